Context: an optimization exercise on an open-source flow, tuned for small area. The choices shown serve that exercise and are no tape-out recipe. In this exercise RTL edits were held to simulation tests only and were not proved equivalent to the original. The runs stand in the order in which they began. Some may have run side by side, so a run need not build on the results above it, and the first need not be the original design. The series may have gaps, and a smaller design here may also do less where the tests do not look. Power is estimated from default activity; no workload was simulated.

===== flow/design.v =====
`timescale 1ns/1ps
module fetch_rv #
	( parameter[29:0] START_ADDR  = 30'b0
	, parameter USE_RISCV  = 1
	)
	( clk_i
	, rst_i
	, lli_re_o
	, lli_adr_o
	, lli_dat_i
	, lli_busy_i
	, lli_cc_invalidate_o
	, word_o
	, next_ip_o
	, valid_o
	, ready_i
	, fence_i_i
	, jump_valid_i
	, jump_dst_i
	, jump_ready_o
	);
	input clk_i; 
	input rst_i; 
	output lli_re_o; 
	output[29:0] lli_adr_o; 
	input[31:0] lli_dat_i; 
	input lli_busy_i; 
	output lli_cc_invalidate_o; 
	output[31:0] word_o; 
	output[29:0] next_ip_o; 
	output reg valid_o; 
	input ready_i; 
	input fence_i_i; 
	input jump_valid_i; 
	input[29:0] jump_dst_i; 
	output jump_ready_o; 
	reg[29:0] fetch_addr; 
	reg[29:0] last_addr; 
	wire next_word; 
	reg suppress_re; 
	wire re; 
	reg requested; 
	wire fifo_rst; 
	wire fifo_we; 
	wire[61:0] fifo_din; 
	reg[61:0] fifo_dout; 
	reg jr; 
	always @(posedge clk_i)
		last_addr <= fetch_addr; 
	always @(posedge clk_i)
		begin
			if (rst_i)
				begin
					fetch_addr <= START_ADDR ; 
					requested <= 1'b0 ; 
					jr <= 1'b0 ; 
					suppress_re <= 1'b0 ; 
				end
			else
				begin
					jr <= 1'b0 ; 
					suppress_re <= jump_valid_i & ~jr & ~next_word ; 
					if (lli_busy_i == 1'b0)
						begin
							requested <= re & ~(jump_valid_i & ~jr) ; 
						end 
					if (next_word == 1'b1)
						begin
							if (jump_valid_i == 1'b1 & jr == 1'b0)
								begin
									fetch_addr <= jump_dst_i ; 
									jr <= 1'b1 ; 
								end
							else
								begin
									fetch_addr <= fetch_addr + 1'b1 ; 
								end 
						end 
				end  
		end 
	assign next_word = (ready_i) & ~lli_busy_i ;
	assign re = (ready_i) & ~suppress_re ;
	assign lli_re_o = re ;
	assign lli_adr_o = (ready_i)?fetch_addr: last_addr;
	assign jump_ready_o = jr ;
	assign lli_cc_invalidate_o = fence_i_i ;
	assign fifo_rst = rst_i | (jump_valid_i & ~jr) ;
	assign fifo_we = requested & ~lli_busy_i ;
	assign fifo_din = (ready_i)? {fetch_addr, lli_dat_i} : {last_addr, lli_dat_i} ;
	always @(posedge clk_i)
		begin
			if (rst_i)
				begin
					valid_o <= 1'b0 ; 
					fifo_dout <= {62'b0} ; 
				end
			else
				begin
					if (ready_i) begin
							valid_o <= 1'b1 ; 
							fifo_dout <= fifo_din ;
					end
				end  
		end 
	assign next_ip_o = fifo_dout[61:32] ;
	assign word_o = fifo_dout[31:0]  ;
endmodule
`timescale 1ns/1ps
module reg_bank
	(input				rst_i
	,input				clk_i
	,input		[4:0]	read1, read2, read3, read4
	,output reg	[31:0]	data1, data2, data3, data4
	,input				regwrite
	,input		[4:0]	wrreg
	,input		[31:0]	wrdata
	,input  			wait_i
	);
	reg 		[31:0]  r [0:31];   
	reg 		[31:0]  data_1, data_2;
	wire		[31:0]  data_3 = 32'b0, data_4 = 32'b0;
	always @(*) begin
			if (read1 == 5'd0)
				data_1 = 32'd0;
			else if ((read1 == wrreg) && regwrite)
				data_1 = wrdata;
			else
				data_1 = r[read1];
		end
	always @(*) begin
			if (read2 == 5'd0)
				data_2 = 32'd0;
			else if ((read2 == wrreg) && regwrite)
				data_2 = wrdata;
			else
				data_2 = r[read2];
		end
	always @(posedge clk_i)
		if (rst_i)
			begin
				r[0]<= 32'b0;
				r[1]<= 32'b0;r[2]<= 32'b0;r[3]<= 32'b0;r[4]<= 32'b0;r[5]<= 32'b0;r[6]<= 32'b0;r[7]<= 32'b0;r[8]<= 32'b0;r[9]<= 32'b0;
				r[10]<= 32'b0;r[11]<= 32'b0;r[12]<= 32'b0;r[13]<= 32'b0;r[14]<= 32'b0;r[15]<= 32'b0;r[16]<= 32'b0;r[17]<= 32'b0;r[18]<= 32'b0;
				r[19]<= 32'b0;r[20]<= 32'b0;r[21]<= 32'b0;r[22]<= 32'b0;r[23]<= 32'b0;r[24]<= 32'b0;r[25]<= 32'b0;r[26]<= 32'b0;r[27]<= 32'b0;
				r[28]<= 32'b0;r[29]<= 32'b0;r[30]<= 32'b0;r[31]<= 32'b0;
			end
		else if (regwrite && wrreg != 5'd0)
			r[wrreg] <= wrdata; 
	always @(posedge clk_i)
		if (rst_i)
			begin
				data1 <= 32'b0;
				data2 <= 32'b0;
				data3 <= 32'b0;
				data4 <= 32'b0;
			end
		else if (!wait_i)
			begin
				data1 <= data_1;
				data2 <= data_2;
				data3 <= data_3;
				data4 <= data_4;
			end
endmodule
`timescale 1ns/1ps
module riscv_decode_k
	( clk_i
	, rst_i
	, word_i
	, next_ip_i
	, valid_i
	, jump_valid_i
	, ready_o
	, fencei_o
	, interrupt_valid_i
	, interrupt_vector_i
	, interrupt_ready_o
	, sp_raddr1_o
	, sp_rdata1_i
	, sp_raddr2_o
	, sp_rdata2_i
	, displacement_o
	, ready_i
	, valid_o
	, cmd_loadop3_o
	, cmd_signed_o
	, cmd_dbus_o
	, cmd_dbus_store_o
	, cmd_dbus_byte_o
	, cmd_dbus_hword_o
	, cmd_addsub_o
	, cmd_mul_o
	, cmd_div_o
	, cmd_div_mod_o
	, cmd_cmp_o
	, cmd_jump_o
	, cmd_negate_op2_o
	, cmd_and_o
	, cmd_xor_o
	, cmd_shift_o
	, cmd_shift_right_o
	, cmd_mul_high_o
	, cmd_signed_b_o
	, cmd_slt_o
	, cmd_csr_o
	, csr_x0_o
	, csr_op_o
	, cmd_trap_o
	, cmd_tret_o
	, trap_cause_o
	, interrupt_o
	, epc_o
	, epc_i
	, tvec_i
	, sstep_i
	, jump_type_o
	, op1_o
	, op2_o
	, op3_o
	, dst_o
	);
	input clk_i; 
	input rst_i; 
	input[31:0] word_i; 
	input[29:0] next_ip_i; 
	input valid_i; 
	input jump_valid_i; 
	output ready_o; 
	output reg fencei_o; 
	input interrupt_valid_i; 
	input[2:0] interrupt_vector_i; 
	output interrupt_ready_o; 
	output[7:0] sp_raddr1_o; 
	input[31:0] sp_rdata1_i; 
	output[7:0] sp_raddr2_o;
	input[31:0] sp_rdata2_i; 
	output reg [11:0] displacement_o; 
	input ready_i; 
	output valid_o; 
	output reg cmd_loadop3_o; 
	output reg cmd_signed_o; 
	output reg cmd_dbus_o; 
	output reg cmd_dbus_store_o; 
	output reg cmd_dbus_byte_o; 
	output reg cmd_dbus_hword_o; 
	output reg cmd_addsub_o; 
	output reg cmd_mul_o; 
	output reg cmd_div_o; 
	output reg cmd_div_mod_o; 
	output reg cmd_cmp_o; 
	output reg cmd_jump_o; 
	output reg cmd_negate_op2_o; 
	output reg cmd_and_o; 
	output reg cmd_xor_o; 
	output reg cmd_shift_o; 
	output reg cmd_shift_right_o; 
	output reg cmd_mul_high_o; 
	output reg cmd_signed_b_o; 
	output reg cmd_slt_o; 
	output reg cmd_csr_o; 
	output reg csr_x0_o; 
	output reg [1:0] csr_op_o; 
	output reg cmd_trap_o; 
	output reg cmd_tret_o; 
	output reg [3:0] trap_cause_o; 
	output reg interrupt_o; 
	output reg [31:2] epc_o; 
	input      [31:2] epc_i; 
	input      [31:2] tvec_i; 
	input sstep_i; 
	output reg [3:0] jump_type_o; 
	output reg [31:0] op1_o; 
	output reg [31:0] op2_o; 
	output reg [31:0] op3_o; 
	output     [7:0] dst_o; 
	wire [6:2] opcode; 
	wire [4:0] rd; 
	wire [4:0] rs1; 
	wire [4:0] rs2; 
	wire [2:0] funct3; 
	wire [6:0] funct7; 
	wire [29:0] current_ip; 
	wire [29:0] link_ip; 
	wire downstream_busy; 
	reg self_busy; 
	wire busy; 
	reg valid_out; 
	reg interrupt_ready; 
	wire [7:0] rd1; 
	reg[7:0] rd1_reg; 
	wire [7:0] rd2; 
	reg[7:0] rd2_reg; 
	parameter[1:0] undef = 0; 
	parameter[1:0] Registered = 1; 
	parameter[1:0] imm = 2; 
	reg[1:0] rd1_select; 
	reg[31:0] rd1_direct; 
	reg[1:0] rd2_select; 
	reg[31:0] rd2_direct; 
	reg rd1_zero; 
	reg rd2_zero; 
	reg[7:0] dst_out; 
	wire [7:0] radr1_out; 
	wire [7:0] radr2_out; 
	reg trap_on_next; 
	reg trap_on_current; 
	parameter[6:2] op_imm = 5'b00100; 
	parameter[6:2] op_op = 5'b01100; 
	parameter[6:2] op_jal = 5'b11011; 
	parameter[6:2] op_jalr = 5'b11001; 
	parameter[6:2] op_load = 5'b00000; 
	parameter[6:2] op_store = 5'b01000; 
	parameter[6:2] op_branch = 5'b11000; 
	parameter[6:2] op_lui = 5'b01101; 
	parameter[6:2] op_auipc = 5'b00101; 
	parameter[6:2] op_system = 5'b11100; 
	parameter[6:2] op_miscmem = 5'b00011; 
	parameter[3:0] rv_imm = 0; 
	parameter[3:0] rv_op = 1; 
	parameter[3:0] rv_jal = 2; 
	parameter[3:0] rv_jalr = 3; 
	parameter[3:0] rv_load = 4; 
	parameter[3:0] rv_store = 5; 
	parameter[3:0] rv_branch = 6; 
	parameter[3:0] rv_lui = 7; 
	parameter[3:0] rv_auipc = 8; 
	parameter[3:0] rv_system = 9; 
	parameter[3:0] rv_miscmem = 10; 
	parameter[3:0] rv_invalid = 11; 
	parameter[2:0] add = 3'b000; 
	parameter[2:0] slt = 3'b010; 
	parameter[2:0] sltu = 3'b011; 
	parameter[2:0] f_xor = 3'b100; 
	parameter[2:0] f_or = 3'b110; 
	parameter[2:0] f_and = 3'b111; 
	parameter[2:0] sl = 3'b001; 
	parameter[2:0] sr = 3'b101; 
	parameter[6:0] mulext = 7'b0000001; 
	parameter[2:0] mul = 3'b000; 
	parameter[2:0] mulh = 3'b001; 
	parameter[2:0] div = 3'b100; 
	parameter[2:0] divu = 3'b101; 
	parameter[2:0] f_rem = 3'b110; 
	parameter[2:0] remu = 3'b111; 
	parameter[1:0] regular = 0; 
	parameter[1:0] continuecjmp = 1; 
	parameter[1:0] halt = 2; 
	reg[1:0] state; 
	wire [31:0] debug_pc; 
	function [32 - 1:0]get_sb_immediate;
		input[32 - 1:0] instr; 
		reg[32 - 1:0] temp; 
		reg[12:0] t2; 
		begin
			t2 = {instr[31], instr[7], instr[30:25], instr[11:8], 1'b0}; 
			temp = { {19{ t2[12]}} , t2};
			get_sb_immediate = temp; 
		end
	endfunction
	function [3:0]decode_op;
		input[6:2] opcode; 
		begin
			case (opcode)
				op_imm :
					begin
						decode_op = rv_imm; 
					end
				op_op :
					begin
						decode_op = rv_op; 
					end
				op_jal :
					begin
						decode_op = rv_jal; 
					end
				op_jalr :
					begin
						decode_op = rv_jalr; 
					end
				op_load :
					begin
						decode_op = rv_load; 
					end
				op_store :
					begin
						decode_op = rv_store; 
					end
				op_branch :
					begin
						decode_op = rv_branch; 
					end
				op_lui :
					begin
						decode_op = rv_lui; 
					end
				op_auipc :
					begin
						decode_op = rv_auipc; 
					end
				op_system :
					begin
						decode_op = rv_system; 
					end
				op_miscmem :
					begin
						decode_op = rv_miscmem; 
					end
				default :
					begin
						decode_op = rv_invalid; 
					end
			endcase 
		end
	endfunction
	assign opcode = word_i[6:2] ;
	assign rd = word_i[11:7] ;
	assign funct3 = word_i[14:12] ;
	assign rs1 = word_i[19:15] ;
	assign rs2 = word_i[24:20] ;
	assign funct7 = word_i[31:25] ;
	assign rd1 = {3'b000, rs1} ;
	assign rd2 = {3'b000, rs2} ;
	assign downstream_busy = valid_out & ~ready_i ;
	assign busy = downstream_busy | self_busy ;
	assign current_ip = next_ip_i ;
	assign link_ip = next_ip_i + 1'b1 ;
	assign debug_pc = {current_ip, 2'b00} ;
	assign valid_o = valid_out ;
	assign dst_o = dst_out ;
	assign ready_o = ~busy ;
	assign interrupt_ready_o = interrupt_ready ;
	always @(posedge clk_i)
		begin : xhdl_18
			reg [31:0] branch_target; 
			reg [31:0] u_immed; 
			reg [11:0] displacement; 
			reg t_valid; 
			reg trap; 
			reg not_implemented; 
			reg [3:0] optype; 
			if (rst_i == 1'b1)
				begin
					valid_out <= 1'b0 ; 
					self_busy <= 1'b0 ; 
					state <= regular ; 
					interrupt_ready <= 1'b0 ; 
					cmd_loadop3_o <= 1'b0 ; 
					cmd_signed_o <= 1'b0 ; 
					cmd_dbus_o <= 1'b0 ; 
					cmd_dbus_store_o <= 1'b0 ; 
					cmd_dbus_byte_o <= 1'b0 ; 
					cmd_dbus_hword_o <= 1'b0 ; 
					cmd_addsub_o <= 1'b0 ; 
					cmd_negate_op2_o <= 1'b0 ; 
					cmd_mul_o <= 1'b0 ; 
					cmd_div_o <= 1'b0 ; 
					cmd_div_mod_o <= 1'b0 ; 
					cmd_cmp_o <= 1'b0 ; 
					cmd_jump_o <= 1'b0 ; 
					cmd_and_o <= 1'b0 ; 
					cmd_xor_o <= 1'b0 ; 
					cmd_shift_o <= 1'b0 ; 
					cmd_shift_right_o <= 1'b0 ; 
					rd1_select <= undef ; 
					rd1_direct <= {32'b0} ; 
					rd2_select <= undef ; 
					rd2_direct <= {32'b0} ; 
					op3_o <= {32'b0} ; 
					jump_type_o <= {4'b0} ; 
					dst_out <= {8'b0} ; 
					displacement = 12'b0; 
					cmd_mul_high_o <= 1'b0 ; 
					cmd_signed_b_o <= 1'b0 ; 
					cmd_slt_o <= 1'b0 ; 
					cmd_csr_o <= 1'b0 ; 
					cmd_trap_o <= 1'b0 ; 
					cmd_tret_o <= 1'b0 ; 
					interrupt_o <= 1'b0 ; 
					trap_on_next <= 1'b0 ; 
					trap_on_current <= 1'b0 ;
					epc_o <= 32'b0;
					trap_cause_o <= 4'h0 ;
					csr_x0_o <= 1'b0 ; 
				end
			else
				begin
					fencei_o <= 1'b0 ; 
					if (jump_valid_i == 1'b1)
						begin
							valid_out <= 1'b0 ; 
							self_busy <= 1'b0 ; 
							state <= regular ; 
						end
					else if (downstream_busy == 1'b0)
						begin
							case (state)
								regular :
									begin
										cmd_loadop3_o <= 1'b0 ; 
										cmd_signed_o <= 1'b0 ; 
										cmd_dbus_o <= 1'b0 ; 
										cmd_dbus_store_o <= 1'b0 ; 
										cmd_dbus_byte_o <= 1'b0 ; 
										cmd_dbus_hword_o <= 1'b0 ; 
										cmd_addsub_o <= 1'b0 ; 
										cmd_negate_op2_o <= 1'b0 ; 
										cmd_mul_o <= 1'b0 ; 
										cmd_div_o <= 1'b0 ; 
										cmd_div_mod_o <= 1'b0 ; 
										cmd_cmp_o <= 1'b0 ; 
										cmd_jump_o <= 1'b0 ; 
										cmd_and_o <= 1'b0 ; 
										cmd_xor_o <= 1'b0 ; 
										cmd_shift_o <= 1'b0 ; 
										cmd_shift_right_o <= 1'b0 ; 
										cmd_slt_o <= 1'b0 ; 
										cmd_csr_o <= 1'b0 ; 
										cmd_trap_o <= 1'b0 ; 
										cmd_tret_o <= 1'b0 ; 
										interrupt_o <= 1'b0 ; 
										jump_type_o <= 4'b0000 ; 
										dst_out <= {8{1'b0}} ; 
										displacement = {12'b0};
										t_valid = 1'b0; 
										not_implemented = 1'b0; 
										trap = 1'b0; 
										if (valid_i == 1'b1)
											begin
												trap_on_current <= trap_on_next ; 
												trap_on_next <= 1'b0 ; 
												if (interrupt_valid_i == 1'b1)
													begin
														t_valid = 1'b1; 
														interrupt_o <= 1'b1 ; 
														cmd_trap_o <= 1'b1 ; 
														cmd_jump_o <= 1'b1 ; 
														trap_on_next <= 1'b0 ; 
														trap_on_current <= 1'b0 ; 
													end
												else if (trap_on_current == 1'b1)
													begin
														cmd_trap_o <= 1'b1 ; 
														cmd_jump_o <= 1'b1 ; 
														trap_cause_o <= 4'h3 ; 
														t_valid = 1'b1; 
													end
												else if (word_i[1:0] == 2'b11)
													begin
														optype = decode_op(opcode); 
														case (optype)
															rv_imm, rv_op :
																begin
																	rd1_select <= Registered ; 
																	dst_out <= {3'b000, rd} ; 
																	if ((opcode[5]) == 1'b1)
																		begin
																			rd2_select <= Registered ; 
																		end
																	else
																		begin
																			rd2_direct <= {{20{word_i[31]}}, word_i[31:20]} ; 
																			rd2_select <= imm ; 
																		end 
																	if (funct7 == mulext & optype == rv_op)
																		begin
																			if ((funct3[2]) == 1'b0)
																				begin
																					cmd_mul_o <= 1'b1 ; 
																					case (funct3[1:0])
																						2'b00 :
																							begin
																								cmd_mul_high_o <= 1'b0 ; 
																								cmd_signed_o <= 1'b0 ; 
																								cmd_signed_b_o <= 1'b0 ; 
																							end
																						2'b11 :
																							begin
																								cmd_mul_high_o <= 1'b1 ; 
																								cmd_signed_o <= 1'b0 ; 
																								cmd_signed_b_o <= 1'b0 ; 
																							end
																						2'b01 :
																							begin
																								cmd_mul_high_o <= 1'b1 ; 
																								cmd_signed_o <= 1'b1 ; 
																								cmd_signed_b_o <= 1'b1 ; 
																							end
																						2'b10 :
																							begin
																								cmd_mul_high_o <= 1'b1 ; 
																								cmd_signed_o <= 1'b1 ; 
																								cmd_signed_b_o <= 1'b0 ; 
																							end
																						default :
																							begin
																								not_implemented = 1'b1; 
																							end
																					endcase 
																				end
																			else
																				begin
																					cmd_div_o <= 1'b1 ; 
																					cmd_div_mod_o <= funct3[1] ; 
																					cmd_signed_o <= ~funct3[0] ; 
																				end 
																		end
																	else
																		begin
																			case (funct3)
																				add :
																					begin
																						cmd_addsub_o <= 1'b1 ; 
																						if ((opcode[5]) == 1'b1)
																							begin
																								cmd_negate_op2_o <= word_i[30] ; 
																							end 
																					end
																				f_and :
																					begin
																						cmd_and_o <= 1'b1 ; 
																					end
																				f_xor :
																					begin
																						cmd_xor_o <= 1'b1 ; 
																					end
																				f_or :
																					begin
																						cmd_and_o <= 1'b1 ; 
																						cmd_xor_o <= 1'b1 ; 
																					end
																				sl :
																					begin
																						cmd_shift_o <= 1'b1 ; 
																					end
																				sr :
																					begin
																						cmd_shift_o <= 1'b1 ; 
																						cmd_shift_right_o <= 1'b1 ; 
																						cmd_signed_o <= word_i[30] ; 
																					end
																				slt :
																					begin
																						cmd_cmp_o <= 1'b1 ; 
																						cmd_negate_op2_o <= 1'b1 ; 
																						cmd_slt_o <= 1'b1 ; 
																						jump_type_o <= 4'b0100 ; 
																					end
																				sltu :
																					begin
																						cmd_cmp_o <= 1'b1 ; 
																						cmd_negate_op2_o <= 1'b1 ; 
																						cmd_slt_o <= 1'b1 ; 
																						jump_type_o <= 4'b0110 ; 
																					end
																				default :
																					begin
																					end
																			endcase 
																		end 
																	t_valid = 1'b1; 
																end
															rv_jal :
																begin
																	rd1_select <= imm ; 
																	rd1_direct <= {current_ip, 2'b00} + ({12'b0, word_i[31], word_i[19:12], word_i[20], word_i[30:21], 1'b0}); 
																	cmd_jump_o <= 1'b1 ; 
																	cmd_loadop3_o <= 1'b1 ; 
																	op3_o <= {link_ip, 2'b00} ; 
																	dst_out <= {3'b000, rd} ; 
																	t_valid = 1'b1; 
																end
															rv_jalr :
																begin
																	rd1_select <= Registered ; 
																	cmd_jump_o <= 1'b1 ; 
																	cmd_loadop3_o <= 1'b1 ; 
																	op3_o <= {link_ip, 2'b00} ; 
																	dst_out <= {3'b000, rd} ; 
																	displacement = word_i[31:20]; 
																	t_valid = 1'b1; 
																end
															rv_branch :
																begin
																	branch_target = {current_ip, 2'b00} + get_sb_immediate(word_i); 
																	rd1_select <= Registered; 
																	rd2_select <= Registered; 
																	jump_type_o <= {1'b0, funct3} ; 
																	cmd_cmp_o <= 1'b1 ; 
																	cmd_negate_op2_o <= 1'b1 ; 
																	t_valid = 1'b1; 
																	self_busy <= 1'b1 ; 
																	state <= continuecjmp ; 
																end
															rv_load :
																begin
																	rd1_select <= Registered; 
																	displacement = word_i[31:20]; 
																	cmd_dbus_o <= 1'b1 ; 
																	dst_out <= {3'b000, rd} ; 
																	if (funct3[1:0] == 2'b00)
																		begin
																			cmd_dbus_byte_o <= 1'b1 ; 
																		end
																	else if (funct3[1:0] == 2'b01)
																		begin
																			cmd_dbus_hword_o <= 1'b1 ; 
																		end 
																	cmd_signed_o <= ~funct3[2] ; 
																	t_valid = 1'b1; 
																end
															rv_store :
																begin
																	rd1_select <= Registered;
																	displacement = {word_i[31:25], word_i[11:7] }; 
																	rd2_select <= Registered; 
																	cmd_dbus_o <= 1'b1 ; 
																	cmd_dbus_store_o <= 1'b1 ; 
																	if (funct3[1:0] == 2'b00)
																		begin
																			cmd_dbus_byte_o <= 1'b1 ; 
																		end
																	else if (funct3[1:0] == 2'b01)
																		begin
																			cmd_dbus_hword_o <= 1'b1 ; 
																		end 
																	t_valid = 1'b1; 
																end
															rv_lui, rv_auipc :
																begin
																	u_immed = {word_i[31:12], 12'b0};
																	rd2_select <= imm ; 
																	rd2_direct <= u_immed ;  
																	rd1_select <= imm ; 
																	cmd_addsub_o <= 1'b1 ; 
																	if ((word_i[5]) == 1'b1)
																		begin
																			rd1_direct <= {32{1'b0}} ; 
																		end
																	else
																		begin
																			rd1_direct <= {current_ip, 2'b00} ; 
																		end 
																	dst_out <= {3'b000, rd} ; 
																	t_valid = 1'b1; 
																end
															rv_system :
																begin
																	if (funct3 == 3'b000)
																		begin
																			cmd_jump_o <= 1'b1 ; 
																			interrupt_o <= 1'b0 ; 
																			case (word_i[21:20])
																				2'b01 :
																					begin
																						trap_cause_o <= 4'h3 ; 
																						trap = 1'b1; 
																						t_valid = 1'b1; 
																					end
																				2'b00 :
																					begin
																						trap_cause_o <= 4'hB ; 
																						trap = 1'b1; 
																						t_valid = 1'b1; 
																					end
																				2'b10 :
																					begin
																						cmd_tret_o <= 1'b1 ; 
																						t_valid = 1'b1; 
																						if (sstep_i == 1'b1)
																							begin
																								trap_on_next <= 1'b1 ; 
																							end 
																					end
																				default :
																					begin
																					end
																			endcase 
																			cmd_trap_o <= trap ; 
																		end
																	else
																		begin
																			cmd_csr_o <= 1'b1 ; 
																			csr_op_o <= funct3[1:0] ; 
																			if (rs1 == 5'b00000)
																				begin
																					csr_x0_o <= 1'b1 ; 
																				end
																			else
																				begin
																					csr_x0_o <= 1'b0 ; 
																				end 
																			displacement = word_i[31:20]; 
																			if ((funct3[2]) == 1'b1)
																				begin
																					rd1_select <= imm ; 
																					rd1_direct <= {{29{word_i[19]}}, word_i[19:15]} ;
																				end
																			else
																				begin
																					rd1_select <= Registered; 
																				end 
																			dst_out <= {3'b000, rd} ; 
																			t_valid = 1'b1; 
																		end 
																end
															rv_miscmem :
																begin
																	case (funct3)
																		3'b000 :
																			begin
																				t_valid = 1'b1; 
																			end
																		3'b001 :
																			begin
																				rd1_select <= imm ; 
																				rd1_direct <= {link_ip, 2'b00};
																				cmd_jump_o <= 1'b1 ; 
																				fencei_o <= 1'b1 ; 
																				t_valid = 1'b1; 
																			end
																		default :
																			begin
																				not_implemented = 1'b1; 
																			end
																	endcase 
																end
															rv_invalid :
																begin
																	not_implemented = 1'b1; 
																end
														endcase 
													end
												else
													begin
														not_implemented = 1'b1; 
													end 
												if (t_valid == 1'b0 | not_implemented == 1'b1)
													begin
														cmd_jump_o <= 1'b1 ; 
														interrupt_o <= 1'b0 ; 
														trap_cause_o <= 'h2 ; 
														cmd_trap_o <= 1'b1 ; 
														valid_out <= 1'b1 ; 
													end
												else
													begin
														valid_out <= t_valid ; 
													end 
												epc_o <= current_ip;  
											end 
									end
								continuecjmp :
									begin
										rd1_select <= imm ; 
										rd1_direct <= branch_target ; 
										valid_out <= 1'b1 ; 
										cmd_jump_o <= 1'b1 ; 
										self_busy <= 1'b0 ; 
										state <= regular ; 
									end
								halt :
									begin
										if (interrupt_valid_i == 1'b1)
											begin
												self_busy <= 1'b0 ; 
												state <= regular ; 
											end 
									end
							endcase 
						end 
				end 
			displacement_o <= displacement ;  
		end 
	always @(posedge clk_i)
		begin
			if (busy == 1'b0)
				begin
					rd1_reg <= rd1 ; 
					if (rd1[4:0] == 5'b00000)
						begin
							rd1_zero <= 1'b1 ; 
						end
					else
						begin
							rd1_zero <= 1'b0 ; 
						end 
					rd2_reg <= rd2 ; 
					if (rd2[4:0] == 5'b00000)
						begin
							rd2_zero <= 1'b1 ; 
						end
					else
						begin
							rd2_zero <= 1'b0 ; 
						end 
				end  
		end 
	assign radr1_out = (busy == 1'b1) ? rd1_reg : rd1 ;
	assign sp_raddr1_o = radr1_out ;
	assign radr2_out = (busy == 1'b1) ? rd2_reg : rd2 ;
	assign sp_raddr2_o = radr2_out ;
	always @(*)
		begin : xhdl_25
			reg[31:0] rdata; 
			if (rd1_select == imm)
				begin
					op1_o <= rd1_direct ; 
				end
			else
				begin
					if (rd1_zero == 1'b1)
						begin
							op1_o <= 'h00000000 ; 
						end
					else
						begin
							op1_o <= sp_rdata1_i ; 
						end 
				end 
		end 
	always @(*)
		begin
			if (rd2_select == imm)
				begin
					op2_o <= rd2_direct ; 
				end
			else
				begin
					if (rd2_zero == 1'b1)
						begin
							op2_o <= 'h00000000 ; 
						end
					else
						begin
							op2_o <= sp_rdata2_i ; 
						end 
				end 
		end 
endmodule
`timescale 1ns/1ps
module riscv_intrpts 
	( mie
	, ir_in
	, ir_out
	, interrupt_exec_o
	, interrupt_ack_i
	, mcause_o
	, ext_irq_in
	, timer_irq_in
	, software_irq_in
	, l_irq_in
	, clk_i
	, rst_i
	);
	parameter NUM_LOCALINTERUPTS  = 8;
	output [18:0] ir_out; 
	output interrupt_exec_o; 
	output reg [4:0] mcause_o; 
	input interrupt_ack_i;
	input mie; 
	input [18:0] ir_in;
	input ext_irq_in; 
	input timer_irq_in; 
	input software_irq_in; 
	input [NUM_LOCALINTERUPTS - 1:0] l_irq_in; 
	input clk_i; 
	input rst_i; 
	reg interrupt_exec; 
	reg [18:0] irq_pending;
	parameter MCYCLE_EN =1'b1;
	parameter [18:0] c_pending_init = 18'b0;
	parameter IRQ_CODE_MSOFTWARE = 3;
	parameter IRQ_CODE_MTIMER = 7;
	parameter IRQ_CODE_MEXTERNAL = 11;
	parameter IRQ_CODE_LOCAL_BASE = 16;
	function [4:0] IrqPosition;
		input [7:0] Irq;
		integer i;
		begin
			IrqPosition = 5'b0;
			for (i = 0; i < 8; i = i + 1)
				if (Irq[i])
					IrqPosition = i;
		end
	endfunction
	assign ir_out = irq_pending ;
	always @(posedge clk_i)
		begin
			if (rst_i == 1'b1)
				begin
					irq_pending <= c_pending_init ; 
				end
			else
				begin
					irq_pending[1] <= timer_irq_in ; 
					irq_pending[0] <= software_irq_in ; 
					irq_pending[2] <= ext_irq_in ; 
					irq_pending[18:3] <= {8'b0, l_irq_in} ; 
				end  
		end 
	assign interrupt_exec_o = interrupt_exec ;
	wire [15:0] irq_req = ir_in[18:3] & irq_pending [18:3];
	always @(posedge clk_i)
		begin : xhdl_5
			reg found;
			if (rst_i == 1'b1)
				interrupt_exec <= 1'b0 ; 
			else
				begin
					found = 0; 
					if (mie == 1'b1 & interrupt_exec == 1'b0)
						begin
							if (irq_req)
								begin
									interrupt_exec <= 1'b1 ; 
									found = 1;
									mcause_o <= IrqPosition (irq_req);
								end
							if (~found)
								begin
									if (ir_in[2] == 1'b1 & irq_pending[2] == 1'b1) 
										begin
											interrupt_exec <= 1'b1 ; 
											mcause_o <= IRQ_CODE_MEXTERNAL;
										end
									else if (ir_in[0] == 1'b1 & irq_pending[0] == 1'b1) 
										begin
											interrupt_exec <= 1'b1 ; 
											mcause_o <= IRQ_CODE_MSOFTWARE ; 
										end
									else if (ir_in[1] == 1'b1 & irq_pending[1] == 1'b1) 
										begin
											interrupt_exec <= 1'b1 ; 
											mcause_o <= IRQ_CODE_MTIMER ; 
										end 
								end 
						end
					else
						if (interrupt_exec == 1'b1 & interrupt_ack_i == 1'b1)
							interrupt_exec <= 1'b0 ; 
				end  
		end 
endmodule
`timescale 1ns/1ps
module rv_alu #
	(
	parameter           DIVIDER_EN    = 0,     
	parameter           MUL_ARCH      = "dsp" 
	)
	( clk_i, rst_i
	, valid_i, cmd_signed_i, cmd_addsub_i, cmd_mul_i
	, cmd_div_i, cmd_div_mod_i, cmd_cmp_i, cmd_negate_op2_i
	, cmd_and_i, cmd_xor_i, cmd_shift_i, cmd_shift_right_i
	, cmd_mul_high_i, cmd_signed_b_i, op1_i, op2_i, result_o
	, cmp_eq_o, cmp_ug_o, cmp_sg_o, we_o, busy_o, wait_o
	);
	input clk_i; 
	input rst_i; 
	input valid_i; 
	input cmd_signed_i; 
	input cmd_addsub_i; 
	input cmd_mul_i; 
	input cmd_div_i; 
	input cmd_div_mod_i; 
	input cmd_cmp_i; 
	input cmd_negate_op2_i; 
	input cmd_and_i; 
	input cmd_xor_i; 
	input cmd_shift_i; 
	input cmd_shift_right_i; 
	input cmd_mul_high_i; 
	input cmd_signed_b_i; 
	input[31:0] op1_i; 
	input[31:0] op2_i; 
	output[31:0] result_o;
	output reg cmp_eq_o; 
	output cmp_ug_o; 
	output cmp_sg_o; 
	output we_o; 
	output busy_o; 
	output wait_o; 
	wire[31:0] addend1; 
	wire[31:0] addend2; 
	wire[32:0] adder_result; 
	wire adder_we; 
	reg cmp_carry; 
	reg cmp_s1; 
	reg cmp_s2; 
	wire[31:0] logic_result; 
	wire logic_we; 
	wire[31:0] mul_result; 
	wire[31:0] mul_result_high; 
	wire[31:0] mul_result_low; 
	wire mul_ce; 
	wire mul_we; 
	reg mul_high; 
	wire[31:0] div_result; 
	wire div_ce; 
	wire div_we; 
	wire[31:0] shift_result; 
	wire shift_ce; 
	wire shift_we; 
	wire result_we; 
	reg busy; 
	wire[31:0] cmd_and_vect; 
	wire[31:0] cmd_xor_vect; 
	wire[31:0] adder_we_vect; 
	wire[31:0] logic_we_vect; 
	wire[31:0] mul_we_vect; 
	wire[31:0] div_we_vect; 
	wire[31:0] shift_we_vect; 
	assign addend1 = op1_i ;
	assign addend2 = (cmd_negate_op2_i == 1'b0) ? op2_i: ((~op2_i) +1'b1);
	assign adder_result = ({1'b0, addend1}) + ({1'b0, addend2}) ;  
	assign adder_we = cmd_addsub_i & valid_i ;
	always @(posedge clk_i)
		if (rst_i)
			begin
				cmp_eq_o     <= 1'b0 ;
				cmp_carry    <= 1'b0 ;
				cmp_s1       <= 1'b0 ; 
				cmp_s2       <= 1'b0 ;
			end
		else if (valid_i & cmd_cmp_i)
			begin
				if (op1_i == op2_i)
					cmp_eq_o <= 1'b1 ; 
				else
					cmp_eq_o <= 1'b0 ; 
				cmp_carry    <= adder_result[32] ; 
				cmp_s1       <= op1_i[31] ; 
				cmp_s2       <= op2_i[31] ; 
			end  
	assign cmp_ug_o     = cmp_carry & ~cmp_eq_o ;
	assign cmp_sg_o     = ((cmp_s1 & cmp_s2 & cmp_carry) | (~cmp_s1 & ~cmp_s2 & cmp_carry) | (~cmp_s1 & cmp_s2)) & ~cmp_eq_o ;
	assign cmd_and_vect = (cmd_and_i) ? {32'hffffffff} : {32'b0} ;
	assign cmd_xor_vect = (cmd_xor_i) ? {32'hffffffff} : {32'b0} ;
	assign logic_result = (op1_i & op2_i & cmd_and_vect) | ((op1_i ^ op2_i) & cmd_xor_vect) ;
	assign logic_we     = (cmd_and_i | cmd_xor_i) & valid_i ;
	assign mul_ce       =  cmd_mul_i & valid_i ;
	always @(posedge clk_i)
		begin : mul_reg
			if (mul_ce )
				mul_high <= cmd_mul_high_i ; 
		end 
	rv_mul_dsp #(.pipelined(1'b0))
		rv_mul_inst
		( .clk_i(clk_i)
		, .rst_i(rst_i)
		, .ce_i(mul_ce)
		, .op1_i(op1_i)
		, .op2_i(op2_i)
		, .ce_o(mul_we)
		, .result_o(mul_result_low)
		, .result_high_o(mul_result_high)
		); 
	assign mul_result = (mul_high ) ? mul_result_high : mul_result_low ;
	assign div_ce = cmd_div_i & valid_i;
	assign div_we = div_ce ;
	assign div_result = 32'b0;
	assign shift_ce = cmd_shift_i & valid_i ;
	rv_shifter
		rv_shifter_inst
		( .clk_i(clk_i)
		, .rst_i(rst_i)
		, .ce_i(shift_ce)
		, .d_i(op1_i)
		, .s_i(op2_i[4:0])
		, .right_i(cmd_shift_right_i)
		, .sig_i(cmd_signed_i)
		, .ce_o(shift_we)
		, .d_o(shift_result)
		); 
	assign adder_we_vect = (adder_we ) ? {32'hffffffff} : {32'b0} ;
	assign logic_we_vect = (logic_we ) ? {32'hffffffff} : {32'b0} ;
	assign mul_we_vect = (mul_we ) ? {32'hffffffff} : {32'b0} ;
	assign div_we_vect = (div_we ) ? {32'hffffffff} : {32'b0} ;
	assign shift_we_vect = (shift_we ) ? {32'hffffffff} : {32'b0} ;
	assign result_o = (adder_result[31:0] & adder_we_vect) | (logic_result & logic_we_vect) | 
		(mul_result & mul_we_vect) | (div_result & div_we_vect) | (shift_result & shift_we_vect) ;
	assign result_we = adder_we | logic_we | mul_we | div_we | shift_we ;
	assign we_o = result_we ;
	always @(posedge clk_i)
		if (rst_i | result_we)
			busy <= 1'b0 ; 
		else if (shift_ce | mul_ce | div_ce)
			busy <= 1'b1 ;
	assign busy_o = busy ;
	assign wait_o = shift_ce | mul_ce | div_ce ;
endmodule
`timescale 1ns/1ps
module rv_ctrl_unit
	#(
	parameter           DIVIDER_EN    = 1,     
	parameter           MUL_ARCH      = "dsp"  
	)
	( clk_i
	, rst_i
	, op1_i
	, wdata_o
	, we_o
	, csr_exception
	, csr_adr
	, ce_i
	, busy_o
	, csr_x0_i
	, csr_op_i
	, mtvec_o
	, mepc_o
	, sstep_o
	, mcause_i
	, mepc_i
	, adr_i
	, mtrap_strobe_i
	, cmd_tret_i
	, ext_irq_in
	, interrupt_exec_o
	, interrupt_ack_i
	);
	parameter [3:0]	m_stdprefix = 4'h3;
	parameter [3:0] m_nonstdprefix =4'h7;
	parameter [3:0] m_roprefix =4'hf; 
	parameter [7:0] status = 8'h00; 
	parameter [7:0] isa    = 8'h01;
	parameter [7:0] edeleg = 8'h02;
	parameter [7:0] ideleg = 8'h03;
	parameter [7:0] a_ie   = 8'h04;
	parameter [7:0] tvec =   8'h05;
	parameter [7:0] vendorid =  8'h11;
	parameter [7:0] marchid =  8'h12;
	parameter [7:0] impid   =  8'h13;
	parameter [7:0] hartid  =  8'h14;
	parameter [7:0] scratch =   8'h40;
	parameter [7:0] epc=        8'h41;
	parameter [7:0] cause =     8'h42;
	parameter [7:0] badaddr =   8'h43;
	parameter [7:0] a_ip =      8'h44;
	parameter [11:0] a_mcycle  = 12'HB00;
	parameter [11:0] a_mcycleh = 12'HB80;
	parameter [11:0] m_bonfire_csr = 12'H7C0;
	parameter [31:0] impvers = 32'h00010010;
	parameter MCYCLE_EN =1'b1;
	input  [31:0] op1_i; 
	output reg [31:0] wdata_o; 
	output we_o; 
	output csr_exception; 
	input  [11:0] csr_adr; 
	input  ce_i; 
	output busy_o; 
	input  csr_x0_i; 
	input  [01:0] csr_op_i; 
	output [31:2] mtvec_o; 
	output [31:2] mepc_o; 
	output sstep_o; 
	input  [3:0] mcause_i; 
	input  [31:2] mepc_i; 
	input  [31:0] adr_i; 
	input  mtrap_strobe_i; 
	input  cmd_tret_i; 
	input  [07:0] ext_irq_in; 
	output interrupt_exec_o; 
	input  interrupt_ack_i; 
	input  clk_i; 
	input  rst_i; 
	wire  [31:0] csr_in; 
	reg   [31:0] csr_out; 
	wire  [07:0] csr_offset; 
	wire  [31:0] csr_t1; 
	wire  busy; 
	reg   we; 
	reg   exception; 
	reg   [31:2] mtvec; 
	reg   [31:0] mscratch; 
	reg   [31:2] mepc; 
	reg   [04:0] mcause; 
	reg   [04:0] mcause_31; 
	reg   [31:0] mbadaddr; 
	reg   mie; 
	reg   mpie; 
	reg   [18:0] irq_enable; 
	wire  [18:0] irq_pending;
	wire  timer_irq_in = 1'b0; 
	function [31:0] get_mie;
		input [18:0] ir;
		reg [31:0] mie;
		begin
			mie = 32'b0;
			mie[3] = ir[0];
			mie[7] = ir[1];
			mie[11] = ir[2];
			mie[31:16] = ir[18:3];
			get_mie = mie;
		end
	endfunction
	function [31:0] cause_csr;
		input is_irq;
		input [4:0] cause;
		reg [31:0] csr;
		begin
			csr = 32'b0;
			csr[4:0]    =  cause;
			csr[31]     =  is_irq;
			cause_csr   =  csr;
		end
	endfunction
	wire  [04:0] mcause_irq; 
	reg   [01:0] m_bonfire;  
	wire  [63:0] mcycle;
	reg   [63:0] mcycl_count;
	assign we_o = we ;
	assign busy_o = we | exception ;
	assign csr_exception = exception ;
	assign mtvec_o = mtvec ;
	assign mepc_o = mepc ;
	assign sstep_o = m_bonfire[1] ;
	assign csr_offset = csr_adr[7:0] ;
	assign csr_t1 = (csr_offset == status) ? {24'b0000-0000-0000-0000-0001-1000, mpie, 3'b0, mie, 3'b0} : (csr_offset == isa) ? 
		32'b0100-0000-0000-0000-0001-0001-0000-0000 : (csr_offset == tvec) ? {mtvec, 2'b00} : (csr_offset == scratch) ?
		mscratch : (csr_offset == cause) ? cause_csr(mcause_31, mcause) : (csr_offset == badaddr) ?
		mbadaddr : (csr_offset == epc) ? {mepc, 2'b00} : (csr_offset == impid) ? impvers : (csr_offset == a_ie) 
		? get_mie(irq_enable) : (csr_offset == a_ip) ? get_mie(irq_pending) : {32{1'b0}} ; 
	assign csr_in = ((csr_adr[11:8] == m_stdprefix) | (csr_adr[11:8] == m_roprefix)) ? csr_t1 : (csr_adr == a_mcycle) ?	mcycle[31:0]
		: (csr_adr == a_mcycleh) ? mcycle[63:32] : (csr_adr == m_bonfire_csr) ? {31'b0, m_bonfire[0]} : {32'b0} ;
	always @(posedge clk_i)
		begin
			if (rst_i)
				mcycl_count <= 0;
			else
				mcycl_count <= mcycl_count + 1'b1;
		end		
	assign mcycle =  mcycl_count;
	always @(*)
		begin : csr_alu
			case (csr_op_i)
				2'b01 :	csr_out <= op1_i ; 
				2'b10 :	csr_out <= csr_in | op1_i ; 
				2'b11 :	csr_out <= csr_in & (~op1_i) ; 
				default : csr_out <= {32{1'b0}} ; 
			endcase 
		end 
	riscv_intrpts #()
		irq_unit
		( .mie(mie)
		, .ir_in(irq_enable)
		, .ir_out(irq_pending)
		, .interrupt_exec_o(interrupt_exec_o)
		, .interrupt_ack_i(interrupt_ack_i)
		, .mcause_o(mcause_irq)
		, .ext_irq_in(ext_irq_in[0])
		, .l_irq_in(ext_irq_in[7:1])
		, .timer_irq_in(timer_irq_in)
		, .software_irq_in(1'b0)
		, .clk_i(clk_i)
		, .rst_i(rst_i)
		); 
	always @(posedge clk_i)
		begin : xhdl_11
			reg l_exception; 
			if (rst_i == 1'b1)
				begin
					exception  <= 1'b0 ; 
					mtvec      <= 30'b0 ; 
					mepc       <= 30'b0 ; 
					mcause     <= 32'b0 ; 
					mcause_31  <= 1'b0 ; 
					we         <= 1'b0 ; 
					mie        <= 1'b0 ; 
					mpie       <= 1'b0 ; 
					irq_enable <= 19'b0 ; 
					m_bonfire  <= 2'b0 ; 
					mscratch   <= 32'b0 ; 
					mbadaddr   <= 32'b0 ; 
				end
			else
				begin
					if (exception == 1'b1)
						exception <= 1'b0 ; 
					if (we == 1'b1)
						we <= 1'b0 ; 
					if (mtrap_strobe_i == 1'b1)
						begin
							if (interrupt_ack_i == 1'b1)
								begin
									mcause_31 <= 1'b1 ; 
									mcause <= mcause_irq ; 
								end
							else
								begin
									mcause_31 <= 1'b0 ; 
									mcause <= {1'b0, mcause_i} ; 
									case (mcause_i)
										'h4, 'h6, 'h0 :
											mbadaddr <= adr_i ; 
										'h2, 'h3 :
											mbadaddr <= {mepc_i, 2'b00} ; 
										default : begin end
									endcase 
								end 
							mepc <= mepc_i ; 
							mpie <= mie ; 
							mie <= 1'b0 ; 
						end
					else if (cmd_tret_i == 1'b1)
						mie <= mpie ; 
					if (ce_i == 1'b1)
						begin
							if (csr_adr[11:8] == m_stdprefix)
								begin
									l_exception = 1'b0; 
									case (csr_adr[7:0])
										status :
											begin
												mie <= csr_out[3] ; 
												mpie <= csr_out[7] ; 
											end
										isa     : begin end
										tvec    : mtvec <= csr_out[31:2];
										scratch : mscratch <= csr_out; 
										epc     : mepc <= csr_out[31:2];
										cause   :
											begin
												mcause <= csr_out[4:0] ; 
												mcause_31 <= csr_out[31] ; 
											end
										badaddr : mbadaddr <= csr_out;
										a_ie    : irq_enable <= {csr_out[31:16], csr_out[11], csr_out[7], csr_out[3]};
										edeleg, ideleg, a_ip : begin end
										default : l_exception = 1'b1;
									endcase 
								end
							else if (MCYCLE_EN & (csr_adr == a_mcycle | csr_adr == a_mcycleh))
								l_exception = 1'b0;
							else if (csr_adr[11:8] == m_roprefix)
								case (csr_adr[7:0])
									vendorid, marchid, impid, hartid :
										l_exception = 1'b0; 
									default :
										l_exception = 1'b1; 
								endcase 
							else if (csr_adr == m_bonfire_csr)
								begin
									l_exception = 1'b0; 
									m_bonfire[1] <= csr_out[0];
								end
							else
								l_exception = 1'b1; 
							if (l_exception == 1'b0)
								begin
									wdata_o <= csr_in ; 
									we <= 1'b1 ; 
								end
							else
								wdata_o <= {32{1'b0}} ; 
							exception <= l_exception ; 
						end 
				end  
		end 
endmodule
`timescale 1ns/1ps
module rv_db
	#(
	parameter           DB_RMW           = 0,     
	parameter           ENABLE_LOCALMAP    = 1,     
	parameter[31:16]    LOCAL_PREFIX       = 'hFFFF
	)
	( clk_i
	, rst_i
	, valid_i
	, cmd_dbus_i
	, cmd_dbus_store_i
	, cmd_dbus_byte_i
	, cmd_dbus_hword_i
	, cmd_signed_i
	, addr_i
	, wdata_i
	, rdata_o
	, we_o
	, busy_o
	, misalign_o
	, dbus_cyc_o
	, dbus_stb_o
	, dbus_we_o
	, dbus_sel_o
	, dbus_ack_i
	, dbus_adr_o
	, dbus_dat_o
	, dbus_dat_i
	);
	input clk_i; 
	input rst_i; 
	input valid_i; 
	input cmd_dbus_i; 
	input cmd_dbus_store_i; 
	input cmd_dbus_byte_i; 
	input cmd_dbus_hword_i; 
	input cmd_signed_i; 
	input[31:0] addr_i; 
	input[31:0] wdata_i; 
	output[31:0] rdata_o; 
	reg[31:0] rdata_o;
	output we_o;
	output busy_o; 
	output misalign_o; 
	output dbus_cyc_o; 
	output dbus_stb_o; 
	output dbus_we_o; 
	output[3:0] dbus_sel_o; 
	input dbus_ack_i; 
	output[31:2] dbus_adr_o; 
	reg[31:2] dbus_adr_o;
	output[31:0] dbus_dat_o; 
	reg[31:0] dbus_dat_o;
	input[31:0] dbus_dat_i; 
	reg strobe;
	reg we_out;
	reg we; 
	reg byte_mode; 
	reg hword_mode; 
	reg[3:0] sel; 
	reg sig; 
	reg[1:0] adr_reg; 
	reg local_cyc; 
	reg dbus_cyc; 
	reg[31:0] dbus_rdata; 
	wire[7:0] selected_byte; 
	reg misalign; 
	function [31:0]dbus_align;
		input[1:0] adr_i; 
		input[31:0] db_i; 
		reg[31:0] db_o; 
		reg[15:0] low16; 
		begin
			low16 = db_i[15:0]; 
			case (adr_i)
				2'b00 : begin
						db_o = db_i; 
					end
				2'b01 : begin
						db_o = {8'h00, low16, 8'h00}; 
					end
				2'b10 : begin
						db_o = {low16, 16'h0000}; 
					end
				2'b11 : begin
						db_o = {low16[7:0], 24'h000000}; 
					end
				default : begin
						db_o = {32{1'b0}}; 
					end
			endcase 
			dbus_align = db_o; 
		end
	endfunction
	always @(posedge clk_i)
		begin 
			reg misalign_t; 
			if (rst_i == 1'b1)
				begin
					we_out <= 1'b0 ; 
					strobe <= 1'b0 ; 
					sig <= 1'b0 ; 
					byte_mode <= 1'b0 ; 
					sel <= 4'b0;
					we <= 1'b0 ; 
					dbus_adr_o <= 30'b0 ; 
					dbus_dat_o <= 32'b0 ; 
					misalign <= 1'b0 ; 
					local_cyc <= 1'b0 ; 
					dbus_cyc <= 1'b0 ;
					hword_mode <= 1'b0 ; 
				end
			else
				begin
					we_out <= 1'b0 ; 
					misalign_t = 1'b0; 
					if (strobe == 1'b0)
						begin
							if (valid_i & cmd_dbus_i)
								begin
									sig <= cmd_signed_i ; 
									dbus_adr_o <= addr_i[31:2] ; 
									adr_reg <= addr_i[1:0] ; 
									dbus_dat_o <= dbus_align(addr_i[1:0], wdata_i) ; 
									if (cmd_dbus_byte_i)
										begin
											byte_mode <= 1'b1 ; 
											hword_mode <= 1'b0 ; 
											case (addr_i[1:0])
												default : begin
														sel <= 4'b0001 ; 
													end
												2'b01 : begin
														sel <= 4'b0010 ; 
													end
												2'b10 : begin
														sel <= 4'b0100 ; 
													end
												2'b11 : begin
														sel <= 4'b1000 ; 
													end
											endcase 
										end
									else if (cmd_dbus_hword_i)
										begin
											byte_mode <= 1'b0 ; 
											hword_mode <= 1'b1 ;
											case (addr_i[1:0])
												default : begin
														sel <= 4'b0011 ; 
													end
												2'b01 : begin
														sel <= 4'b0110 ; 
													end
												2'b10 : begin
														sel <= 4'b1100 ; 
													end
												2'b11 : begin
														sel <= 4'b0000 ; 
														misalign_t = 1'b1; 
													end
											endcase 
										end
									else
										begin 
											byte_mode <= 1'b0 ; 
											hword_mode <= 1'b0 ;
											if (addr_i[1:0] == 2'b00)
												sel <= 4'b1111 ; 
											else
												begin
													sel <= 4'b0000 ; 
													misalign_t = 1'b1; 
												end 
										end 
									we <= cmd_dbus_store_i ; 
									if (misalign_t == 1'b0)
										begin
											strobe <= 1'b1 ; 
											dbus_cyc <= 1'b1 ; 
										end 
								end 
						end
					else
						begin
							if (dbus_ack_i)
								begin
									strobe         <= 1'b0 ; 
									local_cyc      <= 1'b0 ; 
									dbus_cyc       <= 1'b0 ; 
									if (!we)
										we_out <= 1'b1 ; 
								end 
						end 
					misalign <= misalign_t ; 
				end  
		end 
	assign dbus_cyc_o = dbus_cyc ;
	always @(posedge clk_i)
		begin
			dbus_rdata <= dbus_dat_i ;  
		end 
	assign dbus_sel_o = sel;
	assign dbus_stb_o = strobe ;
	assign dbus_we_o  = we ;
	always @(*)
		begin : rdata_mux
			reg[7:0] byte8; 
			reg[15:0] hword; 
			if (byte_mode == 1'b1)
				begin
					case (adr_reg)
						2'b00 : begin
								byte8 = dbus_rdata[7:0]; 
							end
						2'b01 : begin
								byte8 = dbus_rdata[15:8]; 
							end
						2'b10 : begin
								byte8 = dbus_rdata[23:16]; 
							end
						2'b11 : begin
								byte8 = dbus_rdata[31:24]; 
							end
						default : begin
								byte8 = {8{1'b0}}; 
							end
					endcase 
					if ((sig == 1'b0) | (byte8[7] == 1'b0) )
						rdata_o <= {24'h000000, byte8} ; 
					else
						rdata_o <= {24'hFFFFFF, byte8} ; 
				end
			else if (hword_mode == 1'b1)
				begin
					case (adr_reg)
						2'b00 : begin
								hword = dbus_rdata[15:0]; 
							end
						2'b01 :begin
								hword = dbus_rdata[23:8]; 
							end
						2'b10 : begin
								hword = dbus_rdata[31:16]; 
							end
						default : begin
								hword = {16{1'b0}}; 
							end
					endcase 
					if (sig == 1'b0 | (hword[15] == 1'b0))
						rdata_o <= {16'h0000, hword};
					else
						rdata_o <= {16'hFFFF, hword} ;
				end
			else
				begin
					rdata_o <= dbus_rdata ; 
				end 
		end 
	assign we_o = we_out ;
	assign busy_o = strobe | we_out ;
	assign misalign_o = misalign ;
endmodule
`timescale 1ns/1ps
module rv_exec #
	(
	parameter           DB_RMW      = 0,     
	parameter           DIVIDER_EN    = 1,     
	parameter           MUL_ARCH      = "dsp", 
	parameter           USE_RISCV     = 1,     
	parameter           ENABLE_TIMER  = 1,     
	parameter           TIMER_XLEN    = 32     
	)
	(clk_i
	, rst_i
	, cmd_loadop3_i
	, cmd_signed_i
	, cmd_dbus_i
	, cmd_dbus_store_i
	, cmd_dbus_byte_i
	, cmd_dbus_hword_i
	, cmd_addsub_i
	, cmd_mul_i
	, cmd_div_i
	, cmd_div_mod_i
	, cmd_cmp_i
	, cmd_jump_i
	, cmd_negate_op2_i
	, cmd_and_i
	, cmd_xor_i
	, cmd_shift_i
	, cmd_shift_right_i
	, cmd_mul_high_i
	, cmd_signed_b_i
	, cmd_slt_i
	, cmd_csr_i
	, csr_x0_i
	, csr_op_i
	, cmd_trap_i
	, cmd_tret_i
	, trap_cause_i
	, interrupt_i
	, epc_i
	, ext_irq_in
	, riscv_interrupt_exec_o
	, epc_o
	, tvec_o
	, sstep_o
	, jump_type_i
	, op1_i
	, op2_i
	, op3_i
	, dst_i
	, sp_waddr_o
	, sp_we_o
	, sp_wdata_o
	, displacement_i
	, valid_i
	, ready_o
	, dbus_cyc_o
	, dbus_stb_o
	, dbus_we_o
	, dbus_sel_o
	, dbus_ack_i
	, dbus_adr_o
	, dbus_dat_o
	, dbus_dat_i
	, jump_valid_o
	, jump_dst_o
	, jump_ready_i
	, interrupt_return_o
	, wait_o
	);
	output riscv_interrupt_exec_o; 
	output[31:2] epc_o; 
	output[31:2] tvec_o; 
	output sstep_o; 
	output[7:0] sp_waddr_o; 
	output sp_we_o; 
	output[31:0] sp_wdata_o; 
	output ready_o; 
	output dbus_cyc_o; 
	output dbus_stb_o; 
	output dbus_we_o; 
	output[3:0] dbus_sel_o; 
	output[31:2] dbus_adr_o; 
	output[31:0] dbus_dat_o; 
	output jump_valid_o; 
	output[29:0] jump_dst_o; 
	output interrupt_return_o;
	output  wait_o;	
	input clk_i; 
	input rst_i; 
	input cmd_loadop3_i; 
	input cmd_signed_i; 
	input cmd_dbus_i; 
	input cmd_dbus_store_i; 
	input cmd_dbus_byte_i; 
	input cmd_dbus_hword_i; 
	input cmd_addsub_i; 
	input cmd_mul_i; 
	input cmd_div_i; 
	input cmd_div_mod_i; 
	input cmd_cmp_i; 
	input cmd_jump_i; 
	input cmd_negate_op2_i; 
	input cmd_and_i; 
	input cmd_xor_i; 
	input cmd_shift_i; 
	input cmd_shift_right_i; 
	input cmd_mul_high_i; 
	input cmd_signed_b_i; 
	input cmd_slt_i; 
	input cmd_csr_i; 
	input csr_x0_i; 
	input[1:0] csr_op_i; 
	input cmd_trap_i; 
	input cmd_tret_i; 
	input[3:0] trap_cause_i; 
	input interrupt_i; 
	input[31:2] epc_i; 
	input[7:0] ext_irq_in; 
	input[3:0] jump_type_i; 
	input[31:0] op1_i; 
	input[31:0] op2_i; 
	input[31:0] op3_i; 
	input[7:0] dst_i; 
	input[11:0] displacement_i; 
	input valid_i; 
	input dbus_ack_i; 
	input[31:0] dbus_dat_i; 
	input jump_ready_i; 
	wire busy; 
	wire can_execute; 
	wire[31:0] alu_result; 
	wire alu_we; 
	wire alu_busy; 
	wire alu_cmp_eq; 
	wire alu_cmp_ug; 
	wire alu_cmp_sg; 
	wire loadop3_we; 
	reg jump_condition; 
	reg jump_valid; 
	reg[29:0] jump_dst; 
	reg[29:0] jump_dst_r; 
	reg[2:0] cond_reg; 
	reg slt_we; 
	wire slt_ce; 
	reg[31:0] slt_result; 
	reg slt_busy; 
	wire csr_we; 
	wire csr_ce; 
	wire csr_exception; 
	wire csr_busy; 
	wire[31:0] csr_result; 
	wire mtrap_strobe; 
	wire[3:0] trap_cause; 
	wire csr_tret_exec; 
	wire[31:2] mepc; 
	wire[31:2] mtvec; 
	wire mie; 
	reg[31:0] adr_reg; 
	reg store_reg; 
	wire ex_exception; 
	reg ex_exception_r; 
	reg[31:2] epc_reg; 
	wire[31:2] epc_mux; 
	reg[31:0] target_address; 
	wire[31:0] dbus_result; 
	wire dbus_busy; 
	wire dbus_we; 
	wire dbus_misalign; 
	wire s_dbus_cyc_o; 
	wire s_local_cyc_o; 
	wire s_dbus_stb_o; 
	wire s_dbus_we_o; 
	wire[3:0] s_dbus_sel_o; 
	wire s_dbus_ack_i; 
	wire s_local_ack; 
	wire[31:2] s_dbus_adr_o; 
	wire[31:0] s_dbus_dat_o; 
	wire timer_irq; 
	wire[31:0] result_mux; 
	wire result_valid; 
	wire[7:0] result_regaddr; 
	reg[7:0] dst_reg; 
	reg interrupt_return; 
	wire [31:0] alu_we_vect= (alu_we)? 32'hffffffff: 32'b0;
	wire [31:0] csr_we_vect= (csr_we)? 32'hffffffff: 32'b0;
	wire [31:0] slt_we_vect= (slt_we)? 32'hffffffff: 32'b0;
	wire [31:0] dbus_we_vect= (dbus_we)? 32'hffffffff: 32'b0;
	wire [31:0] loadop3_we_vect= (loadop3_we)? 32'hffffffff: 32'b0;
	assign ex_exception = dbus_misalign | csr_exception ;
	assign tvec_o = mtvec ;
	assign epc_o = mepc ;
	assign busy = alu_busy | dbus_busy | slt_busy | csr_busy | ex_exception | ex_exception_r ;
	assign ready_o = ~busy ;
	assign can_execute = valid_i & ~busy ;
	rv_alu #
		( .DIVIDER_EN(DIVIDER_EN)
		, .MUL_ARCH  (MUL_ARCH)
		)
		rv_alu_inst
		( .clk_i(clk_i)
		, .rst_i(rst_i)
		, .valid_i(can_execute)
		, .cmd_signed_i(cmd_signed_i)
		, .cmd_addsub_i(cmd_addsub_i)
		, .cmd_mul_i(cmd_mul_i)
		, .cmd_div_i(cmd_div_i)
		, .cmd_div_mod_i(cmd_div_mod_i)
		, .cmd_cmp_i(cmd_cmp_i)
		, .cmd_negate_op2_i(cmd_negate_op2_i)
		, .cmd_and_i(cmd_and_i)
		, .cmd_xor_i(cmd_xor_i)
		, .cmd_shift_i(cmd_shift_i)
		, .cmd_shift_right_i(cmd_shift_right_i)
		, .cmd_mul_high_i(cmd_mul_high_i)
		, .cmd_signed_b_i(cmd_signed_b_i)
		, .op1_i(op1_i)
		, .op2_i(op2_i)
		, .result_o(alu_result)
		, .cmp_eq_o(alu_cmp_eq)
		, .cmp_ug_o(alu_cmp_ug)
		, .cmp_sg_o(alu_cmp_sg)
		, .we_o(alu_we)
		, .busy_o(alu_busy)
		, .wait_o(wait_o)
		);
	assign loadop3_we = can_execute & cmd_loadop3_i ;
	always @(*)
		begin 
			reg c; 
			case (cond_reg)
				3'b000 :
					begin
						c = alu_cmp_eq; 
					end
				3'b001 :
					begin
						c = ~alu_cmp_eq; 
					end
				3'b100 :
					begin
						c = ~alu_cmp_eq & ~alu_cmp_sg; 
					end
				3'b101 :
					begin
						c = alu_cmp_eq | alu_cmp_sg; 
					end
				3'b110 :
					begin
						c = ~alu_cmp_eq & ~alu_cmp_ug; 
					end
				3'b111 :
					begin
						c = alu_cmp_eq | alu_cmp_ug; 
					end
				default :
					begin
						c = 1'b0; 
					end
			endcase 
			slt_result <= {31'b0, c} ; 
			if (cmd_cmp_i == 1'b0)
				begin
					jump_condition <= 1'b1 ; 
				end
			else
				begin
					jump_condition <= c ; 
				end 
		end 
	assign slt_ce = cmd_slt_i & can_execute ;
	always @(posedge clk_i)
		begin : slt_ctrl
			if (cmd_cmp_i == 1'b1)
				begin
					cond_reg <= jump_type_i[2:0] ; 
				end 
			slt_we <= slt_ce ; 
			if (slt_we == 1'b1 | rst_i == 1'b1)
				begin
					slt_busy <= 1'b0 ; 
				end
			else if (slt_ce == 1'b1)
				begin
					slt_busy <= 1'b1 ; 
				end  
		end 
	always @(*)
		begin : xhdl_12
			reg[11:0] d; 
			target_address <= op1_i +  {{20{displacement_i[11]}},  displacement_i};
		end 
	always @(*)
		begin
			if (cmd_tret_i == 1'b1)
				begin
					jump_dst <= mepc ; 
				end
			else if (cmd_trap_i == 1'b1 | ex_exception == 1'b1)
				begin
					jump_dst <= mtvec ; 
				end
			else
				begin
					jump_dst <= target_address[31:2] ; 
				end 
		end 
	always @(posedge clk_i)
		begin
			if (rst_i == 1'b1)
				begin
					jump_valid <= 1'b0 ; 
					interrupt_return <= 1'b0 ; 
					jump_dst_r <= {30{1'b0}} ; 
					ex_exception_r <= 1'b0 ; 
				end
			else
				begin
					if (jump_valid == 1'b0)
						begin
							jump_dst_r <= jump_dst ; 
							ex_exception_r <= ex_exception ; 
							if ((can_execute == 1'b1 & cmd_jump_i == 1'b1 & jump_condition == 1'b1) | ex_exception == 1'b1)
								begin
									jump_valid <= 1'b1 ; 
								end 
						end
					else if (jump_ready_i == 1'b1)
						begin
							jump_valid <= 1'b0 ; 
							ex_exception_r <= 1'b0 ; 
							interrupt_return <= 1'b0 ; 
						end 
				end  
		end 
	assign jump_valid_o = jump_valid | (can_execute & cmd_jump_i & jump_condition) ;
	assign jump_dst_o = (jump_valid == 1'b1) ? jump_dst_r : jump_dst ;
	assign interrupt_return_o = interrupt_return ;
	assign s_dbus_ack_i = (s_dbus_cyc_o) ? dbus_ack_i : 1'b0 ;
	assign dbus_adr_o = s_dbus_adr_o ;
	assign dbus_cyc_o = s_dbus_cyc_o ;
	assign dbus_stb_o = s_dbus_stb_o & s_dbus_cyc_o ;
	assign dbus_we_o = s_dbus_we_o ;
	assign dbus_dat_o = s_dbus_dat_o ;
	assign dbus_sel_o = s_dbus_sel_o ;
	rv_db #
		(
		.ENABLE_LOCALMAP(USE_RISCV),
		.DB_RMW       (DB_RMW)
		)
		rv_dbus_inst
		(. clk_i(clk_i)
		, .rst_i(rst_i)
		, .valid_i(can_execute)
		, .cmd_dbus_i(cmd_dbus_i)
		, .cmd_dbus_store_i(cmd_dbus_store_i)
		, .cmd_dbus_byte_i(cmd_dbus_byte_i)
		, .cmd_dbus_hword_i(cmd_dbus_hword_i)
		, .cmd_signed_i(cmd_signed_i)
		, .addr_i(target_address)
		, .wdata_i(op2_i)
		, .rdata_o(dbus_result)
		, .busy_o(dbus_busy)
		, .we_o(dbus_we)
		, .misalign_o(dbus_misalign)
		, .dbus_cyc_o(s_dbus_cyc_o)
		, .dbus_stb_o(s_dbus_stb_o)
		, .dbus_we_o(s_dbus_we_o)
		, .dbus_sel_o(s_dbus_sel_o)
		, .dbus_ack_i(s_dbus_ack_i)
		, .dbus_adr_o(s_dbus_adr_o)
		, .dbus_dat_o(s_dbus_dat_o)
		, .dbus_dat_i(dbus_dat_i)
	); 
	assign csr_ce = cmd_csr_i & can_execute ;
	assign mtrap_strobe = (cmd_trap_i & can_execute) | ex_exception ;
	assign trap_cause = (dbus_misalign == 1'b1 & store_reg == 1'b0) ? 'h4 : (dbus_misalign == 1'b1 & store_reg == 1'b1) ? 'h6 : (csr_exception == 1'b1) ? 'h2 : trap_cause_i ;
	always @(posedge clk_i)
		begin
			if (can_execute == 1'b1)
				begin
					epc_reg <= epc_i ; 
					adr_reg <= target_address ; 
					store_reg <= cmd_dbus_store_i ; 
				end  
		end
	assign epc_mux = (ex_exception == 1'b1) ? epc_reg : epc_i ;
	assign csr_tret_exec = cmd_tret_i & can_execute ;
	rv_ctrl_unit #
		(
		.DIVIDER_EN(DIVIDER_EN),
		.MUL_ARCH  (MUL_ARCH)
		)
		rv_ctrl_inst
		(. op1_i(op1_i)
		, .wdata_o(csr_result)
		, .we_o(csr_we)
		, .csr_exception(csr_exception)
		, .csr_adr(displacement_i)
		, .ce_i(csr_ce)
		, .busy_o(csr_busy)
		, .csr_x0_i(csr_x0_i)
		, .csr_op_i(csr_op_i)
		, .clk_i(clk_i)
		, .rst_i(rst_i)
		, .mtvec_o(mtvec)
		, .mepc_o(mepc)
		, .sstep_o(sstep_o)
		, .mcause_i(trap_cause)
		, .mepc_i(epc_mux)
		, .mtrap_strobe_i(mtrap_strobe)
		, .adr_i(adr_reg)
		, .cmd_tret_i(csr_tret_exec)
		, .interrupt_ack_i(interrupt_i)
		, .ext_irq_in(ext_irq_in)
		, .interrupt_exec_o(riscv_interrupt_exec_o)
		); 
	assign result_mux   = (alu_result & alu_we_vect) |(op3_i & loadop3_we_vect) |(dbus_result & dbus_we_vect) |(csr_result & csr_we_vect) |(slt_result & slt_we_vect) ;
	assign result_valid = (                 alu_we   |              loadop3_we  |                    dbus_we  |                   csr_we  |                   slt_we) ;
	always @(posedge clk_i)
		if (can_execute == 1'b1)
			dst_reg <= dst_i ; 
	assign result_regaddr = (can_execute == 1'b1) ? dst_i : dst_reg ;
	assign sp_we_o = result_valid ;
	assign sp_waddr_o = result_regaddr ;
	assign sp_wdata_o = result_mux ;
endmodule
`timescale 1ns/1ps
module rv_mul_dsp 
	( clk_i
	, rst_i
	, ce_i
	, op1_i
	, op2_i
	, ce_o
	, result_o
	, result_high_o
	);
	parameter pipelined  = 1;
	input clk_i; 
	input rst_i; 
	input ce_i; 
	input[31:0] op1_i; 
	input[31:0] op2_i; 
	output ce_o; 
	wire ce_o;
	output[31:0] result_o; 
	wire[31:0] result_o;
	output[31:0] result_high_o; 
	wire[31:0] result_high_o;
	reg[31:0] pp00; 
	reg[31:0] pp01; 
	reg[31:0] pp10; 
	reg[31:0] pp11; 
	wire[31:0] product; 
	wire[31:0] product_h; 
	reg ceo; 
	wire ce1; 
	always @(posedge clk_i)
		begin
			pp00 <= ((op1_i[15:0]) * (op2_i[15:0])) ; 
			pp01 <= ((op1_i[15:0]) * (op2_i[31:16])) ; 
			pp10 <= ((op1_i[31:16]) * (op2_i[15:0])) ; 
			pp11 <= ((op1_i[31:16]) * (op2_i[31:16])) ;  
		end 
	assign product[31:16] = (pp00[31:16]) + (pp01[15:0]) + (pp10[15:0]) ;
	assign product[15:0] = (pp00[15:0]) ;
	assign product_h[15:0] = (pp01[31:16]) + (pp10[31:16]) + (pp11[15:0]) ;
	assign product_h[31:16] = (pp11[31:16]) ;
	assign result_o = (product) ;
	assign result_high_o = (product_h) ;
	always @(posedge clk_i)
		if (rst_i == 1'b1)
			ceo <= 1'b0 ; 
		else
			ceo <= ce_i ;
	assign ce_o = ceo ;
endmodule
`timescale 1ns/1ps
module rv_shifter
	( clk_i
	, rst_i
	, ce_i
	, d_i
	, s_i
	, right_i
	, sig_i
	, ce_o
	, d_o
	);
	input         clk_i; 
	input         rst_i; 
	input         ce_i; 
	input  [31:0] d_i; 
	input  [4:0]  s_i; 
	input         right_i; 
	input         sig_i; 
	output        ce_o; 
	output[31:0]  d_o; 
	wire[31:0]    datax;
	wire[31:0] data_shifted; 
	wire fill; 
	wire[3:0] fill_v; 
	wire[31:0] cascades0; 
	wire[31:0] cascades1; 
	wire[31:0] cascades2; 
	wire[31:0] cascades3; 
	wire[31:0] cascades4; 
	reg[31:0] stage2_data; 
	reg[4:0] stage2_s; 
	reg stage2_fill; 
	wire[15:0] stage2_fill_v; 
	reg stage2_right; 
	reg ceo; 
	function [31:0] ReverseBits32;
		input [31:0] Byte;
		integer i;
		begin
			for (i = 0; i < 32; i = i + 1)
				ReverseBits32[31-i] = Byte[i];
		end
	endfunction
	assign datax = (right_i)? ReverseBits32(d_i): d_i;
	assign fill = sig_i & datax[0] ;
	assign fill_v = {4{fill}} ;
	assign cascades0 = (s_i[0]) ? {datax[30:0], fill_v[0]} : datax ;
	assign cascades1 = (s_i[1]) ? {cascades0[29:0], fill_v[1:0]} : cascades0 ;
	assign cascades2 = (s_i[2]) ? {cascades1[27:0], fill_v[3:0]} : cascades1 ;
	always @(posedge clk_i)
		if (rst_i)
			begin
				ceo <= 1'b0 ; 
				stage2_data <= {32{1'b0}} ; 
				stage2_s <= {5{1'b0}} ; 
				stage2_fill <= 1'b0 ; 
				stage2_right <= 1'b0 ; 
			end
		else
			begin
				ceo <= ce_i ; 
				stage2_data <= cascades2; 
				stage2_s <= s_i ; 
				stage2_fill <= fill ; 
				stage2_right <= right_i ; 
			end  
	assign stage2_fill_v = {16{stage2_fill}} ;
	assign cascades3 = (stage2_s[3]) ? {stage2_data[23:0], stage2_fill_v[7:0]} : stage2_data ;
	assign cascades4 = (stage2_s[4]) ? {cascades3[15:0], stage2_fill_v[15:0]} : cascades3 ;
	assign data_shifted = (stage2_right == 1'b0) ? cascades4 : (ReverseBits32(cascades4));
	assign d_o = data_shifted ;
	assign ce_o = ceo ;
endmodule
`timescale 1ns/1ps
module rv_cpu 
  #(
  parameter           DB_RMW        = 0,     
  parameter           DIVIDER_EN    = 1,     
  parameter           MUL_ARCH      = "dsp", 
  parameter  [29:0]   START_ADDR    = 30'b0, 
  parameter           REG_RAM_STYLE = 1,     
  parameter           ENABLE_TIMER  = 1,     
  parameter           TIMER_XLEN    = 32     
  )
  (
  clk_i,
  rst_i,
  lli_re_o,
  lli_adr_o,
  lli_dat_i, 
  lli_busy_i,
  lli_cc_invalidate_o,
  dbus_cyc_o,
  dbus_stb_o,
  dbus_we_o,
  dbus_sel_o,
  dbus_ack_i, 
  dbus_adr_o, 
  dbus_dat_o, 
  dbus_dat_i,
  irq_i
  );
  input clk_i; 
  input rst_i; 
  output lli_re_o; 
  output [29:0] lli_adr_o; 
  input  [31:0] lli_dat_i; 
  input lli_busy_i; 
  output lli_cc_invalidate_o; 
  output dbus_cyc_o; 
  output dbus_stb_o; 
  output dbus_we_o; 
  output [3:0]  dbus_sel_o; 
  input dbus_ack_i; 
  output [31:2] dbus_adr_o; 
  output [31:0] dbus_dat_o; 
  input  [31:0] dbus_dat_i; 
  input  [7:0]  irq_i; 
  wire [31:0] fetch_word; 
  wire [29:0] fetch_next_ip; 
  wire fetch_valid; 
  wire fetch_jump_ready; 
  wire fetch_fence_i; 
  wire decode_ready; 
  wire decode_valid; 
  wire decode_cmd_loadop3; 
  wire decode_cmd_signed; 
  wire decode_cmd_dbus; 
  wire decode_cmd_dbus_store; 
  wire decode_cmd_dbus_byte; 
  wire decode_cmd_dbus_hword; 
  wire decode_cmd_addsub; 
  wire decode_cmd_mul; 
  wire decode_cmd_div; 
  wire decode_cmd_div_mod; 
  wire decode_cmd_cmp; 
  wire decode_cmd_jump; 
  wire decode_cmd_negate_op2; 
  wire decode_cmd_and; 
  wire decode_cmd_xor; 
  wire decode_cmd_shift; 
  wire decode_cmd_shift_right; 
  wire decode_cmd_mul_high; 
  wire decode_cmd_signed_b; 
  wire decode_cmd_slt; 
  wire decode_cmd_csr; 
  wire decode_cmd_trap; 
  wire decode_cmd_tret; 
  wire [3:0] decode_jump_type; 
  wire [31:0] decode_op1; 
  wire [31:0] decode_op2; 
  wire [31:0] decode_op3; 
  wire [7:0] decode_dst; 
  wire decode_csr_x0_o; 
  wire [1:0] decode_csr_op_o; 
  wire execute_ready; 
  wire execute_jump_valid; 
  wire [29:0] execute_jump_dst; 
  wire [7:0] sp_raddr1; 
  wire [31:0] sp_rdata1; 
  wire [7:0] sp_raddr2; 
  wire [31:0] sp_rdata2; 
  wire [7:0] sp_waddr; 
  wire sp_we; 
  wire [31:0] sp_wdata; 
  wire[11:0] displacement; 
  wire interrupt_valid; 
  wire[2:0] interrupt_vector; 
  wire interrupt_ready; 
  wire interrupt_return; 
  wire[3:0] decode_trap_cause; 
  wire decode_interrupt; 
  wire[31:2] decode_epc; 
  wire[31:2] ex_epc; 
  wire[31:2] ex_tvec; 
  wire sstep; 
  wire wait_s;
  fetch_rv #(
    .START_ADDR (START_ADDR),
    .USE_RISCV  (1)
    )
    fetch_inst
    (
    .  clk_i(clk_i)
    , .rst_i(rst_i)
    , .lli_re_o(lli_re_o)
    , .lli_adr_o(lli_adr_o)
    , .lli_dat_i(lli_dat_i)
    , .lli_busy_i(lli_busy_i)
    , .lli_cc_invalidate_o(lli_cc_invalidate_o)
    , .word_o(fetch_word)
    , .next_ip_o(fetch_next_ip)
    , .valid_o(fetch_valid)
    , .ready_i(decode_ready)
    , .fence_i_i(fetch_fence_i)
    , .jump_valid_i(execute_jump_valid)
    , .jump_dst_i(execute_jump_dst)
    , .jump_ready_o(fetch_jump_ready)
    ); 
  riscv_decode_k decode_inst_k
    (
    .  clk_i(clk_i)
    , .rst_i(rst_i)
    , .word_i(fetch_word)
    , .next_ip_i(fetch_next_ip)
    , .valid_i(fetch_valid)
    , .jump_valid_i(execute_jump_valid)
    , .ready_o(decode_ready)
    , .fencei_o(fetch_fence_i)
    , .interrupt_valid_i(interrupt_valid)
    , .interrupt_vector_i(interrupt_vector)
    , .interrupt_ready_o(interrupt_ready)
    , .sp_raddr1_o(sp_raddr1)
    , .sp_rdata1_i(sp_rdata1)
    , .sp_raddr2_o(sp_raddr2)
    , .sp_rdata2_i(sp_rdata2)
    , .displacement_o(displacement)
    , .ready_i(execute_ready)
    , .valid_o(decode_valid)
    , .cmd_loadop3_o(decode_cmd_loadop3)
    , .cmd_signed_o(decode_cmd_signed)
    , .cmd_dbus_o(decode_cmd_dbus)
    , .cmd_dbus_store_o(decode_cmd_dbus_store)
    , .cmd_dbus_byte_o(decode_cmd_dbus_byte)
    , .cmd_dbus_hword_o(decode_cmd_dbus_hword)
    , .cmd_addsub_o(decode_cmd_addsub)
    , .cmd_mul_o(decode_cmd_mul)
    , .cmd_div_o(decode_cmd_div)
    , .cmd_div_mod_o(decode_cmd_div_mod)
    , .cmd_cmp_o(decode_cmd_cmp)
    , .cmd_jump_o(decode_cmd_jump)
    , .cmd_negate_op2_o(decode_cmd_negate_op2)
    , .cmd_and_o(decode_cmd_and)
    , .cmd_xor_o(decode_cmd_xor)
    , .cmd_shift_o(decode_cmd_shift)
    , .cmd_shift_right_o(decode_cmd_shift_right)
    , .cmd_mul_high_o(decode_cmd_mul_high)
    , .cmd_signed_b_o(decode_cmd_signed_b)
    , .cmd_slt_o(decode_cmd_slt)
    , .cmd_csr_o(decode_cmd_csr)
    , .csr_x0_o(decode_csr_x0_o)
    , .csr_op_o(decode_csr_op_o)
    , .cmd_trap_o(decode_cmd_trap)
    , .cmd_tret_o(decode_cmd_tret)
    , .trap_cause_o(decode_trap_cause)
    , .interrupt_o(decode_interrupt)
    , .epc_o(decode_epc)
    , .epc_i(ex_epc)
    , .tvec_i(ex_tvec)
    , .sstep_i(sstep)
    , .jump_type_o(decode_jump_type)
    , .op1_o(decode_op1)
    , .op2_o(decode_op2)
    , .op3_o(decode_op3)
    , .dst_o(decode_dst)
    ); 		   
  reg [31:0] exec_next_ip, exec_word ;
  reg exec_ready;
  always @ (posedge clk_i)
    begin
      exec_next_ip <= fetch_next_ip;
      exec_word <= fetch_word;
      exec_ready <= decode_ready;
    end
  rv_exec
    #(
    .DB_RMW       (DB_RMW),
    .DIVIDER_EN   (DIVIDER_EN),
    .MUL_ARCH     (MUL_ARCH),
    .USE_RISCV    (1),
    .ENABLE_TIMER (ENABLE_TIMER),
    .TIMER_XLEN   (TIMER_XLEN)
    ) 
    execute_inst
    (
    .  clk_i(clk_i)
    , .rst_i(rst_i)
    , .cmd_loadop3_i(decode_cmd_loadop3)
    , .cmd_signed_i(decode_cmd_signed)
    , .cmd_dbus_i(decode_cmd_dbus)
    , .cmd_dbus_store_i(decode_cmd_dbus_store)
    , .cmd_dbus_byte_i(decode_cmd_dbus_byte)
    , .cmd_dbus_hword_i(decode_cmd_dbus_hword)
    , .cmd_addsub_i(decode_cmd_addsub)
    , .cmd_mul_i(decode_cmd_mul)
    , .cmd_div_i(decode_cmd_div)
    , .cmd_div_mod_i(decode_cmd_div_mod)
    , .cmd_cmp_i(decode_cmd_cmp)
    , .cmd_jump_i(decode_cmd_jump)
    , .cmd_negate_op2_i(decode_cmd_negate_op2)
    , .cmd_and_i(decode_cmd_and)
    , .cmd_xor_i(decode_cmd_xor)
    , .cmd_shift_i(decode_cmd_shift)
    , .cmd_shift_right_i(decode_cmd_shift_right)
    , .cmd_mul_high_i(decode_cmd_mul_high)
    , .cmd_signed_b_i(decode_cmd_signed_b)
    , .cmd_slt_i(decode_cmd_slt)
    , .cmd_csr_i(decode_cmd_csr)
    , .csr_op_i(decode_csr_op_o)
    , .csr_x0_i(decode_csr_x0_o)
    , .cmd_trap_i(decode_cmd_trap)
    , .cmd_tret_i(decode_cmd_tret)
    , .trap_cause_i(decode_trap_cause)
    , .interrupt_i(decode_interrupt)
    , .epc_i(decode_epc)
    , .epc_o(ex_epc)
    , .tvec_o(ex_tvec)
    , .sstep_o(sstep)
    , .jump_type_i(decode_jump_type)
    , .op1_i(decode_op1)
    , .op2_i(decode_op2)
    , .op3_i(decode_op3)
    , .dst_i(decode_dst)
    , .sp_waddr_o(sp_waddr)
    , .sp_we_o(sp_we)
    , .sp_wdata_o(sp_wdata)
    , .displacement_i(displacement)
    , .valid_i(decode_valid)
    , .ready_o(execute_ready)
    , .dbus_cyc_o(dbus_cyc_o)
    , .dbus_stb_o(dbus_stb_o)
    , .dbus_we_o(dbus_we_o)
    , .dbus_sel_o(dbus_sel_o)
    , .dbus_ack_i(dbus_ack_i)
    , .dbus_adr_o(dbus_adr_o)
    , .dbus_dat_o(dbus_dat_o)
    , .dbus_dat_i(dbus_dat_i)
    , .jump_valid_o(execute_jump_valid)
    , .jump_dst_o(execute_jump_dst)
    , .jump_ready_i(fetch_jump_ready)
    , .interrupt_return_o(interrupt_return)
    , .ext_irq_in(irq_i)
    , .riscv_interrupt_exec_o(interrupt_valid)
	, .wait_o(wait_s)
    ); 
  reg [31:0] reg_next_ip, reg_word ;
  reg reg_ready;
  always @ (posedge clk_i)
    begin
      reg_next_ip <= exec_next_ip;
      reg_word <= exec_word;
      reg_ready <= exec_ready;
    end
  wire [4:0] wrreg = sp_waddr;
  reg_bank regfile
    (.rst_i(rst_i)
    ,.clk_i(clk_i)
    ,.read1(sp_raddr1)
    ,.read2(sp_raddr2)
    ,.read3(5'b0)
    ,.read4(5'b0)
    ,.data1(sp_rdata1)
    ,.data2(sp_rdata2)
    ,.data3()
    ,.data4()
    ,.regwrite(sp_we)
    ,.wrreg(wrreg)
    ,.wrdata(sp_wdata)
	,.wait_i(wait_s)
    );
endmodule

===== flow/run.sh =====
#!/bin/bash
# synth_recipe.tcl (not shown) runs the flow's synth.tcl, then flattens the netlist and writes it again
# the make line also repeats each setting of config.mk as NAME=value (left out here)
make -C /OpenROAD-flow-scripts/flow DESIGN_CONFIG=/design/flow/config.mk WORK_HOME=/design/flow/orfs CLKGATE_MAP_FILE= SYNTH_SCRIPT=/design/flow/synth_recipe.tcl finish

===== flow/config.mk =====
export PLATFORM = sky130hd
export DESIGN_NAME = rv_cpu
export DESIGN_NICKNAME = rv_cpu
export VERILOG_FILES = /design/flow/design.v
export SDC_FILE = /design/flow/constraint.sdc
export NUM_CORES = 4
export LEC_CHECK = 0
export CAP_MARGIN = 20
export CORE_MARGIN = 2
export CORE_UTILIZATION = 40
export SLEW_MARGIN = 20

===== flow/constraint.sdc =====
create_clock -name core_clock -period 14.0 [get_ports {clk_i}]
set_input_delay 2.8000 -clock core_clock [delete_from_list [all_inputs] [get_ports {clk_i}]]
set_output_delay 2.8000 -clock core_clock [all_outputs]
set_load 0.01 [all_outputs]

==> results.json, run 1 <==
{
  "drive_gt1_share_pct": 7.081,
  "grt_pass1_wl_um": 933100,
  "numPortBuffers": 176,
  "htree_levels": 4,
  "regMostFlops": "regfile.r",
  "hold_path_class": "reg2reg",
  "dieArea_mm2": 0.3647,
  "hpwl_um": 458600,
  "clock-sinks": 2089,
  "dpl-instance-area_mm2": 0.1510,
  "synthCells": 17030,
  "final_design_area_no_fill_mm2": 0.1593,
  "tightest_slew_ns": 1.316,
  "netlist_area_mm2": 0.1439,
  "fillers": 35080,
  "whs_ns": 0.4199,
  "area_growth_syn_to_layout_pct": 10.70,
  "hold_violations": 0,
  "end_kind": "register",
  "r2r_slack_ns": 5.15,
  "dp.cells": 21100,
  "p_clk_share_pct": 38.7,
  "critPathBufInv": 6,
  "cts.path.max_buffers": 4,
  "path_common_cell": "fa_1",
  "setup_tns_ns": 0,
  "post_drt_wl_per_cell_um": 30.95,
  "track_usage_pct": 35.64,
  "routed_via_density": 6.128,
  "hold_start": "fetch_inst.fetch_addr[14]$_SDFFE_PP0P_",
  "relSlewSlack_pct": 11.76,
  "postRouteAntennaNets": 0,
  "clock_latency_ns": 1.02,
  "root_buffer": "clkbuf_16",
  "wl_met3_um": 81650,
  "rsz0062_at_grt": "false",
  "reg2regPathDepth": 26,
  "start_util_pct": 40.13,
  "seq_area_frac_synth_pct": 37.16,
  "cp_slowest_stage_delay_ns": 0.92,
  "grt_pass1_vias": 123600,
  "p_int_mw": 11.43,
  "crit_family": "adder cells",
  "cts_setup_buffers": 0,
  "drc_errors": 0,
  "worst_path_max_delay_cell": "clkinv_1",
  "mostFrequentLayoutCells": "3,512 x nand2_1, 2,127 x nor2_1, 1,166 x nand3_1, 1,166 x edfxtp_1, 1,093 x inv_1",
  "finalNonFillerCells": 21590,
  "min_period_ns": 8.850,
  "regToRegEndpoint": "execute_inst.rv_alu_inst.rv_mul_inst.pp11[31]$_DFF_P_",
  "cts_resized": 0,
  "outcome": "complete, no violations",
  "ys_ff_latch": 2089,
  "reg_top3": "regfile.r: 1024 flops, execute_inst.rv_ctrl_inst.mcycl_count: 64 flops, fetch_inst.fifo_dout: 62 flops",
  "vias": 132300,
  "place_congestion": 1.071,
  "wl_met2_um": 281500,
  "crit_path_max_fanout": 32,
  "vdd_drop_max_mv": 0.1136,
  "drt_iter0_markers": 19200,
  "cp-start-kind": "register",
  "grt_antenna_before_repair": 42,
  "synth.avg_cell_area_um2": 8.451,
  "p_seq_share_pct": 40.9,
  "core_area_mm2": 0.3587,
  "fp-row-count": 220,
  "min_period_over_period_pct": 63.21,
  "highest-signal-layer": "met5",
  "required_ns": 14.82,
  "ys.flop_type": "edfxtp_1",
  "p_per_area_mw_per_mm2": 107.4,
  "slew_viol_final": 0,
  "worst_ep_arrival_time_ns": 9.67,
  "grt_max_degree": 148,
  "layout_commonest_cell": "nand2_1",
  "fin_skew_ns": 0.1417,
  "r2r_start": "decode_inst_k.rd2_select[0]$_SDFFE_PP0P_",
  "met1_length_um": 239200,
  "drt-total-wl_um": 668000,
  "ios": 177,
  "ys_types": 111,
  "dr.pass1.iters": 11,
  "path_clk_slew_ns": 0.06,
  "combPwrFrac_pct": 20.4,
  "leakagePower_nw": 62.45,
  "cts_hold_buf": 0,
  "cts_buffers": 239,
  "cap_violations": 0,
  "final_nets": 18070,
  "largest_register_ffs": 1024,
  "hold_end": "fetch_inst.last_addr[14]$_DFF_P_",
  "fmax_ghz": 0.1130,
  "dieHeight_um": 603.9,
  "switching_share_pct": 33.21,
  "finalSetupViolCount": 0,
  "path_class": "reg2reg",
  "hold-path-cell-count": 0,
  "tritoncts": "built",
  "overflow": 0,
  "ys.warnings.count": 14,
  "switching_power_mw": 5.684,
  "die_w_um": 603.9,
  "synth_async_sr_flop_share_pct": 0,
  "synth-edff-count": 1166
}
## per-stage QoR
stage	utilization (%)	setup WS, ns	power (mW)
finish	44.42	5.150	17.11
global route	44.41	4.781	17.52
CTS	44.36	5.356	16.97
detailed placement	42.10	5.455	10.42
global placement	42.09	5.387	10.41
floorplan	-	6.218	8.846
## cells by family after synthesis
| logic type | Yosys count | synth area share (%) |
|---|---|---|
| xor+xnor | 349 | 2.134 |
| other cells | 1 | 0.002605 |
| fa+ha+maj | 1407 | 16.47 |
| compound gates | 2726 | 12.93 |
| flops | 2089 | 37.16 |
| buf+inv | 2487 | 6.638 |
| mux | 196 | 1.821 |
| simple gates | 7777 | 22.84 |
## power by group through the flow
stage	clock network [mW]	logic (mW)	registers [mW]
2_1_floorplan	0	1.89	6.96
3_3_place_gp	0	3.30	7.11
3_5_place_dp	0	3.31	7.11
4_1_cts	6.66	3.33	6.98
5_1_grt	6.88	3.64	7.00
6_report	6.63	3.49	6.99
## layer usage
| layer | vias up | track usage, % |
|---|---|---|
| met5 | - | 0 |
| met1 | 64010 | 43.41 |
| li1 | 57000 | - |
| met3 | 2160 | 9.979 |
| met2 | 9091 | 52.68 |
| met4 | 22 | 28.96 |
## synthesized netlist by cell type, drive strengths merged (386+ instances only)
cell type / count / area share, %
dfxtp: 923 / 13
a21oi: 749 / 2.6
o21ai: 454 / 1.6
clkbuf: 1061 / 2.8
inv: 1117 / 2.9
edfxtp: 1166 / 24
nor2: 2166 / 5.7
nand2: 3573 / 9.3
fa: 812 / 11
ha: 595 / 5.2
nand3: 1166 / 4.1
a311oi: 386 / 2.4
## worst max path at each step
| stage | from | to | slack, ns | depth (start not counted) |
|---|---|---|---|---|
| after global routing | decode_inst_k.rd1_zero$_DFFE_PP_ | execute_inst.rv_alu_inst.rv_mul_inst.pp00[29]$_DFF_P_ | 4.78 | 26 |
| after floorplan | decode_inst_k.rd1_select[1]$_SDFFE_PP0P_ | execute_inst.rv_alu_inst.rv_mul_inst.pp01[31]$_DFF_P_ | 6.22 | 31 |
| final | decode_inst_k.rd2_select[0]$_SDFFE_PP0P_ | execute_inst.rv_alu_inst.rv_mul_inst.pp11[31]$_DFF_P_ | 5.15 | 26 |
| after global placement | decode_inst_k.rd2_select[0]$_SDFFE_PP0P_ | execute_inst.rv_alu_inst.rv_mul_inst.pp11[31]$_DFF_P_ | 5.39 | 26 |
| after detailed placement | decode_inst_k.rd1_zero$_DFFE_PP_ | execute_inst.rv_alu_inst.rv_mul_inst.pp00[29]$_DFF_P_ | 5.46 | 25 |
| after CTS | decode_inst_k.rd2_select[0]$_SDFFE_PP0P_ | execute_inst.rv_alu_inst.rv_mul_inst.pp11[31]$_DFF_P_ | 5.36 | 30 |
## layout make-up
class	instances	area, um2	share of cell area, %
multi-input combinational	12490	82020	51.48
sequential	2089	53500	33.58
clock buffer	287	6347	3.984
tap	4773	5972	3.748
timing repair buffer	635	5416	3.399
inverter	1131	4282	2.687
clock inverter	162	1739	1.092
antenna	23	57.56	0.03612
==> inputs of run 2 (changes only) <==
--- a/flow/design.v
+++ b/flow/design.v
@@ -109,58 +109,61 @@
 module reg_bank
 	(input				rst_i
 	,input				clk_i
-	,input		[4:0]	read1, read2, read3, read4
-	,output reg	[31:0]	data1, data2, data3, data4
+	,input		[4:0]	read1, read2
+	,output 	[31:0]	data1, data2
 	,input				regwrite
+	,input				wzero
 	,input		[4:0]	wrreg
 	,input		[31:0]	wrdata
 	,input  			wait_i
 	);
-	reg 		[31:0]  r [0:31];   
-	reg 		[31:0]  data_1, data_2;
-	wire		[31:0]  data_3 = 32'b0, data_4 = 32'b0;
-	always @(*) begin
-			if (read1 == 5'd0)
-				data_1 = 32'd0;
-			else if ((read1 == wrreg) && regwrite)
-				data_1 = wrdata;
-			else
-				data_1 = r[read1];
-		end
-	always @(*) begin
-			if (read2 == 5'd0)
-				data_2 = 32'd0;
-			else if ((read2 == wrreg) && regwrite)
-				data_2 = wrdata;
-			else
-				data_2 = r[read2];
-		end
+	reg 		[31:0]  r [1:31];
+	reg 		[31:1]  valid;
+	reg 		[4:0]   a1q, a2q;
+	reg 				v1q, v2q;
+	wire [31:0] vld = {valid, 1'b0};
+	wire wr = regwrite && wrreg != 5'd0;
+	wire v1n = (wr && wrreg == read1) ? ~wzero : vld[read1];
+	wire v2n = (wr && wrreg == read2) ? ~wzero : vld[read2];
+	integer i;
 	always @(posedge clk_i)
-		if (rst_i)
-			begin
-				r[0]<= 32'b0;
-				r[1]<= 32'b0;r[2]<= 32'b0;r[3]<= 32'b0;r[4]<= 32'b0;r[5]<= 32'b0;r[6]<= 32'b0;r[7]<= 32'b0;r[8]<= 32'b0;r[9]<= 32'b0;
-				r[10]<= 32'b0;r[11]<= 32'b0;r[12]<= 32'b0;r[13]<= 32'b0;r[14]<= 32'b0;r[15]<= 32'b0;r[16]<= 32'b0;r[17]<= 32'b0;r[18]<= 32'b0;
-				r[19]<= 32'b0;r[20]<= 32'b0;r[21]<= 32'b0;r[22]<= 32'b0;r[23]<= 32'b0;r[24]<= 32'b0;r[25]<= 32'b0;r[26]<= 32'b0;r[27]<= 32'b0;
-				r[28]<= 32'b0;r[29]<= 32'b0;r[30]<= 32'b0;r[31]<= 32'b0;
-			end
-		else if (regwrite && wrreg != 5'd0)
-			r[wrreg] <= wrdata; 
+		for (i = 1; i < 32; i = i + 1)
+			if (wr && !wzero && wrreg == i)
+				r[i] <= wrdata;
 	always @(posedge clk_i)
 		if (rst_i)
 			begin
-				data1 <= 32'b0;
-				data2 <= 32'b0;
-				data3 <= 32'b0;
-				data4 <= 32'b0;
+				valid <= 31'b0;
+				v1q <= 1'b0;
+				v2q <= 1'b0;
+				a1q <= 5'b0;
+				a2q <= 5'b0;
 			end
-		else if (!wait_i)
+		else
 			begin
-				data1 <= data_1;
-				data2 <= data_2;
-				data3 <= data_3;
-				data4 <= data_4;
+				if (wr)
+					valid[wrreg] <= ~wzero;
+				if (!wait_i)
+					begin
+						a1q <= read1;
+						a2q <= read2;
+						v1q <= v1n;
+						v2q <= v2n;
+					end
 			end
+	reg [31:0] o1, o2;
+	always @(*)
+		begin
+			o1 = 32'b0;
+			o2 = 32'b0;
+			for (i = 1; i < 32; i = i + 1)
+				begin
+					o1 = o1 | (r[i] & {32{v1q && a1q == i}});
+					o2 = o2 | (r[i] & {32{v2q && a2q == i}});
+				end
+		end
+	assign data1 = o1;
+	assign data2 = o2;
 endmodule
 `timescale 1ns/1ps
 module riscv_decode_k
@@ -218,6 +221,7 @@
 	, op2_o
 	, op3_o
 	, dst_o
+	, opzero_o
 	);
 	input clk_i; 
 	input rst_i; 
@@ -273,6 +277,7 @@
 	output reg [31:0] op2_o; 
 	output reg [31:0] op3_o; 
 	output     [7:0] dst_o; 
+	output opzero_o; 
 	wire [6:2] opcode; 
 	wire [4:0] rd; 
 	wire [4:0] rs1; 
@@ -899,6 +904,7 @@
 	assign sp_raddr1_o = radr1_out ;
 	assign radr2_out = (busy == 1'b1) ? rd2_reg : rd2 ;
 	assign sp_raddr2_o = radr2_out ;
+	assign opzero_o = rd1_zero | rd2_zero ;
 	always @(*)
 		begin : xhdl_25
 			reg[31:0] rdata; 
@@ -1053,6 +1059,7 @@
 	, cmd_and_i, cmd_xor_i, cmd_shift_i, cmd_shift_right_i
 	, cmd_mul_high_i, cmd_signed_b_i, op1_i, op2_i, result_o
 	, cmp_eq_o, cmp_ug_o, cmp_sg_o, we_o, busy_o, wait_o
+	, d1_i, d2_i, zero_i
 	);
 	input clk_i; 
 	input rst_i; 
@@ -1072,6 +1079,9 @@
 	input cmd_signed_b_i; 
 	input[31:0] op1_i; 
 	input[31:0] op2_i; 
+	input[31:0] d1_i; 
+	input[31:0] d2_i; 
+	input zero_i; 
 	output[31:0] result_o;
 	output reg cmp_eq_o; 
 	output cmp_ug_o; 
@@ -1138,23 +1148,20 @@
 	assign logic_result = (op1_i & op2_i & cmd_and_vect) | ((op1_i ^ op2_i) & cmd_xor_vect) ;
 	assign logic_we     = (cmd_and_i | cmd_xor_i) & valid_i ;
 	assign mul_ce       =  cmd_mul_i & valid_i ;
-	always @(posedge clk_i)
-		begin : mul_reg
-			if (mul_ce )
-				mul_high <= cmd_mul_high_i ; 
-		end 
-	rv_mul_dsp #(.pipelined(1'b0))
+	rv_mul_dsp
 		rv_mul_inst
 		( .clk_i(clk_i)
 		, .rst_i(rst_i)
 		, .ce_i(mul_ce)
+		, .high_i(cmd_mul_high_i)
+		, .zero_i(zero_i)
 		, .op1_i(op1_i)
 		, .op2_i(op2_i)
+		, .d1_i(d1_i)
+		, .d2_i(d2_i)
 		, .ce_o(mul_we)
-		, .result_o(mul_result_low)
-		, .result_high_o(mul_result_high)
+		, .result_o(mul_result)
 		); 
-	assign mul_result = (mul_high ) ? mul_result_high : mul_result_low ;
 	assign div_ce = cmd_div_i & valid_i;
 	assign div_we = div_ce ;
 	assign div_result = 32'b0;
@@ -1789,6 +1796,10 @@
 	, jump_ready_i
 	, interrupt_return_o
 	, wait_o
+	, d1_i
+	, d2_i
+	, zero_i
+	, wzero_o
 	);
 	output riscv_interrupt_exec_o; 
 	output[31:2] epc_o; 
@@ -1849,6 +1860,10 @@
 	input dbus_ack_i; 
 	input[31:0] dbus_dat_i; 
 	input jump_ready_i; 
+	input[31:0] d1_i; 
+	input[31:0] d2_i; 
+	input zero_i; 
+	output wzero_o; 
 	wire busy; 
 	wire can_execute; 
 	wire[31:0] alu_result; 
@@ -1945,6 +1960,9 @@
 		, .we_o(alu_we)
 		, .busy_o(alu_busy)
 		, .wait_o(wait_o)
+		, .d1_i(d1_i)
+		, .d2_i(d2_i)
+		, .zero_i(zero_i)
 		);
 	assign loadop3_we = can_execute & cmd_loadop3_i ;
 	always @(*)
@@ -2144,53 +2162,54 @@
 			dst_reg <= dst_i ; 
 	assign result_regaddr = (can_execute == 1'b1) ? dst_i : dst_reg ;
 	assign sp_we_o = result_valid ;
+	assign wzero_o = cmd_div_i & can_execute ;
 	assign sp_waddr_o = result_regaddr ;
 	assign sp_wdata_o = result_mux ;
 endmodule
 `timescale 1ns/1ps
-module rv_mul_dsp 
+module rv_mul_dsp
 	( clk_i
 	, rst_i
 	, ce_i
+	, high_i
+	, zero_i
 	, op1_i
 	, op2_i
+	, d1_i
+	, d2_i
 	, ce_o
 	, result_o
-	, result_high_o
 	);
-	parameter pipelined  = 1;
 	input clk_i; 
 	input rst_i; 
 	input ce_i; 
+	input high_i; 
+	input zero_i; 
 	input[31:0] op1_i; 
 	input[31:0] op2_i; 
+	input[31:0] d1_i; 
+	input[31:0] d2_i; 
 	output ce_o; 
-	wire ce_o;
 	output[31:0] result_o; 
-	wire[31:0] result_o;
-	output[31:0] result_high_o; 
-	wire[31:0] result_high_o;
-	reg[31:0] pp00; 
-	reg[31:0] pp01; 
-	reg[31:0] pp10; 
-	reg[31:0] pp11; 
-	wire[31:0] product; 
-	wire[31:0] product_h; 
 	reg ceo; 
-	wire ce1; 
+	reg hi; 
+	reg zq; 
+	reg[15:0] r; 
+	wire z = ceo ? zq : zero_i;
+	wire[15:0] xa = (ceo & hi) ? d1_i[31:16] : d1_i[15:0];
+	wire[15:0] x = xa & {16{~z}};
+	wire[15:0] y = (ceo & ~hi) ? d2_i[15:0] : d2_i[31:16];
+	wire[31:0] pm = x * y;
+	wire[31:0] p10 = op1_i[31:16] * op2_i[15:0];
 	always @(posedge clk_i)
-		begin
-			pp00 <= ((op1_i[15:0]) * (op2_i[15:0])) ; 
-			pp01 <= ((op1_i[15:0]) * (op2_i[31:16])) ; 
-			pp10 <= ((op1_i[31:16]) * (op2_i[15:0])) ; 
-			pp11 <= ((op1_i[31:16]) * (op2_i[31:16])) ;  
-		end 
-	assign product[31:16] = (pp00[31:16]) + (pp01[15:0]) + (pp10[15:0]) ;
-	assign product[15:0] = (pp00[15:0]) ;
-	assign product_h[15:0] = (pp01[31:16]) + (pp10[31:16]) + (pp11[15:0]) ;
-	assign product_h[31:16] = (pp11[31:16]) ;
-	assign result_o = (product) ;
-	assign result_high_o = (product_h) ;
+		if (ce_i)
+			begin
+				hi <= high_i;
+				zq <= zero_i;
+				r <= high_i ? (pm[31:16] + p10[31:16]) : (pm[15:0] + p10[15:0]);
+			end
+	wire[15:0] s = (hi ? pm[15:0] : pm[31:16]) + r;
+	assign result_o = hi ? {pm[31:16], s} : {s, pm[15:0]};
 	always @(posedge clk_i)
 		if (rst_i == 1'b1)
 			ceo <= 1'b0 ; 
@@ -2376,6 +2395,8 @@
   wire[31:2] ex_tvec; 
   wire sstep; 
   wire wait_s;
+  wire decode_opzero;
+  wire sp_wzero;
   fetch_rv #(
     .START_ADDR (START_ADDR),
     .USE_RISCV  (1)
@@ -2454,6 +2475,7 @@
     , .op2_o(decode_op2)
     , .op3_o(decode_op3)
     , .dst_o(decode_dst)
+    , .opzero_o(decode_opzero)
     ); 		   
   reg [31:0] exec_next_ip, exec_word ;
   reg exec_ready;
@@ -2533,6 +2555,10 @@
     , .ext_irq_in(irq_i)
     , .riscv_interrupt_exec_o(interrupt_valid)
 	, .wait_o(wait_s)
+    , .d1_i(sp_rdata1)
+    , .d2_i(sp_rdata2)
+    , .zero_i(decode_opzero)
+    , .wzero_o(sp_wzero)
     ); 
   reg [31:0] reg_next_ip, reg_word ;
   reg reg_ready;
@@ -2546,17 +2572,14 @@
   reg_bank regfile
     (.rst_i(rst_i)
     ,.clk_i(clk_i)
-    ,.read1(sp_raddr1)
-    ,.read2(sp_raddr2)
-    ,.read3(5'b0)
-    ,.read4(5'b0)
+    ,.read1(sp_raddr1[4:0])
+    ,.read2(sp_raddr2[4:0])
     ,.data1(sp_rdata1)
     ,.data2(sp_rdata2)
-    ,.data3()
-    ,.data4()
     ,.regwrite(sp_we)
+    ,.wzero(sp_wzero)
     ,.wrreg(wrreg)
     ,.wrdata(sp_wdata)
-	,.wait_i(wait_s)
+    ,.wait_i(wait_s)
     );
 endmodule
==> run 2 against run 1 <==
  * Critical endpoint is now regfile.r[30][11]$_DFFE_PP_
  * Worst hold slack got worse by 0.016 ns
  * Largest power group unchanged
  * Area after synthesis decreased by 22%
  * Register-to-register slack got worse by 4.3 ns
  * Synthesized cell count decreased by 32%
  * Sequential power decreased by 13%
  * First-iteration DRC count increased by 1.4%
  * Non-clock buffer count increased by 14
  * Clock power decreased by 12%
==> results.json, run 2 <==
{
  "slew_viol_final": 0,
  "drt-total-wl_um": 577900,
  "rsz0062_at_grt": "false",
  "end_kind": "register",
  "tritoncts": "built",
  "cts_hold_buf": 0,
  "vias": 105600,
  "synth_common_cells": "1,151 x edfxtp_1, 1,103 x nand2_1, 1,039 x nor2_1, 810 x a22oi_1, 774 x dfxtp_1",
  "dieHeight_um": 535.0,
  "numPortBuffers": 176,
  "synth.avg_cell_area_um2": 9.763,
  "path_common_cell": "fa_1",
  "final_nets": 12520,
  "ys.warnings.count": 13,
  "fillers": 26180,
  "reg_top3": "regfile.r: 992 flops, execute_inst.rv_ctrl_inst.mcycl_count: 64 flops, fetch_inst.fifo_dout: 62 flops",
  "place_worst_setup_slack_ns": 1.343,
  "min_period_ns": 13.14,
  "synth_top_area_share_pct": 30.64,
  "largest_register_ffs": 992,
  "post_drt_wl_per_cell_um": 37.18,
  "cp-start-kind": "register",
  "synthCells": 11550,
  "worst_ep_arrival_time_ns": 13.75,
  "required_ns": 14.61,
  "track_usage_pct": 39.08,
  "mostFrequentLayoutCells": "1,151 x edfxtp_1, 1,099 x nand2_1, 1,016 x nor2_1",
  "core_area_mm2": 0.2799,
  "grt_pass1_wl_um": 787900,
  "cts_setup_buffers": 0,
  "outcome": "complete, no violations",
  "utilization_pct": 45.69,
  "hpwl_um": 401000,
  "seq_area_frac_synth_pct": 44.38,
  "die_w_um": 535.0,
  "dieArea_mm2": 0.2863,
  "netlist_area_mm2": 0.1128,
  "fp-row-count": 194,
  "finalSetupViolCount": 0,
  "fmax_ghz": 0.07611,
  "p_per_area_mw_per_mm2": 100.3,
  "cp_slowest_stage_delay_ns": 0.94,
  "clock_latency_ns": 0.95,
  "layout_commonest_cell": "edfxtp_1",
  "grt_max_degree": 98,
  "drive_gt1_share_pct": 10.26,
  "drc_errors": 0,
  "overflow": 0,
  "cts_buffers": 211,
  "ios": 177,
  "routed_via_density": 6.796,
  "min_period_over_period_pct": 93.85,
  "ys.flop_type": "edfxtp_1",
  "finalWorstSetupSlack_ns": 0.8615,
  "path_class": "reg2reg",
  "cts_resized": 0,
  "fin_skew_ns": 0.08630,
  "vdd_drop_max_mv": 0.1015,
  "dp.cells": 15130,
  "tightest_slew_ns": 1.258,
  "yosysTopAreaCell": "edfxtp_1",
  "relSlewSlack_pct": 15.77,
  "htree_levels": 4,
  "postRouteAntennaNets": 0,
  "clock-sinks": 1925,
  "start_util_pct": 40.30,
  "cts.path.max_buffers": 4,
  "hold_violations": 0,
  "yosys.cell_count.top_type": "edfxtp_1",
  "yosys-top-cells-area": "edfxtp_1 31%, dfxtp_1 14%, fa_1 7.0%",
  "place_congestion": 1.086,
  "leakagePower_nw": 47.31,
  "crit_path_max_fanout": 31,
  "ys_types": 97,
  "hold_path_class": "reg2reg",
  "synth_async_sr_flop_share_pct": 0,
  "cap_violations": 0,
  "setup_tns_ns": 0,
  "regMostFlops": "regfile.r",
  "finalNonFillerCells": 15540,
  "synth-edff-count": 1151,
  "root_buffer": "clkbuf_16",
  "grt_pass1_vias": 98600,
  "ys_ff_latch": 1925,
  "grt_antenna_before_repair": 61,
  "worst_path_max_delay_cell": "and2_1",
  "area_growth_syn_to_layout_pct": 13.37,
  "path_clk_slew_ns": 0.06,
  "drt_iter0_markers": 19470,
  "dr.pass1.iters": 15
}
-- run 2: worst paths after layout --
path | start | to | slack [ns] | cells past startpoint
hold reg to reg | fetch_inst.fetch_addr[15]$_SDFFE_PP0P_ | fetch_inst.last_addr[15]$_DFF_P_ | 0.40 | 0
setup reg to reg | regfile.a1q[3]$_SDFFE_PP0N_ | regfile.r[30][11]$_DFFE_PP_ | 0.86 | 38
hold / removal | fetch_inst.fetch_addr[15]$_SDFFE_PP0P_ | fetch_inst.last_addr[15]$_DFF_P_ | 0.40 | 0
setup / recovery | regfile.a1q[3]$_SDFFE_PP0N_ | regfile.r[30][11]$_DFFE_PP_ | 0.86 | 38
-- run 2: metrics by stage --
step / instance area [um2] / hold slack [ns] / total power [mW]
CTS: 127700 / 0.4020 / 12.76
floorplan: 112800 / 0.3729 / 6.612
finish: 127900 / 0.4042 / 12.82
detailed placement: 120600 / 0.3934 / 7.047
global route: 127800 / 0.4138 / 13.04
global placement: 120600 / 0.3973 / 7.038
-- run 2: critical path, delay by kind of cell, from the launching register on --
family	cells	cell delay [ns]
buffers and inverters	6	1.03
xor gates and xnor gates	2	0.61
adders and majority gates	8	3.65
AOI/OAI and AO/OA	11	2.05
muxes	2	1.16
and+or+nand+nor	9	3.65
DFF	1	0.57
-- run 2: cells by family (layout without fill, tap and decap cells) --
| kind of cell | count (synthesis) | after routing | synth area share [%] |
|---|---|---|---|
| flip-flops | 1925 | 1925 | 44.38 |
| AO/OA/AOI/OAI | 2894 | 2894 | 17.68 |
| XOR/XNOR | 308 | 308 | 2.391 |
| other | 0 | 25 | 0 |
| adder cells (fa/ha/maj) | 815 | 815 | 11.67 |
| buffers and inverters | 1467 | 1708 | 4.925 |
| AND/OR/NAND/NOR | 3866 | 3866 | 16.27 |
| multiplexers | 279 | 279 | 2.692 |
-- run 2: where the power goes --
part	total [mW]	switching [mW]	leakage [nW]	internal [mW]
combinational	0.934	0.681	29.2	0.254
clock	5.85	2.48	3.44	3.36
sequential	6.05	0.0554	14.7	5.99
-- run 2: layer usage --
metal	up-vias	part of all wire, %	track usage (%)
met5	-	0.028	0
met4	26	8.8	27.32
met3	2418	14	13.56
met2	8795	40	55.45
met1	51900	36	49.63
li1	42500	-	-
-- run 2: layout make-up --
cell class | instances | area, um2 | area share [%]
diodes | 25 | 62.56 | 0.04892
clock buffers | 273 | 5863 | 4.585
clock inverters | 109 | 1197 | 0.9364
inverters | 677 | 2542 | 1.988
multi-input cells | 8162 | 57960 | 45.32
flip-flops and latches | 1925 | 50060 | 39.15
well taps | 3724 | 4659 | 3.644
repair buffers | 649 | 5534 | 4.328
--- run 3: outline of the changes from run 2 ---
flow/design.v: 2585 -> 2946 lines; modules unchanged: 0
  add_ha: new, 4 lines
  inc_ripple: new, 11 lines
  add_ripple: new, 11 lines
  add30_cs: new, 8 lines
  rf_aoi222: new, 3 lines
  rf_nand2: new, 3 lines
  rf_nand3: new, 3 lines
  rf_nand4: new, 3 lines
  rf_or3: new, 3 lines
  rf_rdbit: new, 16 lines
  mul_fa: new, 4 lines
  mul16x16: new, 642 lines
  rv_cpu: edited, 291 -> 2231 lines, shown in part
  removed: fetch_rv, reg_bank, riscv_decode_k, riscv_intrpts, rv_alu, rv_ctrl_unit, rv_db, rv_exec, rv_mul_dsp, rv_shifter
  code outside the modules changed too, not shown
==> module add_ha as of run 3 <==
module add_ha (input a, b, output s, co);
	assign s = a ^ b;
	assign co = a & b;
endmodule
==> module inc_ripple as of run 3 <==
module inc_ripple #(parameter W = 30) (input [W-1:0] a, input cin, output [W-1:0] s, output co);
	wire [W:0] c;
	assign c[0] = cin;
	genvar i;
	generate
		for (i = 0; i < W; i = i + 1) begin : g
			add_ha u (.a(a[i]), .b(c[i]), .s(s[i]), .co(c[i+1]));
		end
	endgenerate
	assign co = c[W];
endmodule
==> module add_ripple as of run 3 <==
module add_ripple #(parameter W = 15) (input [W-1:0] a, b, input cin, output [W-1:0] s, output co);
	wire [W:0] c;
	assign c[0] = cin;
	genvar i;
	generate
		for (i = 0; i < W; i = i + 1) begin : g
			mul_fa u (.a(a[i]), .b(b[i]), .ci(c[i]), .s(s[i]), .co(c[i+1]));
		end
	endgenerate
	assign co = c[W];
endmodule
==> module add30_cs as of run 3 <==
module add30_cs (input [29:0] a, b, output [29:0] s);
	wire cl, c0, c1;
	wire [14:0] h0, h1;
	add_ripple #(15) lo (.a(a[14:0]), .b(b[14:0]), .cin(1'b0), .s(s[14:0]), .co(cl));
	add_ripple #(15) hz (.a(a[29:15]), .b(b[29:15]), .cin(1'b0), .s(h0), .co(c0));
	add_ripple #(15) ho (.a(a[29:15]), .b(b[29:15]), .cin(1'b1), .s(h1), .co(c1));
	assign s[29:15] = cl ? h1 : h0;
endmodule
==> module rf_aoi222 as of run 3 <==
module rf_aoi222 (input a1, a2, b1, b2, c1, c2, output y);
	assign y = ~((a1 & a2) | (b1 & b2) | (c1 & c2));
endmodule
==> module rf_nand2 as of run 3 <==
module rf_nand2 (input a, b, output y);
	assign y = ~(a & b);
endmodule
==> module rf_nand3 as of run 3 <==
module rf_nand3 (input a, b, c, output y);
	assign y = ~(a & b & c);
endmodule
==> module rf_nand4 as of run 3 <==
module rf_nand4 (input a, b, c, d, output y);
	assign y = ~(a & b & c & d);
endmodule
==> module rf_or3 as of run 3 <==
module rf_or3 (input a, b, c, output y);
	assign y = a | b | c;
endmodule
==> module rf_rdbit as of run 3 <==
module rf_rdbit (input [31:1] sel, input [31:1] d, output q);
	wire [10:0] n;
	genvar k;
	generate
		for (k = 0; k < 10; k = k + 1) begin : g
			rf_aoi222 u (.a1(sel[3*k+1]), .a2(d[3*k+1]), .b1(sel[3*k+2]), .b2(d[3*k+2]),
			             .c1(sel[3*k+3]), .c2(d[3*k+3]), .y(n[k]));
		end
	endgenerate
	rf_nand2 u31 (.a(sel[31]), .b(d[31]), .y(n[10]));
	wire m0, m1, m2;
	rf_nand4 u0 (.a(n[0]), .b(n[1]), .c(n[2]), .d(n[3]), .y(m0));
	rf_nand4 u1 (.a(n[4]), .b(n[5]), .c(n[6]), .d(n[7]), .y(m1));
	rf_nand3 u2 (.a(n[8]), .b(n[9]), .c(n[10]), .y(m2));
	rf_or3 uo (.a(m0), .b(m1), .c(m2), .y(q));
endmodule
==> module mul_fa as of run 3 <==
module mul_fa (input a, b, ci, output s, co);
	assign s = a ^ b ^ ci;
	assign co = (a & b) | (a & ci) | (b & ci);
endmodule
==> module mul16x16 as of run 3 <==
module mul16x16(input [15:0] a, input [15:0] b, output [31:0] p);
	wire [255:0] pp;
	genvar i, j;
	generate for (i = 0; i < 16; i = i + 1) begin : gi
		for (j = 0; j < 16; j = j + 1) begin : gj
			assign pp[i*16+j] = ~(a[i] & b[j]);
		end
	end endgenerate
	wire t1;
	wire t2;
	wire t3;
	wire t4;
	wire t5;
	wire t6;
	wire t7;
	wire t8;
	wire t9;
	wire t10;
	wire t11;
	wire t12;
	wire t13;
	wire t14;
	wire t15;
	wire t16;
	wire t17;
	wire t18;
	wire t19;
	wire t20;
	wire t21;
	wire t22;
	wire t23;
	wire t24;
	wire t25;
	wire t26;
	wire t27;
	wire t28;
	wire t29;
	wire t30;
	wire t31;
	wire t32;
	wire t33;
	wire t34;
	wire t35;
	wire t36;
	wire t37;
	wire t38;
	wire t39;
	wire t40;
	wire t41;
	wire t42;
	wire t43;
	wire t44;
	wire t45;
	wire t46;
	wire t47;
	wire t48;
	wire t49;
	wire t50;
	wire t51;
	wire t52;
	wire t53;
	wire t54;
	wire t55;
	wire t56;
	wire t57;
	wire t58;
	wire t59;
	wire t60;
	wire t61;
	wire t62;
	wire t63;
	wire t64;
	wire t65;
	wire t66;
	wire t67;
	wire t68;
	wire t69;
	wire t70;
	wire t71;
	wire t72;
	wire t73;
	wire t74;
	wire t75;
	wire t76;
	wire t77;
	wire t78;
	wire t79;
	wire t80;
	wire t81;
	wire t82;
	wire t83;
	wire t84;
	wire t85;
	wire t86;
	wire t87;
	wire t88;
	wire t89;
	wire t90;
	wire t91;
	wire t92;
	wire t93;
	wire t94;
	wire t95;
	wire t96;
	wire t97;
	wire t98;
	wire t99;
	wire t100;
	wire t101;
	wire t102;
	wire t103;
	wire t104;
	wire t105;
	wire t106;
	wire t107;
	wire t108;
	wire t109;
	wire t110;
	wire t111;
	wire t112;
	wire t113;
	wire t114;
	wire t115;
	wire t116;
	wire t117;
	wire t118;
	wire t119;
	wire t120;
	wire t121;
	wire t122;
	wire t123;
	wire t124;
	wire t125;
	wire t126;
	wire t127;
	wire t128;
	wire t129;
	wire t130;
	wire t131;
	wire t132;
	wire t133;
	wire t134;
	wire t135;
	wire t136;
	wire t137;
	wire t138;
	wire t139;
	wire t140;
	wire t141;
	wire t142;
	wire t143;
	wire t144;
	wire t145;
	wire t146;
	wire t147;
	wire t148;
	wire t149;
	wire t150;
	wire t151;
	wire t152;
	wire t153;
	wire t154;
	wire t155;
	wire t156;
	wire t157;
	wire t158;
	wire t159;
	wire t160;
	wire t161;
	wire t162;
	wire t163;
	wire t164;
	wire t165;
	wire t166;
	wire t167;
	wire t168;
	wire t169;
	wire t170;
	wire t171;
	wire t172;
	wire t173;
	wire t174;
	wire t175;
	wire t176;
	wire t177;
	wire t178;
	wire t179;
	wire t180;
	wire t181;
	wire t182;
	wire t183;
	wire t184;
	wire t185;
	wire t186;
	wire t187;
	wire t188;
	wire t189;
	wire t190;
	wire t191;
	wire t192;
	wire t193;
	wire t194;
	wire t195;
	wire t196;
	wire t197;
	wire t198;
	wire t199;
	wire t200;
	wire t201;
	wire t202;
	wire t203;
	wire t204;
	wire t205;
	wire t206;
	wire t207;
	wire t208;
	wire t209;
	wire t210;
	wire t211;
	wire t212;
	wire t213;
	wire t214;
	wire t215;
	wire t216;
	wire t217;
	wire t218;
	wire t219;
	wire t220;
	wire t221;
	wire t222;
	wire t223;
	wire t224;
	wire t225;
	wire t226;
	wire t227;
	wire t228;
	wire t229;
	wire t230;
	wire t231;
	wire t232;
	wire t233;
	wire t234;
	wire t235;
	wire t236;
	wire t237;
	wire t238;
	wire t239;
	wire t240;
	wire t241;
	wire t242;
	wire t243;
	wire t244;
	wire t245;
	wire t246;
	wire t247;
	wire t248;
	wire t249;
	wire t250;
	wire t251;
	wire t252;
	wire t253;
	wire t254;
	wire t255;
	wire t256;
	wire t257;
	wire t258;
	wire t259;
	wire t260;
	wire t261;
	wire t262;
	wire t263;
	wire t264;
	wire t265;
	wire t266;
	wire t267;
	wire t268;
	wire t269;
	wire t270;
	wire t271;
	wire t272;
	wire t273;
	wire t274;
	wire t275;
	wire t276;
	wire t277;
	wire t278;
	wire t279;
	wire t280;
	wire t281;
	wire t282;
	wire t283;
	wire t284;
	wire t285;
	wire t286;
	wire t287;
	wire t288;
	wire t289;
	wire t290;
	wire t291;
	wire t292;
	wire t293;
	wire t294;
	wire t295;
	wire t296;
	wire t297;
	wire t298;
	wire t299;
	wire t300;
	wire t301;
	wire t302;
	wire t303;
	wire t304;
	wire t305;
	wire t306;
	wire t307;
	wire t308;
	wire t309;
	wire t310;
	wire t311;
	wire t312;
	wire t313;
	wire t314;
	wire t315;
	wire t316;
	wire t317;
	wire t318;
	wire t319;
	wire t320;
	wire t321;
	wire t322;
	wire t323;
	wire t324;
	wire t325;
	wire t326;
	wire t327;
	wire t328;
	wire t329;
	wire t330;
	wire t331;
	wire t332;
	wire t333;
	wire t334;
	wire t335;
	wire t336;
	wire t337;
	wire t338;
	wire t339;
	wire t340;
	wire t341;
	wire t342;
	wire t343;
	wire t344;
	wire t345;
	wire t346;
	wire t347;
	wire t348;
	wire t349;
	wire t350;
	wire t351;
	wire t352;
	wire t353;
	wire t354;
	wire t355;
	wire t356;
	wire t357;
	wire t358;
	wire t359;
	wire t360;
	wire t361;
	wire t362;
	wire t363;
	wire t364;
	wire t365;
	wire t366;
	wire t367;
	wire t368;
	wire t369;
	wire t370;
	wire t371;
	wire t372;
	wire t373;
	wire t374;
	wire t375;
	wire t376;
	wire t377;
	wire t378;
	wire t379;
	wire t380;
	wire t381;
	wire t382;
	wire t383;
	wire t384;
	wire t385;
	wire t386;
	wire t387;
	wire t388;
	wire t389;
	wire t390;
	wire t391;
	wire t392;
	wire t393;
	wire t394;
	wire t395;
	wire t396;
	wire t397;
	wire t398;
	wire t399;
	wire t400;
	wire t401;
	wire t402;
	wire t403;
	wire t404;
	wire t405;
	wire t406;
	wire t407;
	wire t408;
	wire t409;
	wire t410;
	wire t411;
	wire t412;
	wire t413;
	wire t414;
	wire t415;
	wire t416;
	wire t417;
	wire t418;
	wire t419;
	wire t420;
	mul_fa ut1 (.a(pp[13]), .b(pp[28]), .ci(1'b1), .s(t1), .co(t2));
	mul_fa ut3 (.a(pp[14]), .b(pp[29]), .ci(pp[44]), .s(t3), .co(t4));
	mul_fa ut5 (.a(pp[59]), .b(pp[74]), .ci(1'b1), .s(t5), .co(t6));
	mul_fa ut7 (.a(pp[15]), .b(pp[30]), .ci(pp[45]), .s(t7), .co(t8));
	mul_fa ut9 (.a(pp[60]), .b(pp[75]), .ci(pp[90]), .s(t9), .co(t10));
	mul_fa ut11 (.a(pp[105]), .b(pp[120]), .ci(1'b1), .s(t11), .co(t12));
	mul_fa ut13 (.a(pp[31]), .b(pp[46]), .ci(pp[61]), .s(t13), .co(t14));
	mul_fa ut15 (.a(pp[76]), .b(pp[91]), .ci(pp[106]), .s(t15), .co(t16));
	mul_fa ut17 (.a(pp[121]), .b(pp[136]), .ci(1'b1), .s(t17), .co(t18));
	mul_fa ut19 (.a(pp[47]), .b(pp[62]), .ci(pp[77]), .s(t19), .co(t20));
	mul_fa ut21 (.a(pp[92]), .b(pp[107]), .ci(pp[122]), .s(t21), .co(t22));
	mul_fa ut23 (.a(pp[63]), .b(pp[78]), .ci(pp[93]), .s(t23), .co(t24));
	mul_fa ut25 (.a(pp[9]), .b(pp[24]), .ci(1'b1), .s(t25), .co(t26));
	mul_fa ut27 (.a(pp[10]), .b(pp[25]), .ci(pp[40]), .s(t27), .co(t28));
	mul_fa ut29 (.a(pp[55]), .b(pp[70]), .ci(1'b1), .s(t29), .co(t30));
	mul_fa ut31 (.a(pp[11]), .b(pp[26]), .ci(pp[41]), .s(t31), .co(t32));
	mul_fa ut33 (.a(pp[56]), .b(pp[71]), .ci(pp[86]), .s(t33), .co(t34));
	mul_fa ut35 (.a(pp[101]), .b(pp[116]), .ci(1'b1), .s(t35), .co(t36));
	mul_fa ut37 (.a(pp[12]), .b(pp[27]), .ci(pp[42]), .s(t37), .co(t38));
	mul_fa ut39 (.a(pp[57]), .b(pp[72]), .ci(pp[87]), .s(t39), .co(t40));
	mul_fa ut41 (.a(pp[102]), .b(pp[117]), .ci(pp[132]), .s(t41), .co(t42));
	mul_fa ut43 (.a(pp[147]), .b(pp[162]), .ci(1'b1), .s(t43), .co(t44));
	mul_fa ut45 (.a(t1), .b(pp[43]), .ci(pp[58]), .s(t45), .co(t46));
	mul_fa ut47 (.a(pp[73]), .b(pp[88]), .ci(pp[103]), .s(t47), .co(t48));
	mul_fa ut49 (.a(pp[118]), .b(pp[133]), .ci(pp[148]), .s(t49), .co(t50));
	mul_fa ut51 (.a(pp[163]), .b(pp[178]), .ci(pp[193]), .s(t51), .co(t52));
	mul_fa ut53 (.a(t2), .b(t3), .ci(t5), .s(t53), .co(t54));
	mul_fa ut55 (.a(pp[89]), .b(pp[104]), .ci(pp[119]), .s(t55), .co(t56));
	mul_fa ut57 (.a(pp[134]), .b(pp[149]), .ci(pp[164]), .s(t57), .co(t58));
	mul_fa ut59 (.a(pp[179]), .b(pp[194]), .ci(pp[209]), .s(t59), .co(t60));
	mul_fa ut61 (.a(t4), .b(t6), .ci(t7), .s(t61), .co(t62));
	mul_fa ut63 (.a(t9), .b(t11), .ci(pp[135]), .s(t63), .co(t64));
	mul_fa ut65 (.a(pp[150]), .b(pp[165]), .ci(pp[180]), .s(t65), .co(t66));
	mul_fa ut67 (.a(pp[195]), .b(pp[210]), .ci(pp[225]), .s(t67), .co(t68));
	mul_fa ut69 (.a(t8), .b(t10), .ci(t12), .s(t69), .co(t70));
	mul_fa ut71 (.a(t13), .b(t15), .ci(t17), .s(t71), .co(t72));
	mul_fa ut73 (.a(pp[151]), .b(pp[166]), .ci(pp[181]), .s(t73), .co(t74));
	mul_fa ut75 (.a(pp[196]), .b(pp[211]), .ci(pp[226]), .s(t75), .co(t76));
	mul_fa ut77 (.a(t14), .b(t16), .ci(t18), .s(t77), .co(t78));
	mul_fa ut79 (.a(t19), .b(t21), .ci(pp[137]), .s(t79), .co(t80));
	mul_fa ut81 (.a(pp[152]), .b(pp[167]), .ci(pp[182]), .s(t81), .co(t82));
	mul_fa ut83 (.a(pp[197]), .b(pp[212]), .ci(pp[227]), .s(t83), .co(t84));
	mul_fa ut85 (.a(t20), .b(t22), .ci(t23), .s(t85), .co(t86));
	mul_fa ut87 (.a(pp[108]), .b(pp[123]), .ci(pp[138]), .s(t87), .co(t88));
	mul_fa ut89 (.a(pp[153]), .b(pp[168]), .ci(pp[183]), .s(t89), .co(t90));
	mul_fa ut91 (.a(pp[198]), .b(pp[213]), .ci(pp[228]), .s(t91), .co(t92));
	mul_fa ut93 (.a(t24), .b(pp[79]), .ci(pp[94]), .s(t93), .co(t94));
	mul_fa ut95 (.a(pp[109]), .b(pp[124]), .ci(pp[139]), .s(t95), .co(t96));
	mul_fa ut97 (.a(pp[154]), .b(pp[169]), .ci(pp[184]), .s(t97), .co(t98));
	mul_fa ut99 (.a(pp[199]), .b(pp[214]), .ci(pp[229]), .s(t99), .co(t100));
	mul_fa ut101 (.a(pp[95]), .b(pp[110]), .ci(pp[125]), .s(t101), .co(t102));
	mul_fa ut103 (.a(pp[140]), .b(pp[155]), .ci(pp[170]), .s(t103), .co(t104));
	mul_fa ut105 (.a(pp[185]), .b(pp[200]), .ci(pp[215]), .s(t105), .co(t106));
	mul_fa ut107 (.a(pp[111]), .b(pp[126]), .ci(pp[141]), .s(t107), .co(t108));
	mul_fa ut109 (.a(pp[156]), .b(pp[171]), .ci(pp[186]), .s(t109), .co(t110));
	mul_fa ut111 (.a(pp[127]), .b(pp[142]), .ci(pp[157]), .s(t111), .co(t112));
	mul_fa ut113 (.a(pp[6]), .b(pp[21]), .ci(1'b1), .s(t113), .co(t114));
	mul_fa ut115 (.a(pp[7]), .b(pp[22]), .ci(pp[37]), .s(t115), .co(t116));
	mul_fa ut117 (.a(pp[52]), .b(pp[67]), .ci(1'b1), .s(t117), .co(t118));
	mul_fa ut119 (.a(pp[8]), .b(pp[23]), .ci(pp[38]), .s(t119), .co(t120));
	mul_fa ut121 (.a(pp[53]), .b(pp[68]), .ci(pp[83]), .s(t121), .co(t122));
	mul_fa ut123 (.a(pp[98]), .b(pp[113]), .ci(1'b1), .s(t123), .co(t124));
	mul_fa ut125 (.a(t25), .b(pp[39]), .ci(pp[54]), .s(t125), .co(t126));
	mul_fa ut127 (.a(pp[69]), .b(pp[84]), .ci(pp[99]), .s(t127), .co(t128));
	mul_fa ut129 (.a(pp[114]), .b(pp[129]), .ci(pp[144]), .s(t129), .co(t130));
	mul_fa ut131 (.a(t26), .b(t27), .ci(t29), .s(t131), .co(t132));
	mul_fa ut133 (.a(pp[85]), .b(pp[100]), .ci(pp[115]), .s(t133), .co(t134));
	mul_fa ut135 (.a(pp[130]), .b(pp[145]), .ci(pp[160]), .s(t135), .co(t136));
	mul_fa ut137 (.a(t28), .b(t30), .ci(t31), .s(t137), .co(t138));
	mul_fa ut139 (.a(t33), .b(t35), .ci(pp[131]), .s(t139), .co(t140));
	mul_fa ut141 (.a(pp[146]), .b(pp[161]), .ci(pp[176]), .s(t141), .co(t142));
	mul_fa ut143 (.a(t32), .b(t34), .ci(t36), .s(t143), .co(t144));
	mul_fa ut145 (.a(t37), .b(t39), .ci(t41), .s(t145), .co(t146));
	mul_fa ut147 (.a(t43), .b(pp[177]), .ci(pp[192]), .s(t147), .co(t148));
	mul_fa ut149 (.a(t38), .b(t40), .ci(t42), .s(t149), .co(t150));
	mul_fa ut151 (.a(t44), .b(t45), .ci(t47), .s(t151), .co(t152));
	mul_fa ut153 (.a(t49), .b(t51), .ci(pp[208]), .s(t153), .co(t154));
	mul_fa ut155 (.a(t46), .b(t48), .ci(t50), .s(t155), .co(t156));
	mul_fa ut157 (.a(t52), .b(t53), .ci(t55), .s(t157), .co(t158));
	mul_fa ut159 (.a(t57), .b(t59), .ci(pp[224]), .s(t159), .co(t160));
	mul_fa ut161 (.a(t54), .b(t56), .ci(t58), .s(t161), .co(t162));
	mul_fa ut163 (.a(t60), .b(t61), .ci(t63), .s(t163), .co(t164));
	mul_fa ut165 (.a(t65), .b(t67), .ci(pp[240]), .s(t165), .co(t166));
	mul_fa ut167 (.a(t62), .b(t64), .ci(t66), .s(t167), .co(t168));
	mul_fa ut169 (.a(t68), .b(t69), .ci(t71), .s(t169), .co(t170));
	mul_fa ut171 (.a(t73), .b(t75), .ci(pp[241]), .s(t171), .co(t172));
	mul_fa ut173 (.a(t70), .b(t72), .ci(t74), .s(t173), .co(t174));
	mul_fa ut175 (.a(t76), .b(t77), .ci(t79), .s(t175), .co(t176));
	mul_fa ut177 (.a(t81), .b(t83), .ci(pp[242]), .s(t177), .co(t178));
	mul_fa ut179 (.a(t78), .b(t80), .ci(t82), .s(t179), .co(t180));
	mul_fa ut181 (.a(t84), .b(t85), .ci(t87), .s(t181), .co(t182));
	mul_fa ut183 (.a(t89), .b(t91), .ci(pp[243]), .s(t183), .co(t184));
	mul_fa ut185 (.a(t86), .b(t88), .ci(t90), .s(t185), .co(t186));
	mul_fa ut187 (.a(t92), .b(t93), .ci(t95), .s(t187), .co(t188));
	mul_fa ut189 (.a(t97), .b(t99), .ci(pp[244]), .s(t189), .co(t190));
	mul_fa ut191 (.a(t94), .b(t96), .ci(t98), .s(t191), .co(t192));
	mul_fa ut193 (.a(t100), .b(t101), .ci(t103), .s(t193), .co(t194));
	mul_fa ut195 (.a(t105), .b(pp[230]), .ci(pp[245]), .s(t195), .co(t196));
	mul_fa ut197 (.a(t102), .b(t104), .ci(t106), .s(t197), .co(t198));
	mul_fa ut199 (.a(t107), .b(t109), .ci(pp[201]), .s(t199), .co(t200));
	mul_fa ut201 (.a(pp[216]), .b(pp[231]), .ci(pp[246]), .s(t201), .co(t202));
	mul_fa ut203 (.a(t108), .b(t110), .ci(t111), .s(t203), .co(t204));
	mul_fa ut205 (.a(pp[172]), .b(pp[187]), .ci(pp[202]), .s(t205), .co(t206));
	mul_fa ut207 (.a(pp[217]), .b(pp[232]), .ci(pp[247]), .s(t207), .co(t208));
	mul_fa ut209 (.a(t112), .b(pp[143]), .ci(pp[158]), .s(t209), .co(t210));
	mul_fa ut211 (.a(pp[173]), .b(pp[188]), .ci(pp[203]), .s(t211), .co(t212));
	mul_fa ut213 (.a(pp[218]), .b(pp[233]), .ci(pp[248]), .s(t213), .co(t214));
	mul_fa ut215 (.a(pp[159]), .b(pp[174]), .ci(pp[189]), .s(t215), .co(t216));
	mul_fa ut217 (.a(pp[204]), .b(pp[219]), .ci(pp[234]), .s(t217), .co(t218));
	mul_fa ut219 (.a(pp[175]), .b(pp[190]), .ci(pp[205]), .s(t219), .co(t220));
	mul_fa ut221 (.a(pp[4]), .b(pp[19]), .ci(1'b1), .s(t221), .co(t222));
	mul_fa ut223 (.a(pp[5]), .b(pp[20]), .ci(pp[35]), .s(t223), .co(t224));
	mul_fa ut225 (.a(pp[50]), .b(pp[65]), .ci(1'b1), .s(t225), .co(t226));
	mul_fa ut227 (.a(t113), .b(pp[36]), .ci(pp[51]), .s(t227), .co(t228));
	mul_fa ut229 (.a(pp[66]), .b(pp[81]), .ci(pp[96]), .s(t229), .co(t230));
	mul_fa ut231 (.a(t114), .b(t115), .ci(t117), .s(t231), .co(t232));
	mul_fa ut233 (.a(pp[82]), .b(pp[97]), .ci(pp[112]), .s(t233), .co(t234));
	mul_fa ut235 (.a(t116), .b(t118), .ci(t119), .s(t235), .co(t236));
	mul_fa ut237 (.a(t121), .b(t123), .ci(pp[128]), .s(t237), .co(t238));
	mul_fa ut239 (.a(t120), .b(t122), .ci(t124), .s(t239), .co(t240));
	mul_fa ut241 (.a(t125), .b(t127), .ci(t129), .s(t241), .co(t242));
	mul_fa ut243 (.a(t126), .b(t128), .ci(t130), .s(t243), .co(t244));
	mul_fa ut245 (.a(t131), .b(t133), .ci(t135), .s(t245), .co(t246));
	mul_fa ut247 (.a(t132), .b(t134), .ci(t136), .s(t247), .co(t248));
	mul_fa ut249 (.a(t137), .b(t139), .ci(t141), .s(t249), .co(t250));
	mul_fa ut251 (.a(t138), .b(t140), .ci(t142), .s(t251), .co(t252));
	mul_fa ut253 (.a(t143), .b(t145), .ci(t147), .s(t253), .co(t254));
	mul_fa ut255 (.a(t144), .b(t146), .ci(t148), .s(t255), .co(t256));
	mul_fa ut257 (.a(t149), .b(t151), .ci(t153), .s(t257), .co(t258));
	mul_fa ut259 (.a(t150), .b(t152), .ci(t154), .s(t259), .co(t260));
	mul_fa ut261 (.a(t155), .b(t157), .ci(t159), .s(t261), .co(t262));
	mul_fa ut263 (.a(t156), .b(t158), .ci(t160), .s(t263), .co(t264));
	mul_fa ut265 (.a(t161), .b(t163), .ci(t165), .s(t265), .co(t266));
	mul_fa ut267 (.a(t162), .b(t164), .ci(t166), .s(t267), .co(t268));
	mul_fa ut269 (.a(t167), .b(t169), .ci(t171), .s(t269), .co(t270));
	mul_fa ut271 (.a(t168), .b(t170), .ci(t172), .s(t271), .co(t272));
	mul_fa ut273 (.a(t173), .b(t175), .ci(t177), .s(t273), .co(t274));
	mul_fa ut275 (.a(t174), .b(t176), .ci(t178), .s(t275), .co(t276));
	mul_fa ut277 (.a(t179), .b(t181), .ci(t183), .s(t277), .co(t278));
	mul_fa ut279 (.a(t180), .b(t182), .ci(t184), .s(t279), .co(t280));
	mul_fa ut281 (.a(t185), .b(t187), .ci(t189), .s(t281), .co(t282));
	mul_fa ut283 (.a(t186), .b(t188), .ci(t190), .s(t283), .co(t284));
	mul_fa ut285 (.a(t191), .b(t193), .ci(t195), .s(t285), .co(t286));
	mul_fa ut287 (.a(t192), .b(t194), .ci(t196), .s(t287), .co(t288));
	mul_fa ut289 (.a(t197), .b(t199), .ci(t201), .s(t289), .co(t290));
	mul_fa ut291 (.a(t198), .b(t200), .ci(t202), .s(t291), .co(t292));
	mul_fa ut293 (.a(t203), .b(t205), .ci(t207), .s(t293), .co(t294));
	mul_fa ut295 (.a(t204), .b(t206), .ci(t208), .s(t295), .co(t296));
	mul_fa ut297 (.a(t209), .b(t211), .ci(t213), .s(t297), .co(t298));
	mul_fa ut299 (.a(t210), .b(t212), .ci(t214), .s(t299), .co(t300));
	mul_fa ut301 (.a(t215), .b(t217), .ci(pp[249]), .s(t301), .co(t302));
	mul_fa ut303 (.a(t216), .b(t218), .ci(t219), .s(t303), .co(t304));
	mul_fa ut305 (.a(pp[220]), .b(pp[235]), .ci(pp[250]), .s(t305), .co(t306));
	mul_fa ut307 (.a(t220), .b(pp[191]), .ci(pp[206]), .s(t307), .co(t308));
	mul_fa ut309 (.a(pp[221]), .b(pp[236]), .ci(pp[251]), .s(t309), .co(t310));
	mul_fa ut311 (.a(pp[207]), .b(pp[222]), .ci(pp[237]), .s(t311), .co(t312));
	mul_fa ut313 (.a(pp[3]), .b(pp[18]), .ci(1'b1), .s(t313), .co(t314));
	mul_fa ut315 (.a(t221), .b(pp[34]), .ci(pp[49]), .s(t315), .co(t316));
	mul_fa ut317 (.a(t222), .b(t223), .ci(t225), .s(t317), .co(t318));
	mul_fa ut319 (.a(t224), .b(t226), .ci(t227), .s(t319), .co(t320));
	mul_fa ut321 (.a(t228), .b(t230), .ci(t231), .s(t321), .co(t322));
	mul_fa ut323 (.a(t232), .b(t234), .ci(t235), .s(t323), .co(t324));
	mul_fa ut325 (.a(t236), .b(t238), .ci(t239), .s(t325), .co(t326));
	mul_fa ut327 (.a(t240), .b(t242), .ci(t243), .s(t327), .co(t328));
	mul_fa ut329 (.a(t244), .b(t246), .ci(t247), .s(t329), .co(t330));
	mul_fa ut331 (.a(t248), .b(t250), .ci(t251), .s(t331), .co(t332));
	mul_fa ut333 (.a(t252), .b(t254), .ci(t255), .s(t333), .co(t334));
	mul_fa ut335 (.a(t256), .b(t258), .ci(t259), .s(t335), .co(t336));
	mul_fa ut337 (.a(t260), .b(t262), .ci(t263), .s(t337), .co(t338));
	mul_fa ut339 (.a(t264), .b(t266), .ci(t267), .s(t339), .co(t340));
	mul_fa ut341 (.a(t268), .b(t270), .ci(t271), .s(t341), .co(t342));
	mul_fa ut343 (.a(t272), .b(t274), .ci(t275), .s(t343), .co(t344));
	mul_fa ut345 (.a(t276), .b(t278), .ci(t279), .s(t345), .co(t346));
	mul_fa ut347 (.a(t280), .b(t282), .ci(t283), .s(t347), .co(t348));
	mul_fa ut349 (.a(t284), .b(t286), .ci(t287), .s(t349), .co(t350));
	mul_fa ut351 (.a(t288), .b(t290), .ci(t291), .s(t351), .co(t352));
	mul_fa ut353 (.a(t292), .b(t294), .ci(t295), .s(t353), .co(t354));
	mul_fa ut355 (.a(t296), .b(t298), .ci(t299), .s(t355), .co(t356));
	mul_fa ut357 (.a(t300), .b(t302), .ci(t303), .s(t357), .co(t358));
	mul_fa ut359 (.a(t304), .b(t306), .ci(t307), .s(t359), .co(t360));
	mul_fa ut361 (.a(t308), .b(t310), .ci(t311), .s(t361), .co(t362));
	mul_fa ut363 (.a(t312), .b(pp[223]), .ci(pp[238]), .s(t363), .co(t364));
	mul_fa ut365 (.a(pp[2]), .b(pp[17]), .ci(1'b1), .s(t365), .co(t366));
	mul_fa ut367 (.a(t313), .b(pp[33]), .ci(pp[48]), .s(t367), .co(t368));
	mul_fa ut369 (.a(t314), .b(t315), .ci(pp[64]), .s(t369), .co(t370));
	mul_fa ut371 (.a(t316), .b(t317), .ci(pp[80]), .s(t371), .co(t372));
	mul_fa ut373 (.a(t318), .b(t319), .ci(t229), .s(t373), .co(t374));
	mul_fa ut375 (.a(t320), .b(t321), .ci(t233), .s(t375), .co(t376));
	mul_fa ut377 (.a(t322), .b(t323), .ci(t237), .s(t377), .co(t378));
	mul_fa ut379 (.a(t324), .b(t325), .ci(t241), .s(t379), .co(t380));
	mul_fa ut381 (.a(t326), .b(t327), .ci(t245), .s(t381), .co(t382));
	mul_fa ut383 (.a(t328), .b(t329), .ci(t249), .s(t383), .co(t384));
	mul_fa ut385 (.a(t330), .b(t331), .ci(t253), .s(t385), .co(t386));
	mul_fa ut387 (.a(t332), .b(t333), .ci(t257), .s(t387), .co(t388));
	mul_fa ut389 (.a(t334), .b(t335), .ci(t261), .s(t389), .co(t390));
	mul_fa ut391 (.a(t336), .b(t337), .ci(t265), .s(t391), .co(t392));
	mul_fa ut393 (.a(t338), .b(t339), .ci(t269), .s(t393), .co(t394));
	mul_fa ut395 (.a(t340), .b(t341), .ci(t273), .s(t395), .co(t396));
	mul_fa ut397 (.a(t342), .b(t343), .ci(t277), .s(t397), .co(t398));
	mul_fa ut399 (.a(t344), .b(t345), .ci(t281), .s(t399), .co(t400));
	mul_fa ut401 (.a(t346), .b(t347), .ci(t285), .s(t401), .co(t402));
	mul_fa ut403 (.a(t348), .b(t349), .ci(t289), .s(t403), .co(t404));
	mul_fa ut405 (.a(t350), .b(t351), .ci(t293), .s(t405), .co(t406));
	mul_fa ut407 (.a(t352), .b(t353), .ci(t297), .s(t407), .co(t408));
	mul_fa ut409 (.a(t354), .b(t355), .ci(t301), .s(t409), .co(t410));
	mul_fa ut411 (.a(t356), .b(t357), .ci(t305), .s(t411), .co(t412));
	mul_fa ut413 (.a(t358), .b(t359), .ci(t309), .s(t413), .co(t414));
	mul_fa ut415 (.a(t360), .b(t361), .ci(pp[252]), .s(t415), .co(t416));
	mul_fa ut417 (.a(t362), .b(t363), .ci(pp[253]), .s(t417), .co(t418));
	mul_fa ut419 (.a(t364), .b(pp[239]), .ci(pp[254]), .s(t419), .co(t420));
	wire [31:0] r0 = {1'b1, t420, t418, t416, t414, t412, t410, t408, t406, t404, t402, t400, t398, t396, t394, t392, t390, t388, t386, t384, t382, t380, t378, t376, t374, t372, t370, t368, t366, t365, pp[1], pp[0]};
	wire [31:0] r1 = {1'b1, pp[255], t419, t417, t415, t413, t411, t409, t407, t405, t403, t401, t399, t397, t395, t393, t391, t389, t387, t385, t383, t381, t379, t377, t375, t373, t371, t369, t367, pp[32], pp[16], 1'b1};
	assign p = ~r0 + ~r1;
endmodule
==> module rv_cpu as of run 3, first 75 of 2231 lines <==
module rv_cpu 
  #(
  parameter           DB_RMW        = 0,     
  parameter           DIVIDER_EN    = 1,     
  parameter           MUL_ARCH      = "dsp", 
  parameter  [29:0]   START_ADDR    = 30'b0, 
  parameter           REG_RAM_STYLE = 1,     
  parameter           ENABLE_TIMER  = 1,     
  parameter           TIMER_XLEN    = 32     
  )
  (
  clk_i,
  rst_i,
  lli_re_o,
  lli_adr_o,
  lli_dat_i, 
  lli_busy_i,
  lli_cc_invalidate_o,
  dbus_cyc_o,
  dbus_stb_o,
  dbus_we_o,
  dbus_sel_o,
  dbus_ack_i, 
  dbus_adr_o, 
  dbus_dat_o, 
  dbus_dat_i,
  irq_i
  );
  input clk_i; 
  input rst_i; 
  output lli_re_o; 
  output [29:0] lli_adr_o; 
  input  [31:0] lli_dat_i; 
  input lli_busy_i; 
  output lli_cc_invalidate_o; 
  output dbus_cyc_o; 
  output dbus_stb_o; 
  output dbus_we_o; 
  output [3:0]  dbus_sel_o; 
  input dbus_ack_i; 
  output [31:2] dbus_adr_o; 
  output [31:0] dbus_dat_o; 
  input  [31:0] dbus_dat_i; 
  input  [7:0]  irq_i; 
  wire [31:0] fetch_word; 
  wire [29:0] fetch_next_ip; 
  wire fetch_valid; 
  wire fetch_jump_ready; 
  wire fetch_fence_i; 
  wire decode_ready; 
  wire decode_valid; 
  wire decode_cmd_loadop3; 
  wire decode_cmd_signed; 
  wire decode_cmd_dbus; 
  wire decode_cmd_dbus_store; 
  wire decode_cmd_dbus_byte; 
  wire decode_cmd_dbus_hword; 
  wire decode_cmd_addsub; 
  wire decode_cmd_mul; 
  wire decode_cmd_div; 
  wire decode_cmd_div_mod; 
  wire decode_cmd_cmp; 
  wire decode_cmd_jump; 
  wire decode_cmd_negate_op2; 
  wire decode_cmd_and; 
  wire decode_cmd_xor; 
  wire decode_cmd_shift; 
  wire decode_cmd_shift_right; 
  wire decode_cmd_mul_high; 
  wire decode_cmd_signed_b; 
  wire decode_cmd_slt; 
  wire decode_cmd_csr; 
  wire decode_cmd_trap; 
  wire decode_cmd_tret; 
  wire [3:0] decode_jump_type; 
--- a/flow/config.mk
+++ b/flow/config.mk
@@ -9,3 +9,4 @@
 export CORE_MARGIN = 2
 export CORE_UTILIZATION = 40
 export SLEW_MARGIN = 20
+export SYNTH_HIERARCHICAL = 1
==> run 3 against run 2 <==
  * Count of clock-buffer cells in the layout down 26
  * Critical path depth down 3
  * Worst setup slack better by 1.0 ns
  * Non-clock buffer count down 141
  * Synthesized cell count down 19%
  * Via count down 17%
  * Area after synthesis down 12%
  * Global-route usage down 4.6 points
  * Sequential share of layout area up 1.3 points
  * Combinational power down 11%
  * Sequential power down 9.4%
  * Routed wire length down 22%
  * Critical path type unchanged
  * Critical endpoint is now rf__r[27][15]$_DFFE_PP_
==> results.json, run 3 <==
{
  "cap_violations": 0,
  "hold-path-cell-count": 0,
  "ys_ff_latch": 1743,
  "regMostFlops": "rf__r",
  "path_clk_slew_ns": 0.06,
  "cts_resized": 0,
  "cp_slowest_stage_delay_ns": 0.84,
  "use_met1_pct": 45.53,
  "dieHeight_um": 503.3,
  "yosys-top-cells-area": "edfxtp_1 33%, dfxtp_1 13%, fa_1 9.5%",
  "track_usage_pct": 34.52,
  "seq_area_frac_synth_pct": 45.91,
  "path_class": "reg2reg",
  "die_w_um": 503.3,
  "place_worst_setup_slack_ns": 2.349,
  "ys.flop_type": "edfxtp_1",
  "hold_start": "de__jump_type_o[0]$_SDFFE_PP0P_",
  "whs_ns": 0.4442,
  "dr.pass1.iters": 14,
  "r2r_start": "rf__a1q[2]$_SDFFE_PP0N_",
  "synth_common_cells": "1,410 x nand2_1, 1,088 x edfxtp_1, 704 x a222oi_1, 704 x nor2_1, 655 x dfxtp_1",
  "rsz0062_at_grt": "false",
  "worst_path_max_delay_cell": "nor2_4",
  "regToRegEndpoint": "rf__r[27][15]$_DFFE_PP_",
  "cp-start-kind": "register",
  "drt_iter0_markers": 17810,
  "setup_tns_ns": 0,
  "vdd_drop_max_mv": 0.1260,
  "overflow": 0,
  "synth-edff-count": 1088,
  "hold_path_class": "reg2reg",
  "min_period_ns": 12.11,
  "drc_errors": 0,
  "end_kind": "register",
  "min_period_over_period_pct": 86.47,
  "hold_violations": 0,
  "use_met3_pct": 10.40,
  "clock-sinks": 1743,
  "final_nets": 10360,
  "cts_setup_buffers": 0,
  "outcome": "complete, no violations",
  "numPortBuffers": 176,
  "synth_top_area_share_pct": 32.76,
  "grt_max_degree": 90,
  "start_util_pct": 40.18,
  "grtUsageMet2_pct": 50.58,
  "ys_types": 116,
  "mostFrequentLayoutCells": "1,407 x nand2_1, 1,088 x edfxtp_1, 704 x a222oi_1",
  "worst_ep_arrival_time_ns": 12.69,
  "post_drt_wl_per_cell_um": 34.66,
  "ys.warnings.count": 8,
  "relSlewSlack_pct": 11.25,
  "hpwl_um": 315100,
  "synth.avg_cell_area_um2": 10.62,
  "required_ns": 14.59,
  "fin_skew_ns": 0.1077,
  "cts.path.max_buffers": 3,
  "tritoncts": "built",
  "finalSetupViolCount": 0,
  "reg2regPathDepth": 35,
  "r2r_slack_ns": 1.89,
  "grt_pass1_vias": 82940,
  "leakagePower_nw": 37.68,
  "finalWorstSetupSlack_ns": 1.894,
  "hold_end": "ex__cond_reg[0]$_DFFE_PP_",
  "routed_via_density": 6.737,
  "place_congestion": 1.028,
  "synth_async_sr_flop_share_pct": 0,
  "tightest_slew_ns": 1.325,
  "vias": 87750,
  "p_per_area_mw_per_mm2": 101.7,
  "netlist_area_mm2": 0.09973,
  "drt-total-wl_um": 451500,
  "dieArea_mm2": 0.2533,
  "yosysTopAreaCell": "edfxtp_1",
  "postRouteAntennaNets": 0,
  "crit_path_max_fanout": 31,
  "slew_viol_final": 0,
  "synthCells": 9391,
  "largest_register_ffs": 992,
  "grt_antenna_before_repair": 44,
  "clock_latency_ns": 0.93,
  "reg_top3": "rf__r: 992 flops, cu__mcycl_count: 64 flops, fe__fifo_dout: 62 flops",
  "yosys.cell_count.top_type": "nand2_1",
  "layout_commonest_cell": "nand2_1",
  "htree_levels": 4,
  "cts_hold_buf": 0,
  "area_growth_syn_to_layout_pct": 13.39,
  "top_usage_layer": "met2",
  "drive_gt1_share_pct": 10.44,
  "grt_pass1_wl_um": 626900,
  "path_common_cell": "fa_1",
  "ios": 177,
  "cts_buffers": 187,
  "fp-row-count": 183,
  "fmax_ghz": 0.08260,
  "root_buffer": "clkbuf_16",
  "core_area_mm2": 0.2482
}
-- run 3: cell types whose count changed after synthesis, sizes merged, moves of 94 or more --
cell and delta:
a22oi -727, a222oi +589, inv -425, nor2 -331, and3 -320, nand2 +307, nand3 -208, clkbuf -205
a21oi -162, or2 -138, ha -124, dfxtp -119, xnor2 -112, a2111oi -94
-- run 3: worst max-delay path by stage --
stage / cells after the start / slack, ns / start / endpoint
global route: 37 / 1.47 / rf__v1q$_SDFFE_PP0N_ / rf__r[27][15]$_DFFE_PP_
detailed placement: 36 / 2.35 / rf__v1q$_SDFFE_PP0N_ / rf__r[25][15]$_DFFE_PP_
CTS: 35 / 2.27 / rf__v1q$_SDFFE_PP0N_ / rf__r[31][27]$_DFFE_PP_
finish: 35 / 1.89 / rf__a1q[2]$_SDFFE_PP0N_ / rf__r[27][15]$_DFFE_PP_
floorplan: 36 / 3.33 / rf__v2q$_SDFFE_PP0N_ / rf__r[10][14]$_DFFE_PP_
global placement: 35 / 2.42 / rf__v1q$_SDFFE_PP0N_ / rf__r[1][28]$_DFFE_PP_
-- run 3: logic make-up after synthesis --
| family | Yosys count | share of synthesized area [%] |
|---|---|---|
| muxes | 351 | 3.927 |
| other | 5 | 0.01882 |
| and+or+nand+nor | 3058 | 13.77 |
| DFF | 1743 | 45.91 |
| xor gates and xnor gates | 155 | 1.369 |
| AOI/OAI and AO/OA | 2470 | 18.42 |
| buffers and inverters | 842 | 3.419 |
| adders and majority gates | 767 | 13.17 |
-- run 3: report_power, final --
part / leakage (nW) / internal (mW) / switching (mW) / total (mW)
Clock: 3.12 / 2.93 / 2.26 / 5.19
Combinational: 20.0 / 0.245 / 0.590 / 0.835
Sequential: 14.6 / 5.43 / 0.0459 / 5.48
Total: 37.7 / 8.61 / 2.89 / 11.5
-- run 3: final cells by class --
class | instances | area (um2)
timing repair buffer | 508 | 4257
antenna | 19 | 47.55
multi-input combinational | 6837 | 51500
tap | 3330 | 4167
inverter | 235 | 888.4
fill | 23070 | 135100
clock buffer | 247 | 5086
clock inverter | 106 | 1353
sequential | 1743 | 45790
-- run 3: per-module statistics from Yosys (local to each module, per instance), a selection --
module	cells	area, um2
add30_cs	19	245.2
rf_aoi222	1	10.01
rf_nand2	1	3.754
rf_nand4	1	6.256
rf_or3	1	6.256
rv_cpu	6641	74520
-- run 3: stage by stage --
step	total power, mW	cells	cell area [um2]	utilization, %
2_1_floorplan	6.034	9422	99850	-
6_report	11.50	13030	113100	45.56
3_5_place_dp	6.388	12650	106600	42.94
3_3_place_gp	6.380	12650	106600	42.94
4_1_cts	11.49	13010	113000	45.54
5_1_grt	11.78	13010	113100	45.55
-- run 3: metal layers --
| layer | wire, um | share of wire [%] |
|---|---|---|
| met2 | 191400 | 42 |
| met5 | 180 | 0.040 |
| met3 | 61760 | 14 |
| met1 | 168200 | 37 |
| met4 | 29970 | 6.6 |
-- run 3: worst max-delay path: cells and delay by family (launching register included) --
family	cells	cell delay, ns
adders and majority gates	8	3.70
DFF	1	0.41
xor gates and xnor gates	2	1.06
and+or+nand+nor	10	3.00
buffers and inverters	3	0.67
muxes	1	0.29
AOI/OAI and AO/OA	11	2.57
==> inputs of run 4 (changes only) <==
--- a/flow/design.v
+++ b/flow/design.v
@@ -953,6 +953,9 @@
 	wire [7:0] de__sp_raddr2_o;
 	wire [31:0] de__sp_rdata2_i; 
 	reg [11:0] de__displacement_o; 
+	reg [7:0] de__dext_o; 
+	reg [1:0] de__dmode_o; 
+	reg [1:0] de__rd1_kind; 
 	wire  de__ready_i; 
 	wire  de__valid_o; 
 	reg  de__cmd_loadop3_o; 
@@ -1013,7 +1016,6 @@
 	parameter[1:0] de__Registered = 1; 
 	parameter[1:0] de__imm = 2; 
 	reg[1:0] de__rd1_select; 
-	reg[31:0] de__rd1_direct; 
 	reg[1:0] de__rd2_select; 
 	reg[31:0] de__rd2_direct; 
 	reg de__rd1_zero; 
@@ -1142,11 +1144,6 @@
 	assign de__downstream_busy = de__valid_out & ~de__ready_i ;
 	assign de__busy = de__downstream_busy | de__self_busy ;
 	assign de__current_ip = de__next_ip_i ;
-	wire [31:0] de__pc_imm = (de__opcode == de__op_jal) ? {11'b0, de__word_i[31], de__word_i[19:12], de__word_i[20], de__word_i[30:21], 1'b0} :
-	                     (de__opcode == de__op_branch) ? de__get_sb_immediate(de__word_i) : 32'd4 ;
-	wire [31:0] de__pc_add;
-	assign de__pc_add[1:0] = de__pc_imm[1:0];
-	add30_cs de__pc_adder (.a(de__current_ip), .b(de__pc_imm[31:2]), .s(de__pc_add[31:2]));
 	wire [29:0] de__link;
 	inc_ripple #(30) de__link_inc (.a(de__epc_o), .cin(1'b1), .s(de__link), .co());
 	assign de__op3_o = {de__link, 2'b00} ;
@@ -1159,6 +1156,8 @@
 		begin : de__xhdl_18
 			reg [31:0] de__u_immed; 
 			reg [11:0] de__displacement; 
+			reg [7:0] de__dext; 
+			reg [1:0] de__dmode; 
 			reg de__t_valid; 
 			reg de__trap; 
 			reg de__not_implemented; 
@@ -1187,12 +1186,13 @@
 					de__cmd_shift_o <= 1'b0 ; 
 					de__cmd_shift_right_o <= 1'b0 ; 
 					de__rd1_select <= de__undef ; 
-					de__rd1_direct <= {32'b0} ; 
 					de__rd2_select <= de__undef ; 
 					de__rd2_direct <= {32'b0} ; 
 					de__jump_type_o <= {4'b0} ; 
 					de__dst_out <= {8'b0} ; 
 					de__displacement = 12'b0; 
+					de__dext = 8'b0; 
+					de__dmode = 2'b0; 
 					de__cmd_mul_high_o <= 1'b0 ; 
 					de__cmd_signed_b_o <= 1'b0 ; 
 					de__cmd_slt_o <= 1'b0 ; 
@@ -1245,6 +1245,8 @@
 										de__jump_type_o <= 4'b0000 ; 
 										de__dst_out <= {8{1'b0}} ; 
 										de__displacement = {12'b0};
+										de__dext = 8'b0; 
+										de__dmode = 2'b0; 
 										de__t_valid = 1'b0; 
 										de__not_implemented = 1'b0; 
 										de__trap = 1'b0; 
@@ -1386,7 +1388,9 @@
 															de__rv_jal :
 																begin
 																	de__rd1_select <= de__imm ; 
-																	de__rd1_direct <= de__pc_add ; 
+																	de__rd1_kind <= 2'd0 ; 
+																	{de__dext, de__displacement} = {de__word_i[31], de__word_i[19:12], de__word_i[20], de__word_i[30:21]}; 
+																	de__dmode = 2'd1; 
 																	de__cmd_jump_o <= 1'b1 ; 
 																	de__cmd_loadop3_o <= 1'b1 ; 
 																	de__dst_out <= {3'b000, de__rd} ; 
@@ -1403,7 +1407,9 @@
 																end
 															de__rv_branch :
 																begin
-																	de__rd1_direct <= de__pc_add ; 
+																	de__rd1_kind <= 2'd0 ; 
+																	de__displacement = {de__word_i[31], de__word_i[7], de__word_i[30:25], de__word_i[11:8]}; 
+																	de__dmode = 2'd2; 
 																	de__rd1_select <= de__Registered; 
 																	de__rd2_select <= de__Registered; 
 																	de__jump_type_o <= {1'b0, de__funct3} ; 
@@ -1456,11 +1462,11 @@
 																	de__cmd_addsub_o <= 1'b1 ; 
 																	if ((de__word_i[5]) == 1'b1)
 																		begin
-																			de__rd1_direct <= {32{1'b0}} ; 
+																			de__rd1_kind <= 2'd1 ; 
 																		end
 																	else
 																		begin
-																			de__rd1_direct <= {de__current_ip, 2'b00} ; 
+																			de__rd1_kind <= 2'd0 ; 
 																		end 
 																	de__dst_out <= {3'b000, de__rd} ; 
 																	de__t_valid = 1'b1; 
@@ -1515,7 +1521,7 @@
 																			if ((de__funct3[2]) == 1'b1)
 																				begin
 																					de__rd1_select <= de__imm ; 
-																					de__rd1_direct <= {{29{de__word_i[19]}}, de__word_i[19:15]} ;
+																					de__rd1_kind <= 2'd2 ;
 																				end
 																			else
 																				begin
@@ -1535,7 +1541,8 @@
 																		3'b001 :
 																			begin
 																				de__rd1_select <= de__imm ; 
-																				de__rd1_direct <= de__pc_add ;
+																				de__rd1_kind <= 2'd0 ; 
+																				de__dmode = 2'd3; 
 																				de__cmd_jump_o <= 1'b1 ; 
 																				de__fencei_o <= 1'b1 ; 
 																				de__t_valid = 1'b1; 
@@ -1591,6 +1598,8 @@
 						end 
 				end 
 			de__displacement_o <= de__displacement ;  
+			de__dext_o <= de__dext ;  
+			de__dmode_o <= de__dmode ;  
 		end 
 	always @(posedge clk_i)
 		begin
@@ -1627,7 +1636,11 @@
 			reg[31:0] de__rdata; 
 			if (de__rd1_select == de__imm)
 				begin
-					de__op1_o <= de__rd1_direct ; 
+					case (de__rd1_kind)
+						2'd0 : de__op1_o <= {de__epc_o, 2'b00} ; 
+						2'd1 : de__op1_o <= 32'b0 ; 
+						default : de__op1_o <= {{27{de__rd1_reg[4]}}, de__rd1_reg[4:0]} ; 
+					endcase
 				end
 			else
 				begin
@@ -1793,7 +1806,7 @@
 	reg ex__jump_condition; 
 	reg ex__jump_valid; 
 	reg[29:0] ex__jump_dst; 
-	reg[29:0] ex__jump_dst_r; 
+	reg ex__tret_r; 
 	reg[2:0] ex__cond_reg; 
 	reg ex__slt_we; 
 	wire ex__slt_ce; 
@@ -1934,14 +1947,14 @@
 				begin
 					ex__jump_valid <= 1'b0 ; 
 					ex__interrupt_return <= 1'b0 ; 
-					ex__jump_dst_r <= {30{1'b0}} ; 
+					ex__tret_r <= 1'b0 ; 
 					ex__ex_exception_r <= 1'b0 ; 
 				end
 			else
 				begin
 					if (ex__jump_valid == 1'b0)
 						begin
-							ex__jump_dst_r <= ex__jump_dst ; 
+							ex__tret_r <= ex__cmd_tret_i ; 
 							ex__ex_exception_r <= ex__ex_exception ; 
 							if ((ex__can_execute == 1'b1 & ex__cmd_jump_i == 1'b1 & ex__jump_condition == 1'b1) | ex__ex_exception == 1'b1)
 								begin
@@ -1957,7 +1970,8 @@
 				end  
 		end 
 	assign ex__jump_valid_o = ex__jump_valid | (ex__can_execute & ex__cmd_jump_i & ex__jump_condition) ;
-	assign ex__jump_dst_o = (ex__jump_valid == 1'b1) ? ex__jump_dst_r : ex__jump_dst ;
+	assign ex__jump_dst_o = (ex__jump_valid == 1'b1) ? (ex__tret_r ? ex__mepc : ex__mtvec) : ex__jump_dst ;
+	wire ex__exc_taken = ex__jump_valid & ex__jump_ready_i & ex__ex_exception_r ;
 	assign ex__interrupt_return_o = ex__interrupt_return ;
 	assign ex__s_dbus_ack_i = (ex__s_dbus_cyc_o) ? ex__dbus_ack_i : 1'b0 ;
 	assign ex__dbus_adr_o = ex__s_dbus_adr_o ;
@@ -2113,7 +2127,15 @@
 	assign al__addend1 = al__op1_i ;
 	wire al__use_disp = ex__cmd_dbus_i | ex__cmd_jump_i;
 	wire al__sub = al__cmd_negate_op2_i & ~al__use_disp;
-	assign al__addend2 = al__use_disp ? {{20{ex__displacement_i[11]}}, ex__displacement_i} : (al__op2_i ^ {32{al__sub}});
+	reg [31:0] al__disp;
+	always @(*)
+		case (de__dmode_o)
+			2'd0 : al__disp = {{20{ex__displacement_i[11]}}, ex__displacement_i};
+			2'd1 : al__disp = {11'b0, de__dext_o, ex__displacement_i, 1'b0};
+			2'd2 : al__disp = {{19{ex__displacement_i[11]}}, ex__displacement_i, 1'b0};
+			default : al__disp = 32'd4;
+		endcase
+	assign al__addend2 = al__use_disp ? al__disp : (al__op2_i ^ {32{al__sub}});
 	assign al__adder_result = {1'b0, al__addend1} + {1'b0, al__addend2} + {32'b0, al__sub} ;  
 	assign al__adder_we = al__cmd_addsub_i & al__valid_i ;
 	always @(posedge clk_i)
@@ -2559,7 +2581,7 @@
 	parameter [31:0] cu__impvers = 32'h00010010;
 	parameter cu__MCYCLE_EN =1'b1;
 	wire [31:0] cu__op1_i; 
-	reg [31:0] cu__wdata_o; 
+	wire [31:0] cu__wdata_o; 
 	wire  cu__we_o; 
 	wire  cu__csr_exception; 
 	wire [11:0] cu__csr_adr; 
@@ -2623,20 +2645,38 @@
 	reg   [01:0] cu__m_bonfire;  
 	wire  [63:0] cu__mcycle;
 	reg   [63:0] cu__mcycl_count;
-	assign cu__we_o = cu__we ;
+	wire cu__csr_ok = ((cu__csr_adr[11:8] == cu__m_stdprefix) &
+	                   ((cu__csr_adr[7:0] <= 8'h05) | (cu__csr_adr[7:0] >= 8'h40 & cu__csr_adr[7:0] <= 8'h44))) |
+	                  (cu__csr_adr == cu__a_mcycle) | (cu__csr_adr == cu__a_mcycleh) |
+	                  ((cu__csr_adr[11:8] == cu__m_roprefix) & (cu__csr_adr[7:0] >= 8'h11 & cu__csr_adr[7:0] <= 8'h14)) |
+	                  (cu__csr_adr == cu__m_bonfire_csr);
+	assign cu__we_o = cu__ce_i & cu__csr_ok ;
+	assign cu__wdata_o = cu__csr_in ;
 	assign cu__busy_o = cu__we | cu__exception ;
 	assign cu__csr_exception = cu__exception ;
 	assign cu__mtvec_o = cu__mtvec ;
 	assign cu__mepc_o = cu__mepc ;
 	assign cu__sstep_o = cu__m_bonfire[1] ;
 	assign cu__csr_offset = cu__csr_adr[7:0] ;
-	assign cu__csr_t1 = (cu__csr_offset == cu__status) ? {24'b0000-0000-0000-0000-0001-1000, cu__mpie, 3'b0, cu__mie, 3'b0} : (cu__csr_offset == cu__isa) ? 
-		32'b0100-0000-0000-0000-0001-0001-0000-0000 : (cu__csr_offset == cu__tvec) ? {cu__mtvec, 2'b00} : (cu__csr_offset == cu__scratch) ?
-		cu__mscratch : (cu__csr_offset == cu__cause) ? cu__cause_csr(cu__mcause_31, cu__mcause) : (cu__csr_offset == cu__badaddr) ?
-		cu__mbadaddr : (cu__csr_offset == cu__epc) ? {cu__mepc, 2'b00} : (cu__csr_offset == cu__impid) ? cu__impvers : (cu__csr_offset == cu__a_ie) 
-		? cu__get_mie(cu__irq_enable) : (cu__csr_offset == cu__a_ip) ? cu__get_mie(cu__irq_pending) : {32{1'b0}} ; 
-	assign cu__csr_in = ((cu__csr_adr[11:8] == cu__m_stdprefix) | (cu__csr_adr[11:8] == cu__m_roprefix)) ? cu__csr_t1 : (cu__csr_adr == cu__a_mcycle) ?	cu__mcycle[31:0]
-		: (cu__csr_adr == cu__a_mcycleh) ? cu__mcycle[63:32] : (cu__csr_adr == cu__m_bonfire_csr) ? {31'b0, cu__m_bonfire[0]} : {32'b0} ;
+	wire [31:0] cu__v_status = {24'b0000-0000-0000-0000-0001-1000, cu__mpie, 3'b0, cu__mie, 3'b0};
+	wire [31:0] cu__v_isa = 32'b0100-0000-0000-0000-0001-0001-0000-0000;
+	wire cu__p3f = (cu__csr_adr[11:8] == cu__m_stdprefix) | (cu__csr_adr[11:8] == cu__m_roprefix);
+	assign cu__csr_t1 = 
+		({32{cu__csr_offset == cu__status}}  & cu__v_status) |
+		({32{cu__csr_offset == cu__isa}}     & cu__v_isa) |
+		({32{cu__csr_offset == cu__tvec}}    & {cu__mtvec, 2'b00}) |
+		({32{cu__csr_offset == cu__scratch}} & cu__mscratch) |
+		({32{cu__csr_offset == cu__cause}}   & cu__cause_csr(cu__mcause_31, cu__mcause)) |
+		({32{cu__csr_offset == cu__badaddr}} & cu__mbadaddr) |
+		({32{cu__csr_offset == cu__epc}}     & {cu__mepc, 2'b00}) |
+		({32{cu__csr_offset == cu__impid}}   & cu__impvers) |
+		({32{cu__csr_offset == cu__a_ie}}    & cu__get_mie(cu__irq_enable)) |
+		({32{cu__csr_offset == cu__a_ip}}    & cu__get_mie(cu__irq_pending)) ;
+	assign cu__csr_in = 
+		({32{cu__p3f}} & cu__csr_t1) |
+		({32{cu__csr_adr == cu__a_mcycle}} & cu__mcycle[31:0]) |
+		({32{cu__csr_adr == cu__a_mcycleh}} & cu__mcycle[63:32]) |
+		({32{cu__csr_adr == cu__m_bonfire_csr}} & {31'b0, cu__m_bonfire[0]}) ;
 	always @(posedge clk_i)
 		begin
 			if (rst_i)
@@ -2697,12 +2737,15 @@
 										default : begin end
 									endcase 
 								end 
-							cu__mepc <= cu__mepc_i ; 
+							if (!ex__ex_exception)
+								cu__mepc <= cu__mepc_i ; 
 							cu__mpie <= cu__mie ; 
 							cu__mie <= 1'b0 ; 
 						end
 					else if (cu__cmd_tret_i == 1'b1)
-						cu__mie <= cu__mpie ; 
+						cu__mie <= cu__mpie ;
+					if (ex__exc_taken)
+						cu__mepc <= ex__epc_reg ; 
 					if (cu__ce_i == 1'b1)
 						begin
 							if (cu__csr_adr[11:8] == cu__m_stdprefix)
@@ -2746,12 +2789,7 @@
 							else
 								cu__l_exception = 1'b1; 
 							if (cu__l_exception == 1'b0)
-								begin
-									cu__wdata_o <= cu__csr_in ; 
-									cu__we <= 1'b1 ; 
-								end
-							else
-								cu__wdata_o <= {32{1'b0}} ; 
+								cu__we <= 1'b1 ; 
 							cu__exception <= cu__l_exception ; 
 						end 
 				end  
==> flow/flow/run.sh (new file) <==
#!/bin/bash
set -euo pipefail
export BUFFER_PORTS_ARGS="-buffer_cell sky130_fd_sc_hd__buf_1"
export CTS_ARGS="-sink_clustering_enable -repair_clock_nets -buf_list sky130_fd_sc_hd__clkbuf_8 -dont_use_dummy_load"
bash standard.sh > standard.log 2>&1
==> flow/standard.sh (new file) <==
#!/bin/bash
# synth_recipe.tcl (not shown) runs the flow's synth.tcl, then flattens the netlist and writes it again
# the make line also repeats each setting of config.mk as NAME=value (left out here)
make -C /OpenROAD-flow-scripts/flow DESIGN_CONFIG=/design/flow/config.mk WORK_HOME=/design/flow/orfs CLKGATE_MAP_FILE= SYNTH_SCRIPT=/design/flow/synth_recipe.tcl "${@:-finish}"
removed: flow/run.sh
==> run 4 against run 3 <==
  * Global-route usage is 1.1 points lower
  * Design area decreased by 6.1%
  * Still clean
  * Combinational power up 11%
  * First-iteration DRC count decreased by 7.7%
  * Area after synthesis fell by 3.8%
  * Critical path type unchanged
  * Clock power shrank 27%
  * Utilization decreased by 0.99 points
  * Via count is 2.8% lower
==> results.json, run 4 <==
{
  "leakagePower_nw": 34.76,
  "netlist_area_mm2": 0.09598,
  "cap_violations": 0,
  "hold_violations": 0,
  "ys.warnings.count": 8,
  "cts_resized": 0,
  "utilization_pct": 44.57,
  "postRouteAntennaNets": 0,
  "grt_max_degree": 149,
  "cp_slowest_stage_delay_ns": 0.75,
  "track_usage_pct": 33.39,
  "seq_area_frac_synth_pct": 45.70,
  "final_design_area_no_fill_mm2": 0.1062,
  "synth_top_area_share_pct": 33.10,
  "yosys-top-cells-area": "edfxtp_1 33%, dfxtp_1 13%, fa_1 8.9%",
  "worst_path_max_delay_cell": "nand2_1",
  "ys_types": 99,
  "r2r_slack_ns": 1.83,
  "synth-edff-count": 1058,
  "start_util_pct": 40.28,
  "final_nets": 10080,
  "drt-total-wl_um": 422100,
  "dp.cells": 12140,
  "die_w_um": 493.8,
  "overflow": 0,
  "routed_via_density": 6.830,
  "cp-start-kind": "register",
  "min_period_over_period_pct": 86.96,
  "synth.avg_cell_area_um2": 10.64,
  "dieArea_mm2": 0.2439,
  "end_kind": "register",
  "ys.flop_type": "edfxtp_1",
  "synth_common_cells": "1,249 x nand2_1, 1,058 x edfxtp_1, 716 x a222oi_1, 655 x a21oi_1, 644 x nor2_1",
  "path_common_cell": "fa_1",
  "fp-row-count": 179,
  "hpwl_um": 295700,
  "finalNonFillerCells": 12480,
  "vias": 85260,
  "cts.path.max_buffers": 4,
  "finalSetupViolCount": 0,
  "drt_iter0_markers": 16440,
  "power.total_mw": 9.962,
  "synthCells": 9020,
  "root_buffer": "clkbuf_8",
  "path_class": "reg2reg",
  "grt_antenna_before_repair": 50,
  "regMostFlops": "rf__r",
  "fmax_ghz": 0.08214,
  "ios": 177,
  "required_ns": 14.69,
  "ys_ff_latch": 1662,
  "slew_viol_final": 0,
  "htree_levels": 5,
  "reg_top3": "rf__r: 992 flops, cu__mcycl_count: 64 flops, fe__fifo_dout: 62 flops",
  "rsz0062_at_grt": "false",
  "yosysTopAreaCell": "edfxtp_1",
  "grt_pass1_wl_um": 591200,
  "tightest_slew_ns": 1.317,
  "drive_gt1_share_pct": 11.08,
  "p_per_area_mw_per_mm2": 93.79,
  "min_period_ns": 12.17,
  "worst_ep_arrival_time_ns": 12.87,
  "setup_tns_ns": 0,
  "cts_hold_buf": 0,
  "yosys.cell_count.top_type": "nand2_1",
  "hold_path_class": "reg2reg",
  "dieHeight_um": 493.8,
  "area_growth_syn_to_layout_pct": 10.67,
  "outcome": "complete, no violations",
  "path_clk_slew_ns": 0.06,
  "largest_register_ffs": 992,
  "drc_errors": 0,
  "post_drt_wl_per_cell_um": 33.82,
  "relSlewSlack_pct": 12.18,
  "numPortBuffers": 176,
  "core_area_mm2": 0.2383,
  "clock-sinks": 1662,
  "grt_pass1_vias": 81070,
  "layout_commonest_cell": "nand2_1",
  "crit_path_max_fanout": 31,
  "dr.pass1.iters": 14,
  "fillers": 22500,
  "dpl-instance-area_mm2": 0.1019,
  "synth_async_sr_flop_share_pct": 0,
  "fin_skew_ns": 0.1486,
  "cts_setup_buffers": 0,
  "cts_buffers": 303,
  "mostFrequentLayoutCells": "1,245 x nand2_1, 1,058 x edfxtp_1, 716 x a222oi_1",
  "tritoncts": "built",
  "place_congestion": 1.012,
  "vdd_drop_max_mv": 0.09396,
  "clock_latency_ns": 1.07
}
## run 4: cell types whose count changed after synthesis, moves of 16 or more
cell      delta
edfxtp_1    -30
o21ai_0    -136
nor3_1      -23
a22oi_1     -29
clkbuf_1    +16
nor2_1      -60
buf_2       -24
inv_1       -22
a21oi_1    +126
dfxtp_1     -51
o211ai_1    +20
fa_1        -45
nand2_1    -161
a221oi_1    +27
## run 4: cell families (layout without fill, tap and decap cells)
group | Yosys count | count (layout) | share of synthesized area (%)
AOI/OAI and AO/OA | 2471 | 2471 | 19.17
xor gates and xnor gates | 153 | 153 | 1.396
adders and majority gates | 725 | 725 | 12.78
buffers and inverters | 809 | 1040 | 3.306
DFF | 1662 | 1662 | 45.70
muxes | 352 | 352 | 4.174
other | 3 | 68 | 0.01173
and+or+nand+nor | 2845 | 2845 | 13.46
## run 4: final timing paths
kind                                      start                      end  cells after the start
max                        rf__v2q$_SDFFE_PP0N_  rf__r[30][30]$_DFFE_PP_                     35
min          de__cmd_shift_right_o$_SDFFE_PP0P_           sh__rq$_DFF_P_                      0
max reg2reg                rf__v2q$_SDFFE_PP0N_  rf__r[30][30]$_DFFE_PP_                     35
min reg2reg  de__cmd_shift_right_o$_SDFFE_PP0P_           sh__rq$_DFF_P_                      0
## run 4: layout make-up
cell class                 count  area (um2)  share of cell area (%)
timing repair buffer         525        3307                   3.113
inverter                     212       795.8                  0.7492
sequential                  1662       43860                   41.30
clock buffer                 303        4170                   3.926
antenna                       35       87.58                 0.08246
tap                         3167        3963                   3.731
multi-input combinational   6579       50030                   47.10
## run 4: worst max-delay path: cells and delay by family, from the launching register on
kind	cells	cell delay (ns)
adders and majority gates	9	4.05
AOI/OAI and AO/OA	12	2.36
and+or+nand+nor	8	3.09
DFF	1	0.43
muxes	1	0.28
xor gates and xnor gates	2	0.67
buffers and inverters	3	0.82
## run 4: stage by stage
stage | hold WS (ns) | worst slack, ns
final | 0.3879 | 1.826
after global routing | 0.4052 | 1.501
after detailed placement | 0.4244 | 2.242
after floorplan | 0.3306 | 3.059
after global placement | 0.4206 | 2.277
after CTS | 0.3966 | 2.145
## run 4: per-module statistics from Yosys, one instance, submodules excluded, excerpt
module	cells	cell area, um2	flops+latches	copies in the design
rf_or3	1	6.256	0	64
rv_cpu	6334	71910	1662	1
mul_fa	1	20.02	0	420
add_ha	1	12.51	0	124
rf_nand2	1	3.754	0	64
rf_aoi222	1	10.01	0	640
mul16x16	591	2972	0	2
rf_nand4	1	6.256	0	128
rf_nand3	1	5.005	0	64
## run 4: per-layer routing
layer | wire (um) | global-route usage (%) | up-vias | part of all wire (%)
li1 | - | - | 35200 | -
met1 | 153800 | 42.98 | 42000 | 36
met2 | 180100 | 49.39 | 6687 | 43
met3 | 56490 | 9.367 | 1366 | 13
met4 | 31640 | 21.25 | 14 | 7.5
met5 | 80 | 0 | - | 0.019
## run 4: power by group
part           switching [mW]  internal [mW]  total [mW]  leakage, nW
Combinational           0.670          0.260       0.930         19.2
Sequential             0.0469           5.20        5.25         13.4
Clock                    1.88           1.91        3.78         2.18
Total                    2.60           7.37        9.96         34.8
==> inputs of run 5 (changes only) <==
--- a/flow/design.v
+++ b/flow/design.v
@@ -14,25 +14,6 @@
 	endgenerate
 	assign co = c[W];
 endmodule
-module add_ripple #(parameter W = 15) (input [W-1:0] a, b, input cin, output [W-1:0] s, output co);
-	wire [W:0] c;
-	assign c[0] = cin;
-	genvar i;
-	generate
-		for (i = 0; i < W; i = i + 1) begin : g
-			mul_fa u (.a(a[i]), .b(b[i]), .ci(c[i]), .s(s[i]), .co(c[i+1]));
-		end
-	endgenerate
-	assign co = c[W];
-endmodule
-module add30_cs (input [29:0] a, b, output [29:0] s);
-	wire cl, c0, c1;
-	wire [14:0] h0, h1;
-	add_ripple #(15) lo (.a(a[14:0]), .b(b[14:0]), .cin(1'b0), .s(s[14:0]), .co(cl));
-	add_ripple #(15) hz (.a(a[29:15]), .b(b[29:15]), .cin(1'b0), .s(h0), .co(c0));
-	add_ripple #(15) ho (.a(a[29:15]), .b(b[29:15]), .cin(1'b1), .s(h1), .co(c1));
-	assign s[29:15] = cl ? h1 : h0;
-endmodule
 `timescale 1ns/1ps
 module rf_aoi222 (input a1, a2, b1, b2, c1, c2, output y);
 	assign y = ~((a1 & a2) | (b1 & b2) | (c1 & c2));
@@ -712,6 +693,649 @@
 	wire [31:0] r1 = {1'b1, pp[255], t419, t417, t415, t413, t411, t409, t407, t405, t403, t401, t399, t397, t395, t393, t391, t389, t387, t385, t383, t381, t379, t377, t375, t373, t371, t369, t367, pp[32], pp[16], 1'b1};
 	assign p = ~r0 + ~r1;
 endmodule
+module mul16x16cs(input [15:0] a, input [15:0] b, output [31:0] nr0, nr1);
+	wire [255:0] pp;
+	genvar i, j;
+	generate for (i = 0; i < 16; i = i + 1) begin : gi
+		for (j = 0; j < 16; j = j + 1) begin : gj
+			assign pp[i*16+j] = ~(a[i] & b[j]);
+		end
+	end endgenerate
+	wire t1;
+	wire t2;
+	wire t3;
+	wire t4;
+	wire t5;
+	wire t6;
+	wire t7;
+	wire t8;
+	wire t9;
+	wire t10;
+	wire t11;
+	wire t12;
+	wire t13;
+	wire t14;
+	wire t15;
+	wire t16;
+	wire t17;
+	wire t18;
+	wire t19;
+	wire t20;
+	wire t21;
+	wire t22;
+	wire t23;
+	wire t24;
+	wire t25;
+	wire t26;
+	wire t27;
+	wire t28;
+	wire t29;
+	wire t30;
+	wire t31;
+	wire t32;
+	wire t33;
+	wire t34;
+	wire t35;
+	wire t36;
+	wire t37;
+	wire t38;
+	wire t39;
+	wire t40;
+	wire t41;
+	wire t42;
+	wire t43;
+	wire t44;
+	wire t45;
+	wire t46;
+	wire t47;
+	wire t48;
+	wire t49;
+	wire t50;
+	wire t51;
+	wire t52;
+	wire t53;
+	wire t54;
+	wire t55;
+	wire t56;
+	wire t57;
+	wire t58;
+	wire t59;
+	wire t60;
+	wire t61;
+	wire t62;
+	wire t63;
+	wire t64;
+	wire t65;
+	wire t66;
+	wire t67;
+	wire t68;
+	wire t69;
+	wire t70;
+	wire t71;
+	wire t72;
+	wire t73;
+	wire t74;
+	wire t75;
+	wire t76;
+	wire t77;
+	wire t78;
+	wire t79;
+	wire t80;
+	wire t81;
+	wire t82;
+	wire t83;
+	wire t84;
+	wire t85;
+	wire t86;
+	wire t87;
+	wire t88;
+	wire t89;
+	wire t90;
+	wire t91;
+	wire t92;
+	wire t93;
+	wire t94;
+	wire t95;
+	wire t96;
+	wire t97;
+	wire t98;
+	wire t99;
+	wire t100;
+	wire t101;
+	wire t102;
+	wire t103;
+	wire t104;
+	wire t105;
+	wire t106;
+	wire t107;
+	wire t108;
+	wire t109;
+	wire t110;
+	wire t111;
+	wire t112;
+	wire t113;
+	wire t114;
+	wire t115;
+	wire t116;
+	wire t117;
+	wire t118;
+	wire t119;
+	wire t120;
+	wire t121;
+	wire t122;
+	wire t123;
+	wire t124;
+	wire t125;
+	wire t126;
+	wire t127;
+	wire t128;
+	wire t129;
+	wire t130;
+	wire t131;
+	wire t132;
+	wire t133;
+	wire t134;
+	wire t135;
+	wire t136;
+	wire t137;
+	wire t138;
+	wire t139;
+	wire t140;
+	wire t141;
+	wire t142;
+	wire t143;
+	wire t144;
+	wire t145;
+	wire t146;
+	wire t147;
+	wire t148;
+	wire t149;
+	wire t150;
+	wire t151;
+	wire t152;
+	wire t153;
+	wire t154;
+	wire t155;
+	wire t156;
+	wire t157;
+	wire t158;
+	wire t159;
+	wire t160;
+	wire t161;
+	wire t162;
+	wire t163;
+	wire t164;
+	wire t165;
+	wire t166;
+	wire t167;
+	wire t168;
+	wire t169;
+	wire t170;
+	wire t171;
+	wire t172;
+	wire t173;
+	wire t174;
+	wire t175;
+	wire t176;
+	wire t177;
+	wire t178;
+	wire t179;
+	wire t180;
+	wire t181;
+	wire t182;
+	wire t183;
+	wire t184;
+	wire t185;
+	wire t186;
+	wire t187;
+	wire t188;
+	wire t189;
+	wire t190;
+	wire t191;
+	wire t192;
+	wire t193;
+	wire t194;
+	wire t195;
+	wire t196;
+	wire t197;
+	wire t198;
+	wire t199;
+	wire t200;
+	wire t201;
+	wire t202;
+	wire t203;
+	wire t204;
+	wire t205;
+	wire t206;
+	wire t207;
+	wire t208;
+	wire t209;
+	wire t210;
+	wire t211;
+	wire t212;
+	wire t213;
+	wire t214;
+	wire t215;
+	wire t216;
+	wire t217;
+	wire t218;
+	wire t219;
+	wire t220;
+	wire t221;
+	wire t222;
+	wire t223;
+	wire t224;
+	wire t225;
+	wire t226;
+	wire t227;
+	wire t228;
+	wire t229;
+	wire t230;
+	wire t231;
+	wire t232;
+	wire t233;
+	wire t234;
+	wire t235;
+	wire t236;
+	wire t237;
+	wire t238;
+	wire t239;
+	wire t240;
+	wire t241;
+	wire t242;
+	wire t243;
+	wire t244;
+	wire t245;
+	wire t246;
+	wire t247;
+	wire t248;
+	wire t249;
+	wire t250;
+	wire t251;
+	wire t252;
+	wire t253;
+	wire t254;
+	wire t255;
+	wire t256;
+	wire t257;
+	wire t258;
+	wire t259;
+	wire t260;
+	wire t261;
+	wire t262;
+	wire t263;
+	wire t264;
+	wire t265;
+	wire t266;
+	wire t267;
+	wire t268;
+	wire t269;
+	wire t270;
+	wire t271;
+	wire t272;
+	wire t273;
+	wire t274;
+	wire t275;
+	wire t276;
+	wire t277;
+	wire t278;
+	wire t279;
+	wire t280;
+	wire t281;
+	wire t282;
+	wire t283;
+	wire t284;
+	wire t285;
+	wire t286;
+	wire t287;
+	wire t288;
+	wire t289;
+	wire t290;
+	wire t291;
+	wire t292;
+	wire t293;
+	wire t294;
+	wire t295;
+	wire t296;
+	wire t297;
+	wire t298;
+	wire t299;
+	wire t300;
+	wire t301;
+	wire t302;
+	wire t303;
+	wire t304;
+	wire t305;
+	wire t306;
+	wire t307;
+	wire t308;
+	wire t309;
+	wire t310;
+	wire t311;
+	wire t312;
+	wire t313;
+	wire t314;
+	wire t315;
+	wire t316;
+	wire t317;
+	wire t318;
+	wire t319;
+	wire t320;
+	wire t321;
+	wire t322;
+	wire t323;
+	wire t324;
+	wire t325;
+	wire t326;
+	wire t327;
+	wire t328;
+	wire t329;
+	wire t330;
+	wire t331;
+	wire t332;
+	wire t333;
+	wire t334;
+	wire t335;
+	wire t336;
+	wire t337;
+	wire t338;
+	wire t339;
+	wire t340;
+	wire t341;
+	wire t342;
+	wire t343;
+	wire t344;
+	wire t345;
+	wire t346;
+	wire t347;
+	wire t348;
+	wire t349;
+	wire t350;
+	wire t351;
+	wire t352;
+	wire t353;
+	wire t354;
+	wire t355;
+	wire t356;
+	wire t357;
+	wire t358;
+	wire t359;
+	wire t360;
+	wire t361;
+	wire t362;
+	wire t363;
+	wire t364;
+	wire t365;
+	wire t366;
+	wire t367;
+	wire t368;
+	wire t369;
+	wire t370;
+	wire t371;
+	wire t372;
+	wire t373;
+	wire t374;
+	wire t375;
+	wire t376;
+	wire t377;
+	wire t378;
+	wire t379;
+	wire t380;
+	wire t381;
+	wire t382;
+	wire t383;
+	wire t384;
+	wire t385;
+	wire t386;
+	wire t387;
+	wire t388;
+	wire t389;
+	wire t390;
+	wire t391;
+	wire t392;
+	wire t393;
+	wire t394;
+	wire t395;
+	wire t396;
+	wire t397;
+	wire t398;
+	wire t399;
+	wire t400;
+	wire t401;
+	wire t402;
+	wire t403;
+	wire t404;
+	wire t405;
+	wire t406;
+	wire t407;
+	wire t408;
+	wire t409;
+	wire t410;
+	wire t411;
+	wire t412;
+	wire t413;
+	wire t414;
+	wire t415;
+	wire t416;
+	wire t417;
+	wire t418;
+	wire t419;
+	wire t420;
+	mul_fa ut1 (.a(pp[13]), .b(pp[28]), .ci(1'b1), .s(t1), .co(t2));
+	mul_fa ut3 (.a(pp[14]), .b(pp[29]), .ci(pp[44]), .s(t3), .co(t4));
+	mul_fa ut5 (.a(pp[59]), .b(pp[74]), .ci(1'b1), .s(t5), .co(t6));
+	mul_fa ut7 (.a(pp[15]), .b(pp[30]), .ci(pp[45]), .s(t7), .co(t8));
+	mul_fa ut9 (.a(pp[60]), .b(pp[75]), .ci(pp[90]), .s(t9), .co(t10));
+	mul_fa ut11 (.a(pp[105]), .b(pp[120]), .ci(1'b1), .s(t11), .co(t12));
+	mul_fa ut13 (.a(pp[31]), .b(pp[46]), .ci(pp[61]), .s(t13), .co(t14));
+	mul_fa ut15 (.a(pp[76]), .b(pp[91]), .ci(pp[106]), .s(t15), .co(t16));
+	mul_fa ut17 (.a(pp[121]), .b(pp[136]), .ci(1'b1), .s(t17), .co(t18));
+	mul_fa ut19 (.a(pp[47]), .b(pp[62]), .ci(pp[77]), .s(t19), .co(t20));
+	mul_fa ut21 (.a(pp[92]), .b(pp[107]), .ci(pp[122]), .s(t21), .co(t22));
+	mul_fa ut23 (.a(pp[63]), .b(pp[78]), .ci(pp[93]), .s(t23), .co(t24));
+	mul_fa ut25 (.a(pp[9]), .b(pp[24]), .ci(1'b1), .s(t25), .co(t26));
+	mul_fa ut27 (.a(pp[10]), .b(pp[25]), .ci(pp[40]), .s(t27), .co(t28));
+	mul_fa ut29 (.a(pp[55]), .b(pp[70]), .ci(1'b1), .s(t29), .co(t30));
+	mul_fa ut31 (.a(pp[11]), .b(pp[26]), .ci(pp[41]), .s(t31), .co(t32));
+	mul_fa ut33 (.a(pp[56]), .b(pp[71]), .ci(pp[86]), .s(t33), .co(t34));
+	mul_fa ut35 (.a(pp[101]), .b(pp[116]), .ci(1'b1), .s(t35), .co(t36));
+	mul_fa ut37 (.a(pp[12]), .b(pp[27]), .ci(pp[42]), .s(t37), .co(t38));
+	mul_fa ut39 (.a(pp[57]), .b(pp[72]), .ci(pp[87]), .s(t39), .co(t40));
+	mul_fa ut41 (.a(pp[102]), .b(pp[117]), .ci(pp[132]), .s(t41), .co(t42));
+	mul_fa ut43 (.a(pp[147]), .b(pp[162]), .ci(1'b1), .s(t43), .co(t44));
+	mul_fa ut45 (.a(t1), .b(pp[43]), .ci(pp[58]), .s(t45), .co(t46));
+	mul_fa ut47 (.a(pp[73]), .b(pp[88]), .ci(pp[103]), .s(t47), .co(t48));
+	mul_fa ut49 (.a(pp[118]), .b(pp[133]), .ci(pp[148]), .s(t49), .co(t50));
+	mul_fa ut51 (.a(pp[163]), .b(pp[178]), .ci(pp[193]), .s(t51), .co(t52));
+	mul_fa ut53 (.a(t2), .b(t3), .ci(t5), .s(t53), .co(t54));
+	mul_fa ut55 (.a(pp[89]), .b(pp[104]), .ci(pp[119]), .s(t55), .co(t56));
+	mul_fa ut57 (.a(pp[134]), .b(pp[149]), .ci(pp[164]), .s(t57), .co(t58));
+	mul_fa ut59 (.a(pp[179]), .b(pp[194]), .ci(pp[209]), .s(t59), .co(t60));
+	mul_fa ut61 (.a(t4), .b(t6), .ci(t7), .s(t61), .co(t62));
+	mul_fa ut63 (.a(t9), .b(t11), .ci(pp[135]), .s(t63), .co(t64));
+	mul_fa ut65 (.a(pp[150]), .b(pp[165]), .ci(pp[180]), .s(t65), .co(t66));
+	mul_fa ut67 (.a(pp[195]), .b(pp[210]), .ci(pp[225]), .s(t67), .co(t68));
+	mul_fa ut69 (.a(t8), .b(t10), .ci(t12), .s(t69), .co(t70));
+	mul_fa ut71 (.a(t13), .b(t15), .ci(t17), .s(t71), .co(t72));
+	mul_fa ut73 (.a(pp[151]), .b(pp[166]), .ci(pp[181]), .s(t73), .co(t74));
+	mul_fa ut75 (.a(pp[196]), .b(pp[211]), .ci(pp[226]), .s(t75), .co(t76));
+	mul_fa ut77 (.a(t14), .b(t16), .ci(t18), .s(t77), .co(t78));
+	mul_fa ut79 (.a(t19), .b(t21), .ci(pp[137]), .s(t79), .co(t80));
+	mul_fa ut81 (.a(pp[152]), .b(pp[167]), .ci(pp[182]), .s(t81), .co(t82));
+	mul_fa ut83 (.a(pp[197]), .b(pp[212]), .ci(pp[227]), .s(t83), .co(t84));
+	mul_fa ut85 (.a(t20), .b(t22), .ci(t23), .s(t85), .co(t86));
+	mul_fa ut87 (.a(pp[108]), .b(pp[123]), .ci(pp[138]), .s(t87), .co(t88));
+	mul_fa ut89 (.a(pp[153]), .b(pp[168]), .ci(pp[183]), .s(t89), .co(t90));
+	mul_fa ut91 (.a(pp[198]), .b(pp[213]), .ci(pp[228]), .s(t91), .co(t92));
+	mul_fa ut93 (.a(t24), .b(pp[79]), .ci(pp[94]), .s(t93), .co(t94));
+	mul_fa ut95 (.a(pp[109]), .b(pp[124]), .ci(pp[139]), .s(t95), .co(t96));
+	mul_fa ut97 (.a(pp[154]), .b(pp[169]), .ci(pp[184]), .s(t97), .co(t98));
+	mul_fa ut99 (.a(pp[199]), .b(pp[214]), .ci(pp[229]), .s(t99), .co(t100));
+	mul_fa ut101 (.a(pp[95]), .b(pp[110]), .ci(pp[125]), .s(t101), .co(t102));
+	mul_fa ut103 (.a(pp[140]), .b(pp[155]), .ci(pp[170]), .s(t103), .co(t104));
+	mul_fa ut105 (.a(pp[185]), .b(pp[200]), .ci(pp[215]), .s(t105), .co(t106));
+	mul_fa ut107 (.a(pp[111]), .b(pp[126]), .ci(pp[141]), .s(t107), .co(t108));
+	mul_fa ut109 (.a(pp[156]), .b(pp[171]), .ci(pp[186]), .s(t109), .co(t110));
+	mul_fa ut111 (.a(pp[127]), .b(pp[142]), .ci(pp[157]), .s(t111), .co(t112));
+	mul_fa ut113 (.a(pp[6]), .b(pp[21]), .ci(1'b1), .s(t113), .co(t114));
+	mul_fa ut115 (.a(pp[7]), .b(pp[22]), .ci(pp[37]), .s(t115), .co(t116));
+	mul_fa ut117 (.a(pp[52]), .b(pp[67]), .ci(1'b1), .s(t117), .co(t118));
+	mul_fa ut119 (.a(pp[8]), .b(pp[23]), .ci(pp[38]), .s(t119), .co(t120));
+	mul_fa ut121 (.a(pp[53]), .b(pp[68]), .ci(pp[83]), .s(t121), .co(t122));
+	mul_fa ut123 (.a(pp[98]), .b(pp[113]), .ci(1'b1), .s(t123), .co(t124));
+	mul_fa ut125 (.a(t25), .b(pp[39]), .ci(pp[54]), .s(t125), .co(t126));
+	mul_fa ut127 (.a(pp[69]), .b(pp[84]), .ci(pp[99]), .s(t127), .co(t128));
+	mul_fa ut129 (.a(pp[114]), .b(pp[129]), .ci(pp[144]), .s(t129), .co(t130));
+	mul_fa ut131 (.a(t26), .b(t27), .ci(t29), .s(t131), .co(t132));
+	mul_fa ut133 (.a(pp[85]), .b(pp[100]), .ci(pp[115]), .s(t133), .co(t134));
+	mul_fa ut135 (.a(pp[130]), .b(pp[145]), .ci(pp[160]), .s(t135), .co(t136));
+	mul_fa ut137 (.a(t28), .b(t30), .ci(t31), .s(t137), .co(t138));
+	mul_fa ut139 (.a(t33), .b(t35), .ci(pp[131]), .s(t139), .co(t140));
+	mul_fa ut141 (.a(pp[146]), .b(pp[161]), .ci(pp[176]), .s(t141), .co(t142));
+	mul_fa ut143 (.a(t32), .b(t34), .ci(t36), .s(t143), .co(t144));
+	mul_fa ut145 (.a(t37), .b(t39), .ci(t41), .s(t145), .co(t146));
+	mul_fa ut147 (.a(t43), .b(pp[177]), .ci(pp[192]), .s(t147), .co(t148));
+	mul_fa ut149 (.a(t38), .b(t40), .ci(t42), .s(t149), .co(t150));
+	mul_fa ut151 (.a(t44), .b(t45), .ci(t47), .s(t151), .co(t152));
+	mul_fa ut153 (.a(t49), .b(t51), .ci(pp[208]), .s(t153), .co(t154));
+	mul_fa ut155 (.a(t46), .b(t48), .ci(t50), .s(t155), .co(t156));
+	mul_fa ut157 (.a(t52), .b(t53), .ci(t55), .s(t157), .co(t158));
+	mul_fa ut159 (.a(t57), .b(t59), .ci(pp[224]), .s(t159), .co(t160));
+	mul_fa ut161 (.a(t54), .b(t56), .ci(t58), .s(t161), .co(t162));
+	mul_fa ut163 (.a(t60), .b(t61), .ci(t63), .s(t163), .co(t164));
+	mul_fa ut165 (.a(t65), .b(t67), .ci(pp[240]), .s(t165), .co(t166));
+	mul_fa ut167 (.a(t62), .b(t64), .ci(t66), .s(t167), .co(t168));
+	mul_fa ut169 (.a(t68), .b(t69), .ci(t71), .s(t169), .co(t170));
+	mul_fa ut171 (.a(t73), .b(t75), .ci(pp[241]), .s(t171), .co(t172));
+	mul_fa ut173 (.a(t70), .b(t72), .ci(t74), .s(t173), .co(t174));
+	mul_fa ut175 (.a(t76), .b(t77), .ci(t79), .s(t175), .co(t176));
+	mul_fa ut177 (.a(t81), .b(t83), .ci(pp[242]), .s(t177), .co(t178));
+	mul_fa ut179 (.a(t78), .b(t80), .ci(t82), .s(t179), .co(t180));
+	mul_fa ut181 (.a(t84), .b(t85), .ci(t87), .s(t181), .co(t182));
+	mul_fa ut183 (.a(t89), .b(t91), .ci(pp[243]), .s(t183), .co(t184));
+	mul_fa ut185 (.a(t86), .b(t88), .ci(t90), .s(t185), .co(t186));
+	mul_fa ut187 (.a(t92), .b(t93), .ci(t95), .s(t187), .co(t188));
+	mul_fa ut189 (.a(t97), .b(t99), .ci(pp[244]), .s(t189), .co(t190));
+	mul_fa ut191 (.a(t94), .b(t96), .ci(t98), .s(t191), .co(t192));
+	mul_fa ut193 (.a(t100), .b(t101), .ci(t103), .s(t193), .co(t194));
+	mul_fa ut195 (.a(t105), .b(pp[230]), .ci(pp[245]), .s(t195), .co(t196));
+	mul_fa ut197 (.a(t102), .b(t104), .ci(t106), .s(t197), .co(t198));
+	mul_fa ut199 (.a(t107), .b(t109), .ci(pp[201]), .s(t199), .co(t200));
+	mul_fa ut201 (.a(pp[216]), .b(pp[231]), .ci(pp[246]), .s(t201), .co(t202));
+	mul_fa ut203 (.a(t108), .b(t110), .ci(t111), .s(t203), .co(t204));
+	mul_fa ut205 (.a(pp[172]), .b(pp[187]), .ci(pp[202]), .s(t205), .co(t206));
+	mul_fa ut207 (.a(pp[217]), .b(pp[232]), .ci(pp[247]), .s(t207), .co(t208));
+	mul_fa ut209 (.a(t112), .b(pp[143]), .ci(pp[158]), .s(t209), .co(t210));
+	mul_fa ut211 (.a(pp[173]), .b(pp[188]), .ci(pp[203]), .s(t211), .co(t212));
+	mul_fa ut213 (.a(pp[218]), .b(pp[233]), .ci(pp[248]), .s(t213), .co(t214));
+	mul_fa ut215 (.a(pp[159]), .b(pp[174]), .ci(pp[189]), .s(t215), .co(t216));
+	mul_fa ut217 (.a(pp[204]), .b(pp[219]), .ci(pp[234]), .s(t217), .co(t218));
+	mul_fa ut219 (.a(pp[175]), .b(pp[190]), .ci(pp[205]), .s(t219), .co(t220));
+	mul_fa ut221 (.a(pp[4]), .b(pp[19]), .ci(1'b1), .s(t221), .co(t222));
+	mul_fa ut223 (.a(pp[5]), .b(pp[20]), .ci(pp[35]), .s(t223), .co(t224));
+	mul_fa ut225 (.a(pp[50]), .b(pp[65]), .ci(1'b1), .s(t225), .co(t226));
+	mul_fa ut227 (.a(t113), .b(pp[36]), .ci(pp[51]), .s(t227), .co(t228));
+	mul_fa ut229 (.a(pp[66]), .b(pp[81]), .ci(pp[96]), .s(t229), .co(t230));
+	mul_fa ut231 (.a(t114), .b(t115), .ci(t117), .s(t231), .co(t232));
+	mul_fa ut233 (.a(pp[82]), .b(pp[97]), .ci(pp[112]), .s(t233), .co(t234));
+	mul_fa ut235 (.a(t116), .b(t118), .ci(t119), .s(t235), .co(t236));
+	mul_fa ut237 (.a(t121), .b(t123), .ci(pp[128]), .s(t237), .co(t238));
+	mul_fa ut239 (.a(t120), .b(t122), .ci(t124), .s(t239), .co(t240));
+	mul_fa ut241 (.a(t125), .b(t127), .ci(t129), .s(t241), .co(t242));
+	mul_fa ut243 (.a(t126), .b(t128), .ci(t130), .s(t243), .co(t244));
+	mul_fa ut245 (.a(t131), .b(t133), .ci(t135), .s(t245), .co(t246));
+	mul_fa ut247 (.a(t132), .b(t134), .ci(t136), .s(t247), .co(t248));
+	mul_fa ut249 (.a(t137), .b(t139), .ci(t141), .s(t249), .co(t250));
+	mul_fa ut251 (.a(t138), .b(t140), .ci(t142), .s(t251), .co(t252));
+	mul_fa ut253 (.a(t143), .b(t145), .ci(t147), .s(t253), .co(t254));
+	mul_fa ut255 (.a(t144), .b(t146), .ci(t148), .s(t255), .co(t256));
+	mul_fa ut257 (.a(t149), .b(t151), .ci(t153), .s(t257), .co(t258));
+	mul_fa ut259 (.a(t150), .b(t152), .ci(t154), .s(t259), .co(t260));
+	mul_fa ut261 (.a(t155), .b(t157), .ci(t159), .s(t261), .co(t262));
+	mul_fa ut263 (.a(t156), .b(t158), .ci(t160), .s(t263), .co(t264));
+	mul_fa ut265 (.a(t161), .b(t163), .ci(t165), .s(t265), .co(t266));
+	mul_fa ut267 (.a(t162), .b(t164), .ci(t166), .s(t267), .co(t268));
+	mul_fa ut269 (.a(t167), .b(t169), .ci(t171), .s(t269), .co(t270));
+	mul_fa ut271 (.a(t168), .b(t170), .ci(t172), .s(t271), .co(t272));
+	mul_fa ut273 (.a(t173), .b(t175), .ci(t177), .s(t273), .co(t274));
+	mul_fa ut275 (.a(t174), .b(t176), .ci(t178), .s(t275), .co(t276));
+	mul_fa ut277 (.a(t179), .b(t181), .ci(t183), .s(t277), .co(t278));
+	mul_fa ut279 (.a(t180), .b(t182), .ci(t184), .s(t279), .co(t280));
+	mul_fa ut281 (.a(t185), .b(t187), .ci(t189), .s(t281), .co(t282));
+	mul_fa ut283 (.a(t186), .b(t188), .ci(t190), .s(t283), .co(t284));
+	mul_fa ut285 (.a(t191), .b(t193), .ci(t195), .s(t285), .co(t286));
+	mul_fa ut287 (.a(t192), .b(t194), .ci(t196), .s(t287), .co(t288));
+	mul_fa ut289 (.a(t197), .b(t199), .ci(t201), .s(t289), .co(t290));
+	mul_fa ut291 (.a(t198), .b(t200), .ci(t202), .s(t291), .co(t292));
+	mul_fa ut293 (.a(t203), .b(t205), .ci(t207), .s(t293), .co(t294));
+	mul_fa ut295 (.a(t204), .b(t206), .ci(t208), .s(t295), .co(t296));
+	mul_fa ut297 (.a(t209), .b(t211), .ci(t213), .s(t297), .co(t298));
+	mul_fa ut299 (.a(t210), .b(t212), .ci(t214), .s(t299), .co(t300));
+	mul_fa ut301 (.a(t215), .b(t217), .ci(pp[249]), .s(t301), .co(t302));
+	mul_fa ut303 (.a(t216), .b(t218), .ci(t219), .s(t303), .co(t304));
+	mul_fa ut305 (.a(pp[220]), .b(pp[235]), .ci(pp[250]), .s(t305), .co(t306));
+	mul_fa ut307 (.a(t220), .b(pp[191]), .ci(pp[206]), .s(t307), .co(t308));
+	mul_fa ut309 (.a(pp[221]), .b(pp[236]), .ci(pp[251]), .s(t309), .co(t310));
+	mul_fa ut311 (.a(pp[207]), .b(pp[222]), .ci(pp[237]), .s(t311), .co(t312));
+	mul_fa ut313 (.a(pp[3]), .b(pp[18]), .ci(1'b1), .s(t313), .co(t314));
+	mul_fa ut315 (.a(t221), .b(pp[34]), .ci(pp[49]), .s(t315), .co(t316));
+	mul_fa ut317 (.a(t222), .b(t223), .ci(t225), .s(t317), .co(t318));
+	mul_fa ut319 (.a(t224), .b(t226), .ci(t227), .s(t319), .co(t320));
+	mul_fa ut321 (.a(t228), .b(t230), .ci(t231), .s(t321), .co(t322));
+	mul_fa ut323 (.a(t232), .b(t234), .ci(t235), .s(t323), .co(t324));
+	mul_fa ut325 (.a(t236), .b(t238), .ci(t239), .s(t325), .co(t326));
+	mul_fa ut327 (.a(t240), .b(t242), .ci(t243), .s(t327), .co(t328));
+	mul_fa ut329 (.a(t244), .b(t246), .ci(t247), .s(t329), .co(t330));
+	mul_fa ut331 (.a(t248), .b(t250), .ci(t251), .s(t331), .co(t332));
+	mul_fa ut333 (.a(t252), .b(t254), .ci(t255), .s(t333), .co(t334));
+	mul_fa ut335 (.a(t256), .b(t258), .ci(t259), .s(t335), .co(t336));
+	mul_fa ut337 (.a(t260), .b(t262), .ci(t263), .s(t337), .co(t338));
+	mul_fa ut339 (.a(t264), .b(t266), .ci(t267), .s(t339), .co(t340));
+	mul_fa ut341 (.a(t268), .b(t270), .ci(t271), .s(t341), .co(t342));
+	mul_fa ut343 (.a(t272), .b(t274), .ci(t275), .s(t343), .co(t344));
+	mul_fa ut345 (.a(t276), .b(t278), .ci(t279), .s(t345), .co(t346));
+	mul_fa ut347 (.a(t280), .b(t282), .ci(t283), .s(t347), .co(t348));
+	mul_fa ut349 (.a(t284), .b(t286), .ci(t287), .s(t349), .co(t350));
+	mul_fa ut351 (.a(t288), .b(t290), .ci(t291), .s(t351), .co(t352));
+	mul_fa ut353 (.a(t292), .b(t294), .ci(t295), .s(t353), .co(t354));
+	mul_fa ut355 (.a(t296), .b(t298), .ci(t299), .s(t355), .co(t356));
+	mul_fa ut357 (.a(t300), .b(t302), .ci(t303), .s(t357), .co(t358));
+	mul_fa ut359 (.a(t304), .b(t306), .ci(t307), .s(t359), .co(t360));
+	mul_fa ut361 (.a(t308), .b(t310), .ci(t311), .s(t361), .co(t362));
+	mul_fa ut363 (.a(t312), .b(pp[223]), .ci(pp[238]), .s(t363), .co(t364));
+	mul_fa ut365 (.a(pp[2]), .b(pp[17]), .ci(1'b1), .s(t365), .co(t366));
+	mul_fa ut367 (.a(t313), .b(pp[33]), .ci(pp[48]), .s(t367), .co(t368));
+	mul_fa ut369 (.a(t314), .b(t315), .ci(pp[64]), .s(t369), .co(t370));
+	mul_fa ut371 (.a(t316), .b(t317), .ci(pp[80]), .s(t371), .co(t372));
+	mul_fa ut373 (.a(t318), .b(t319), .ci(t229), .s(t373), .co(t374));
+	mul_fa ut375 (.a(t320), .b(t321), .ci(t233), .s(t375), .co(t376));
+	mul_fa ut377 (.a(t322), .b(t323), .ci(t237), .s(t377), .co(t378));
+	mul_fa ut379 (.a(t324), .b(t325), .ci(t241), .s(t379), .co(t380));
+	mul_fa ut381 (.a(t326), .b(t327), .ci(t245), .s(t381), .co(t382));
+	mul_fa ut383 (.a(t328), .b(t329), .ci(t249), .s(t383), .co(t384));
+	mul_fa ut385 (.a(t330), .b(t331), .ci(t253), .s(t385), .co(t386));
+	mul_fa ut387 (.a(t332), .b(t333), .ci(t257), .s(t387), .co(t388));
+	mul_fa ut389 (.a(t334), .b(t335), .ci(t261), .s(t389), .co(t390));
+	mul_fa ut391 (.a(t336), .b(t337), .ci(t265), .s(t391), .co(t392));
+	mul_fa ut393 (.a(t338), .b(t339), .ci(t269), .s(t393), .co(t394));
+	mul_fa ut395 (.a(t340), .b(t341), .ci(t273), .s(t395), .co(t396));
+	mul_fa ut397 (.a(t342), .b(t343), .ci(t277), .s(t397), .co(t398));
+	mul_fa ut399 (.a(t344), .b(t345), .ci(t281), .s(t399), .co(t400));
+	mul_fa ut401 (.a(t346), .b(t347), .ci(t285), .s(t401), .co(t402));
+	mul_fa ut403 (.a(t348), .b(t349), .ci(t289), .s(t403), .co(t404));
+	mul_fa ut405 (.a(t350), .b(t351), .ci(t293), .s(t405), .co(t406));
+	mul_fa ut407 (.a(t352), .b(t353), .ci(t297), .s(t407), .co(t408));
+	mul_fa ut409 (.a(t354), .b(t355), .ci(t301), .s(t409), .co(t410));
+	mul_fa ut411 (.a(t356), .b(t357), .ci(t305), .s(t411), .co(t412));
+	mul_fa ut413 (.a(t358), .b(t359), .ci(t309), .s(t413), .co(t414));
+	mul_fa ut415 (.a(t360), .b(t361), .ci(pp[252]), .s(t415), .co(t416));
+	mul_fa ut417 (.a(t362), .b(t363), .ci(pp[253]), .s(t417), .co(t418));
+	mul_fa ut419 (.a(t364), .b(pp[239]), .ci(pp[254]), .s(t419), .co(t420));
+	wire [31:0] r0 = {1'b1, t420, t418, t416, t414, t412, t410, t408, t406, t404, t402, t400, t398, t396, t394, t392, t390, t388, t386, t384, t382, t380, t378, t376, t374, t372, t370, t368, t366, t365, pp[1], pp[0]};
+	wire [31:0] r1 = {1'b1, pp[255], t419, t417, t415, t413, t411, t409, t407, t405, t403, t401, t399, t397, t395, t393, t391, t389, t387, t385, t383, t381, t379, t377, t375, t373, t371, t369, t367, pp[32], pp[16], 1'b1};
+	assign nr0 = r0;
+	assign nr1 = r1;
+endmodule
 `timescale 1ns/1ps
 module rv_cpu 
   #(
@@ -1017,7 +1641,8 @@
 	parameter[1:0] de__imm = 2; 
 	reg[1:0] de__rd1_select; 
 	reg[1:0] de__rd2_select; 
-	reg[31:0] de__rd2_direct; 
+	reg[19:0] de__rd2_raw; 
+	reg de__rd2_u; 
 	reg de__rd1_zero; 
 	reg de__rd2_zero; 
 	reg[7:0] de__dst_out; 
@@ -1187,7 +1812,8 @@
 					de__cmd_shift_right_o <= 1'b0 ; 
 					de__rd1_select <= de__undef ; 
 					de__rd2_select <= de__undef ; 
-					de__rd2_direct <= {32'b0} ; 
+					de__rd2_raw <= 20'b0 ; 
+					de__rd2_u <= 1'b0 ; 
 					de__jump_type_o <= {4'b0} ; 
 					de__dst_out <= {8'b0} ; 
 					de__displacement = 12'b0; 
@@ -1284,7 +1910,7 @@
 																		end
 																	else
 																		begin
-																			de__rd2_direct <= {{20{de__word_i[31]}}, de__word_i[31:20]} ; 
+																			de__rd2_raw <= de__word_i[31:12] ; de__rd2_u <= 1'b0 ; 
 																			de__rd2_select <= de__imm ; 
 																		end 
 																	if (de__funct7 == de__mulext & de__optype == de__rv_op)
@@ -1457,7 +2083,7 @@
 																begin
 																	de__u_immed = {de__word_i[31:12], 12'b0};
 																	de__rd2_select <= de__imm ; 
-																	de__rd2_direct <= de__u_immed ;  
+																	de__rd2_raw <= de__word_i[31:12] ; de__rd2_u <= 1'b1 ;  
 																	de__rd1_select <= de__imm ; 
 																	de__cmd_addsub_o <= 1'b1 ; 
 																	if ((de__word_i[5]) == 1'b1)
@@ -1658,7 +2284,7 @@
 		begin
 			if (de__rd2_select == de__imm)
 				begin
-					de__op2_o <= de__rd2_direct ; 
+					de__op2_o <= de__rd2_u ? {de__rd2_raw, 12'b0} : {{20{de__rd2_raw[19]}}, de__rd2_raw[19:8]} ; 
 				end
 			else
 				begin
@@ -2136,7 +2762,29 @@
 			default : al__disp = 32'd4;
 		endcase
 	assign al__addend2 = al__use_disp ? al__disp : (al__op2_i ^ {32{al__sub}});
-	assign al__adder_result = {1'b0, al__addend1} + {1'b0, al__addend2} + {32'b0, al__sub} ;  
+	wire [31:0] al__p = al__addend1 ^ al__addend2;
+	wire [31:0] al__g = al__addend1 & al__addend2;
+	reg  [31:0] al__pg, al__gg;
+	integer al__d, al__k;
+	always @(*)
+		begin
+			al__pg = al__p;
+			al__gg = al__g;
+			al__gg[0] = al__g[0] | (al__p[0] & al__sub);
+			for (al__d = 1; al__d < 32; al__d = al__d * 2)
+				for (al__k = 2 * al__d - 1; al__k < 32; al__k = al__k + 2 * al__d)
+					begin
+						al__gg[al__k] = al__gg[al__k] | (al__pg[al__k] & al__gg[al__k - al__d]);
+						al__pg[al__k] = al__pg[al__k] & al__pg[al__k - al__d];
+					end
+			for (al__d = 8; al__d >= 1; al__d = al__d / 2)
+				for (al__k = 3 * al__d - 1; al__k < 32; al__k = al__k + 2 * al__d)
+					begin
+						al__gg[al__k] = al__gg[al__k] | (al__pg[al__k] & al__gg[al__k - al__d]);
+						al__pg[al__k] = al__pg[al__k] & al__pg[al__k - al__d];
+					end
+		end
+	assign al__adder_result = {al__gg[31], al__p ^ {al__gg[30:0], al__sub}} ;  
 	assign al__adder_we = al__cmd_addsub_i & al__valid_i ;
 	always @(posedge clk_i)
 		if (rst_i)
@@ -2157,7 +2805,7 @@
 	assign al__cmp_sg_o     = ((al__cmp_s1 & al__cmp_s2 & al__cmp_carry) | (~al__cmp_s1 & ~al__cmp_s2 & al__cmp_carry) | (~al__cmp_s1 & al__cmp_s2)) & ~al__cmp_eq_o ;
 	assign al__cmd_and_vect = (al__cmd_and_i) ? {32'hffffffff} : {32'b0} ;
 	assign al__cmd_xor_vect = (al__cmd_xor_i) ? {32'hffffffff} : {32'b0} ;
-	assign al__logic_result = (al__op1_i & al__op2_i & al__cmd_and_vect) | ((al__op1_i ^ al__op2_i) & al__cmd_xor_vect) ;
+	assign al__logic_result = (al__g & al__cmd_and_vect) | (al__p & al__cmd_xor_vect) ;
 	assign al__logic_we     = (al__cmd_and_i | al__cmd_xor_i) & al__valid_i ;
 	assign al__mul_ce       =  al__cmd_mul_i & al__valid_i ;
 	assign al__div_ce = al__cmd_div_i & al__valid_i;
@@ -2225,15 +2873,27 @@
 	wire[15:0] mu__x = mu__xa & {16{~mu__z}};
 	wire[15:0] mu__y = (mu__ceo & ~mu__hi) ? mu__d2_i[15:0] : mu__d2_i[31:16];
 	wire[31:0] mu__pm;
-	wire[31:0] mu__p10;
 	mul16x16 mu__m1 (.a(mu__x), .b(mu__y), .p(mu__pm));
-	mul16x16 mu__m2 (.a(mu__op1_i[31:16]), .b(mu__op2_i[15:0]), .p(mu__p10));
+	wire[31:0] mu__nr0, mu__nr1;
+	mul16x16cs mu__m2 (.a(mu__op1_i[31:16]), .b(mu__op2_i[15:0]), .nr0(mu__nr0), .nr1(mu__nr1));
+	wire[16:0] mu__lo_sum = {1'b0, ~mu__nr0[15:0]} + {1'b0, ~mu__nr1[15:0]};
+	wire mu__c16 = mu__lo_sum[16];
+	wire[15:0] mu__nx = ~(mu__high_i ? mu__pm[31:16] : mu__pm[15:0]);
+	wire[15:0] mu__ny0 = mu__high_i ? mu__nr0[31:16] : mu__nr0[15:0];
+	wire[15:0] mu__ny1 = mu__high_i ? mu__nr1[31:16] : mu__nr1[15:0];
+	wire[15:0] mu__ns, mu__nc;
+	genvar mu__k;
+	generate
+		for (mu__k = 0; mu__k < 16; mu__k = mu__k + 1) begin : mu__csa
+			mul_fa u (.a(mu__nx[mu__k]), .b(mu__ny0[mu__k]), .ci(mu__ny1[mu__k]), .s(mu__ns[mu__k]), .co(mu__nc[mu__k]));
+		end
+	endgenerate
 	always @(posedge clk_i)
 		if (mu__ce_i)
 			begin
 				mu__hi <= mu__high_i;
 				mu__zq <= mu__zero_i;
-				mu__r <= (mu__high_i ? mu__pm[31:16] : mu__pm[15:0]) + (mu__high_i ? mu__p10[31:16] : mu__p10[15:0]);
+				mu__r <= ~mu__ns + {~mu__nc[14:0], mu__high_i & mu__c16};
 			end
 	wire[15:0] mu__s = (mu__hi ? mu__pm[15:0] : mu__pm[31:16]) + mu__r;
 	assign mu__result_o = mu__hi ? {mu__pm[31:16], mu__s} : {mu__s, mu__pm[15:0]};
@@ -2943,8 +3603,9 @@
 			end
 		else
 			begin
-				if (rf__wr)
-					rf__valid[rf__wrreg] <= ~rf__wzero;
+				for (rf__i = 1; rf__i < 32; rf__i = rf__i + 1)
+					if (rf__wr && rf__wrreg == rf__i)
+						rf__valid[rf__i] <= ~rf__wzero;
 				if (!rf__wait_i)
 					begin
 						rf__a1q <= rf__read1;
==> flow/flow/run.sh (replaced) <==
#!/bin/bash
set -euo pipefail
export BUFFER_PORTS_ARGS="-buffer_cell sky130_fd_sc_hd__buf_1"
export CTS_ARGS="-sink_clustering_enable -repair_clock_nets -buf_list sky130_fd_sc_hd__clkbuf_8 -dont_use_dummy_load -sink_clustering_size 12 -sink_clustering_max_diameter 80"
bash standard.sh > standard.log 2>&1
==> run 5 against run 4 <==
  * Still clean on timing, DRC and antenna
  * Critical path type unchanged
  * Utilization down 1.4 points
  * First-iteration DRC count up 9.7%
  * Largest cell class unchanged
  * Critical path depth down 2
  * Routed wire length up 0.59%
  * Die area down 0.83%
  * Cell count down 3.6%
  * Global-route usage up 0.61 points
==> results.json, run 5 <==
{
  "outcome": "complete, no violations",
  "postRouteAntennaNets": 0,
  "fmax_ghz": 0.08199,
  "fin_skew_ns": 0.1260,
  "min_period_over_period_pct": 87.12,
  "required_ns": 14.66,
  "cp_slowest_stage_delay_ns": 0.87,
  "cts_buffers": 160,
  "hold_path_class": "reg2reg",
  "vdd_drop_max_mv": 0.1012,
  "drt-total-wl_um": 424600,
  "min_period_ns": 12.20,
  "crit_path_max_fanout": 31,
  "reg_top3": "rf__r: 992 flops, cu__mcycl_count: 64 flops, fe__fifo_dout: 62 flops",
  "grt_antenna_before_repair": 35,
  "synthAdderAreaFrac_pct": 12.79,
  "path_common_cell": "fa_1",
  "ys_ff_latch": 1651,
  "relSlewSlack_pct": 16.87,
  "cts_resized": 0,
  "cts_setup_buffers": 0,
  "regMostFlops": "rf__r",
  "clock-sinks": 1651,
  "dr.pass1.iters": 17,
  "p_per_area_mw_per_mm2": 88.03,
  "synth_common_cells": "1,306 x nand2_1, 1,058 x edfxtp_1, 701 x a222oi_1, 593 x dfxtp_1, 554 x a21oi_1",
  "mostFrequentLayoutCells": "1,304 x nand2_1, 1,058 x edfxtp_1, 701 x a222oi_1",
  "switching_power_mw": 2.518,
  "synth_top_area_share_pct": 33.38,
  "combPwrFrac_pct": 12.6,
  "synth_mux_area_share_pct": 4.104,
  "slew_viol_final": 0,
  "finalWorstSetupSlack_ns": 1.804,
  "overflow": 0,
  "clock_latency_ns": 1.04,
  "drc_errors": 0,
  "final_nets": 9615,
  "ios": 177,
  "layout_commonest_cell": "nand2_1",
  "synth.avg_cell_area_um2": 10.84,
  "synth_compound_area_share_pct": 18.67,
  "grt_max_degree": 156,
  "seq_area_frac_synth_pct": 45.86,
  "post_synth_xor_area_fraction_pct": 1.049,
  "post_drt_wl_per_cell_um": 35.30,
  "ys.flop_type": "edfxtp_1",
  "rsz0062_at_grt": "false",
  "hold_violations": 0,
  "numPortBuffers": 176,
  "whs_ns": 0.4446,
  "area_growth_syn_to_layout_pct": 7.555,
  "yosys-top-cells-area": "edfxtp_1 33%, dfxtp_1 12%, fa_1 9.6%",
  "p_int_mw": 6.492,
  "synth-edff-count": 1058,
  "path_class": "reg2reg",
  "finalSetupViolCount": 0,
  "track_usage_pct": 33.99,
  "drt_iter0_markers": 18030,
  "core_area_mm2": 0.2372,
  "synthCells": 8780,
  "vias": 82710,
  "start_util_pct": 40.13,
  "htree_levels": 4,
  "place_congestion": 1.017,
  "dieArea_mm2": 0.2418,
  "cap_violations": 0,
  "p_seq_share_pct": 57.7,
  "cts_hold_buf": 0,
  "worst_ep_arrival_time_ns": 12.85,
  "dieHeight_um": 491.8,
  "cts.path.max_buffers": 3,
  "tightest_slew_ns": 1.238,
  "drive_gt1_share_pct": 10.17,
  "grt_pass1_wl_um": 593200,
  "largest_register_ffs": 992,
  "hpwl_um": 299400,
  "netlist_area_mm2": 0.09517,
  "synth_simple_gate_area_share_pct": 13.08,
  "cp-start-kind": "register",
  "p_clk_share_pct": 29.8,
  "fp-row-count": 179,
  "synth_top_family_by_area": "compound AO/OA/AOI/OAI gates",
  "leakagePower_nw": 31.59,
  "switching_share_pct": 27.95,
  "path_clk_slew_ns": 0.08,
  "die_w_um": 491.8,
  "setup_tns_ns": 0,
  "final_design_area_no_fill_mm2": 0.1024,
  "tritoncts": "built",
  "grt_pass1_vias": 78400,
  "yosys.cell_count.top_type": "nand2_1",
  "ys_types": 103,
  "place_worst_setup_slack_ns": 2.022,
  "worst_path_max_delay_cell": "nor2_2",
  "ys.warnings.count": 8,
  "yosysTopAreaCell": "edfxtp_1",
  "end_kind": "register",
  "root_buffer": "clkbuf_8",
  "synth_async_sr_flop_share_pct": 0,
  "routed_via_density": 6.876,
  "dpl-instance-area_mm2": 0.1001,
  "fillers": 22290
}
==> run 5: power groups by stage <==
stage | registers (mW) | logic, mW | clock network, mW
6_report | 5.20 | 1.13 | 2.68
5_1_grt | 5.20 | 1.17 | 2.87
4_1_cts | 5.19 | 1.08 | 2.69
3_5_place_dp | 5.31 | 1.08 | 0
3_3_place_gp | 5.30 | 1.07 | 0
2_1_floorplan | 5.28 | 0.659 | 0
==> run 5: critical path, delay by kind of cell (launching register included) <==
kind	cells	cell delay [ns]
mux	2	0.66
fa+ha+maj	8	3.72
simple gates	11	3.64
flops	1	0.44
buf+inv	2	0.46
compound gates	8	2.49
xor+xnor	2	0.40
==> run 5: stage by stage <==
stage / util [%] / total power [mW] / cells
final: 43.16 / 9.010 / 12030
after detailed placement: 42.18 / 6.383 / 11840
after floorplan: - / 5.944 / 8813
after global routing: 43.14 / 9.239 / 12010
after CTS: 43.11 / 8.967 / 12000
after global placement: 42.15 / 6.378 / 11840
==> run 5: modules after synthesis, one instance, submodules excluded, excerpt <==
module | flip-flops and latches | copies in the design | cells
mul_fa | 0 | 436 | 1
mul16x16 | 0 | 1 | 611
rf_nand4 | 0 | 128 | 1
rf_nand3 | 0 | 64 | 1
mul16x16cs | 0 | 1 | 385
rf_aoi222 | 0 | 640 | 1
rf_or3 | 0 | 64 | 1
rv_cpu | 1651 | 1 | 6264
add_ha | 0 | 124 | 1
rf_nand2 | 0 | 64 | 1
==> run 5: path summary, 6_finish.rpt <==
| kind | from | endpoint | slack (ns) | cells after the start |
|---|---|---|---|---|
| hold reg to reg | fe__fifo_dout[42]$_SDFFE_PP0P_ | de__epc_o[12]$_SDFFE_PP0P_ | 0.44 | 2 |
| hold / removal | fe__fifo_dout[42]$_SDFFE_PP0P_ | de__epc_o[12]$_SDFFE_PP0P_ | 0.44 | 2 |
| setup reg to reg | rf__v2q$_SDFFE_PP0N_ | rf__r[8][15]$_DFFE_PP_ | 1.80 | 33 |
| setup / recovery | rf__v2q$_SDFFE_PP0N_ | rf__r[8][15]$_DFFE_PP_ | 1.80 | 33 |
==> run 5: logic make-up (layout without fill, tap and decap cells) <==
family | after synthesis | count (layout)
AO/OA/AOI/OAI | 2367 | 2367
AND/OR/NAND/NOR | 2743 | 2743
XOR/XNOR | 114 | 114
other | 3 | 59
multiplexers | 320 | 320
buffers and inverters | 883 | 908
flip-flops | 1651 | 1651
adder cells (fa/ha/maj) | 699 | 699
==> run 5: cell type report <==
cell class | instances | area, um2 | share of cell area, %
multi-input combinational | 6279 | 48230 | 47.12
sequential | 1651 | 43650 | 42.64
tap | 3167 | 3963 | 3.871
timing repair buffer | 534 | 3451 | 3.371
clock buffer | 160 | 2202 | 2.151
inverter | 214 | 809.5 | 0.7909
antenna | 23 | 57.56 | 0.05623
==> run 5: routing by layer <==
metal  share of wire [%]  global-route usage, %  routed length (um)  up-vias
met4                 7.9                  22.55               33740       28
met2                  42                  48.98              177500     6799
met3                  14                  9.758               57630     1328
li1                    -                      -                   -    33710
met5               0.049                0.07937                 207        -
met1                  37                  44.34              155500    40840
==> inputs of run 6 (changes only) <==
==> flow/flow/run.sh (replaced) <==
#!/bin/bash
set -euo pipefail
export BUFFER_PORTS_ARGS="-buffer_cell sky130_fd_sc_hd__buf_1"
export CTS_ARGS="-sink_clustering_enable -repair_clock_nets -buf_list sky130_fd_sc_hd__clkbuf_8 -dont_use_dummy_load -sink_clustering_size 13 -sink_clustering_max_diameter 90"
bash standard.sh > standard.log 2>&1
--- a/flow/config.mk
+++ b/flow/config.mk
@@ -7,6 +7,7 @@
 export LEC_CHECK = 0
 export CAP_MARGIN = 20
 export CORE_MARGIN = 2
-export CORE_UTILIZATION = 40
+export CORE_UTILIZATION = 50
+export PLACE_DENSITY = 0.65
 export SLEW_MARGIN = 20
 export SYNTH_HIERARCHICAL = 1
==> run 6 against run 5 <==
  * Routed wire length is 0.84% lower
  * Count of clock-buffer cells in the layout shrank 11
  * First-iteration DRC count rose by 6.0%
  * Register-to-register slack worse by 0.61 ns
  * Sequential power hardly changed
  * Combinational power hardly changed
  * Cell count shrank 5.5%
  * Clock power down 4%
  * Via count increased by 1.1%
  * Area after synthesis unchanged
  * Worst hold slack got worse by 0.070 ns
==> results.json, run 6 <==
{
  "drive_gt1_share_pct": 9.665,
  "combPwrFrac_pct": 12.6,
  "synth_top_area_share_pct": 33.38,
  "hold_path_class": "reg2reg",
  "switching_share_pct": 27.67,
  "post_drt_wl_per_cell_um": 37.03,
  "ys_ff_latch": 1651,
  "fmax_ghz": 0.07809,
  "cp_slowest_stage_delay_ns": 0.89,
  "start_util_pct": 50.20,
  "p_seq_share_pct": 58.6,
  "ys_types": 103,
  "cp-start-kind": "register",
  "vias": 83600,
  "finalSetupViolCount": 0,
  "cts.path.max_buffers": 3,
  "final_nets": 9582,
  "fp-row-count": 160,
  "p_clk_share_pct": 28.9,
  "yosys.cell_count.top_type": "nand2_1",
  "grt_antenna_before_repair": 72,
  "hold_violations": 0,
  "switching_power_mw": 2.455,
  "reg_top3": "rf__r: 992 flops, cu__mcycl_count: 64 flops, fe__fifo_dout: 62 flops",
  "dr.pass1.iters": 15,
  "seqCellArea_mm2": 0.04365,
  "mostFrequentLayoutCells": "1,304 x nand2_1, 1,058 x edfxtp_1, 701 x a222oi_1",
  "clock-sinks": 1651,
  "ys.flop_type": "edfxtp_1",
  "fillers": 16550,
  "grt_pass1_wl_um": 585400,
  "area_growth_syn_to_layout_pct": 6.358,
  "slew_viol_final": 0,
  "rsz0062_at_grt": "false",
  "seq_area_frac_synth_pct": 45.86,
  "hpwl_um": 300400,
  "largest_register_ffs": 992,
  "worst_ep_arrival_time_ns": 13.54,
  "path_clk_slew_ns": 0.10,
  "ios": 177,
  "r2r_slack_ns": 1.19,
  "hold_end": "sh__rq$_DFF_P_",
  "crit_path_max_fanout": 31,
  "postRouteAntennaNets": 0,
  "netlist_area_mm2": 0.09517,
  "track_usage_pct": 42.40,
  "yosys-top-cells-area": "edfxtp_1 33%, dfxtp_1 12%, fa_1 9.6%",
  "tightest_slew_ns": 1.286,
  "regMostFlops": "rf__r",
  "outcome": "complete, no violations",
  "synthCells": 8780,
  "root_buffer": "clkbuf_8",
  "ys.warnings.count": 8,
  "regToRegEndpoint": "rf__r[3][31]$_DFFE_PP_",
  "place_congestion": 1.060,
  "die_w_um": 440.3,
  "drt_iter0_markers": 19110,
  "overflow": 0,
  "synth-edff-count": 1058,
  "numPortBuffers": 176,
  "path_class": "reg2reg",
  "cts_hold_buf": 0,
  "drc_errors": 0,
  "p_per_area_mw_per_mm2": 87.67,
  "routed_via_density": 7.351,
  "tritoncts": "built",
  "p_int_mw": 6.419,
  "vdd_drop_max_mv": 0.08237,
  "multi_input_area_mm2": 0.04816,
  "cts_setup_buffers": 0,
  "utilization_pct": 53.39,
  "layout_commonest_cell": "nand2_1",
  "hold-path-cell-count": 0,
  "reg2regPathDepth": 34,
  "synth_common_cells": "1,306 x nand2_1, 1,058 x edfxtp_1, 701 x a222oi_1, 593 x dfxtp_1, 554 x a21oi_1",
  "place_worst_setup_slack_ns": 1.888,
  "leakagePower_nw": 31.33,
  "min_period_ns": 12.81,
  "path_common_cell": "fa_1",
  "synth_async_sr_flop_share_pct": 0,
  "relSlewSlack_pct": 14.25,
  "synth.avg_cell_area_um2": 10.84,
  "dieHeight_um": 440.3,
  "cts_resized": 0,
  "htree_levels": 4,
  "grt_max_degree": 212,
  "r2r_start": "rf__v1q$_SDFFE_PP0N_",
  "finalWorstSetupSlack_ns": 1.194,
  "drt-total-wl_um": 421100,
  "required_ns": 14.74,
  "dieArea_mm2": 0.1938,
  "end_kind": "register",
  "min_period_over_period_pct": 91.47,
  "setup_tns_ns": 0,
  "fin_skew_ns": 0.1806,
  "hold_start": "de__cmd_shift_right_o$_SDFFE_PP0P_",
  "cts_buffers": 149,
  "grt_pass1_vias": 77800,
  "worst_path_max_delay_cell": "nor2_2",
  "yosysTopAreaCell": "edfxtp_1",
  "cap_violations": 0,
  "clock_latency_ns": 1.04,
  "core_area_mm2": 0.1896
}
## run 6: cell count changes in the layout (fill, tap and decap cells not counted), sizes merged
cell    before  now
diode       23   56
buf        531  511
clkbuf     163  150
inv        210  198
clkinv       4   16
## run 6: cell type report
| type | count | area share [%] |
|---|---|---|
| inverter | 214 | 0.7948 |
| multi-input combinational | 6279 | 47.58 |
| timing repair buffer | 512 | 3.236 |
| sequential | 1651 | 43.12 |
| antenna | 56 | 0.1384 |
| tap | 2511 | 3.104 |
| clock buffer | 149 | 2.026 |
## run 6: modules after synthesis, one instance, submodules excluded, a selection
module / times used / area, um2 / flops+latches
mul16x16cs: 1 / 2207 / 0
rf_nand4: 128 / 6.256 / 0
add_ha: 124 / 12.51 / 0
rf_aoi222: 640 / 10.01 / 0
rv_cpu: 1 / 71410 / 1651
rf_or3: 64 / 6.256 / 0
rf_nand2: 64 / 3.754 / 0
rf_nand3: 64 / 5.005 / 0
mul_fa: 436 / 20.02 / 0
mul16x16: 1 / 3102 / 0
## run 6: metrics by stage
step           cells  total power, mW  area [um2]  hold WS (ns)
2_1_floorplan   8813            5.944       95300        0.3306
3_3_place_gp   11160            6.361       98910        0.3403
3_5_place_dp   11160            6.365       98940        0.3428
4_1_cts        11310            8.821      101000        0.3697
5_1_grt        11340            9.077      101100        0.3757
6_report       11370            8.874      101200        0.3746
## run 6: how the worst max path moves through the flow
stage                               startpoint                       to
after floorplan           rf__v1q$_SDFFE_PP0N_  rf__r[10][15]$_DFFE_PP_
after detailed placement  rf__v1q$_SDFFE_PP0N_  rf__r[20][30]$_DFFE_PP_
after global placement    rf__v1q$_SDFFE_PP0N_  rf__r[17][26]$_DFFE_PP_
after global routing      rf__v1q$_SDFFE_PP0N_  rf__r[31][30]$_DFFE_PP_
final                     rf__v1q$_SDFFE_PP0N_   rf__r[3][31]$_DFFE_PP_
after CTS                 rf__v1q$_SDFFE_PP0N_   rf__r[2][31]$_DFFE_PP_
## run 6: critical path, delay by kind of cell, from the launching register on
family,cells,cell delay [ns]
AOI/OAI and AO/OA,8,2.26
xor gates and xnor gates,3,1.06
adders and majority gates,8,3.77
buffers and inverters,2,0.43
DFF,1,0.42
muxes,1,0.29
and+or+nand+nor,12,4.28
## run 6: routing by layer
layer | share of wire, % | track usage [%]
met1 | 36 | 54.74
met3 | 16 | 17.28
met5 | 0.065 | 0.07444
met4 | 7.4 | 25.46
met2 | 41 | 59.35
## run 6: logic make-up (layout without fill, tap and decap cells)
group,count (synthesis),after routing,share of synthesized area (%)
flip-flops,1651,1651,45.86
other,3,92,0.01183
buffers and inverters,883,875,4.442
multiplexers,320,320,4.104
AND/OR/NAND/NOR,2743,2743,13.08
XOR/XNOR,114,114,1.049
adder cells (fa/ha/maj),699,699,12.79
AO/OA/AOI/OAI,2367,2367,18.67
## run 6: power by group through the flow
stage	combinational [mW]	sequential, mW	clock (mW)
finish	1.12	5.20	2.56
CTS	1.06	5.20	2.56
floorplan	0.659	5.28	0
detailed placement	1.06	5.31	0
global placement	1.06	5.31	0
global route	1.16	5.20	2.72

-- re-timing with driven ports --
The flow's constraints put no driver on any port. The routed layouts listed below were extracted and timed again, unchanged, in two steps. Step 1 (the two cells are an assumption about what drives the block):
set clk [get_ports {clk_i}]
set_driving_cell -lib_cell sky130_fd_sc_hd__clkbuf_16 $clk
set_driving_cell -lib_cell sky130_fd_sc_hd__buf_2 [delete_from_list [all_inputs] $clk]
Step 2 times the ports against the registers' clock, not the clock port: input delays grow and output delays shrink by t, the midpoint of the rising clock arrivals with the driver on. Three values: ideal, step 1, step 2; two values: the first two.
| run | t (ns) | setup slack, ns | worst hold slack (ns) | worst setup path after step 2 | worst register clock-pin slew, ns |
|---|---|---|---|---|---|
| run 1 | 1.077 | 5.150 / 5.150 / 5.150 | 0.420 / 0.420 / 0.420 | register to register | 0.08 / 0.08 |
| run 2 | 1.016 | 0.861 / 0.861 / 0.861 | 0.404 / 0.404 / 0.404 | register to register | 0.07 / 0.07 |
| run 3 | 0.980 | 1.894 / 1.894 / 1.894 | 0.444 / 0.444 / 0.444 | register to register | 0.09 / 0.09 |
| run 4 | 1.102 | 1.826 / 1.826 / 1.826 | 0.388 / 0.388 / 0.388 | register to register | 0.07 / 0.07 |
| run 5 | 1.065 | 1.804 / 1.804 / 1.804 | 0.445 / 0.445 / 0.445 | register to register | 0.10 / 0.10 |
| run 6 | 1.043 | 1.194 / 1.194 / 1.194 | 0.375 / 0.375 / 0.375 | register to register | 0.10 / 0.10 |
After both steps every run listed still meets setup and hold.
